From an optimization exercise on the open Yosys and OpenROAD flow, aimed at small area; shortcuts taken in it are not production practice.
Where RTL was checked, it was by simulation tests only, not by an equivalence proof against the original.
Runs are listed by start time; runs that overlapped did not see each other's results, and the first one shown may already differ from the original design.
Not every run is shown, and edits may drop behaviour that the tests do not exercise.
Function not checked in runs 1 to 7: the RTL went through the layout flow alone.
No activity file was given, so power comes from the tool's default toggle rates.

<file path="config.mk">
export PLATFORM = sky130hd
export DESIGN_NAME = pll
export DESIGN_NICKNAME = pll
export VERILOG_FILES = /design/flow/design.v
export SDC_FILE = /design/flow/constraint.sdc
export NUM_CORES = 4
export LEC_CHECK = 0
export CAP_MARGIN = 20
export CORE_MARGIN = 2
export CORE_UTILIZATION = 45
export SLEW_MARGIN = 20
</file>
<file path="constraint.sdc">
create_clock -name core_clock -period 10.0 [get_ports {clk}]
set_input_delay 2.0000 -clock core_clock [delete_from_list [all_inputs] [get_ports {clk}]]
set_output_delay 2.0000 -clock core_clock [all_outputs]
set_load 0.01 [all_outputs]
</file>
<file path="design.v">
module pll(
	input clk, 
	input reset,
	input sig_in,
	input [6:0] phase_adj,      
	input [11:0] delay_adj,     
	input [15:0] default_freq,  
	output reg osc_out,
	output reg sig_bad,
	output reg [14-1:0] per_avg);
	reg [15:0] freq, freq_nxt, diff, diff_nxt;
	reg        fb, fb_nxt, fb_buf_dly, sig, sig_dly, sig_buf_dly, osc, osc_dly;
	reg        sig_bad_nxt;
	reg [768 - 1:0] sig_buffer, fb_buffer;
	wire fb_buf = fb_buffer[768 - 1];
	wire sig_buf = sig_buffer[768 - 1];
	reg [23:0] ctr, ctr_nxt, osc_nxt;
	reg [16:0] freq_nxt_x;
	always @(*) begin
		ctr_nxt = ctr + {8'b0, freq};
		osc_nxt = ctr_nxt + {phase_adj, 17'b0};
		freq_nxt_x = {1'b0, freq} + {diff[15], diff};
		if(!reset)
			freq_nxt = default_freq;
		else if(freq_nxt_x[16])
			freq_nxt = diff[0] ? 16'b0 : 16'hFFFF;
		else
			freq_nxt = freq_nxt_x[15:0];
	end
	always @(posedge clk or negedge reset) begin
		if(!reset) begin
			ctr     <= 24'b0;
			osc     <= 1'b0;
			osc_dly <= 1'b0;
		end else begin
			ctr     <= ctr_nxt;
			osc     <= osc_nxt[23];
			osc_dly <= osc;
		end
	end
	always @(posedge clk) begin
		osc_out <= ctr_nxt[23];
		freq <= freq_nxt;
	end
	reg [1:0] err, err_nxt, err_dif;
	reg       pd_up, pd_up_nxt, pd_dn, pd_dn_nxt;
	wire sig_edge = sig_buf && !sig_buf_dly;
	wire fb_edge  = fb_buf && !fb_buf_dly;
	always @(*) begin
		pd_up_nxt = ((pd_up && pd_dn) || sig_bad) ? 1'b0 : pd_up | sig_edge;
		pd_dn_nxt = ((pd_up && pd_dn) || sig_bad) ? 1'b0 : pd_dn | fb_edge;
		err     = {1'b0, pd_up} - {1'b0, pd_dn};
		err_nxt = {1'b0, pd_up_nxt} - {1'b0, pd_dn_nxt};
		err_dif = err_nxt - err;
		diff_nxt = {{9{err_nxt[1]}}, err_nxt, 5'b0} + {err_dif, 14'b0};
	end
	always @(posedge clk or negedge reset) begin
		if(!reset) begin
			diff  <= 16'b0;
			pd_up <= 1'b0;
			pd_dn <= 1'b0;
		end else begin
			diff  <= diff_nxt;
			pd_up <= pd_up_nxt;
			pd_dn <= pd_dn_nxt;
		end
	end
	reg [11:0] dly_ctr, dly_ctr_nxt, dly_ctr_max;
	reg        dly_count, dly_count_nxt;
	always @(*) begin
		dly_count_nxt = dly_count;
		dly_ctr_nxt = dly_ctr;
		fb_nxt = fb;
		if(osc ^ osc_dly) begin
			dly_ctr_nxt = dly_ctr_max;
			dly_count_nxt = 1'b1;
		end else if(!dly_ctr) begin
			dly_count_nxt = 1'b0;
			fb_nxt = osc;
		end else if(dly_count) begin
			dly_ctr_nxt = dly_ctr - 1;
		end
	end
	always @(posedge clk or negedge reset) begin
		if(!reset) begin
			dly_ctr   <= 12'b0;
			dly_count <= 1'b0;
			fb        <= 1'b0;
			sig       <= 1'b0;
		end else begin
			dly_ctr   <= dly_ctr_nxt;
			dly_count <= dly_count_nxt;
			fb        <= fb_nxt;
			sig       <= sig_in;
		end
	end
	always @(posedge clk) begin
		dly_ctr_max <= delay_adj;
		sig_dly     <= sig;
		sig_buf_dly <= sig_buf;
		fb_buf_dly  <= fb_buf;
	end
	reg [14-1:0] per_buffer[4 - 1:0];
	reg [14-1:0] per_ctr, per_ctr_nxt, bad_ctr, bad_ctr_nxt, trn_ctr, trn_ctr_nxt;
	reg [14-1:0] post_bad_ctr, post_bad_ctr_nxt;
	reg     [3:0] flush_ctr, flush_ctr_nxt;
	reg           per_upd, per_upd_nxt, post_bad_cnt, post_bad_cnt_nxt;
	wire [14:0] per_buf_sum00 = {1'b0, per_buffer[0]} + {1'b0, per_buffer[1]};
	wire [14:0] per_buf_sum01 = {1'b0, per_buffer[2]} + {1'b0, per_buffer[3]};
	wire [14:0] per_buf_sum10 = {1'b0, per_buf_sum00[14:1]} + {1'b0, per_buf_sum01[14:1]};
	wire not_flushed = |(flush_ctr);
	wire trn_bad = (trn_ctr < {2'b0, per_avg[14-1:2]}) || (trn_ctr > per_avg);
	always @(*) begin
		if(per_upd)
			per_ctr_nxt = 14'b0;
		else
			per_ctr_nxt = per_ctr + 1;
		per_upd_nxt = fb && !fb_buffer[0];
		if(per_upd_nxt && not_flushed)
			flush_ctr_nxt = flush_ctr - 1;
		else
			flush_ctr_nxt = flush_ctr;
		if(sig ^ sig_dly)
			trn_ctr_nxt = 1'b0;
		else if(trn_ctr == 14'hFFFF)
			trn_ctr_nxt = trn_ctr;
		else
			trn_ctr_nxt = trn_ctr + 1;
		if((sig ^ sig_dly && (trn_ctr < {2'b0, per_avg[14-1:2]})) ||
		   (trn_ctr > per_avg) || not_flushed)
			bad_ctr_nxt = 768;
		else if(bad_ctr == 14'b0)
			bad_ctr_nxt = 14'b0;
		else
			bad_ctr_nxt = bad_ctr - 1;
		post_bad_ctr_nxt = post_bad_ctr;
		post_bad_cnt_nxt = post_bad_cnt;
		if(bad_ctr) begin
			post_bad_ctr_nxt = {2'b0, per_avg[14-1:2]};
		end else if(post_bad_ctr && (post_bad_cnt || fb_edge)) begin
			post_bad_ctr_nxt = post_bad_ctr - 1;
			post_bad_cnt_nxt = 1'b1;
		end else if(!post_bad_ctr) begin
			post_bad_ctr_nxt = 14'b0;
			post_bad_cnt_nxt = 1'b0;
		end
		sig_bad_nxt = (|(bad_ctr)) || (|(post_bad_ctr));
	end
	always @(posedge clk or negedge reset) begin
		if(!reset) begin
			per_ctr      <= 14'b0;
			trn_ctr      <= 14'b0;
			per_avg      <= 14'b0;
			per_upd      <= 1'b1;
			bad_ctr      <= 14'b0;
			sig_bad      <= 1'b0;
			post_bad_ctr <= 14'b0;
			post_bad_cnt <= 1'b0;
			flush_ctr    <= 8;
		end else begin
			per_ctr      <= per_ctr_nxt;
			trn_ctr      <= trn_ctr_nxt;
			per_avg      <= per_buf_sum10[14:1];
			per_upd      <= per_upd_nxt;
			bad_ctr      <= bad_ctr_nxt;
			sig_bad      <= sig_bad_nxt;
			post_bad_ctr <= post_bad_ctr_nxt;
			post_bad_cnt <= post_bad_cnt_nxt;
			flush_ctr    <= flush_ctr_nxt;
		end
	end
	integer i;
	always @(posedge clk) begin
		if(per_upd) begin
			for(i = 0; i < 4 - 1; i = i + 1)
				per_buffer[i + 1] <= per_buffer[i];
			per_buffer[0] <= per_ctr;
		end
		sig_buffer <= {sig_buffer[768-2:0], sig_dly};
		fb_buffer  <= {fb_buffer [768-2:0], fb     };
	end
endmodule
</file>
<file path="run.sh">
#!/bin/bash
# synth_recipe.tcl (not shown) runs the flow's synth.tcl, then flattens the netlist and writes it again
# the make line also repeats each setting of config.mk as NAME=value (left out here)
make -C /OpenROAD-flow-scripts/flow DESIGN_CONFIG=/design/flow/config.mk WORK_HOME=/design/flow/orfs CLKGATE_MAP_FILE= SYNTH_SCRIPT=/design/flow/synth_recipe.tcl finish
</file>
==> impl_metrics.env, run 1 <==
export IMPL_slew_headroom_pct=41.38
export IMPL_drtAntennaViolNets=0
export IMPL_syn_area_um2=42170
export IMPL_p_leak_nw=20.25
export IMPL_io_pins=54
export IMPL_critical_path_max_stage_delay_ns=0.43
export IMPL_floorplan_die_area_um2=96170
export IMPL_yosysUniqueCellTypes=71
export IMPL_cp_slowest_cell="fa_1"
export IMPL_cp_cell_sequence="ha_1 > fa_1 > a211oi_1 > o21ai_0 > a31oi_1 > a211oi_1 > o31a_1 > o211ai_1 > xnor2_1 > ha_1 > a21o_1 > a21oi_1 > o21ai_0 > o32ai_1 > a21oi_1 > mux2i_1 > xnor2_1"
export IMPL_cp_end_kind="flip-flop"
export IMPL_root_buffer="clkbuf_16"
export IMPL_gp_congestion=0.8168
export IMPL_cts_resized=0
export IMPL_grt_total_usage_pct=11.94
export IMPL_die_w_um=310.1
export IMPL_design_core_area_um2=93050
export IMPL_grt_max_degree=71
export IMPL_synth_compound_area_share_pct=3.489
export IMPL_overflow=0
export IMPL_grt_pass1_vias=19162
export IMPL_antenna_found_initial=0
export IMPL_syn_inst=2607
export IMPL_synth_common_cells="dfxtp_1, dfrtp_1, ha_1"
export IMPL_start_util_pct=45.32
export IMPL_outcome="timing/DRC/antenna clean"
export IMPL_vdd_drop_max_v=0.0001813
export IMPL_synth_seq_cells=1748
export IMPL_crit_fanout=4
export IMPL_hold_buffers=0
export IMPL_drv_slew=0
export IMPL_fmax_ghz=0.2445
export IMPL_ys_warn_count=3
export IMPL_fin_area_um2=49720
export IMPL_drc=0
export IMPL_post_route_min_period_ns=4.090
export IMPL_cp_required_ns=10.62
export IMPL_clock_sinks=1748
export IMPL_critical_path_class="reg2reg"
export IMPL_cts_setup_buffers=0
export IMPL_vias_per_cell=4.276
export IMPL_crit_buf_inv=0
export IMPL_cts_tree="built"
export IMPL_clk_latency_ns=0.74
export IMPL_clk_transition_reported_paths_ns=0.06
export IMPL_seq_area_frac_synth_pct=85.91
export IMPL_synth_top_cell_area_share_pct=74.20
export IMPL_rsz0062_at_grt="false"
export IMPL_cp_arrival_ns=4.71
export IMPL_fin_crit_sh_pct=40.90
export IMPL_syn_to_final_growth_pct=17.91
export IMPL_synth_avg_cell_area_um2=16.17
export IMPL_setup_violations=0
export IMPL_rows=112
export IMPL_hold_violations=0
export IMPL_synth_edf_count=61
export IMPL_io_buffers=53
export IMPL_vias=17952
export IMPL_synth_xor_area_share_pct=2.469
export IMPL_powerDensity_nw_per_um2=283.8
export IMPL_final_nets=2961
export IMPL_max_cap_violations=0
export IMPL_grt_pass1_wl_um=94100
export IMPL_synth_fp_nets=2758
export IMPL_synthMuxAreaShare_pct=0.2403
export IMPL_synth_top_family_by_area="simple AND/OR/NAND/NOR gates"
export IMPL_tightest_slew_ns=0.8749
export IMPL_ys_dominant_reg_cell="dfxtp_1"
export IMPL_min_path_type="reg2reg"
export IMPL_cp_start_kind="flip-flop"
export IMPL_yosysTopAreaCell="dfxtp_1"
export IMPL_dp_final_hpwl_um=30460
export IMPL_fp_dieH_um=310.1
export IMPL_yosys_area_share_simple_pct=3.807
export IMPL_ys_async_sr_fraction_pct=7.094
export IMPL_setup_tns_final_ns=0
export IMPL_dr_pass1_iters=5
export IMPL_numCtsBuffers=158
export IMPL_wl_um=55080
export IMPL_htreeDepth=4
export IMPL_layout_drive_gt1_share_pct=9.619
export IMPL_crit_family="compound AO/OA/AOI/OAI gates"
export IMPL_clock_path_buffers=3
export IMPL_post_dp_cell_area_um2=44240
export IMPL_finalClockSkew_ns=0.02900
export IMPL_synthAdderAreaFrac_pct=3.442
export IMPL_dr_first_iter_drc_count=724
export IMPL_post_drt_wl_per_cell_um=13.12
export IMPL_yosysMostFrequentCell="dfxtp_1"
export IMPL_synthTopCellsByArea="dfxtp_1, dfrtp_1, edfxtp_1, ha_1, xnor2_1"
## placed cells by master (no fill, tap or decap), types with 46 or more instances in the layout
master	count
o21ai_0	46
xor2_1	47
edfxtp_1	61
clkbuf_16	162
ha_1	108
dfrtp_1	122
clkdlybuf4s50_1	52
a21oi_1	53
nand2_1	60
dfxtp_1	1563
inv_1	52
nor2_1	98
xnor2_1	70
## registers in the layout, summed over array words and instances, names as in the netlist, 4 cells and up
| signal | cells |
|---|---|
| sig_buffer | 768 |
| ctr | 24 |
| flush_ctr | 4 |
| fb_buffer | 768 |
| per_ctr | 14 |
| dly_ctr_max | 12 |
| per_buffer | 56 |
| bad_ctr | 14 |
| trn_ctr | 14 |
| dly_ctr | 12 |
| per_avg | 14 |
| diff | 4 |
| freq | 16 |
| post_bad_ctr | 14 |
## per-layer routing
metal  share of wire [%]  vias to the layer above  track usage, %  routed length, um
met5                   0                        -               0                  0
met4                 2.7                        0           5.393               1471
met3                 4.6                      118           3.249               2514
met2                  42                      288           17.24              23090
met1                  51                     8517           16.77              28000
li1                    -                     9029               -                  -
## power by group
group          internal [W]  total, W  switching (W)
Clock               0.00360   0.00611        0.00252
Sequential          0.00715   0.00727       0.000119
Combinational      0.000328  0.000725       0.000396
## cell families (layout without fill, tap and decap cells)
group | after synthesis | count (layout)
multiplexers | 10 | 10
AND/OR/NAND/NOR | 325 | 325
other | 0 | 2
flip-flops | 1748 | 1748
adder cells (fa/ha/maj) | 113 | 113
buffers and inverters | 67 | 402
XOR/XNOR | 118 | 118
AO/OA/AOI/OAI | 226 | 226
## path summary, 6_finish.rpt
check / to / slack, ns / cells past startpoint / startpoint
setup / recovery: osc$_DFF_PN0_ / 5.91 / 17 / freq[0]$_DFFE_PP_
hold / removal: sig_buffer[330]$_DFF_P_ / 0.30 / 0 / sig_buffer[329]$_DFF_P_
setup reg to reg: osc$_DFF_PN0_ / 5.91 / 17 / freq[0]$_DFFE_PP_
hold reg to reg: sig_buffer[330]$_DFF_P_ / 0.30 / 0 / sig_buffer[329]$_DFF_P_
max in group asynchronous: ctr[10]$_DFF_PN0_ / 7.54 / 2 / reset
min in group asynchronous: per_ctr[12]$_DFF_PN0_ / 1.23 / 1 / reset
## stage by stage
stage / setup slack (ns) / instances / hold slack (ns) / util, % / power (W)
floorplan: 6.502 / 2607 / 0.3096 / - / 0.007941
global placement: 5.884 / 3904 / 0.3106 / 47.54 / 0.008097
finish: 5.910 / 4198 / 0.3048 / 53.43 / 0.01411
CTS: 5.902 / 4196 / 0.3007 / 53.43 / 0.01430
global route: 5.567 / 4196 / 0.3050 / 53.43 / 0.01468
detailed placement: 5.884 / 3904 / 0.3121 / 47.55 / 0.008145
## final cells by class
cell class	count	area (um^2)
fillers	7402	43330
flip-flops and latches	1748	36230
multi-input cells	792	5683
clock buffers	229	4586
well taps	1254	1569
clock inverters	63	885.9
repair buffers	58	569.3
inverters	52	195.2
diodes	2	5.005
==> run 2, diff against run 1 <==
==> design.v (replaced) <==
module pll(
	input clk,
	input reset,
	input sig_in,
	input [6:0] phase_adj,      
	input [11:0] delay_adj,     
	input [15:0] default_freq,  
	output osc_out,
	output reg sig_bad,
	output reg [14-1:0] per_avg);
	reg [15:0] freq, freq_nxt, diff;
	reg        fb, fb_nxt, fb_d1, sig, sig_dly, sig_buf_dly, osc, osc_dly;
	reg        sig_bad_nxt;
	reg [768 - 1:0] sig_buffer;
	wire sig_buf = sig_buffer[768 - 1];
	reg [23:0] ctr, ctr_nxt, osc_nxt;
	reg [16:0] freq_nxt_x;
	assign osc_out = ctr[23];
	always @(*) begin
		ctr_nxt = ctr + {8'b0, freq};
		osc_nxt = ctr_nxt + {phase_adj, 17'b0};
		freq_nxt_x = {1'b0, freq} + {diff[15], diff};
		if(!reset)
			freq_nxt = default_freq;
		else if(freq_nxt_x[16])
			freq_nxt = 16'hFFFF;  
		else
			freq_nxt = freq_nxt_x[15:0];
	end
	always @(posedge clk or negedge reset) begin
		if(!reset) begin
			ctr     <= 24'b0;
			osc     <= 1'b0;
			osc_dly <= 1'b0;
		end else begin
			ctr     <= ctr_nxt;
			osc     <= osc_nxt[23];
			osc_dly <= osc;
		end
	end
	always @(posedge clk)
		freq <= freq_nxt;
	reg [1:0] err, err_prev, err_dif;
	reg       pd_up, pd_up_nxt, pd_dn, pd_dn_nxt, pd_up_d, pd_dn_d;
	wire sig_edge = sig_buf && !sig_buf_dly;
	wire fb_edge;
	always @(*) begin
		pd_up_nxt = ((pd_up && pd_dn) || sig_bad) ? 1'b0 : pd_up | sig_edge;
		pd_dn_nxt = ((pd_up && pd_dn) || sig_bad) ? 1'b0 : pd_dn | fb_edge;
		err      = {1'b0, pd_up} - {1'b0, pd_dn};
		err_prev = {1'b0, pd_up_d} - {1'b0, pd_dn_d};
		err_dif  = err - err_prev;
		diff     = {{9{err[1]}}, err, 5'b0} + {err_dif, 14'b0};
	end
	always @(posedge clk or negedge reset) begin
		if(!reset) begin
			pd_up   <= 1'b0;
			pd_dn   <= 1'b0;
			pd_up_d <= 1'b0;
			pd_dn_d <= 1'b0;
		end else begin
			pd_up   <= pd_up_nxt;
			pd_dn   <= pd_dn_nxt;
			pd_up_d <= pd_up;
			pd_dn_d <= pd_dn;
		end
	end
	reg [11:0] dly_ctr, dly_ctr_nxt, dly_ctr_max;
	always @(*) begin
		dly_ctr_nxt = dly_ctr;
		fb_nxt = fb;
		if(osc ^ osc_dly)
			dly_ctr_nxt = dly_ctr_max;
		else if(!dly_ctr)
			fb_nxt = osc;
		else
			dly_ctr_nxt = dly_ctr - 1;
	end
	always @(posedge clk or negedge reset) begin
		if(!reset) begin
			dly_ctr   <= 12'b0;
			fb        <= 1'b0;
			sig       <= 1'b0;
		end else begin
			dly_ctr   <= dly_ctr_nxt;
			fb        <= fb_nxt;
			sig       <= sig_in;
		end
	end
	always @(posedge clk) begin
		dly_ctr_max <= delay_adj;
		sig_dly     <= sig;
		sig_buf_dly <= sig_buf;
		fb_d1       <= fb;
	end
	reg [14-1:0] per_buffer[4 - 1:0];
	reg [14-1:0] per_ctr, per_ctr_nxt, trn_ctr, trn_ctr_nxt;
	reg     [9:0] bad_ctr, bad_ctr_nxt;
	reg    [11:0] post_bad_ctr, post_bad_ctr_nxt;
	reg     [3:0] flush_ctr, flush_ctr_nxt;
	reg           per_upd, per_upd_nxt, post_bad_cnt, post_bad_cnt_nxt;
	wire [14:0] per_buf_sum00 = {1'b0, per_buffer[0]} + {1'b0, per_buffer[1]};
	wire [14:0] per_buf_sum01 = {1'b0, per_buffer[2]} + {1'b0, per_buffer[3]};
	wire [14:0] per_buf_sum10 = {1'b0, per_buf_sum00[14:1]} + {1'b0, per_buf_sum01[14:1]};
	wire not_flushed = |(flush_ctr);
	always @(*) begin
		if(per_upd)
			per_ctr_nxt = 14'b0;
		else
			per_ctr_nxt = per_ctr + 1;
		per_upd_nxt = fb && !fb_d1;
		if(per_upd_nxt && not_flushed)
			flush_ctr_nxt = flush_ctr - 1;
		else
			flush_ctr_nxt = flush_ctr;
		if(sig ^ sig_dly)
			trn_ctr_nxt = 1'b0;
		else if(trn_ctr == 14'h3FFF)
			trn_ctr_nxt = trn_ctr;
		else
			trn_ctr_nxt = trn_ctr + 1;
		if((sig ^ sig_dly && (trn_ctr < {2'b0, per_avg[14-1:2]})) ||
		   (trn_ctr > per_avg) || not_flushed)
			bad_ctr_nxt = 768;
		else if(bad_ctr == 10'b0)
			bad_ctr_nxt = 10'b0;
		else
			bad_ctr_nxt = bad_ctr - 1;
		post_bad_ctr_nxt = post_bad_ctr;
		post_bad_cnt_nxt = post_bad_cnt;
		if(bad_ctr) begin
			post_bad_ctr_nxt = per_avg[14-1:2];
		end else if(post_bad_ctr && (post_bad_cnt || fb_edge)) begin
			post_bad_ctr_nxt = post_bad_ctr - 1;
			post_bad_cnt_nxt = 1'b1;
		end else if(!post_bad_ctr) begin
			post_bad_ctr_nxt = 12'b0;
			post_bad_cnt_nxt = 1'b0;
		end
		sig_bad_nxt = (|(bad_ctr)) || (|(post_bad_ctr));
	end
	always @(posedge clk or negedge reset) begin
		if(!reset) begin
			per_ctr      <= 14'b0;
			trn_ctr      <= 14'b0;
			per_avg      <= 14'b0;
			per_upd      <= 1'b1;
			bad_ctr      <= 10'b0;
			sig_bad      <= 1'b0;
			post_bad_ctr <= 12'b0;
			post_bad_cnt <= 1'b0;
			flush_ctr    <= 8;
		end else begin
			per_ctr      <= per_ctr_nxt;
			trn_ctr      <= trn_ctr_nxt;
			per_avg      <= per_buf_sum10[14:1];
			per_upd      <= per_upd_nxt;
			bad_ctr      <= bad_ctr_nxt;
			sig_bad      <= sig_bad_nxt;
			post_bad_ctr <= post_bad_ctr_nxt;
			post_bad_cnt <= post_bad_cnt_nxt;
			flush_ctr    <= flush_ctr_nxt;
		end
	end
	integer i;
	always @(posedge clk) begin
		if(per_upd) begin
			for(i = 0; i < 4 - 1; i = i + 1)
				per_buffer[i + 1] <= per_buffer[i];
			per_buffer[0] <= per_ctr;
		end
		sig_buffer <= {sig_buffer[768-2:0], sig_dly};
	end
	reg [2:0] fe_n, fe_n_nxt;
	reg [9:0] fe_ctr, fe_ctr_nxt, fe_gap;
	reg [2:0] fe_sel;
	assign fb_edge = (fe_n != 3'd0) && (fe_ctr == 10'd0);
	always @(*) begin
		fe_sel = fe_n - {2'b0, per_upd};
		case(fe_sel)
			3'd1:    fe_gap = per_ctr[9:0];
			3'd2:    fe_gap = per_buffer[0][9:0];
			3'd3:    fe_gap = per_buffer[1][9:0];
			default: fe_gap = per_buffer[2][9:0];
		endcase
		fe_n_nxt = fe_n + {2'b0, per_upd_nxt} - {2'b0, fb_edge};
		if(fb_edge && fe_n != 3'd1)
			fe_ctr_nxt = fe_gap;
		else if(per_upd_nxt && (fe_n == 3'd0 || fb_edge))
			fe_ctr_nxt = 768 - 1;
		else
			fe_ctr_nxt = fe_ctr - 1;
	end
	always @(posedge clk or negedge reset) begin
		if(!reset)
			fe_n <= 3'd0;
		else
			fe_n <= fe_n_nxt;
	end
	always @(posedge clk)
		fe_ctr <= fe_ctr_nxt;
endmodule
==> run 2 against run 1 <==
Against the previous run:
- largest power group unchanged
- routed wire length fell by 27%
- final cell count fell by 31%
- clock skew fell by 0.012 ns
- clock power fell by 43%
- critical path type unchanged
==> impl_metrics.env, run 2 <==
export IMPL_htreeDepth=3
export IMPL_synth_common_cells="dfxtp_1, dfrtp_1, ha_1"
export IMPL_crit_fanout=4
export IMPL_synthMuxAreaShare_pct=0.5165
export IMPL_regMostFlops="sig_buffer"
export IMPL_clock_path_buffers=3
export IMPL_fp_dieH_um=250.6
export IMPL_ys_async_sr_fraction_pct=12.00
export IMPL_p_leak_nw=13.22
export IMPL_final_nets=2210
export IMPL_gp_congestion=0.8195
export IMPL_hold_buffers=0
export IMPL_whs_ns=0.3177
export IMPL_min_path_type="reg2reg"
export IMPL_r2r_setup_slack_ns=6.05
export IMPL_cp_cell_sequence="ha_1 > fa_1 > a21oi_1 > o21ai_1 > a21oi_1 > o22ai_1 > a221o_1 > o211ai_1 > xnor2_1 > ha_1 > and3_1 > a221o_1 > a221oi_2 > xor2_1"
export IMPL_cp_end_kind="flip-flop"
export IMPL_layout_drive_gt1_share_pct=8.929
export IMPL_outcome="timing/DRC/antenna clean"
export IMPL_final_common_cell="dfxtp_1"
export IMPL_root_buffer="clkbuf_16"
export IMPL_grt_max_degree=77
export IMPL_yosys_area_share_simple_pct=6.395
export IMPL_drv_slew=0
export IMPL_synth_top_family_by_area="simple AND/OR/NAND/NOR gates"
export IMPL_top_regs="sig_buffer: 768 flops, per_buffer: 56 flops, ctr: 24 flops"
export IMPL_io_buffers=53
export IMPL_post_drt_wl_per_cell_um=13.91
export IMPL_dp_final_hpwl_um=24560
export IMPL_critical_path_max_stage_delay_ns=0.42
export IMPL_synth_compound_area_share_pct=6.358
export IMPL_final_cell_mix="dfxtp_1, dfrtp_1, ha_1"
export IMPL_post_dp_cell_area_um2=28870
export IMPL_p_sw_share_pct=25.69
export IMPL_reg2regPathDepth=14
export IMPL_synth_avg_cell_area_um2=14.27
export IMPL_cp_arrival_ns=4.51
export IMPL_powerDensity_nw_per_um2=284.8
export IMPL_whs_endpoint="sig_buffer[652]$_DFF_P_"
export IMPL_post_route_min_period_ns=3.954
export IMPL_r2r_start="freq[0]$_DFFE_PP_"
export IMPL_antenna_found_initial=1
export IMPL_seq_area_frac_synth_pct=76.29
export IMPL_ys_warn_count=2
export IMPL_rows=90
export IMPL_synth_fp_nets=2075
export IMPL_vias=13558
export IMPL_wl_um=40490
export IMPL_clock_sinks=983
export IMPL_drtAntennaViolNets=0
export IMPL_holdPathStages=0
export IMPL_switchingPower_w=0.002342
export IMPL_finalClockSkew_ns=0.01678
export IMPL_grt_total_usage_pct=13.39
export IMPL_synth_top_cell_area_share_pct=58.80
export IMPL_start_util_pct=45.44
export IMPL_syn_area_um2=27370
export IMPL_ys_dominant_reg_cell="dfxtp_1"
export IMPL_dr_first_iter_drc_count=621
export IMPL_fin_crit_sh_pct=39.54
export IMPL_yosysUniqueCellTypes=78
export IMPL_cp_slowest_cell="fa_1"
export IMPL_hold_violations=0
export IMPL_cts_tree="built"
export IMPL_io_pins=54
export IMPL_dr_pass1_iters=4
export IMPL_place_ws_ns=5.860
export IMPL_max_cap_violations=0
export IMPL_die_w_um=250.6
export IMPL_vias_per_cell=4.659
export IMPL_yosysTopAreaCell="dfxtp_1"
export IMPL_crit_buf_inv=0
export IMPL_setup_tns_final_ns=0
export IMPL_yosysMostFrequentCell="dfxtp_1"
export IMPL_drc=0
export IMPL_synthAdderAreaFrac_pct=5.604
export IMPL_cp_required_ns=10.55
export IMPL_syn_inst=1918
export IMPL_cts_resized=0
export IMPL_synth_seq_cells=983
export IMPL_clock_power_share_pct=38.0
export IMPL_critical_path_class="reg2reg"
export IMPL_vdd_drop_max_v=0.0001601
export IMPL_synth_edf_count=61
export IMPL_largest_reg_flops=768
export IMPL_fin_area_um2=32010
export IMPL_clk_latency_ns=0.63
export IMPL_numCtsBuffers=91
export IMPL_share_comb_of_total_power_pct=14.1
export IMPL_syn_to_final_growth_pct=16.94
export IMPL_tightest_slew_ns=0.9065
export IMPL_clk_transition_reported_paths_ns=0.06
export IMPL_synthTopCellsByArea="dfxtp_1, dfrtp_1, edfxtp_1, ha_1, xnor2_1"
export IMPL_pwr_share_seq_pct=47.9
export IMPL_setup_violations=0
export IMPL_hold_start="sig_buffer[651]$_DFF_P_"
export IMPL_reg2reg_to="osc$_DFF_PN0_"
export IMPL_floorplan_die_area_um2=62820
export IMPL_grt_pass1_wl_um=69010
export IMPL_synth_xor_area_share_pct=3.831
export IMPL_slew_headroom_pct=39.57
export IMPL_intPower_w=0.006774
export IMPL_cp_start_kind="flip-flop"
export IMPL_setup_slack_ns=6.046
export IMPL_overflow=0
export IMPL_grt_pass1_vias=13933
export IMPL_antenna_cells=0
export IMPL_crit_family="compound AO/OA/AOI/OAI gates"
export IMPL_design_core_area_um2=60250
export IMPL_fmax_ghz=0.2529
export IMPL_rsz0062_at_grt="false"
export IMPL_cts_setup_buffers=0
run 2: cell types whose count changed after synthesis, moves of 5 or more:
| cell | before | now |
|---|---|---|
| nand2_1 | 60 | 75 |
| a22oi_1 | 0 | 11 |
| ha_1 | 108 | 113 |
| or3_1 | 9 | 16 |
| nand2b_1 | 13 | 8 |
| dfxtp_1 | 1563 | 804 |
| dfrtp_1 | 122 | 116 |
| o21ai_0 | 46 | 41 |
| a21oi_1 | 53 | 71 |
| nor2_1 | 98 | 111 |
run 2: power by group through the flow:
| stage | logic, W | clock network [W] | registers (W) |
|---|---|---|---|
| floorplan | 0.000948 | 0 | 0.00439 |
| global placement | 0.00125 | 0 | 0.00444 |
| detailed placement | 0.00128 | 0 | 0.00445 |
| CTS | 0.00129 | 0.00357 | 0.00437 |
| global route | 0.00145 | 0.00372 | 0.00439 |
| finish | 0.00128 | 0.00346 | 0.00437 |
run 2: cell type report:
cell class / instances / area [um^2]
repair buffers: 60 / 584.3
clock buffers: 129 / 2684
fillers: 4936 / 28240
inverters: 54 / 202.7
flip-flops and latches: 983 / 20880
well taps: 782 / 978.4
multi-input cells: 863 / 6235
clock inverters: 39 / 442.9
run 2: kinds of logic after synthesis:
group / after synthesis
XOR/XNOR: 118
flip-flops: 983
multiplexers: 14
buffers and inverters: 72
adder cells (fa/ha/maj): 119
AO/OA/AOI/OAI: 259
AND/OR/NAND/NOR: 353
run 2: worst register-to-register path, delay by kind of cell (launching register included):
kind | cells | cell delay, ns
xor gates and xnor gates | 2 | 0.34
AOI/OAI and AO/OA | 8 | 2.04
DFF | 1 | 0.38
and+or+nand+nor | 1 | 0.18
adders and majority gates | 3 | 0.95
run 2: worst max path at each step:
stage,slack [ns],end,startpoint,cells after the start
floorplan,6.44,osc$_DFF_PN0_,freq[0]$_DFFE_PP_,14
global placement,5.95,freq[0]$_DFFE_PP_,reset,3
detailed placement,5.86,freq[0]$_DFFE_PP_,reset,3
CTS,6.04,osc$_DFF_PN0_,freq[0]$_DFFE_PP_,14
global route,5.72,osc$_DFF_PN0_,freq[0]$_DFFE_PP_,14
finish,6.05,osc$_DFF_PN0_,freq[0]$_DFFE_PP_,14
run 2: stage by stage:
stage	cells	power, W	utilization, %
global route	2910	0.009568	53.13
global placement	2742	0.005691	47.92
CTS	2910	0.009233	53.11
detailed placement	2742	0.005732	47.92
finish	2910	0.009116	53.13
floorplan	1918	0.005342	-
run 2: routing by layer:
metal | vias up | track usage (%) | wire length [um]
met1 | 6430 | 18.95 | 20390
met5 | - | 0 | 0
met3 | 107 | 3.627 | 1969
li1 | 6828 | - | -
met4 | 0 | 5.218 | 1305
met2 | 193 | 19.56 | 16820
==> run 3, diff against run 2 <==
--- a/config.mk
+++ b/config.mk
@@ -9,3 +9,4 @@
 export CORE_MARGIN = 2
 export CORE_UTILIZATION = 45
+export CTS_BUF_LIST = sky130_fd_sc_hd__clkbuf_4
 export SLEW_MARGIN = 20
==> run 3 against run 2 <==
Against the previous run:
- still clean on timing, DRC and antenna
- power fell by 4.7%
- setup slack worse by 0.095 ns
- final cell count increased by 8.5%
- fmax shrank 2.4%
- critical path depth decreased by 13
- combinational power barely moved
- die area did not move
- non-clock buffer count unchanged
- worst hold slack lost 0.020 ns
==> impl_metrics.env, run 3 <==
export IMPL_final_common_cell="dfxtp_1"
export IMPL_pwr_share_seq_pct=50.2
export IMPL_rows=90
export IMPL_hold_buffers=0
export IMPL_top_regs="sig_buffer: 768 flops, per_buffer: 56 flops, ctr: 24 flops"
export IMPL_root_buffer="clkbuf_4"
export IMPL_dp_final_hpwl_um=24560
export IMPL_min_path_type="reg2reg"
export IMPL_synth_seq_cells=983
export IMPL_fin_crit_sh_pct=40.50
export IMPL_syn_to_final_growth_pct=16.16
export IMPL_share_comb_of_total_power_pct=14.8
export IMPL_dr_pass1_iters=5
export IMPL_synth_fp_nets=2075
export IMPL_synth_edf_count=61
export IMPL_hold_violations=0
export IMPL_yosysMostFrequentCell="dfxtp_1"
export IMPL_overflow=0
export IMPL_post_drt_wl_per_cell_um=13.13
export IMPL_ys_warn_count=2
export IMPL_rsz0062_at_grt="false"
export IMPL_switchingPower_w=0.002355
export IMPL_cts_tree="built"
export IMPL_holdPathStages=0
export IMPL_cts_setup_buffers=0
export IMPL_powerDensity_nw_per_um2=273.1
export IMPL_cp_arrival_ns=2.05
export IMPL_vias=14346
export IMPL_clk_latency_ns=0.97
export IMPL_largest_reg_flops=768
export IMPL_critical_path_max_stage_delay_ns=0.60
export IMPL_p_sw_share_pct=27.11
export IMPL_finalClockSkew_ns=0.05919
export IMPL_final_nets=2344
export IMPL_intPower_w=0.006330
export IMPL_r2r_start="freq[0]$_DFFE_PP_"
export IMPL_syn_inst=1918
export IMPL_slew_headroom_pct=41.02
export IMPL_tightest_slew_ns=0.8848
export IMPL_post_route_min_period_ns=4.050
export IMPL_clock_sinks=983
export IMPL_clk_transition_reported_paths_ns=0.06
export IMPL_synth_avg_cell_area_um2=14.27
export IMPL_clock_path_buffers=3
export IMPL_yosysTopAreaCell="dfxtp_1"
export IMPL_setup_violations=0
export IMPL_design_core_area_um2=60250
export IMPL_htreeDepth=4
export IMPL_crit_fanout=2
export IMPL_yosysUniqueCellTypes=78
export IMPL_cp_cell_sequence="clkdlybuf4s50_1"
export IMPL_whs_ns=0.2977
export IMPL_synthTopCellsByArea="dfxtp_1, dfrtp_1, edfxtp_1, ha_1, xnor2_1"
export IMPL_grt_total_usage_pct=13.98
export IMPL_setup_tns_final_ns=0
export IMPL_cp_required_ns=8.00
export IMPL_floorplan_die_area_um2=62820
export IMPL_fmax_ghz=0.2469
export IMPL_antenna_found_initial=3
export IMPL_gp_congestion=0.8195
export IMPL_drtAntennaViolNets=0
export IMPL_seq_area_frac_synth_pct=76.29
export IMPL_ys_async_sr_fraction_pct=12.00
export IMPL_die_w_um=250.6
export IMPL_hold_start="sig_buffer[684]$_DFF_P_"
export IMPL_numCtsBuffers=225
export IMPL_io_buffers=53
export IMPL_vias_per_cell=4.544
export IMPL_cts_resized=0
export IMPL_startpoint="per_avg[8]$_DFF_PN0_"
export IMPL_max_cap_violations=0
export IMPL_ys_dominant_reg_cell="dfxtp_1"
export IMPL_io_pins=54
export IMPL_crit_buf_inv=1
export IMPL_outcome="timing/DRC/antenna clean"
export IMPL_regMostFlops="sig_buffer"
export IMPL_grt_pass1_vias=15138
export IMPL_cp_slowest_cell="clkdlybuf4s50_1"
export IMPL_final_cell_mix="dfxtp_1, clkbuf_4, dfrtp_1"
export IMPL_layout_drive_gt1_share_pct=16.86
export IMPL_cp_end_kind="primary output"
export IMPL_critical_path_class="reg2out"
export IMPL_grt_pass1_wl_um=71600
export IMPL_drv_slew=0
export IMPL_clock_power_share_pct=35.0
export IMPL_dr_first_iter_drc_count=712
export IMPL_drc=0
export IMPL_fp_dieH_um=250.6
export IMPL_wl_um=41460
export IMPL_p_total_w=0.008685
export IMPL_cp_start_kind="flip-flop"
export IMPL_start_util_pct=45.44
export IMPL_reg2regPathDepth=14
export IMPL_vdd_drop_max_v=0.0001385
export IMPL_synth_common_cells="dfxtp_1, dfrtp_1, ha_1"
export IMPL_synth_top_cell_area_share_pct=58.80
export IMPL_p_leak_nw=13.42
export IMPL_grt_max_degree=77
export IMPL_cp_depth=1
export IMPL_crit_family="buffers and inverters"
export IMPL_syn_area_um2=27370
[run 3: cell counts after synthesis]
Identical to the previous run, type by type.
[run 3: power by group through the flow]
stage                     clock [W]  combinational [W]  sequential [W]
after CTS                   0.00319            0.00129         0.00436
after floorplan                   0           0.000948         0.00439
after global placement            0            0.00125         0.00444
after detailed placement          0            0.00128         0.00445
final                       0.00304            0.00128         0.00436
after global routing        0.00340            0.00145         0.00439
[run 3: worst paths after layout]
check	endpoint	slack, ns
max in group asynchronous	trn_ctr[7]$_DFFE_PN0P_	7.54
setup / recovery	per_avg[8]	5.95
hold reg to reg	sig_buffer[685]$_DFF_P_	0.30
min in group asynchronous	ctr[7]$_DFF_PN0_	1.07
setup reg to reg	osc$_DFF_PN0_	6.03
hold / removal	sig_buffer[685]$_DFF_P_	0.30
[run 3: per-layer routing]
| layer | global-route usage [%] | wire, um | vias up |
|---|---|---|---|
| met3 | 4.978 | 2153 | 72 |
| met5 | 0 | 0 | - |
| li1 | - | - | 7259 |
| met1 | 18.82 | 20790 | 6744 |
| met4 | 7.305 | 909 | 0 |
| met2 | 19.78 | 17610 | 271 |
[run 3: cell type report]
type	count	area, um^2
Fill cell	5065	28450
Multi-Input combinational cell	863	6235
Antenna cell	2	5.005
Clock inverter	76	377.9
Inverter	54	202.7
Sequential cell	983	20880
Tap cell	782	978.4
Timing Repair Buffer	60	584.3
Clock buffer	337	2530
[run 3: cells by family after synthesis]
logic type / Yosys count / synth area share [%]
compound gates: 259 / 6.358
xor+xnor: 118 / 3.830
fa+ha+maj: 119 / 5.604
buf+inv: 72 / 1.006
flops: 983 / 76.29
mux: 14 / 0.5165
simple gates: 353 / 6.395
[run 3: stage by stage]
step                      worst slack (ns)  cell area, um^2  instances  utilization, %
after CTS                            5.772            31780       3155           52.74
final                                5.950            31800       3157           52.78
after floorplan                      6.438            27370       1918               -
after global routing                 5.716            31800       3157           52.78
after detailed placement             5.860            28870       2742           47.92
after global placement               5.949            28870       2742           47.92
==> run 4, diff against run 3 <==
==> flow/run.sh (new file) <==
#!/bin/bash
# Standard ORFS layout, with two changes: CTS uses small clock buffers and no
# dummy loads, and the port buffers are the smallest buffer cell.
set -euo pipefail
export CTS_ARGS="-sink_clustering_enable -repair_clock_nets -dont_use_dummy_load -buf_list sky130_fd_sc_hd__clkbuf_4"
export BUFFER_PORTS_ARGS="-buffer_cell sky130_fd_sc_hd__buf_1"
bash standard.sh synth > synth.log 2>&1
bash standard.sh finish > finish.log 2>&1
==> standard.sh (new file) <==
#!/bin/bash
# synth_recipe.tcl (not shown) runs the flow's synth.tcl, then flattens the netlist and writes it again
# the make line also repeats each setting of config.mk as NAME=value (left out here)
make -C /OpenROAD-flow-scripts/flow DESIGN_CONFIG=/design/flow/config.mk WORK_HOME=/design/flow/orfs CLKGATE_MAP_FILE= SYNTH_SCRIPT=/design/flow/synth_recipe.tcl "${@:-finish}"
--- a/config.mk
+++ b/config.mk
@@ -9,4 +9,3 @@
 export CORE_MARGIN = 2
 export CORE_UTILIZATION = 45
-export CTS_BUF_LIST = sky130_fd_sc_hd__clkbuf_4
 export SLEW_MARGIN = 20
removed: run.sh
==> run 4 against run 3 <==
Against the previous run:
- sequential power barely moved
- routed wire length shrank 0.91%
- final area down 4.7%
- fmax rose by 0.86%
- synthesized area stayed put
- register-to-register slack got worse by 0.05 ns
- sequential cell count unchanged
- final cell count is 5.7% lower
- critical path type is now reg2reg
==> impl_metrics.env, run 4 <==
export IMPL_syn_area_um2=27370
export IMPL_final_common_cell="dfxtp_1"
export IMPL_slew_headroom_pct=34.77
export IMPL_clock_path_buffers=3
export IMPL_vdd_drop_max_v=0.00009411
export IMPL_yosysTopAreaCell="dfxtp_1"
export IMPL_wl_met1_um=20340
export IMPL_ys_async_sr_fraction_pct=12.00
export IMPL_seq_area_frac_synth_pct=76.29
export IMPL_antenna_found_initial=2
export IMPL_largest_reg_flops=768
export IMPL_cp_start_kind="flip-flop"
export IMPL_drc=0
export IMPL_cts_resized=0
export IMPL_synth_seq_cells=983
export IMPL_cts_setup_buffers=0
export IMPL_post_route_min_period_ns=4.015
export IMPL_grt_max_degree=75
export IMPL_wl_met3_um=2287
export IMPL_clk_latency_ns=1.02
export IMPL_setup_tns_final_ns=0
export IMPL_gp_congestion=0.8041
export IMPL_cp_cell_sequence="ha_1 > fa_1 > a21oi_1 > o21ai_1 > a21oi_1 > o22ai_1 > a221o_1 > o211ai_1 > xnor2_1 > ha_1 > and3_1 > a221o_1 > a221oi_2 > xor2_1"
export IMPL_regMostFlops="sig_buffer"
export IMPL_fin_crit_sh_pct=40.15
export IMPL_grt_total_usage_pct=13.76
export IMPL_cp_slowest_cell="fa_1"
export IMPL_syn_inst=1918
export IMPL_final_nets=2349
export IMPL_hold_buffers=0
export IMPL_drtAntennaViolNets=0
export IMPL_rsz0062_at_grt="false"
export IMPL_overflow=0
export IMPL_p_leak_nw=12.59
export IMPL_htreeDepth=4
export IMPL_root_buffer="clkbuf_4"
export IMPL_ys_dominant_reg_cell="dfxtp_1"
export IMPL_synth_edf_count=61
export IMPL_finalClockSkew_ns=0.1085
export IMPL_crit_buf_inv=0
export IMPL_synth_avg_cell_area_um2=14.27
export IMPL_p_total_w=0.007880
export IMPL_top_regs="sig_buffer: 768 flops, per_buffer: 56 flops, ctr: 24 flops"
export IMPL_yosysUniqueCellTypes=78
export IMPL_yosysMostFrequentCell="dfxtp_1"
export IMPL_syn_to_final_growth_pct=10.66
export IMPL_cts_tree="built"
export IMPL_clock_sinks=983
export IMPL_outcome="timing/DRC/antenna clean"
export IMPL_synth_top_cell_area_share_pct=58.80
export IMPL_synth_fp_nets=2075
export IMPL_crit_family="compound AO/OA/AOI/OAI gates"
export IMPL_start_util_pct=45.44
export IMPL_layout_drive_gt1_share_pct=12.19
export IMPL_fmax_ghz=0.2491
export IMPL_dr_first_iter_drc_count=687
export IMPL_grt_pass1_vias=14776
export IMPL_setup_violations=0
export IMPL_design_core_area_um2=60250
export IMPL_min_path_type="reg2reg"
export IMPL_rows=90
export IMPL_grt_pass1_wl_um=70110
export IMPL_wl_um=41090
export IMPL_io_buffers=53
export IMPL_io_pins=54
export IMPL_ys_warn_count=2
export IMPL_critical_path_max_stage_delay_ns=0.41
export IMPL_final_cell_mix="dfxtp_1, clkbuf_4, dfrtp_1"
export IMPL_powerDensity_nw_per_um2=260.1
export IMPL_hold_violations=0
export IMPL_fp_dieH_um=250.6
export IMPL_vias=14086
export IMPL_max_cap_violations=0
export IMPL_die_w_um=250.6
export IMPL_wl_met2_um=17350
export IMPL_clk_transition_reported_paths_ns=0.06
export IMPL_synthTopCellsByArea="dfxtp_1, dfrtp_1, edfxtp_1, ha_1, xnor2_1"
export IMPL_post_drt_wl_per_cell_um=13.81
export IMPL_floorplan_die_area_um2=62820
export IMPL_vias_per_cell=4.733
export IMPL_dr_pass1_iters=5
export IMPL_drv_slew=0
export IMPL_crit_fanout=4
export IMPL_cp_required_ns=10.85
export IMPL_synth_common_cells="dfxtp_1, dfrtp_1, ha_1"
export IMPL_numCtsBuffers=229
export IMPL_critical_path_class="reg2reg"
export IMPL_cp_arrival_ns=4.86
export IMPL_fillers=5150
export IMPL_tightest_slew_ns=0.9784
export IMPL_highest_layer="met5"
export IMPL_cp_end_kind="flip-flop"
export IMPL_dp_final_hpwl_um=24910
==> run 4: power breakdown <==
group | total, W | internal (W) | leakage [nW] | switching [W]
sequential | 0.00436 | 0.00418 | 8.53 | 0.000182
clock | 0.00227 | 0.00103 | 1.05 | 0.00124
combinational | 0.00125 | 0.000533 | 3.01 | 0.000717
total | 0.00788 | 0.00574 | 12.6 | 0.00214
==> run 4: worst reg2reg max path, delay by kind of cell (launching register included) <==
family	cells	cell delay, ns
xor+xnor	2	0.35
flops	1	0.36
simple gates	1	0.19
compound gates	8	2.06
fa+ha+maj	3	0.94
==> run 4: final timing paths <==
kind                                         start                       to  slack (ns)  cells after the start
max                              freq[0]$_DFFE_PP_            osc$_DFF_PN0_        5.98                     14
min                        sig_buffer[161]$_DFF_P_  sig_buffer[162]$_DFF_P_        0.23                      0
max reg2reg                      freq[0]$_DFFE_PP_            osc$_DFF_PN0_        5.98                     14
min reg2reg                sig_buffer[161]$_DFF_P_  sig_buffer[162]$_DFF_P_        0.23                      0
max in group asynchronous                    reset   trn_ctr[2]$_DFFE_PN0P_        7.19                      3
min in group asynchronous                    reset         ctr[1]$_DFF_PN0_        1.28                      2
==> run 4: cell type report <==
cell class              instances  area (um^2)  area share, %
flip-flops and latches        983        20880          68.94
inverters                      54        202.7         0.6692
multi-input cells             863         6235          20.58
repair buffers                 61        262.8         0.8674
well taps                     782        978.4          3.230
diodes                          4        10.01        0.03305
clock buffers                 229         1719          5.676
==> run 4: cells by family after synthesis <==
kind of cell | synth area share, %
flip-flops | 76.29
XOR/XNOR | 3.830
buffers and inverters | 1.006
AO/OA/AOI/OAI | 6.358
adder cells (fa/ha/maj) | 5.604
multiplexers | 0.5165
AND/OR/NAND/NOR | 6.395
==> run 4: per-stage QoR <==
stage | setup slack, ns | instance area [um^2] | cells | util (%) | hold slack (ns)
4_1_cts | 5.974 | 30270 | 2972 | 50.25 | 0.2092
5_1_grt | 5.627 | 30280 | 2973 | 50.27 | 0.1939
3_5_place_dp | 5.713 | 28550 | 2743 | 47.40 | 0.3121
3_3_place_gp | 5.721 | 28550 | 2743 | 47.38 | 0.3120
2_1_floorplan | 6.438 | 27370 | 1918 | - | 0.3096
6_report | 5.985 | 30290 | 2976 | 50.28 | 0.2260
==> run 4: routing by layer <==
metal	up-vias	track usage (%)
met4	2	7.819
met5	-	0
li1	7102	-
met1	6657	18.31
met3	81	5.206
met2	244	19.17
==> run 5, diff against run 4 <==
==> flow/run.sh (replaced) <==
#!/bin/bash
# Standard ORFS layout, with two changes: CTS uses small clock buffers in
# larger clusters and no dummy loads, and the port buffers are the smallest
# buffer cell.
set -euo pipefail
export CTS_ARGS="-sink_clustering_enable -repair_clock_nets -dont_use_dummy_load -buf_list {sky130_fd_sc_hd__clkbuf_4 sky130_fd_sc_hd__clkbuf_8} -sink_clustering_size 20 -sink_clustering_max_diameter 50"
export BUFFER_PORTS_ARGS="-buffer_cell sky130_fd_sc_hd__buf_1"
bash standard.sh synth > synth.log 2>&1
bash standard.sh finish > finish.log 2>&1
==> run 5 against run 4 <==
Against the previous run:
- clock-buffer cell count down 151
- first-iteration DRC count is 3.2% higher
- die area unchanged
- clock power decreased by 21%
- setup slack better by 0.044 ns
- clock skew fell by 0.028 ns
- synthesized cell count stayed put
- worst hold slack improved by 0.037 ns
- final cell count is 5.1% lower
- still clean
==> impl_metrics.env, run 5 <==
export IMPL_outcome="timing/DRC/antenna clean"
export IMPL_yosysMostFrequentCell="dfxtp_1"
export IMPL_final_nets=2198
export IMPL_cts_resized=0
export IMPL_vias_per_cell=4.705
export IMPL_cp_end_kind="flip-flop"
export IMPL_max_cap_violations=0
export IMPL_pwr_share_seq_pct=58.8
export IMPL_floorplan_die_area_um2=62820
export IMPL_rows=90
export IMPL_cts_tree="built"
export IMPL_setup_slack_ns=6.029
export IMPL_dr_pass1_iters=7
export IMPL_clock_sinks=983
export IMPL_syn_inst=1918
export IMPL_htreeDepth=3
export IMPL_slew_headroom_pct=34.79
export IMPL_clock_path_buffers=3
export IMPL_wl_um=39480
export IMPL_io_buffers=53
export IMPL_dp_final_hpwl_um=24910
export IMPL_synth_avg_cell_area_um2=14.27
export IMPL_seq_area_frac_synth_pct=76.29
export IMPL_r2r_start="freq[0]$_DFFE_PP_"
export IMPL_synth_top_cell_area_share_pct=58.80
export IMPL_cts_setup_buffers=0
export IMPL_ys_dominant_reg_cell="dfxtp_1"
export IMPL_die_w_um=250.6
export IMPL_fmax_ghz=0.2518
export IMPL_clk_latency_ns=0.67
export IMPL_root_buffer="clkbuf_8"
export IMPL_setup_violations=0
export IMPL_cp_depth=14
export IMPL_antenna_found_initial=2
export IMPL_synth_common_cells="dfxtp_1, dfrtp_1, ha_1"
export IMPL_fin_cells=2823
export IMPL_fin_crit_sh_pct=39.71
export IMPL_crit_fanout=4
export IMPL_hold_violations=0
export IMPL_fp_dieH_um=250.6
export IMPL_final_common_cell="dfxtp_1"
export IMPL_syn_to_final_growth_pct=8.283
export IMPL_design_core_area_um2=60250
export IMPL_drtAntennaViolNets=0
export IMPL_largest_reg_flops=768
export IMPL_yosysTopAreaCell="dfxtp_1"
export IMPL_post_drt_wl_per_cell_um=13.99
export IMPL_cp_required_ns=10.55
export IMPL_tightest_slew_ns=0.9782
export IMPL_holdPathStages=0
export IMPL_share_comb_of_total_power_pct=16.9
export IMPL_overflow=0
export IMPL_clock_power_share_pct=24.3
export IMPL_finalClockSkew_ns=0.08045
export IMPL_critical_path_max_stage_delay_ns=0.41
export IMPL_switchingPower_w=0.002002
export IMPL_grt_pass1_wl_um=66960
export IMPL_r2r_setup_slack_ns=6.03
export IMPL_ys_async_sr_fraction_pct=12.00
export IMPL_hold_buffers=0
export IMPL_grt_pass1_vias=13365
export IMPL_min_path_type="reg2reg"
export IMPL_synth_fp_nets=2075
export IMPL_grt_max_degree=75
export IMPL_p_sw_share_pct=27.03
export IMPL_intPower_w=0.005404
export IMPL_whs_endpoint="sig_buffer[676]$_DFF_P_"
export IMPL_numCtsBuffers=78
export IMPL_place_inst=2743
export IMPL_fillers=5125
export IMPL_synth_edf_count=61
export IMPL_reg2regPathDepth=14
export IMPL_drv_slew=0
export IMPL_io_pins=54
export IMPL_powerDensity_nw_per_um2=249.8
export IMPL_synthTopCellsByArea="dfxtp_1, dfrtp_1, edfxtp_1, ha_1, xnor2_1"
export IMPL_cp_slowest_cell="fa_1"
export IMPL_top_regs="sig_buffer: 768 flops, per_buffer: 56 flops, ctr: 24 flops"
export IMPL_layout_drive_gt1_share_pct=5.689
export IMPL_ys_warn_count=2
export IMPL_crit_buf_inv=0
export IMPL_crit_family="compound AO/OA/AOI/OAI gates"
export IMPL_clk_transition_reported_paths_ns=0.10
export IMPL_cp_arrival_ns=4.52
export IMPL_vdd_drop_max_v=0.0001044
export IMPL_final_cell_mix="dfxtp_1, dfrtp_1, ha_1"
export IMPL_place_ws_ns=5.713
export IMPL_critical_path_class="reg2reg"
export IMPL_hold_start="sig_buffer[675]$_DFF_P_"
export IMPL_drc=0
export IMPL_yosysUniqueCellTypes=78
export IMPL_post_route_min_period_ns=3.971
export IMPL_syn_area_um2=27370
export IMPL_gp_congestion=0.8041
export IMPL_regMostFlops="sig_buffer"
export IMPL_vias=13283
export IMPL_reg2reg_to="osc$_DFF_PN0_"
export IMPL_setup_tns_final_ns=0
export IMPL_p_leak_nw=12.10
export IMPL_cp_start_kind="flip-flop"
export IMPL_synth_seq_cells=983
export IMPL_dr_first_iter_drc_count=709
export IMPL_rsz0062_at_grt="false"
export IMPL_cp_cell_sequence="ha_1 > fa_1 > a21oi_1 > o21ai_1 > a21oi_1 > o22ai_1 > a221o_1 > o211ai_1 > xnor2_1 > ha_1 > and3_1 > a221o_1 > a221oi_2 > xor2_1"
export IMPL_grt_total_usage_pct=12.99
export IMPL_start_util_pct=45.44
run 5: logic make-up (layout without fill, tap and decap cells):
logic type               after synthesis  in the layout  share of synthesized area, %
other                                  0              2                             0
buffers and inverters                 72            193                         1.006
multiplexers                          14             14                        0.5165
flip-flops                           983            983                         76.29
AND/OR/NAND/NOR                      353            353                         6.395
AO/OA/AOI/OAI                        259            259                         6.358
XOR/XNOR                             118            118                         3.830
adder cells (fa/ha/maj)              119            119                         5.604
run 5: worst reg2reg max path: cells and delay by family (launching register included):
family / cells / cell delay [ns]
compound gates: 8 / 2.06
fa+ha+maj: 3 / 0.94
flops: 1 / 0.37
xor+xnor: 2 / 0.35
simple gates: 1 / 0.19
run 5: area by class of cell:
type | instances | area, um^2 | area share (%)
Inverter | 54 | 202.7 | 0.6839
Sequential cell | 983 | 20880 | 70.45
Timing Repair Buffer | 61 | 262.8 | 0.8865
Antenna cell | 2 | 5.005 | 0.01689
Multi-Input combinational cell | 863 | 6235 | 21.04
Clock buffer | 78 | 1074 | 3.622
Tap cell | 782 | 978.4 | 3.301
run 5: metrics by stage:
stage / total power, W / cell area (um^2) / hold slack (ns) / util (%)
detailed placement: 0.005697 / 28550 / 0.3121 / 47.40
CTS: 0.007524 / 29630 / 0.2564 / 49.18
finish: 0.007405 / 29640 / 0.2631 / 49.20
floorplan: 0.005342 / 27370 / 0.3096 / -
global placement: 0.005650 / 28550 / 0.3120 / 47.38
global route: 0.007850 / 29640 / 0.2559 / 49.19
run 5: layer usage:
layer | wire, um | up-vias | GRT usage [%] | share of wire, %
met5 | 0 | - | 0 | 0
met3 | 2105 | 79 | 3.783 | 5.3
li1 | - | 6738 | - | -
met2 | 16250 | 201 | 18.75 | 41
met4 | 1136 | 0 | 4.842 | 2.9
met1 | 19990 | 6265 | 18.49 | 51
run 5: power groups by stage:
stage,clock (W),sequential [W],combinational [W]
finish,0.00180,0.00435,0.00125
global route,0.00204,0.00438,0.00143
CTS,0.00191,0.00435,0.00126
detailed placement,0,0.00444,0.00126
global placement,0,0.00443,0.00122
floorplan,0,0.00439,0.000948
run 5: how the worst max path moves through the flow:
stage / from / slack, ns / to
floorplan: freq[0]$_DFFE_PP_ / 6.44 / osc$_DFF_PN0_
global placement: reset / 5.72 / freq[15]$_DFF_P_
detailed placement: reset / 5.71 / freq[15]$_DFF_P_
CTS: freq[0]$_DFFE_PP_ / 6.03 / osc$_DFF_PN0_
global route: freq[0]$_DFFE_PP_ / 5.65 / osc$_DFF_PN0_
finish: freq[0]$_DFFE_PP_ / 6.03 / osc$_DFF_PN0_
==> run 6, diff against run 5 <==
--- a/design.v
+++ b/design.v
@@ -8,6 +8,7 @@
 	output osc_out,
 	output reg sig_bad,
-	output reg [14-1:0] per_avg);
+	output [14-1:0] per_avg);
 	reg [15:0] freq, freq_nxt, diff;
+	reg        pd_up_d, pd_dn_d;
 	reg        fb, fb_nxt, fb_d1, sig, sig_dly, sig_buf_dly, osc, osc_dly;
 	reg        sig_bad_nxt;
@@ -32,15 +33,17 @@
 			ctr     <= 24'b0;
 			osc     <= 1'b0;
-			osc_dly <= 1'b0;
 		end else begin
 			ctr     <= ctr_nxt;
 			osc     <= osc_nxt[23];
-			osc_dly <= osc;
-		end
-	end
-	always @(posedge clk)
-		freq <= freq_nxt;
+		end
+	end
+	always @(posedge clk) begin
+		freq    <= freq_nxt;
+		osc_dly <= osc;
+		pd_up_d <= pd_up;
+		pd_dn_d <= pd_dn;
+	end
 	reg [1:0] err, err_prev, err_dif;
-	reg       pd_up, pd_up_nxt, pd_dn, pd_dn_nxt, pd_up_d, pd_dn_d;
+	reg       pd_up, pd_up_nxt, pd_dn, pd_dn_nxt;
 	wire sig_edge = sig_buf && !sig_buf_dly;
 	wire fb_edge;
@@ -57,11 +60,7 @@
 			pd_up   <= 1'b0;
 			pd_dn   <= 1'b0;
-			pd_up_d <= 1'b0;
-			pd_dn_d <= 1'b0;
 		end else begin
 			pd_up   <= pd_up_nxt;
 			pd_dn   <= pd_dn_nxt;
-			pd_up_d <= pd_up;
-			pd_dn_d <= pd_dn;
 		end
 	end
@@ -80,13 +79,12 @@
 		if(!reset) begin
 			dly_ctr   <= 12'b0;
-			fb        <= 1'b0;
 			sig       <= 1'b0;
 		end else begin
 			dly_ctr   <= dly_ctr_nxt;
-			fb        <= fb_nxt;
 			sig       <= sig_in;
 		end
 	end
 	always @(posedge clk) begin
+		fb          <= fb_nxt;
 		dly_ctr_max <= delay_adj;
 		sig_dly     <= sig;
@@ -99,11 +97,13 @@
 	reg    [11:0] post_bad_ctr, post_bad_ctr_nxt;
 	reg     [3:0] flush_ctr, flush_ctr_nxt;
-	reg           per_upd, per_upd_nxt, post_bad_cnt, post_bad_cnt_nxt;
+	reg           per_upd, per_upd_nxt, per_upd_d, post_bad_cnt, post_bad_cnt_nxt;
 	wire [14:0] per_buf_sum00 = {1'b0, per_buffer[0]} + {1'b0, per_buffer[1]};
 	wire [14:0] per_buf_sum01 = {1'b0, per_buffer[2]} + {1'b0, per_buffer[3]};
 	wire [14:0] per_buf_sum10 = {1'b0, per_buf_sum00[14:1]} + {1'b0, per_buf_sum01[14:1]};
+	wire [14-1:0] per_avg_r = per_buf_sum10[14:1];
+	assign per_avg = reset ? per_avg_r : 14'b0;
 	wire not_flushed = |(flush_ctr);
 	always @(*) begin
-		if(per_upd)
+		if(per_upd_d)
 			per_ctr_nxt = 14'b0;
 		else
@@ -120,6 +120,6 @@
 		else
 			trn_ctr_nxt = trn_ctr + 1;
-		if((sig ^ sig_dly && (trn_ctr < {2'b0, per_avg[14-1:2]})) ||
-		   (trn_ctr > per_avg) || not_flushed)
+		if((sig ^ sig_dly && (trn_ctr < {2'b0, per_avg_r[14-1:2]})) ||
+		   (trn_ctr > per_avg_r) || not_flushed)
 			bad_ctr_nxt = 768;
 		else if(bad_ctr == 10'b0)
@@ -130,5 +130,5 @@
 		post_bad_cnt_nxt = post_bad_cnt;
 		if(bad_ctr) begin
-			post_bad_ctr_nxt = per_avg[14-1:2];
+			post_bad_ctr_nxt = per_avg_r[14-1:2];
 		end else if(post_bad_ctr && (post_bad_cnt || fb_edge)) begin
 			post_bad_ctr_nxt = post_bad_ctr - 1;
@@ -142,7 +142,5 @@
 	always @(posedge clk or negedge reset) begin
 		if(!reset) begin
-			per_ctr      <= 14'b0;
 			trn_ctr      <= 14'b0;
-			per_avg      <= 14'b0;
 			per_upd      <= 1'b1;
 			bad_ctr      <= 10'b0;
@@ -152,7 +150,5 @@
 			flush_ctr    <= 8;
 		end else begin
-			per_ctr      <= per_ctr_nxt;
 			trn_ctr      <= trn_ctr_nxt;
-			per_avg      <= per_buf_sum10[14:1];
 			per_upd      <= per_upd_nxt;
 			bad_ctr      <= bad_ctr_nxt;
@@ -165,5 +161,7 @@
 	integer i;
 	always @(posedge clk) begin
-		if(per_upd) begin
+		per_upd_d <= per_upd;
+		per_ctr   <= per_ctr_nxt;
+		if(per_upd_d) begin
 			for(i = 0; i < 4 - 1; i = i + 1)
 				per_buffer[i + 1] <= per_buffer[i];
@@ -177,7 +175,7 @@
 	assign fb_edge = (fe_n != 3'd0) && (fe_ctr == 10'd0);
 	always @(*) begin
-		fe_sel = fe_n - {2'b0, per_upd};
+		fe_sel = fe_n - {2'b0, per_upd | per_upd_d};
 		case(fe_sel)
-			3'd1:    fe_gap = per_ctr[9:0];
+			3'd1:    fe_gap = {8'b10111111, per_upd, !per_upd};
 			3'd2:    fe_gap = per_buffer[0][9:0];
 			3'd3:    fe_gap = per_buffer[1][9:0];
==> flow/run.sh (replaced) <==
#!/bin/bash
# Standard ORFS layout, with two changes: CTS uses small clock buffers in
# larger clusters and no dummy loads, and the port buffers are the smallest
# buffer cell.
set -euo pipefail
export CTS_ARGS="-sink_clustering_enable -repair_clock_nets -dont_use_dummy_load -buf_list sky130_fd_sc_hd__clkbuf_8 -sink_clustering_size 20 -sink_clustering_max_diameter 50"
export BUFFER_PORTS_ARGS="-buffer_cell sky130_fd_sc_hd__buf_1"
bash standard.sh synth > synth.log 2>&1
bash standard.sh finish > finish.log 2>&1
==> run 6 against run 5 <==
Against the previous run:
- sequential cell count is 13 lower
- register-to-register slack got worse by 2.3 ns
- largest cell class unchanged
- sequential share of layout area is 0.88 points lower
- synthesized cell count increased by 2.9%
- critical path depth rose by 7
- via count is 2.4% higher
- highest routed layer unchanged
- power shrank 11%
- synthesized area decreased by 0.51%
- final cell count grew 1.5%
- sequential power is 5.3% lower
- clock skew increased by 0.015 ns
- routed wire length grew 2.3%
==> impl_metrics.env, run 6 <==
export IMPL_outcome="timing/DRC/antenna clean"
export IMPL_max_cap_violations=0
export IMPL_drc=0
export IMPL_yosysMostFrequentCell="dfxtp_1"
export IMPL_vdd_drop_max_v=0.00009054
export IMPL_powerDensity_nw_per_um2=224.7
export IMPL_synth_common_cells="dfxtp_1, nor2_1, ha_1"
export IMPL_grt_max_degree=72
export IMPL_crit_buf_inv=1
export IMPL_hold_buffers=0
export IMPL_fp_dieH_um=250
export IMPL_layout_drive_gt1_share_pct=6.292
export IMPL_reg2regPathDepth=25
export IMPL_cp_cell_sequence="and2_1 > fa_1 > a21o_1 > a21oi_1 > o21bai_1 > a21oi_1 > nor2b_1 > o21a_1 > o31a_1 > nor2_1 > xnor2_1 > ha_1 > a21oi_1 > o21ai_1 > a211oi_1 > nor2b_1 > o21ai_0 > nand2b_1 > a21oi_1 > nor2_1 > buf_1"
export IMPL_setup_violations=0
export IMPL_cts_tree="built"
export IMPL_cp_slowest_cell="a21oi_1"
export IMPL_grt_pass1_vias=13701
export IMPL_r2r_setup_slack_ns=3.72
export IMPL_regMostFlops="sig_buffer"
export IMPL_yosysUniqueCellTypes=88
export IMPL_hold_start="sig_buffer[760]$_DFF_P_"
export IMPL_holdPathStages=0
export IMPL_final_nets=2231
export IMPL_synth_fp_nets=2121
export IMPL_post_route_min_period_ns=7.612
export IMPL_fin_crit_sh_pct=76.12
export IMPL_crit_top_cell="a21oi_1"
export IMPL_floorplan_die_area_um2=62500
export IMPL_hold_violations=0
export IMPL_die_w_um=250
export IMPL_synthTopCellsByArea="dfxtp_1, dfrtp_1, edfxtp_1, ha_1, xnor2_1"
export IMPL_clk_transition_reported_paths_ns=0.09
export IMPL_dr_pass1_iters=5
export IMPL_design_core_area_um2=60130
export IMPL_clock_sinks=970
export IMPL_syn_inst=1974
export IMPL_cts_setup_buffers=0
export IMPL_io_pins=54
export IMPL_grt_total_usage_pct=13.17
export IMPL_gp_congestion=0.8205
export IMPL_ys_async_sr_fraction_pct=8.866
export IMPL_tightest_slew_ns=0.9682
export IMPL_syn_area_um2=27230
export IMPL_synth_edf_count=62
export IMPL_grt_pass1_wl_um=68350
export IMPL_rows=90
export IMPL_dr_first_iter_drc_count=710
export IMPL_wl_um=40370
export IMPL_finalClockSkew_ns=0.09546
export IMPL_critical_path_max_stage_delay_ns=0.54
export IMPL_dp_final_hpwl_um=25210
export IMPL_reg2reg_to="bad_ctr[8]$_DFF_PN0_"
export IMPL_yosysTopAreaCell="dfxtp_1"
export IMPL_overflow=0
export IMPL_fillers=5179
export IMPL_ys_warn_count=2
export IMPL_whs_endpoint="sig_buffer[761]$_DFF_P_"
export IMPL_fmax_ghz=0.1314
export IMPL_ys_dominant_reg_cell="dfxtp_1"
export IMPL_numCtsBuffers=75
export IMPL_drv_slew=0
export IMPL_synth_seq_cells=970
export IMPL_syn_to_final_growth_pct=8.050
export IMPL_min_path_type="reg2reg"
export IMPL_cp_start_kind="flip-flop"
export IMPL_p_leak_nw=11.82
export IMPL_p_total_w=0.006611
export IMPL_clk_latency_ns=0.68
export IMPL_rsz0062_at_grt="false"
export IMPL_crit_fanout=10
export IMPL_setup_tns_final_ns=0
export IMPL_cp_end_kind="primary output"
export IMPL_slew_headroom_pct=34.99
export IMPL_final_cell_mix="dfxtp_1, nor2_1, ha_1"
export IMPL_start_util_pct=45.29
export IMPL_final_common_cell="dfxtp_1"
export IMPL_vias=13600
export IMPL_drtAntennaViolNets=0
export IMPL_cp_required_ns=8.00
export IMPL_largest_reg_flops=768
export IMPL_clock_path_buffers=3
export IMPL_io_buffers=53
export IMPL_antenna_found_initial=1
export IMPL_cp_arrival_ns=5.61
export IMPL_root_buffer="clkbuf_8"
export IMPL_r2r_start="per_buffer[0][0]$_DFFE_PP_"
export IMPL_crit_family="compound AO/OA/AOI/OAI gates"
export IMPL_cts_resized=0
export IMPL_synth_avg_cell_area_um2=13.80
export IMPL_vias_per_cell=4.747
export IMPL_post_drt_wl_per_cell_um=14.09
export IMPL_synth_top_cell_area_share_pct=60.43
export IMPL_top_regs="sig_buffer: 768 flops, per_buffer: 56 flops, ctr: 24 flops"
export IMPL_seq_area_frac_synth_pct=75.18
export IMPL_htreeDepth=3
export IMPL_critical_path_class="reg2out"
## run 6: area by class of cell
cell class | count | area (um^2) | area share, %
sequential | 970 | 20470 | 69.58
inverter | 73 | 274.0 | 0.9312
timing repair buffer | 62 | 270.3 | 0.9185
multi-input combinational | 902 | 6394 | 21.73
antenna | 1 | 2.502 | 0.008504
tap | 782 | 978.4 | 3.325
clock buffer | 75 | 1032 | 3.508
## run 6: worst max-delay path by stage
| stage | start | to | slack [ns] | depth (start not counted) |
|---|---|---|---|---|
| global placement | per_buffer[0][0]$_DFFE_PP_ | per_avg[13] | 3.09 | 21 |
| global route | per_buffer[0][1]$_DFFE_PP_ | per_avg[13] | 1.90 | 20 |
| detailed placement | per_buffer[0][0]$_DFFE_PP_ | per_avg[13] | 2.93 | 21 |
| CTS | per_buffer[0][0]$_DFFE_PP_ | per_avg[13] | 2.25 | 21 |
| finish | per_buffer[0][0]$_DFFE_PP_ | per_avg[13] | 2.39 | 21 |
| floorplan | per_buffer[0][0]$_DFFE_PP_ | per_avg[12] | 3.89 | 19 |
## run 6: worst register-to-register path: stages (launching register included)
cell and delay [ns]:
edfxtp_1 0.43, and2_1 0.19, fa_1 0.41, a21o_1 0.18, a21oi_1 0.24, o21bai_1 0.10, a21oi_1 0.25, nor2b_1 0.08
o21a_1 0.19, o31a_1 0.27, nor2_1 0.12, xnor2_1 0.09, ha_1 0.44, a21oi_1 0.30, o21ai_1 0.18, a211oi_1 0.42
nor2b_1 0.09, o21ai_0 0.17, nand2b_1 0.07, a21oi_1 0.54, ha_1 0.28, o31ai_1 0.10, nor4_2 0.27, a32o_1 0.29
nand4_4 0.19, a211o_1 0.29
## run 6: cell families after synthesis
| kind of cell | Yosys count | share of synthesized area [%] |
|---|---|---|
| AO/OA/AOI/OAI | 290 | 7.135 |
| multiplexers | 3 | 0.1149 |
| buffers and inverters | 102 | 1.420 |
| adder cells (fa/ha/maj) | 109 | 5.201 |
| AND/OR/NAND/NOR | 388 | 7.250 |
| XOR/XNOR | 112 | 3.703 |
| flip-flops | 970 | 75.18 |
## run 6: power breakdown
group	switching (W)	internal (W)
combinational	0.000408	0.000314
sequential	0.0000957	0.00403
clock	0.00109	0.000673
## run 6: layer usage
metal	global-route usage (%)	wire length (um)	vias to the layer above
met5	0	0	-
met4	5.731	1194	0
met3	2.712	1695	85
met2	19.57	17030	212
met1	18.65	20450	6428
li1	-	-	6875
## run 6: through the flow
| stage | std cells | util, % | setup WS (ns) | area [um^2] | hold WS [ns] |
|---|---|---|---|---|---|
| after floorplan | 1974 | - | 3.892 | 27230 | 0.3096 |
| after detailed placement | 2789 | 47.20 | 2.931 | 28380 | 0.3121 |
| after global routing | 2865 | 48.93 | 1.900 | 29420 | 0.2869 |
| final | 2865 | 48.93 | 2.388 | 29420 | 0.2880 |
| after global placement | 2789 | 47.20 | 3.088 | 28380 | 0.3107 |
| after CTS | 2864 | 48.92 | 2.247 | 29410 | 0.2824 |
==> run 7, diff against run 6 <==
==> flow/run.sh (replaced) <==
#!/bin/bash
# Standard ORFS layout, with two changes: CTS uses small clock buffers in
# larger clusters and no dummy loads, and the port buffers are the smallest
# buffer cell.
set -euo pipefail
export CTS_ARGS="-sink_clustering_enable -repair_clock_nets -dont_use_dummy_load -buf_list sky130_fd_sc_hd__clkbuf_8 -sink_clustering_size 24 -sink_clustering_max_diameter 35"
export BUFFER_PORTS_ARGS="-buffer_cell sky130_fd_sc_hd__buf_1"
bash standard.sh synth > synth.log 2>&1
bash standard.sh finish > finish.log 2>&1
--- a/config.mk
+++ b/config.mk
@@ -8,4 +8,4 @@
 export CAP_MARGIN = 20
 export CORE_MARGIN = 2
-export CORE_UTILIZATION = 45
+export CORE_UTILIZATION = 60
 export SLEW_MARGIN = 20
==> run 7 against run 6 <==
Against the previous run:
- still clean
- setup slack got worse by 0.035 ns
- clock power grew 17%
- worst hold slack lost 0.019 ns
- non-clock buffer count is 3 lower
- clock skew shrank 0.021 ns
- sequential power is essentially flat
- sequential share of layout area down 0.44 points
- clock-buffer cell count up 32
- critical path depth did not move
- largest power group unchanged
==> impl_metrics.env, run 7 <==
export IMPL_fmax_ghz=0.1308
export IMPL_cp_slowest_cell="a21oi_1"
export IMPL_htreeDepth=3
export IMPL_grt_total_usage_pct=17.15
export IMPL_critical_path_class="reg2out"
export IMPL_synth_top_cell_area_share_pct=60.43
export IMPL_cts_tree="built"
export IMPL_clock_power_share_pct=29.8
export IMPL_yosysMostFrequentCell="dfxtp_1"
export IMPL_drtAntennaViolNets=0
export IMPL_clk_latency_ns=0.68
export IMPL_cts_setup_buffers=0
export IMPL_largest_reg_flops=768
export IMPL_rows=78
export IMPL_final_common_cell="dfxtp_1"
export IMPL_fin_crit_sh_pct=76.47
export IMPL_synth_seq_cells=970
export IMPL_io_buffers=53
export IMPL_antenna_cells=0
export IMPL_hold_buffers=0
export IMPL_start_util_pct=60.40
export IMPL_cp_end_kind="primary output"
export IMPL_crit_top_cell="a21oi_1"
export IMPL_cp_required_ns=8.00
export IMPL_grt_max_degree=82
export IMPL_dr_first_iter_drc_count=716
export IMPL_rsz0062_at_grt="false"
export IMPL_ys_dominant_reg_cell="dfxtp_1"
export IMPL_clock_sinks=970
export IMPL_hold_violations=0
export IMPL_seq_area_frac_synth_pct=75.18
export IMPL_outcome="timing/DRC/antenna clean"
export IMPL_finalClockSkew_ns=0.07419
export IMPL_drc=0
export IMPL_slew_headroom_pct=34.16
export IMPL_critical_path_max_stage_delay_ns=0.50
export IMPL_place_ws_ns=3.075
export IMPL_setup_slack_ns=2.353
export IMPL_setup_tns_final_ns=0
export IMPL_dr_pass1_iters=5
export IMPL_vdd_drop_max_v=0.0001681
export IMPL_min_path_type="reg2reg"
export IMPL_clock_path_buffers=3
export IMPL_syn_inst=1974
export IMPL_max_cap_violations=0
export IMPL_cp_cell_sequence="and2_1 > fa_1 > a21o_1 > a21oi_1 > o21bai_1 > a21oi_1 > nor2b_1 > o21a_1 > o31a_1 > nor2_1 > xnor2_1 > ha_1 > a21oi_1 > o21ai_1 > a211oi_1 > nor2b_1 > o21ai_0 > nand2b_1 > a21oi_1 > nor2_1 > buf_1"
export IMPL_fp_dieH_um=217.0
export IMPL_layout_drive_gt1_share_pct=7.579
export IMPL_cts_resized=0
export IMPL_syn_area_um2=27230
export IMPL_post_drt_wl_per_cell_um=14.34
export IMPL_intPower_w=0.005288
export IMPL_vias_per_cell=5.070
export IMPL_wl_um=38860
export IMPL_antenna_found_initial=0
export IMPL_overflow=0
export IMPL_dp_final_hpwl_um=23920
export IMPL_post_route_min_period_ns=7.647
export IMPL_share_comb_of_total_power_pct=10.5
export IMPL_final_nets=2260
export IMPL_powerDensity_nw_per_um2=233.7
export IMPL_numCtsBuffers=107
export IMPL_synth_edf_count=62
export IMPL_top_regs="sig_buffer: 768 flops, per_buffer: 56 flops, ctr: 24 flops"
export IMPL_yosysUniqueCellTypes=88
export IMPL_synth_common_cells="dfxtp_1, nor2_1, ha_1"
export IMPL_crit_fanout=10
export IMPL_syn_to_final_growth_pct=8.739
export IMPL_drv_slew=0
export IMPL_switchingPower_w=0.001633
export IMPL_die_w_um=217.0
export IMPL_final_cell_mix="dfxtp_1, nor2_1, clkbuf_8"
export IMPL_p_leak_nw=12.04
export IMPL_ys_warn_count=2
export IMPL_floorplan_die_area_um2=47110
export IMPL_regMostFlops="sig_buffer"
export IMPL_gp_congestion=0.8399
export IMPL_root_buffer="clkbuf_8"
export IMPL_grt_pass1_vias=13744
export IMPL_cp_arrival_ns=5.65
export IMPL_design_core_area_um2=45090
export IMPL_synth_avg_cell_area_um2=13.80
export IMPL_clk_transition_reported_paths_ns=0.08
export IMPL_yosysTopAreaCell="dfxtp_1"
export IMPL_synthTopCellsByArea="dfxtp_1, dfrtp_1, edfxtp_1, ha_1, xnor2_1"
export IMPL_pwr_share_seq_pct=59.6
export IMPL_ys_async_sr_fraction_pct=8.866
export IMPL_p_sw_share_pct=23.59
export IMPL_io_pins=54
export IMPL_synth_fp_nets=2121
export IMPL_cp_start_kind="flip-flop"
export IMPL_grt_pass1_wl_um=66210
export IMPL_vias=13745
export IMPL_setup_violations=0
export IMPL_tightest_slew_ns=0.9806
[run 7: path summary, 6_finish.rpt]
path / from / to / slack (ns) / cells past startpoint
max: per_buffer[0][0]$_DFFE_PP_ / per_avg[13] / 2.35 / 21
min: sig_buffer[15]$_DFF_P_ / sig_buffer[16]$_DFF_P_ / 0.27 / 0
max reg2reg: per_buffer[0][0]$_DFFE_PP_ / bad_ctr[8]$_DFF_PN0_ / 3.69 / 26
min reg2reg: sig_buffer[15]$_DFF_P_ / sig_buffer[16]$_DFF_P_ / 0.27 / 0
max in group asynchronous: reset / dly_ctr[2]$_DFFE_PN0N_ / 7.26 / 2
min in group asynchronous: reset / bad_ctr[5]$_DFF_PN0_ / 1.34 / 1
[run 7: final cells by class]
cell class,instances,area [um^2]
inverters,73,274.0
flip-flops and latches,970,20470
clock buffers,107,1473
well taps,600,750.7
fillers,3390,15480
repair buffers,59,247.7
multi-input cells,902,6394
[run 7: power by group through the flow]
stage / Sequential [W] / Combinational (W) / Clock [W]
global placement: 0.00421 / 0.000704 / 0
finish: 0.00413 / 0.000729 / 0.00206
CTS: 0.00413 / 0.000733 / 0.00216
detailed placement: 0.00421 / 0.000728 / 0
floorplan: 0.00418 / 0.000580 / 0
global route: 0.00414 / 0.000821 / 0.00231
[run 7: worst max-delay path: cells and delay by family, from the launching register on]
family / cells / cell delay, ns
xor+xnor: 1 / 0.10
flops: 1 / 0.44
fa+ha+maj: 2 / 0.86
compound gates: 11 / 2.80
buf+inv: 1 / 0.15
simple gates: 6 / 0.63
[run 7: logic make-up (layout without fill, tap and decap cells)]
kind of cell | Yosys count | after routing | share of synthesized area, %
AO/OA/AOI/OAI | 290 | 290 | 7.135
buffers and inverters | 102 | 239 | 1.420
flip-flops | 970 | 970 | 75.18
adder cells (fa/ha/maj) | 109 | 109 | 5.201
AND/OR/NAND/NOR | 388 | 388 | 7.250
XOR/XNOR | 112 | 112 | 3.703
multiplexers | 3 | 3 | 0.1149
[run 7: routing by layer]
metal,GRT usage (%),wire [um]
met2,25.30,16760
met1,24.58,19640
met3,4.193,1515
met5,0,0
met4,6.621,942
[run 7: per-stage QoR]
step,instance area (um^2),total power [W],hold WS [ns],utilization [%],std cells
after floorplan,27230,0.004755,0.3096,-,1974
after global placement,28130,0.004910,0.3111,62.39,2604
after detailed placement,28130,0.004938,0.3121,62.39,2604
after CTS,29600,0.007017,0.2682,65.66,2711
after global routing,29610,0.007270,0.2577,65.68,2711
final,29610,0.006921,0.2688,65.68,2711
==> run 8, diff against run 7 <==
--- a/design.v
+++ b/design.v
@@ -65,14 +65,18 @@
 		end
 	end
-	reg [11:0] dly_ctr, dly_ctr_nxt, dly_ctr_max;
+	reg [11:0] dly_ctr, dly_ctr_nxt;
 	always @(*) begin
 		dly_ctr_nxt = dly_ctr;
 		fb_nxt = fb;
 		if(osc ^ osc_dly)
-			dly_ctr_nxt = dly_ctr_max;
-		else if(!dly_ctr)
-			fb_nxt = osc;
-		else
-			dly_ctr_nxt = dly_ctr - 1;
+			dly_ctr_nxt = dly_ctr;
+		else begin
+			if(!dly_ctr)
+				fb_nxt = osc;
+			else
+				dly_ctr_nxt = dly_ctr - 1;
+			if(osc_nxt[23] ^ osc)
+				dly_ctr_nxt = delay_adj;
+		end
 	end
 	always @(posedge clk or negedge reset) begin
@@ -87,5 +91,4 @@
 	always @(posedge clk) begin
 		fb          <= fb_nxt;
-		dly_ctr_max <= delay_adj;
 		sig_dly     <= sig;
 		sig_buf_dly <= sig_buf;
==> flow/run.sh (replaced) <==
#!/bin/bash
# Standard ORFS layout, with two changes: CTS uses small clock buffers in
# larger clusters and no dummy loads, and the port buffers are the smallest
# buffer cell.
set -euo pipefail
export CTS_ARGS="-sink_clustering_enable -repair_clock_nets -dont_use_dummy_load -buf_list sky130_fd_sc_hd__clkbuf_8 -sink_clustering_size 20 -sink_clustering_max_diameter 50"
export BUFFER_PORTS_ARGS="-buffer_cell sky130_fd_sc_hd__buf_1"
bash standard.sh synth > synth.log 2>&1
bash standard.sh finish > finish.log 2>&1
--- a/config.mk
+++ b/config.mk
@@ -6,6 +6,7 @@
 export NUM_CORES = 4
 export LEC_CHECK = 0
+export ABC_AREA = 1
 export CAP_MARGIN = 20
 export CORE_MARGIN = 2
-export CORE_UTILIZATION = 60
+export CORE_UTILIZATION = 45
 export SLEW_MARGIN = 20
==> run 8 against run 7 <==
Against the previous run:
- global-route usage down 3.7 points
- routed wire length up 4.9%
- die area up 33%
- critical path depth up 2
- sequential power about the same
- clock power down 14%
- synthesized cell count up 13%
- utilization down 17 points
- worst hold slack worse by 0.013 ns
- synthesized area unchanged
- largest power group unchanged
- still clean
- combinational power up 39%
==> impl_metrics.env, run 8 <==
export IMPL_p_total_w=0.006889
export IMPL_overflow=0
export IMPL_largest_reg_flops=768
export IMPL_synth_top_cell_area_share_pct=59.55
export IMPL_syn_area_um2=27230
export IMPL_clk_latency_ns=0.66
export IMPL_antenna_cells=0
export IMPL_cp_arrival_ns=4.52
export IMPL_outcome="timing/DRC/antenna clean"
export IMPL_root_buffer="clkbuf_8"
export IMPL_final_nets=2495
export IMPL_setup_violations=0
export IMPL_cp_required_ns=8.00
export IMPL_wl_um=40790
export IMPL_drv_slew=0
export IMPL_design_core_area_um2=60130
export IMPL_fin_crit_sh_pct=65.21
export IMPL_drtAntennaViolNets=0
export IMPL_synthMuxAreaShare_pct=0
export IMPL_yosysMostFrequentCell="dfxtp_1"
export IMPL_vias=14336
export IMPL_grt_pass1_wl_um=69610
export IMPL_clock_path_buffers=3
export IMPL_critical_path_max_stage_delay_ns=0.45
export IMPL_yosysUniqueCellTypes=49
export IMPL_post_drt_wl_per_cell_um=13.04
export IMPL_yosys_area_share_simple_pct=9.662
export IMPL_layout_drive_gt1_share_pct=4.604
export IMPL_grt_max_degree=63
export IMPL_critical_path_class="reg2out"
export IMPL_synth_edf_count=62
export IMPL_cts_resized=0
export IMPL_crit_fanout=5
export IMPL_cp_cell_sequence="ha_1 > nand2_1 > o21ai_0 > a21oi_1 > o21bai_1 > a21oi_1 > nor2_1 > nor2_1 > o21bai_1 > nand4_1 > nand2_1 > nand2_1 > nand2_1 > inv_1 > ha_1 > inv_1 > nor3_1 > and2_1 > nand2_1 > nand3_1 > nand2_1 > nor2_1 > buf_1"
export IMPL_final_cell_mix="dfxtp_1, nand2_1, inv_1"
export IMPL_dr_pass1_iters=5
export IMPL_grt_total_usage_pct=13.41
export IMPL_tightest_slew_ns=0.8493
export IMPL_setup_tns_final_ns=0
export IMPL_vias_per_cell=4.583
export IMPL_ys_warn_count=2
export IMPL_synth_avg_cell_area_um2=12.24
export IMPL_post_route_min_period_ns=6.521
export IMPL_cts_setup_buffers=0
export IMPL_ys_dominant_reg_cell="dfxtp_1"
export IMPL_top_regs="sig_buffer: 768 flops, per_buffer: 56 flops, ctr: 24 flops"
export IMPL_final_common_cell="dfxtp_1"
export IMPL_max_cap_violations=0
export IMPL_fp_dieH_um=250
export IMPL_slew_headroom_pct=42.98
export IMPL_synth_xor_area_share_pct=2.959
export IMPL_place_inst=3051
export IMPL_ys_async_sr_fraction_pct=8.977
export IMPL_seq_area_frac_synth_pct=74.29
export IMPL_hold_violations=0
export IMPL_cts_tree="built"
export IMPL_numCtsBuffers=77
export IMPL_fmax_ghz=0.1534
export IMPL_whs_ns=0.2561
export IMPL_p_leak_nw=12.53
export IMPL_powerDensity_nw_per_um2=234.1
export IMPL_synth_top_family_by_area="simple AND/OR/NAND/NOR gates"
export IMPL_cp_slowest_cell="edfxtp_1"
export IMPL_drc=0
export IMPL_rows=90
export IMPL_htreeDepth=3
export IMPL_clock_sinks=958
export IMPL_clk_transition_reported_paths_ns=0.10
export IMPL_dp_final_hpwl_um=26370
export IMPL_io_pins=54
export IMPL_rsz0062_at_grt="false"
export IMPL_grt_pass1_vias=14256
export IMPL_crit_top_cell="nand2_1"
export IMPL_yosysTopAreaCell="dfxtp_1"
export IMPL_vdd_drop_max_v=0.00009824
export IMPL_fin_cells=3128
export IMPL_synth_fp_nets=2372
export IMPL_cp_end_kind="primary output"
export IMPL_io_buffers=53
export IMPL_cp_start_kind="flip-flop"
export IMPL_hold_buffers=0
export IMPL_synth_common_cells="dfxtp_1, nand2_1, inv_1"
export IMPL_synthAdderAreaFrac_pct=5.201
export IMPL_synthTopCellsByArea="dfxtp_1, dfrtp_1, edfxtp_1, ha_1, nand2_1"
export IMPL_syn_inst=2225
export IMPL_fillers=5347
export IMPL_start_util_pct=45.29
export IMPL_antenna_found_initial=0
export IMPL_finalClockSkew_ns=0.08008
export IMPL_die_w_um=250
export IMPL_synth_compound_area_share_pct=4.820
export IMPL_min_path_type="reg2reg"
export IMPL_floorplan_die_area_um2=62500
export IMPL_synth_seq_cells=958
export IMPL_syn_to_final_growth_pct=8.077
export IMPL_regMostFlops="sig_buffer"
export IMPL_dr_first_iter_drc_count=781
export IMPL_gp_congestion=0.8329
==> run 8: cells by family (layout without fill, tap and decap cells) <==
kind of cell	Yosys count	count (layout)
xor+xnor	92	92
fa+ha+maj	109	109
buf+inv	216	337
compound gates	228	228
flops	958	958
simple gates	622	622
==> run 8: layout make-up <==
cell class	count	area (um^2)	area share, %
tap	782	978.4	3.324
multi-input combinational	1051	6166	20.95
sequential	958	20230	68.75
clock buffer	77	1060	3.601
timing repair buffer	57	232.7	0.7907
inverter	203	762.0	2.589
==> run 8: path summary, 6_finish.rpt <==
check / startpoint / to / slack [ns] / cells after the start
setup / recovery: per_buffer[2][2]$_DFFE_PP_ / per_avg[12] / 3.48 / 23
hold / removal: sig_buffer[764]$_DFF_P_ / sig_buffer[765]$_DFF_P_ / 0.26 / 0
setup reg to reg: per_buffer[0][0]$_DFFE_PP_ / bad_ctr[6]$_DFF_PN0_ / 5.05 / 32
hold reg to reg: sig_buffer[764]$_DFF_P_ / sig_buffer[765]$_DFF_P_ / 0.26 / 0
max in group asynchronous: reset / trn_ctr[10]$_DFFE_PN0P_ / 7.32 / 2
min in group asynchronous: reset / post_bad_ctr[7]$_DFFE_PN0P_ / 1.44 / 1
==> run 8: through the flow <==
step                setup WS, ns  area [um^2]  utilization [%]
finish                     3.479        29430            48.95
CTS                        3.336        29430            48.95
detailed placement         4.125        28370            47.18
floorplan                  4.799        27230                -
global placement           4.215        28370            47.18
global route               2.892        29430            48.95
==> run 8: routing by layer <==
metal,routed length (um),part of all wire (%),up-vias,track usage [%]
met2,16880,41,232,19.96
li1,-,-,7364,-
met4,1202,2.9,0,4.876
met1,21040,52,6657,19.10
met5,0,0,-,0
met3,1670,4.1,83,3.118
==> run 8: where the power goes <==
part	internal, W	switching, W
logic	0.000380	0.000631
registers	0.00401	0.0000970
clock network	0.000690	0.00109
==> run 8: critical path, delay by kind of cell (launching register included) <==
family | cells | cell delay, ns
AND/OR/NAND/NOR | 13 | 1.38
AO/OA/AOI/OAI | 5 | 1.00
flip-flops | 1 | 0.45
buffers and inverters | 3 | 0.28
adder cells (fa/ha/maj) | 2 | 0.73
==> run 9, diff against run 8 <==
--- a/config.mk
+++ b/config.mk
@@ -6,5 +6,4 @@
 export NUM_CORES = 4
 export LEC_CHECK = 0
-export ABC_AREA = 1
 export CAP_MARGIN = 20
 export CORE_MARGIN = 2
==> run 9 against run 8 <==
Against the previous run:
- power is 3.6% lower
- utilization fell by 0.18 points
- sequential cell count is the same
- sequential power about the same
- synthesized area fell by 0.34%
- clock skew down 0.015 ns
- still clean
- final cell count fell by 8.0%
==> impl_metrics.env, run 9 <==
export IMPL_rows=90
export IMPL_critical_path_class="reg2out"
export IMPL_die_w_um=249.6
export IMPL_fin_cells=2878
export IMPL_start_util_pct=45.22
export IMPL_cp_end_kind="primary output"
export IMPL_grt_pass1_vias=13801
export IMPL_fp_dieH_um=249.6
export IMPL_antenna_found_initial=0
export IMPL_syn_area_um2=27140
export IMPL_crit_fanout=7
export IMPL_cp_start_kind="flip-flop"
export IMPL_io_buffers=53
export IMPL_synth_seq_cells=958
export IMPL_setup_violations=0
export IMPL_clk_transition_reported_paths_ns=0.11
export IMPL_drv_slew=0
export IMPL_design_core_area_um2=60020
export IMPL_multi_input_comb_area_um2=6523
export IMPL_max_cap_violations=0
export IMPL_p_leak_nw=11.75
export IMPL_slew_headroom_pct=30.03
export IMPL_vdd_drop_max_v=0.0001027
export IMPL_vias=13604
export IMPL_fin_crit_sh_pct=73.13
export IMPL_drc=0
export IMPL_wl_um=39760
export IMPL_clk_latency_ns=0.63
export IMPL_io_pins=54
export IMPL_yosysUniqueCellTypes=84
export IMPL_syn_to_final_growth_pct=7.856
export IMPL_synth_edf_count=62
export IMPL_antenna_cells=0
export IMPL_yosysTopAreaCell="dfxtp_1"
export IMPL_post_drt_wl_per_cell_um=13.82
export IMPL_seq_area_frac_synth_pct=74.55
export IMPL_place_inst=2802
export IMPL_layout_drive_gt1_share_pct=5.582
export IMPL_fin_area_um2=29270
export IMPL_tightest_slew_ns=1.046
export IMPL_regMostFlops="sig_buffer"
export IMPL_synth_top_cell_area_share_pct=59.75
export IMPL_fmax_ghz=0.1368
export IMPL_synth_fp_nets=2142
export IMPL_overflow=0
export IMPL_final_nets=2245
export IMPL_gp_congestion=0.8791
export IMPL_cts_resized=0
export IMPL_setup_tns_final_ns=0
export IMPL_syn_inst=1995
export IMPL_vias_per_cell=4.727
export IMPL_dr_pass1_iters=5
export IMPL_dr_first_iter_drc_count=665
export IMPL_synth_avg_cell_area_um2=13.60
export IMPL_post_route_min_period_ns=7.313
export IMPL_cts_setup_buffers=0
export IMPL_ys_warn_count=2
export IMPL_outcome="timing/DRC/antenna clean"
export IMPL_finalClockSkew_ns=0.06487
export IMPL_synth_common_cells="dfxtp_1, nor2_1, ha_1"
export IMPL_top_regs="sig_buffer: 768 flops, per_buffer: 56 flops, ctr: 24 flops"
export IMPL_min_path_type="reg2reg"
export IMPL_htreeDepth=3
export IMPL_ys_async_sr_fraction_pct=8.977
export IMPL_grt_pass1_wl_um=68120
export IMPL_grt_total_usage_pct=13.11
export IMPL_powerDensity_nw_per_um2=226.9
export IMPL_final_common_cell="dfxtp_1"
export IMPL_cp_arrival_ns=5.31
export IMPL_drtAntennaViolNets=0
export IMPL_dp_final_hpwl_um=24890
export IMPL_hold_buffers=0
export IMPL_fillers=5223
export IMPL_cts_tree="built"
export IMPL_clock_sinks=958
export IMPL_post_dp_cell_area_um2=28230
export IMPL_hold_violations=0
export IMPL_yosysMostFrequentCell="dfxtp_1"
export IMPL_grt_max_degree=83
export IMPL_ys_dominant_reg_cell="dfxtp_1"
export IMPL_cp_required_ns=8.00
export IMPL_final_cell_mix="dfxtp_1, nor2_1, ha_1"
export IMPL_clock_path_buffers=3
export IMPL_largest_reg_flops=768
export IMPL_ff_latch_area_um2=20230
export IMPL_rsz0062_at_grt="false"
export IMPL_root_buffer="clkbuf_8"
export IMPL_numCtsBuffers=76
export IMPL_synthTopCellsByArea="dfxtp_1, dfrtp_1, edfxtp_1, ha_1, xnor2_1"
export IMPL_floorplan_die_area_um2=62290
run 9: worst max-delay path: stages (launching register included):
cell and delay (ns):
edfxtp_1 0.44, and2_1 0.18, fa_1 0.39, a21o_1 0.17
a21oi_1 0.22, o21bai_1 0.09, a21oi_1 0.24, nor2b_1 0.08
o21a_1 0.19, nor3_1 0.15, nor2_1 0.09, o41ai_1 0.41
xnor2_1 0.15, ha_1 0.41, and3_1 0.21, a221oi_1 0.30
o31ai_2 0.17, a21o_1 0.20, a21oi_1 0.34, nor2_1 0.10
buf_1 0.16
run 9: path summary, 6_finish.rpt:
kind                                                 start                       to  slack (ns)  depth (start not counted)
worst max-delay path            per_buffer[1][0]$_DFFE_PP_              per_avg[13]        2.69                         20
worst min-delay path               sig_buffer[754]$_DFF_P_  sig_buffer[755]$_DFF_P_        0.28                          0
worst max register to register           freq[0]$_DFFE_PP_  dly_ctr[10]$_DFFE_PN0P_        3.60                         24
worst min register to register     sig_buffer[754]$_DFF_P_  sig_buffer[755]$_DFF_P_        0.28                          0
max in group asynchronous                            reset   dly_ctr[5]$_DFFE_PN0P_        7.25                          2
min in group asynchronous                            reset  trn_ctr[10]$_DFFE_PN0P_        1.35                          1
run 9: area by class of cell:
type,instances,share of cell area (%)
clock buffer,76,3.573
inverter,65,0.8335
multi-input combinational,938,22.28
sequential,958,69.12
tap,782,3.343
timing repair buffer,59,0.8463
run 9: kinds of logic (layout without fill, tap and decap cells):
kind of cell / after synthesis / count (layout) / synth area share [%]
muxes: 4 / 4 / 0.1475
and+or+nand+nor: 388 / 388 / 7.095
AOI/OAI and AO/OA: 308 / 308 / 7.312
adders and majority gates: 112 / 112 / 5.334
buffers and inverters: 99 / 200 / 1.438
DFF: 958 / 958 / 74.55
xor gates and xnor gates: 126 / 126 / 4.126
run 9: report_power, final:
part / switching [W] / internal, W / total (W)
registers: 0.000102 / 0.00398 / 0.00408
logic: 0.000459 / 0.000340 / 0.000799
clock network: 0.00108 / 0.000681 / 0.00176
total: 0.00164 / 0.00500 / 0.00664
run 9: per-layer routing:
layer	wire length (um)	global-route usage [%]	up-vias
li1	-	-	6903
met4	1127	5.422	0
met1	20240	18.40	6404
met2	16710	19.84	210
met3	1679	2.680	87
met5	0	0	-
run 9: metrics by stage:
stage	total power, W	utilization (%)	setup slack [ns]	hold slack (ns)
floorplan	0.004779	-	4.015	0.3096
global placement	0.004940	47.03	3.409	0.3116
detailed placement	0.004968	47.03	3.355	0.3121
CTS	0.006750	48.77	2.625	0.2793
global route	0.007007	48.77	2.123	0.2796
finish	0.006642	48.77	2.687	0.2782
==> run 10, diff against run 9 <==
==> flow/run.sh (replaced) <==
#!/bin/bash
# The standard ORFS layout, with these changes:
# - synthesis: ABC uses an area script, adders are left to ABC (no full-adder
#   cell extraction) and carry chains are mapped as ripple carry;
# - CTS: clkbuf_8 leaf buffers in clusters of up to 20 sinks, no dummy loads;
# - port buffers are buf_1 cells.
# Each step's full output goes to its own log file here.
set -euo pipefail
W=$PWD
sed "s#SYNTH_SCRIPT=[^ ]*#SYNTH_SCRIPT=$W/flow/synth.tcl#" standard.sh > my_standard.sh
export FLOW_ABC_SCRIPT=$W/flow/abc_area.script
export ADDER_MAP_FILE=
export SYNTH_OPERATIONS_ARGS="-extra-map $W/flow/lcu_ripple.v"
export CTS_ARGS="-sink_clustering_enable -repair_clock_nets -dont_use_dummy_load -buf_list sky130_fd_sc_hd__clkbuf_8 -sink_clustering_size 20 -sink_clustering_max_diameter 50"
export BUFFER_PORTS_ARGS="-buffer_cell sky130_fd_sc_hd__buf_1"
bash my_standard.sh synth > synth.log 2>&1
bash my_standard.sh finish > finish.log 2>&1
==> flow/abc_area.script (new file) <==
strash
&get -n
&fraig -x
&put
scorr
dc2
strash
&get -n
&dch -f
&nf
&put
==> flow/lcu_ripple.v (new file) <==
(* techmap_celltype = "$lcu" *)
module _lcu_ripple (P, G, CI, CO);
	parameter WIDTH = 2;
	(* force_downto *)
	input [WIDTH-1:0] P, G;
	input CI;
	(* force_downto *)
	output [WIDTH-1:0] CO;
	genvar i;
	generate
		for (i = 0; i < WIDTH; i = i + 1) begin : stage
			if (i == 0)
				assign CO[0] = G[0] | (P[0] & CI);
			else
				assign CO[i] = G[i] | (P[i] & CO[i-1]);
		end
	endgenerate
endmodule
==> flow/synth.tcl (new file) <==
# The standard flow's synthesis script (synth_recipe.tcl), with one change: ABC maps the
# logic with an area-oriented script (flow/abc_area.script) in place of
# ORFS's delay-oriented one. Registers are mapped before ABC runs, so they
# are the standard synthesis's.
proc synth {args} { yosys synth -nofsm -noshare {*}$args }
proc abc {args} {
  set i [lsearch $args -script]
  if {$i >= 0} {
    set args [lreplace $args $i [expr {$i + 1}] -script $::env(FLOW_ABC_SCRIPT)]
  }
  yosys abc {*}$args
}
source $::env(SCRIPTS_DIR)/synth.tcl
# left out here: clear keep_hierarchy, flatten, clean up, hide names made inside functions, write 1_2_yosys.v
==> run 10 against run 9 <==
Against the previous run:
- final cell count is 14% lower
- highest routed layer unchanged
- critical path depth is 1 lower
- utilization is 0.37 points higher
- synthesized area is 8.4% lower
- register-to-register slack worse by 1.2 ns
- first-iteration DRC count is 25% lower
- die area is 8.2% lower
- final area is 7.9% lower
- clock-buffer cell count is 8 lower
- clock power is 6% lower
- sequential cell count stayed put
==> impl_metrics.env, run 10 <==
export IMPL_outcome="timing/DRC/antenna clean"
export IMPL_final_cell_mix="dfxtp_1, xnor2_1, nor2_1"
export IMPL_synth_xor_area_share_pct=6.187
export IMPL_synth_common_cells="dfxtp_1, xnor2_1, nor2_1"
export IMPL_design_core_area_um2=54880
export IMPL_numCtsBuffers=68
export IMPL_max_cap_violations=0
export IMPL_gp_congestion=0.7754
export IMPL_dp_final_hpwl_um=18420
export IMPL_tightest_slew_ns=0.8656
export IMPL_rows=86
export IMPL_cp_arrival_ns=7.54
export IMPL_rsz0062_at_grt="true"
export IMPL_syn_to_final_growth_pct=8.431
export IMPL_critical_path_max_stage_delay_ns=0.46
export IMPL_synthAdderAreaFrac_pct=2.455
export IMPL_cts_tree="built"
export IMPL_synthMuxAreaShare_pct=1.117
export IMPL_hold_buffers=0
export IMPL_yosysUniqueCellTypes=44
export IMPL_antenna_cells=0
export IMPL_layout_drive_gt1_share_pct=4.622
export IMPL_fin_cells=2478
export IMPL_cp_slowest_cell="edfxtp_1"
export IMPL_fp_dieH_um=239.1
export IMPL_critical_path_class="reg2out"
export IMPL_holdPathStages=0
export IMPL_vias=11030
export IMPL_clock_sinks=958
export IMPL_final_nets=1814
export IMPL_finalClockSkew_ns=0.07196
export IMPL_grt_max_degree=72
export IMPL_ys_async_sr_fraction_pct=8.977
export IMPL_grt_total_usage_pct=11.43
export IMPL_io_pins=54
export IMPL_synth_top_family_by_area="XOR/XNOR gates"
export IMPL_setup_tns_final_ns=0
export IMPL_min_path_type="reg2reg"
export IMPL_hold_violations=0
export IMPL_final_common_cell="dfxtp_1"
export IMPL_clk_transition_reported_paths_ns=0.10
export IMPL_post_drt_wl_per_cell_um=12.67
export IMPL_seq_area_frac_synth_pct=81.34
export IMPL_vias_per_cell=4.451
export IMPL_dr_first_iter_drc_count=502
export IMPL_reg2regPathDepth=21
export IMPL_floorplan_die_area_um2=57170
export IMPL_cp_cell_sequence="xnor2_1 > o21ai_0 > maj3_1 > maj3_1 > maj3_1 > maj3_1 > xnor2_1 > clkinv_1 > maj3_1 > maj3_1 > maj3_1 > maj3_1 > maj3_1 > maj3_1 > maj3_1 > maj3_1 > a21oi_1 > and2_0 > buf_1"
export IMPL_p_leak_nw=10.27
export IMPL_synth_top_cell_area_share_pct=65.19
export IMPL_setup_violations=0
export IMPL_largest_reg_flops=768
export IMPL_powerDensity_nw_per_um2=236.8
export IMPL_place_inst=2410
export IMPL_grt_pass1_vias=11046
export IMPL_antenna_found_initial=0
export IMPL_post_route_min_period_ns=9.539
export IMPL_synthTopCellsByArea="dfxtp_1, dfrtp_1, edfxtp_1, xnor2_1, maj3_1"
export IMPL_start_util_pct=45.32
export IMPL_ys_warn_count=2
export IMPL_drc=0
export IMPL_synth_edf_count=62
export IMPL_fillers=4738
export IMPL_cp_start_kind="flip-flop"
export IMPL_clock_path_buffers=3
export IMPL_synth_compound_area_share_pct=3.899
export IMPL_clk_latency_ns=0.64
export IMPL_overflow=0
export IMPL_fin_crit_sh_pct=95.39
export IMPL_yosysTopAreaCell="dfxtp_1"
export IMPL_crit_fanout=6
export IMPL_dr_pass1_iters=5
export IMPL_crit_top_cell="maj3_1"
export IMPL_synth_fp_nets=1682
export IMPL_htreeDepth=3
export IMPL_die_w_um=239.1
export IMPL_yosysMostFrequentCell="dfxtp_1"
export IMPL_synth_seq_cells=958
export IMPL_grt_pass1_wl_um=53390
export IMPL_wl_um=31410
export IMPL_slew_headroom_pct=42.29
export IMPL_yosys_area_share_simple_pct=4.487
export IMPL_fmax_ghz=0.1048
export IMPL_syn_area_um2=24870
export IMPL_top_regs="sig_buffer: 768 flops, per_buffer: 56 flops, ctr: 24 flops"
export IMPL_fin_area_um2=26970
export IMPL_vdd_drop_max_v=0.0001256
export IMPL_cp_end_kind="primary output"
export IMPL_io_buffers=53
export IMPL_synth_avg_cell_area_um2=15.13
export IMPL_syn_inst=1644
export IMPL_ys_dominant_reg_cell="dfxtp_1"
export IMPL_drv_slew=0
export IMPL_root_buffer="clkbuf_8"
export IMPL_post_dp_cell_area_um2=26030
export IMPL_drtAntennaViolNets=0
export IMPL_cp_required_ns=8.00
export IMPL_regMostFlops="sig_buffer"
==> run 10: report_power, final <==
part / switching, W / internal (W)
Sequential: 0.000110 / 0.00399
Clock: 0.00104 / 0.000614
Combinational: 0.000308 / 0.000315
==> run 10: critical path: cells and delay by family (launching register included) <==
kind / cells / cell delay, ns
adder cells (fa/ha/maj): 12 / 4.80
AND/OR/NAND/NOR: 1 / 0.20
AO/OA/AOI/OAI: 2 / 0.64
XOR/XNOR: 2 / 0.52
flip-flops: 1 / 0.46
buffers and inverters: 2 / 0.27
==> run 10: worst paths after layout <==
kind | startpoint | endpoint | slack [ns]
min reg2reg | sig_buffer[294]$_DFF_P_ | sig_buffer[295]$_DFF_P_ | 0.27
max in group asynchronous | reset | dly_ctr[4]$_DFFE_PN0P_ | 7.27
min | sig_buffer[294]$_DFF_P_ | sig_buffer[295]$_DFF_P_ | 0.27
min in group asynchronous | reset | ctr[0]$_DFF_PN0_ | 1.43
max reg2reg | per_buffer[0][1]$_DFFE_PP_ | bad_ctr[3]$_DFF_PN0_ | 2.39
max | per_buffer[0][1]$_DFFE_PP_ | per_avg[13] | 0.46
==> run 10: logic make-up after synthesis <==
logic type      Yosys count
flops                   958
simple gates            237
xor+xnor                174
compound gates          155
fa+ha+maj                61
buf+inv                  34
mux                      25
==> run 10: repair_timing <==
action / CTS / global route
setup endpoints to repair: 0 / 2
gates resized for setup: 0 / 0
hold endpoints to repair: 0 / 0
buffers inserted: 0 / 0
==> run 10: final cells by class <==
cell class / count / area [um^2] / area share, %
repair buffers: 62 / 270.3 / 1.002
multi-input cells: 652 / 4522 / 16.77
flip-flops and latches: 958 / 20230 / 75.02
well taps: 704 / 880.8 / 3.266
inverters: 34 / 127.6 / 0.4732
clock buffers: 68 / 935.9 / 3.470
==> run 10: layer usage <==
layer  GRT usage, %  wire length, um  share of wire, %  up-vias
li1               -                -                 -     5637
met1          16.35            16440                52     5189
met2          16.35            12640                40      129
met3          3.487             1490               4.7       75
met4          4.148              830               2.6        0
met5              0                0                 0        -
==> run 10: stage by stage <==
| step | utilization (%) | hold slack, ns | setup slack (ns) | total power, W |
|---|---|---|---|---|
| floorplan | - | 0.3096 | 1.670 | 0.004670 |
| global placement | 47.42 | 0.3113 | 1.211 | 0.004786 |
| detailed placement | 47.44 | 0.3121 | 1.071 | 0.004818 |
| CTS | 49.14 | 0.2675 | 0.3325 | 0.006490 |
| global route | 49.15 | 0.2676 | -0.08201 | 0.006717 |
| finish | 49.15 | 0.2720 | 0.4608 | 0.006385 |
==> run 11, diff against run 10 <==
--- a/design.v
+++ b/design.v
@@ -97,5 +97,6 @@
 	reg [14-1:0] per_buffer[4 - 1:0];
 	reg [14-1:0] per_ctr, per_ctr_nxt, trn_ctr, trn_ctr_nxt;
-	reg     [9:0] bad_ctr, bad_ctr_nxt;
+	reg     [9:0] bad_lfsr, bad_lfsr_nxt;
+	reg           bad_act, bad_act_nxt, bad_evt;
 	reg    [11:0] post_bad_ctr, post_bad_ctr_nxt;
 	reg     [3:0] flush_ctr, flush_ctr_nxt;
@@ -123,14 +124,11 @@
 		else
 			trn_ctr_nxt = trn_ctr + 1;
-		if((sig ^ sig_dly && (trn_ctr < {2'b0, per_avg_r[14-1:2]})) ||
-		   (trn_ctr > per_avg_r) || not_flushed)
-			bad_ctr_nxt = 768;
-		else if(bad_ctr == 10'b0)
-			bad_ctr_nxt = 10'b0;
-		else
-			bad_ctr_nxt = bad_ctr - 1;
+		bad_evt = (sig ^ sig_dly && (trn_ctr < {2'b0, per_avg_r[14-1:2]})) ||
+		          (trn_ctr > per_avg_r) || not_flushed;
+		bad_lfsr_nxt = bad_evt ? 10'h3FF : {bad_lfsr[8:0], bad_lfsr[9] ^ bad_lfsr[6]};
+		bad_act_nxt  = bad_evt || (bad_act && bad_lfsr != 10'h1E0);
 		post_bad_ctr_nxt = post_bad_ctr;
 		post_bad_cnt_nxt = post_bad_cnt;
-		if(bad_ctr) begin
+		if(bad_act) begin
 			post_bad_ctr_nxt = per_avg_r[14-1:2];
 		end else if(post_bad_ctr && (post_bad_cnt || fb_edge)) begin
@@ -141,5 +139,5 @@
 			post_bad_cnt_nxt = 1'b0;
 		end
-		sig_bad_nxt = (|(bad_ctr)) || (|(post_bad_ctr));
+		sig_bad_nxt = bad_act || (|(post_bad_ctr));
 	end
 	always @(posedge clk or negedge reset) begin
@@ -147,5 +145,5 @@
 			trn_ctr      <= 14'b0;
 			per_upd      <= 1'b1;
-			bad_ctr      <= 10'b0;
+			bad_act      <= 1'b0;
 			sig_bad      <= 1'b0;
 			post_bad_ctr <= 12'b0;
@@ -155,5 +153,5 @@
 			trn_ctr      <= trn_ctr_nxt;
 			per_upd      <= per_upd_nxt;
-			bad_ctr      <= bad_ctr_nxt;
+			bad_act      <= bad_act_nxt;
 			sig_bad      <= sig_bad_nxt;
 			post_bad_ctr <= post_bad_ctr_nxt;
@@ -165,4 +163,5 @@
 	always @(posedge clk) begin
 		per_upd_d <= per_upd;
+		bad_lfsr  <= bad_lfsr_nxt;
 		per_ctr   <= per_ctr_nxt;
 		if(per_upd_d) begin
==> run 11 against run 10 <==
Against the previous run:
- clock power increased by 2%
- first-iteration DRC count increased by 9.4%
- via count decreased by 0.20%
- clock skew increased by 0.0087 ns
- global-route usage decreased by 0.067 points
- critical path depth unchanged
- die area decreased by 0.54%
- clock-buffer cell count increased by 4
- critical endpoint is now per_avg[12]
- final cell count decreased by 0.44%
- still clean on timing, DRC and antenna
- final area decreased by 0.36%
==> impl_metrics.env, run 11 <==
export IMPL_p_leak_nw=10.21
export IMPL_slew_headroom_pct=36.96
export IMPL_reg2regPathDepth=20
export IMPL_cts_setup_buffers=0
export IMPL_vias_per_cell=4.462
export IMPL_final_cell_mix="dfxtp_1, xnor2_1, nor2_1"
export IMPL_clock_path_buffers=3
export IMPL_ff_latch_area_um2=20210
export IMPL_ys_dominant_reg_cell="dfxtp_1"
export IMPL_multi_input_comb_area_um2=4431
export IMPL_regMostFlops="sig_buffer"
export IMPL_holdPathStages=0
export IMPL_synth_xor_area_share_pct=5.898
export IMPL_critical_path_class="reg2out"
export IMPL_r2r_start="per_buffer[0][1]$_DFFE_PP_"
export IMPL_max_cap_violations=0
export IMPL_switchingPower_w=0.001437
export IMPL_gp_congestion=0.7286
export IMPL_synth_fp_nets=1676
export IMPL_numCtsBuffers=72
export IMPL_htreeDepth=3
export IMPL_grt_pass1_vias=10953
export IMPL_io_pins=54
export IMPL_yosysTopAreaCell="dfxtp_1"
export IMPL_synthAdderAreaFrac_pct=2.549
export IMPL_dr_pass1_iters=5
export IMPL_startpoint="per_buffer[0][1]$_DFFE_PP_"
export IMPL_syn_to_final_growth_pct=8.634
export IMPL_cp_cell_sequence="xnor2_1 > o21ai_0 > maj3_1 > maj3_1 > maj3_1 > maj3_1 > maj3_1 > maj3_1 > maj3_1 > maj3_1 > xnor2_1 > clkinv_1 > maj3_1 > maj3_1 > maj3_1 > maj3_1 > xnor2_1 > and2_0 > buf_1"
export IMPL_final_common_cell="dfxtp_1"
export IMPL_p_sw_share_pct=22.73
export IMPL_vdd_drop_max_v=0.0001596
export IMPL_fmax_ghz=0.1057
export IMPL_setup_violations=0
export IMPL_clk_latency_ns=0.66
export IMPL_wl_met3_um=1342
export IMPL_rsz0062_at_grt="false"
export IMPL_crit_buf_inv=2
export IMPL_whs_endpoint="sig_buffer[469]$_DFF_P_"
export IMPL_yosysUniqueCellTypes=49
export IMPL_design_core_area_um2=54130
export IMPL_io_buffers=53
export IMPL_dp_final_hpwl_um=18280
export IMPL_die_w_um=238.5
export IMPL_drc=0
export IMPL_fin_area_um2=26870
export IMPL_fp_dieH_um=238.5
export IMPL_clock_power_share_pct=27.0
export IMPL_layout_drive_gt1_share_pct=4.856
export IMPL_yosysMostFrequentCell="dfxtp_1"
export IMPL_clock_sinks=959
export IMPL_min_path_type="reg2reg"
export IMPL_cp_end_kind="primary output"
export IMPL_ys_warn_count=2
export IMPL_floorplan_die_area_um2=56860
export IMPL_synth_top_cell_area_share_pct=66.36
export IMPL_overflow=0
export IMPL_antenna_cells=0
export IMPL_seq_area_frac_synth_pct=81.69
export IMPL_grt_max_degree=75
export IMPL_grt_pass1_wl_um=52780
export IMPL_hold_violations=0
export IMPL_yosys_area_share_simple_pct=4.891
export IMPL_crit_fanout=4
export IMPL_reg2reg_to="bad_act$_DFF_PN0_"
export IMPL_crit_top_cell="maj3_1"
export IMPL_hold_start="sig_buffer[468]$_DFF_P_"
export IMPL_wl_um=31290
export IMPL_synth_avg_cell_area_um2=15.10
export IMPL_root_buffer="clkbuf_8"
export IMPL_tightest_slew_ns=0.9455
export IMPL_synthTopCellsByArea="dfxtp_1, dfrtp_1, edfxtp_1, xnor2_1, maj3_1"
export IMPL_powerDensity_nw_per_um2=235.3
export IMPL_vias=11008
export IMPL_intPower_w=0.004887
export IMPL_synth_edf_count=62
export IMPL_post_drt_wl_per_cell_um=12.68
export IMPL_cp_slowest_cell="edfxtp_1"
export IMPL_ys_async_sr_fraction_pct=8.029
export IMPL_synth_common_cells="dfxtp_1, xnor2_1, nor2_1"
export IMPL_syn_area_um2=24740
export IMPL_outcome="timing/DRC/antenna clean"
export IMPL_cp_arrival_ns=7.46
export IMPL_grt_total_usage_pct=11.36
export IMPL_synthMuxAreaShare_pct=0.5260
export IMPL_cts_resized=0
export IMPL_drv_slew=0
export IMPL_fin_crit_sh_pct=94.57
export IMPL_highest_layer="met4"
export IMPL_cp_required_ns=8.00
export IMPL_critical_path_max_stage_delay_ns=0.47
export IMPL_share_comb_of_total_power_pct=8.7
export IMPL_largest_reg_flops=768
export IMPL_setup_tns_final_ns=0
export IMPL_top_regs="sig_buffer: 768 flops, per_buffer: 56 flops, ctr: 24 flops"
export IMPL_pwr_share_seq_pct=64.4
export IMPL_cp_start_kind="flip-flop"
export IMPL_rows=85
export IMPL_antenna_found_initial=0
export IMPL_crit_family="adder cells"
export IMPL_hold_buffers=0
export IMPL_final_nets=1811
export IMPL_clk_transition_reported_paths_ns=0.11
export IMPL_cts_tree="built"
export IMPL_synth_top_family_by_area="XOR/XNOR gates"
export IMPL_synth_seq_cells=959
export IMPL_wl_met2_um=12470
export IMPL_post_route_min_period_ns=9.457
export IMPL_dr_first_iter_drc_count=549
export IMPL_drtAntennaViolNets=0
export IMPL_syn_inst=1638
export IMPL_fillers=4652
export IMPL_synth_compound_area_share_pct=4.006
export IMPL_wl_met1_um=16360
export IMPL_start_util_pct=45.70
export IMPL_post_dp_cell_area_um2=25870
export IMPL_r2r_setup_slack_ns=2.37
export IMPL_finalClockSkew_ns=0.08064
## run 11: cell count changes in the layout (fill, tap and decap cells not counted), sizes merged, moves of 5 or more
cell	change
mux2	-22
nand3b	+9
clkinv	-5
a22oi	-5
mux2i	+10
a21oi	+6
nor2	+7
dfrtp	-9
xnor2	-12
dfxtp	+10
## run 11: through the flow
step                instances  hold slack, ns  power [W]  utilization (%)  setup WS, ns
global placement         2395          0.3106   0.004676            47.79         1.225
global route             2467          0.2684   0.006656            49.64       0.02004
finish                   2467          0.2635   0.006324            49.64        0.5426
detailed placement       2395          0.3121   0.004709            47.79         1.134
CTS                      2467          0.2701   0.006429            49.62        0.3856
floorplan                1638          0.3096   0.004582                -         1.726
## run 11: worst register-to-register path: cells and delay by family, from the launching register on
kind | cells | cell delay [ns]
simple gates | 1 | 0.14
flops | 1 | 0.47
fa+ha+maj | 13 | 5.20
compound gates | 2 | 0.75
xor+xnor | 4 | 0.89
## run 11: cells by family after synthesis
group / after synthesis
adders and majority gates: 63
and+or+nand+nor: 251
xor gates and xnor gates: 165
buffers and inverters: 29
muxes: 13
DFF: 959
AOI/OAI and AO/OA: 158
## run 11: power by group through the flow
stage / Combinational, W / Sequential [W] / Clock [W]
6_report: 0.000549 / 0.00407 / 0.00170
5_1_grt: 0.000621 / 0.00409 / 0.00195
4_1_cts: 0.000557 / 0.00407 / 0.00180
3_5_place_dp: 0.000553 / 0.00416 / 0
3_3_place_gp: 0.000528 / 0.00415 / 0
2_1_floorplan: 0.000447 / 0.00414 / 0
## run 11: final cells by class
type                    instances  share of cell area (%)
clock buffers                  72                   3.688
inverters                      29                  0.4051
multi-input cells             650                   16.49
flip-flops and latches        959                   75.20
well taps                     696                   3.241
repair buffers                 61                  0.9778
## run 11: routing by layer
metal / GRT usage [%] / vias up
met5: 0 / -
met4: 5.019 / 0
met3: 3.216 / 86
met2: 16.08 / 141
met1: 16.23 / 5138
li1: - / 5643
## run 11: how the worst max path moves through the flow
stage	to	cells after the start
3_3_place_gp	per_avg[12]	19
6_report	per_avg[12]	19
2_1_floorplan	per_avg[12]	18
3_5_place_dp	per_avg[12]	19
4_1_cts	per_avg[12]	19
5_1_grt	per_avg[12]	19
==> run 12, diff against run 11 <==
--- a/flow/run.sh
+++ b/flow/run.sh
@@ -12,5 +12,5 @@
 export ADDER_MAP_FILE=
 export SYNTH_OPERATIONS_ARGS="-extra-map $W/flow/lcu_ripple.v"
-export CTS_ARGS="-sink_clustering_enable -repair_clock_nets -dont_use_dummy_load -buf_list sky130_fd_sc_hd__clkbuf_8 -sink_clustering_size 20 -sink_clustering_max_diameter 50"
+export CTS_ARGS="-sink_clustering_enable -repair_clock_nets -dont_use_dummy_load -buf_list sky130_fd_sc_hd__clkbuf_16 -sink_clustering_size 40 -sink_clustering_max_diameter 60"
 export BUFFER_PORTS_ARGS="-buffer_cell sky130_fd_sc_hd__buf_1"
 bash my_standard.sh synth > synth.log 2>&1
==> run 12 against run 11 <==
Against the previous run:
- largest cell class unchanged
- combinational power is essentially flat
- non-clock buffer count unchanged
- clock-buffer cell count shrank 27
- fmax increased by 0.34%
- power grew 2.4%
- setup slack gained 0.032 ns
- clock skew grew 0.010 ns
- die area did not move
- first-iteration DRC count decreased by 5.3%
- critical path depth stayed put
- global-route usage shrank 0.30 points
==> impl_metrics.env, run 12 <==
export IMPL_outcome="timing/DRC/antenna clean"
export IMPL_cp_start_kind="flip-flop"
export IMPL_crit_top_cell="maj3_1"
export IMPL_r2r_setup_slack_ns=2.38
export IMPL_clk_transition_reported_paths_ns=0.12
export IMPL_design_core_area_um2=54130
export IMPL_final_common_cell="dfxtp_1"
export IMPL_yosysTopAreaCell="dfxtp_1"
export IMPL_grt_max_degree=75
export IMPL_cp_cell_sequence="xnor2_1 > o21ai_0 > maj3_1 > maj3_1 > maj3_1 > maj3_1 > maj3_1 > xnor2_1 > clkinv_1 > maj3_1 > maj3_1 > maj3_1 > maj3_1 > maj3_1 > maj3_1 > maj3_1 > xnor2_1 > and2_0 > buf_1"
export IMPL_fp_dieH_um=238.5
export IMPL_grt_total_usage_pct=11.06
export IMPL_drtAntennaViolNets=0
export IMPL_final_nets=1784
export IMPL_clock_sinks=959
export IMPL_r2r_start="per_buffer[0][1]$_DFFE_PP_"
export IMPL_cp_slowest_cell="edfxtp_1"
export IMPL_cts_setup_buffers=0
export IMPL_numCtsBuffers=45
export IMPL_clock_path_buffers=3
export IMPL_min_path_type="reg2reg"
export IMPL_setup_slack_ns=0.5746
export IMPL_top_regs="sig_buffer: 768 flops, per_buffer: 56 flops, ctr: 24 flops"
export IMPL_fin_area_um2=27010
export IMPL_synthTopCellsByArea="dfxtp_1, dfrtp_1, edfxtp_1, xnor2_1, maj3_1"
export IMPL_layout_drive_gt1_share_pct=3.383
export IMPL_critical_path_class="reg2out"
export IMPL_cp_required_ns=8.00
export IMPL_tightest_slew_ns=0.9559
export IMPL_root_buffer="clkbuf_16"
export IMPL_hold_buffers=0
export IMPL_setup_violations=0
export IMPL_cts_tree="built"
export IMPL_floorplan_die_area_um2=56860
export IMPL_rsz0062_at_grt="false"
export IMPL_yosysMostFrequentCell="dfxtp_1"
export IMPL_clk_latency_ns=0.62
export IMPL_yosysUniqueCellTypes=49
export IMPL_seq_area_frac_synth_pct=81.69
export IMPL_antenna_found_initial=0
export IMPL_post_drt_wl_per_cell_um=12.62
export IMPL_largest_reg_flops=768
export IMPL_powerDensity_nw_per_um2=239.7
export IMPL_grt_pass1_wl_um=51750
export IMPL_fillers=4611
export IMPL_p_leak_nw=10.24
export IMPL_post_dp_cell_area_um2=25870
export IMPL_syn_to_final_growth_pct=9.181
export IMPL_setup_tns_final_ns=0
export IMPL_synth_avg_cell_area_um2=15.10
export IMPL_vias=10846
export IMPL_finalClockSkew_ns=0.09108
export IMPL_start_util_pct=45.70
export IMPL_vias_per_cell=4.445
export IMPL_fmax_ghz=0.1061
export IMPL_cp_arrival_ns=7.43
export IMPL_dp_final_hpwl_um=18280
export IMPL_grt_busiest_layer="met1"
export IMPL_rows=85
export IMPL_vdd_drop_max_v=0.0001691
export IMPL_ys_dominant_reg_cell="dfxtp_1"
export IMPL_dr_pass1_iters=5
export IMPL_grt_pass1_vias=10632
export IMPL_fin_crit_sh_pct=94.25
export IMPL_synth_edf_count=62
export IMPL_synth_common_cells="dfxtp_1, xnor2_1, nor2_1"
export IMPL_critical_path_max_stage_delay_ns=0.47
export IMPL_cp_end_kind="primary output"
export IMPL_io_buffers=53
export IMPL_use_met3_pct=2.788
export IMPL_dr_first_iter_drc_count=520
export IMPL_use_met1_pct=16.22
export IMPL_die_w_um=238.5
export IMPL_whs_ns=0.2491
export IMPL_ys_async_sr_fraction_pct=8.029
export IMPL_gp_congestion=0.7286
export IMPL_final_cell_mix="dfxtp_1, xnor2_1, nor2_1"
export IMPL_hold_start="sig_buffer[357]$_DFF_P_"
export IMPL_syn_inst=1638
export IMPL_regMostFlops="sig_buffer"
export IMPL_slew_headroom_pct=36.27
export IMPL_synth_seq_cells=959
export IMPL_wl_um=30790
export IMPL_hold_violations=0
export IMPL_io_pins=54
export IMPL_holdPathStages=0
export IMPL_drc=0
export IMPL_overflow=0
export IMPL_synth_top_cell_area_share_pct=66.36
export IMPL_gr_usage_met2_pct=15.79
export IMPL_htreeDepth=2
export IMPL_reg2reg_to="bad_lfsr[2]$_SDFF_PP1_"
export IMPL_reg2regPathDepth=20
export IMPL_ys_warn_count=2
export IMPL_cts_resized=0
export IMPL_place_ws_ns=1.134
export IMPL_syn_area_um2=24740
export IMPL_max_cap_violations=0
export IMPL_synth_fp_nets=1676
export IMPL_crit_fanout=4
export IMPL_drv_slew=0
export IMPL_whs_endpoint="sig_buffer[358]$_DFF_P_"
export IMPL_antenna_cells=0
export IMPL_post_route_min_period_ns=9.425
## run 12: layer usage
| metal | vias to the layer above | share of wire, % |
|---|---|---|
| li1 | 5594 | - |
| met1 | 5071 | 53 |
| met2 | 123 | 40 |
| met3 | 58 | 4.1 |
| met4 | 0 | 3.0 |
| met5 | - | 0 |
## run 12: area by class of cell
| cell class | instances | area, um^2 | area share (%) |
|---|---|---|---|
| clock buffer | 45 | 1126 | 4.170 |
| inverter | 29 | 108.9 | 0.4031 |
| multi-input combinational | 650 | 4431 | 16.40 |
| tap | 696 | 870.8 | 3.224 |
| timing repair buffer | 61 | 262.8 | 0.9729 |
| sequential | 959 | 20210 | 74.82 |
## run 12: worst max path at each step
stage | from | end | slack, ns | cells after the start
floorplan | per_buffer[1][1]$_DFFE_PP_ | per_avg[12] | 1.73 | 18
global placement | per_buffer[1][1]$_DFFE_PP_ | per_avg[12] | 1.22 | 19
detailed placement | per_buffer[1][1]$_DFFE_PP_ | per_avg[12] | 1.13 | 19
CTS | per_buffer[0][1]$_DFFE_PP_ | per_avg[12] | 0.45 | 19
global route | per_buffer[0][1]$_DFFE_PP_ | per_avg[12] | 0.08 | 19
finish | per_buffer[0][1]$_DFFE_PP_ | per_avg[12] | 0.57 | 19
## run 12: critical path, delay by kind of cell (launching register included)
| kind | cells | cell delay (ns) |
|---|---|---|
| fa+ha+maj | 12 | 4.84 |
| flops | 1 | 0.47 |
| compound gates | 1 | 0.17 |
| xor+xnor | 3 | 0.89 |
| simple gates | 1 | 0.20 |
| buf+inv | 2 | 0.26 |
## run 12: cell families (layout without fill, tap and decap cells)
family	Yosys count	in the layout	share of synthesized area [%]
adders and majority gates	63	63	2.549
buffers and inverters	29	135	0.4400
DFF	959	959	81.69
and+or+nand+nor	251	251	4.891
muxes	13	13	0.5260
xor gates and xnor gates	165	165	5.898
AOI/OAI and AO/OA	158	158	4.006
## run 12: power breakdown
| group | internal (W) | switching (W) | total (W) |
|---|---|---|---|
| Sequential | 0.00398 | 0.0000889 | 0.00407 |
| Clock | 0.000805 | 0.00105 | 0.00185 |
| Combinational | 0.000259 | 0.000291 | 0.000550 |
## run 12: stage by stage
stage	util [%]	cells	total power, W
final	49.89	2440	0.006474
after global routing	49.89	2440	0.006790
after CTS	49.87	2440	0.006571
after detailed placement	47.79	2395	0.004709
after global placement	47.79	2395	0.004676
after floorplan	-	1638	0.004582
==> run 13, diff against run 12 <==
--- a/flow/run.sh
+++ b/flow/run.sh
@@ -12,5 +12,5 @@
 export ADDER_MAP_FILE=
 export SYNTH_OPERATIONS_ARGS="-extra-map $W/flow/lcu_ripple.v"
-export CTS_ARGS="-sink_clustering_enable -repair_clock_nets -dont_use_dummy_load -buf_list sky130_fd_sc_hd__clkbuf_16 -sink_clustering_size 40 -sink_clustering_max_diameter 60"
+export CTS_ARGS="-sink_clustering_enable -repair_clock_nets -dont_use_dummy_load -buf_list sky130_fd_sc_hd__clkbuf_8 -sink_clustering_size 24 -sink_clustering_max_diameter 30"
 export BUFFER_PORTS_ARGS="-buffer_cell sky130_fd_sc_hd__buf_1"
 bash my_standard.sh synth > synth.log 2>&1
==> run 13 against run 12 <==
Against the previous run:
- sequential share of layout area down 2.1 points
- routed wire length up 4.2%
- critical path type unchanged
- setup slack better by 0.0068 ns
- fmax about the same
- register-to-register slack better by 0.04 ns
- still clean
- global-route usage up 0.89 points
- sequential cell count unchanged
- clock power up 29%
- critical path depth unchanged
- non-clock buffer count unchanged
==> impl_metrics.env, run 13 <==
export IMPL_outcome="timing/DRC/antenna clean"
export IMPL_syn_inst=1638
export IMPL_rows=85
export IMPL_antenna_cells=0
export IMPL_cp_end_kind="primary output"
export IMPL_synthMuxAreaShare_pct=0.5260
export IMPL_cts_tree="built"
export IMPL_cp_arrival_ns=7.42
export IMPL_ys_dominant_reg_cell="dfxtp_1"
export IMPL_syn_area_um2=24740
export IMPL_vias=11316
export IMPL_cp_start_kind="flip-flop"
export IMPL_gp_congestion=0.7286
export IMPL_floorplan_die_area_um2=56860
export IMPL_synth_common_cells="dfxtp_1, xnor2_1, nor2_1"
export IMPL_synth_avg_cell_area_um2=15.10
export IMPL_ys_async_sr_fraction_pct=8.029
export IMPL_clock_sinks=959
export IMPL_hold_buffers=0
export IMPL_antenna_found_initial=0
export IMPL_finalClockSkew_ns=0.06734
export IMPL_fin_area_um2=27770
export IMPL_top_regs="sig_buffer: 768 flops, per_buffer: 56 flops, ctr: 24 flops"
export IMPL_root_buffer="clkbuf_8"
export IMPL_multi_input_comb_area_um2=4438
export IMPL_numCtsBuffers=137
export IMPL_clk_latency_ns=0.75
export IMPL_design_core_area_um2=54130
export IMPL_start_util_pct=45.70
export IMPL_synth_edf_count=62
export IMPL_powerDensity_nw_per_um2=252.6
export IMPL_drv_slew=0
export IMPL_regMostFlops="sig_buffer"
export IMPL_min_path_type="reg2reg"
export IMPL_synth_top_cell_area_share_pct=66.36
export IMPL_io_buffers=53
export IMPL_final_nets=1876
export IMPL_io_pins=54
export IMPL_yosysMostFrequentCell="dfxtp_1"
export IMPL_largest_reg_flops=768
export IMPL_setup_tns_final_ns=0
export IMPL_synth_xor_area_share_pct=5.898
export IMPL_tightest_slew_ns=0.9344
export IMPL_yosys_area_share_simple_pct=4.891
export IMPL_p_total_w=0.007015
export IMPL_overflow=0
export IMPL_dr_first_iter_drc_count=544
export IMPL_synth_seq_cells=959
export IMPL_setup_violations=0
export IMPL_cp_required_ns=8.00
export IMPL_ys_warn_count=2
export IMPL_ff_latch_area_um2=20210
export IMPL_clk_transition_reported_paths_ns=0.06
export IMPL_synthAdderAreaFrac_pct=2.549
export IMPL_grt_total_usage_pct=11.94
export IMPL_dr_pass1_iters=7
export IMPL_p_leak_nw=10.68
export IMPL_clock_path_buffers=3
export IMPL_grt_max_degree=75
export IMPL_rsz0062_at_grt="false"
export IMPL_grt_pass1_wl_um=54320
export IMPL_hold_violations=0
export IMPL_htreeDepth=4
export IMPL_dp_final_hpwl_um=18280
export IMPL_slew_headroom_pct=37.70
export IMPL_grt_pass1_vias=11521
export IMPL_synth_fp_nets=1676
export IMPL_die_w_um=238.5
export IMPL_fmax_ghz=0.1062
export IMPL_synth_top_family_by_area="XOR/XNOR gates"
export IMPL_yosysTopAreaCell="dfxtp_1"
export IMPL_layout_drive_gt1_share_pct=8.279
export IMPL_vias_per_cell=4.469
export IMPL_vdd_drop_max_v=0.0001429
export IMPL_post_route_min_period_ns=9.419
export IMPL_post_drt_wl_per_cell_um=12.67
export IMPL_wl_um=32090
export IMPL_synth_compound_area_share_pct=4.006
export IMPL_fp_dieH_um=238.5
export IMPL_drc=0
export IMPL_yosysUniqueCellTypes=49
export IMPL_synthTopCellsByArea="dfxtp_1, dfrtp_1, edfxtp_1, xnor2_1, maj3_1"
export IMPL_final_cell_mix="dfxtp_1, clkbuf_8, xnor2_1"
export IMPL_post_dp_cell_area_um2=25870
export IMPL_max_cap_violations=0
export IMPL_drtAntennaViolNets=0
export IMPL_fillers=4584
export IMPL_fin_crit_sh_pct=94.19
export IMPL_seq_area_frac_synth_pct=81.69
export IMPL_critical_path_class="reg2out"
export IMPL_crit_fanout=4
export IMPL_final_common_cell="dfxtp_1"
export IMPL_syn_to_final_growth_pct=12.28
-- run 13: cell counts after synthesis --
Identical to the previous run, type by type.
-- run 13: cells by family after synthesis --
group,after synthesis
flip-flops,959
AND/OR/NAND/NOR,251
AO/OA/AOI/OAI,158
XOR/XNOR,165
adder cells (fa/ha/maj),63
multiplexers,13
buffers and inverters,29
-- run 13: metal layers --
layer	global-route usage, %	vias up	wire length (um)
met5	0	-	0
met4	7.083	0	1125
met3	4.593	86	1772
met2	16.03	203	12810
met1	16.28	5261	16380
li1	-	5766	-
-- run 13: worst paths after layout --
path                                       startpoint                       end  slack (ns)  cells after the start
hold / removal                sig_buffer[357]$_DFF_P_   sig_buffer[358]$_DFF_P_        0.27                      0
hold reg to reg               sig_buffer[357]$_DFF_P_   sig_buffer[358]$_DFF_P_        0.27                      0
max in group asynchronous                       reset  flush_ctr[3]$_DFFE_PN1P_        7.50                      2
setup reg to reg           per_buffer[2][1]$_DFFE_PP_         bad_act$_DFF_PN0_        2.42                     20
setup / recovery           per_buffer[0][1]$_DFFE_PP_               per_avg[12]        0.58                     19
min in group asynchronous                       reset          ctr[1]$_DFF_PN0_        1.44                      1
-- run 13: worst max-delay path, stage by stage, from the launching register on --
cell      delay, ns
edfxtp_1       0.44
xnor2_1        0.25
o21ai_0        0.17
maj3_1         0.42
maj3_1         0.41
maj3_1         0.41
maj3_1         0.41
maj3_1         0.40
maj3_1         0.40
maj3_1         0.40
maj3_1         0.41
xnor2_1        0.25
clkinv_1       0.10
maj3_1         0.37
maj3_1         0.40
maj3_1         0.41
maj3_1         0.42
xnor2_2        0.28
and2_0         0.19
buf_1          0.16
-- run 13: what timing repair did --
item / in CTS / in global routing
buffers inserted: 0 / 0
endpoints found under the setup margin: 0 / 1
resized for setup: 0 / 1
-- run 13: layout make-up --
type	count	share of cell area [%]
Sequential cell	959	72.76
Multi-Input combinational cell	650	15.98
Clock buffer	137	6.789
Tap cell	696	3.135
Timing Repair Buffer	61	0.9460
Inverter	29	0.3919
-- run 13: power breakdown --
part           internal (W)  leakage [nW]  switching (W)
combinational      0.000259          1.54       0.000292
clock               0.00120         0.985        0.00119
sequential          0.00399          8.15      0.0000891
total               0.00545          10.7        0.00157
-- run 13: per-stage QoR --
stage	setup slack [ns]	util, %	cells	hold WS, ns
CTS	0.2944	51.27	2532	0.2552
finish	0.5814	51.31	2532	0.2676
floorplan	1.726	-	1638	0.3096
global route	0.09866	51.31	2532	0.2885
detailed placement	1.134	47.79	2395	0.3121
global placement	1.225	47.79	2395	0.3106
==> run 14, diff against run 13 <==
==> flow/run.sh (replaced) <==
#!/bin/bash
# The standard ORFS layout, with these changes:
# - synthesis: ABC uses an area script, adders are left to ABC (no full-adder
#   cell extraction), carry chains are mapped as ripple carry, and plain
#   additions of two variable operands are ripples of fa_1/ha_1 cells;
# - CTS: clkbuf_8 leaf buffers in clusters of up to 20 sinks, no dummy loads;
# - port buffers are buf_1 cells.
# Each step's full output goes to its own log file here.
set -euo pipefail
W=$PWD
sed "s#SYNTH_SCRIPT=[^ ]*#SYNTH_SCRIPT=$W/flow/synth.tcl#" standard.sh > my_standard.sh
export FLOW_ABC_SCRIPT=$W/flow/abc_area.script
export ADDER_MAP_FILE=
export SYNTH_OPERATIONS_ARGS="-extra-map $W/flow/lcu_ripple.v -extra-map $W/flow/alu_fa.v"
export CTS_ARGS="-sink_clustering_enable -repair_clock_nets -dont_use_dummy_load -buf_list sky130_fd_sc_hd__clkbuf_8 -sink_clustering_size 20 -sink_clustering_max_diameter 80"
export BUFFER_PORTS_ARGS="-buffer_cell sky130_fd_sc_hd__buf_1"
bash my_standard.sh synth > synth.log 2>&1
bash my_standard.sh finish > finish.log 2>&1
==> flow/alu_fa.v (new file) <==
// Plain additions of two variable operands (BI = 0, CI = 0) as a ripple of
// sky130 full/half adder cells; everything else falls back to yosys's maps.
(* techmap_celltype = "$alu" *)
module _80_alu_fa (A, B, CI, BI, X, Y, CO);
	parameter A_SIGNED = 0;
	parameter B_SIGNED = 0;
	parameter A_WIDTH = 1;
	parameter B_WIDTH = 1;
	parameter Y_WIDTH = 1;
	parameter _TECHMAP_CONSTMSK_CI_ = 0;
	parameter _TECHMAP_CONSTVAL_CI_ = 0;
	parameter _TECHMAP_CONSTMSK_BI_ = 0;
	parameter _TECHMAP_CONSTVAL_BI_ = 0;
	parameter _TECHMAP_CONSTMSK_A_ = 0;
	parameter _TECHMAP_CONSTVAL_A_ = 0;
	parameter _TECHMAP_CONSTMSK_B_ = 0;
	parameter _TECHMAP_CONSTVAL_B_ = 0;

	(* force_downto *) input [A_WIDTH-1:0] A;
	(* force_downto *) input [B_WIDTH-1:0] B;
	(* force_downto *) output [Y_WIDTH-1:0] X, Y;
	input CI, BI;
	(* force_downto *) output [Y_WIDTH-1:0] CO;

	(* force_downto *) wire [Y_WIDTH-1:0] AA, BB;
	\$pos #(.A_SIGNED(A_SIGNED), .A_WIDTH(A_WIDTH), .Y_WIDTH(Y_WIDTH)) A_conv (.A(A), .Y(AA));
	\$pos #(.A_SIGNED(B_SIGNED), .A_WIDTH(B_WIDTH), .Y_WIDTH(Y_WIDTH)) B_conv (.A(B), .Y(BB));

	function integer nvar;
		input integer msk, w;
		integer k;
		begin
			nvar = 0;
			for (k = 0; k < w; k = k + 1)
				if (!msk[k]) nvar = nvar + 1;
		end
	endfunction

	// constant bits only as zero extension of a narrower operand
	localparam OK = _TECHMAP_CONSTMSK_CI_ == 1 && _TECHMAP_CONSTVAL_CI_ == 0 &&
	                _TECHMAP_CONSTMSK_BI_ == 1 && _TECHMAP_CONSTVAL_BI_ == 0 &&
	                !A_SIGNED && !B_SIGNED &&
	                _TECHMAP_CONSTMSK_A_ == 0 && _TECHMAP_CONSTMSK_B_ == 0 &&
	                A_WIDTH >= 8 && B_WIDTH >= 8 && Y_WIDTH <= 32;
	wire _TECHMAP_FAIL_ = !OK;

	wire [Y_WIDTH:0] c;
	assign c[0] = 1'b0;
	assign X = AA ^ BB;
	genvar i;
	generate
		for (i = 0; i < Y_WIDTH; i = i + 1) begin : bit
			if (i >= A_WIDTH && i >= B_WIDTH) begin
				assign Y[i] = c[i];
				assign c[i+1] = 1'b0;
			end else if (i >= A_WIDTH || i >= B_WIDTH) begin
				if (i == 0) begin
					assign Y[i] = (i >= A_WIDTH) ? BB[i] : AA[i];
					assign c[i+1] = 1'b0;
				end else begin
					sky130_fd_sc_hd__ha_1 h (.A((i >= A_WIDTH) ? BB[i] : AA[i]), .B(c[i]), .COUT(c[i+1]), .SUM(Y[i]));
				end
			end else if (i == 0) begin
				sky130_fd_sc_hd__ha_1 h (.A(AA[i]), .B(BB[i]), .COUT(c[i+1]), .SUM(Y[i]));
			end else begin
				sky130_fd_sc_hd__fa_1 f (.A(AA[i]), .B(BB[i]), .CIN(c[i]), .COUT(c[i+1]), .SUM(Y[i]));
			end
			assign CO[i] = c[i+1];
		end
	endgenerate
endmodule
==> run 14 against run 13 <==
Against the previous run:
- still clean
- first-iteration DRC count rose by 3.5%
- sequential power hardly changed
- setup slack got worse by 0.30 ns
- worst hold slack better by 0.041 ns
- synthesized cell count shrank 10%
- critical path depth fell by 1
- fmax down 3.0%
- critical endpoint unchanged
- largest cell class unchanged
==> impl_metrics.env, run 14 <==
export IMPL_top_regs="sig_buffer: 768 flops, per_buffer: 56 flops, ctr: 24 flops"
export IMPL_ys_dominant_reg_cell="dfxtp_1"
export IMPL_post_drt_wl_per_cell_um=13.77
export IMPL_fin_crit_sh_pct=97.15
export IMPL_die_w_um=236.6
export IMPL_rows=85
export IMPL_max_cap_violations=0
export IMPL_antenna_cells=0
export IMPL_use_met3_pct=2.751
export IMPL_grt_total_usage_pct=11.58
export IMPL_yosysTopAreaCell="dfxtp_1"
export IMPL_critical_path_max_stage_delay_ns=0.59
export IMPL_fmax_ghz=0.1029
export IMPL_vias=10366
export IMPL_grt_busiest_layer="met1"
export IMPL_p_total_w=0.006073
export IMPL_regMostFlops="sig_buffer"
export IMPL_clock_sinks=959
export IMPL_yosysMostFrequentCell="dfxtp_1"
export IMPL_p_leak_nw=10.22
export IMPL_vdd_drop_max_v=0.0001094
export IMPL_crit_top_cell="fa_1"
export IMPL_antenna_found_initial=0
export IMPL_vias_per_cell=4.513
export IMPL_drc=0
export IMPL_cp_end_kind="primary output"
export IMPL_min_path_type="reg2reg"
export IMPL_post_dp_cell_area_um2=25520
export IMPL_finalClockSkew_ns=0.05646
export IMPL_syn_to_final_growth_pct=8.435
export IMPL_dr_pass1_iters=5
export IMPL_hold_violations=0
export IMPL_setup_violations=0
export IMPL_dr_first_iter_drc_count=563
export IMPL_yosysUniqueCellTypes=57
export IMPL_ys_warn_count=2
export IMPL_root_buffer="clkbuf_8"
export IMPL_cp_arrival_ns=7.71
export IMPL_cp_cell_sequence="ha_1 > fa_1 > fa_1 > fa_1 > fa_1 > fa_1 > fa_2 > fa_1 > fa_1 > fa_2 > fa_1 > fa_1 > fa_1 > fa_1 > fa_1 > fa_2 > and2_0 > clkbuf_2"
export IMPL_synth_top_cell_area_share_pct=67.43
export IMPL_overflow=0
export IMPL_syn_inst=1474
export IMPL_final_cell_mix="dfxtp_1, dfrtp_1, edfxtp_1"
export IMPL_synth_avg_cell_area_um2=16.52
export IMPL_cp_required_ns=8.00
export IMPL_multi_input_comb_area_um2=4109
export IMPL_clk_transition_reported_paths_ns=0.11
export IMPL_crit_buf_inv=1
export IMPL_largest_reg_flops=768
export IMPL_ff_latch_area_um2=20210
export IMPL_whs_ns=0.3088
export IMPL_synth_edf_count=62
export IMPL_hold_buffers=0
export IMPL_io_buffers=53
export IMPL_final_common_cell="dfxtp_1"
export IMPL_cp_slowest_cell="fa_2"
export IMPL_post_route_min_period_ns=9.715
export IMPL_setup_slack_ns=0.2854
export IMPL_synth_fp_nets=1590
export IMPL_crit_fanout=3
export IMPL_syn_area_um2=24340
export IMPL_grt_pass1_wl_um=53360
export IMPL_ys_async_sr_fraction_pct=8.029
export IMPL_drtAntennaViolNets=0
export IMPL_slew_headroom_pct=35.56
export IMPL_outcome="timing/DRC/antenna clean"
export IMPL_io_pins=54
export IMPL_cp_start_kind="flip-flop"
export IMPL_tightest_slew_ns=0.9540
export IMPL_place_ws_ns=0.1480
export IMPL_wl_um=31640
export IMPL_clock_path_buffers=3
export IMPL_clk_latency_ns=0.67
export IMPL_fp_dieH_um=236.6
export IMPL_start_util_pct=45.42
export IMPL_final_nets=1719
export IMPL_seq_area_frac_synth_pct=83.01
export IMPL_setup_tns_final_ns=0
export IMPL_crit_family="adder cells"
export IMPL_floorplan_die_area_um2=55970
export IMPL_synth_common_cells="dfxtp_1, dfrtp_1, fa_1"
export IMPL_use_met1_pct=17.31
export IMPL_fillers=4505
export IMPL_powerDensity_nw_per_um2=230.1
export IMPL_numCtsBuffers=55
export IMPL_design_core_area_um2=53600
export IMPL_layout_drive_gt1_share_pct=5.871
export IMPL_cts_tree="built"
export IMPL_htreeDepth=2
export IMPL_critical_path_class="reg2out"
export IMPL_grt_pass1_vias=10421
export IMPL_rsz0062_at_grt="false"
export IMPL_dp_final_hpwl_um=18460
export IMPL_grt_max_degree=71
export IMPL_fin_area_um2=26400
export IMPL_gp_congestion=0.7819
export IMPL_drv_slew=0
export IMPL_gr_usage_met2_pct=16.43
export IMPL_synth_seq_cells=959
export IMPL_synthTopCellsByArea="dfxtp_1, dfrtp_1, edfxtp_1, fa_1, a21oi_1"
==> run 14: cell types whose count changed in the layout (fill, tap and decap cells not counted), sizes merged, moves of 11 or more <==
cell / previous run / this run
clkbuf: 138 / 57
fa: 0 / 64
ha: 0 / 14
maj3: 63 / 2
mux2i: 13 / 0
nand2: 47 / 36
nor2: 94 / 49
o22a: 0 / 12
xnor2: 117 / 27
xor2: 47 / 18
==> run 14: path summary, 6_finish.rpt <==
path	start	endpoint	slack, ns	cells after the start
min	sig_buffer[105]$_DFF_P_	sig_buffer[106]$_DFF_P_	0.31	0
max	per_buffer[1][0]$_DFFE_PP_	per_avg[12]	0.29	18
max in group asynchronous	reset	per_upd$_DFF_PN1_	7.33	3
max reg2reg	freq[0]$_DFFE_PP_	dly_ctr[8]$_DFFE_PN0P_	0.44	32
min reg2reg	sig_buffer[105]$_DFF_P_	sig_buffer[106]$_DFF_P_	0.31	0
min in group asynchronous	reset	pd_dn$_DFF_PN0_	1.30	1
==> run 14: per-stage QoR <==
step / util [%] / std cells
final: 49.25 / 2297
after global routing: 49.25 / 2297
after CTS: 49.05 / 2291
after detailed placement: 47.61 / 2234
after global placement: 47.61 / 2234
after floorplan: - / 1474
==> run 14: where the power goes <==
group	switching (W)	total [W]	internal, W	leakage (nW)
Sequential	0.0000834	0.00406	0.00398	8.16
Combinational	0.000248	0.000481	0.000233	1.67
Clock	0.00104	0.00153	0.000496	0.395
==> run 14: routing by layer <==
layer | share of wire [%] | vias to the layer above
li1 | - | 5128
met1 | 52 | 5002
met2 | 40 | 159
met3 | 4.6 | 77
met4 | 3.1 | 0
met5 | 0 | -
==> run 14: final cells by class <==
class	count	area share, %
multi-input combinational	490	15.57
clock buffer	55	2.868
timing repair buffer	72	1.356
inverter	25	0.3555
sequential	959	76.56
tap	696	3.299
==> run 14: timing repair <==
action                     in CTS  in global routing
setup endpoints to repair       1                 13
setup buffers                   2                  4
pin swaps                       1                  2
cloned                          0                  2
gates resized for setup         1                 20
==> run 14: worst register-to-register path: cells and delay by family (launching register included) <==
family	cells	cell delay, ns
compound gates	5	1.11
flops	1	0.38
fa+ha+maj	23	7.36
buf+inv	2	0.35
xor+xnor	2	0.29
==> run 14: kinds of logic after synthesis <==
group,after synthesis,share of synthesized area (%)
compound gates,171,4.826
xor+xnor,45,1.619
fa+ha+maj,80,6.065
buf+inv,25,0.3855
flops,959,83.01
simple gates,194,4.097
==> run 15, diff against run 14 <==
--- a/flow/run.sh
+++ b/flow/run.sh
@@ -13,5 +13,5 @@
 export ADDER_MAP_FILE=
 export SYNTH_OPERATIONS_ARGS="-extra-map $W/flow/lcu_ripple.v -extra-map $W/flow/alu_fa.v"
-export CTS_ARGS="-sink_clustering_enable -repair_clock_nets -dont_use_dummy_load -buf_list sky130_fd_sc_hd__clkbuf_8 -sink_clustering_size 20 -sink_clustering_max_diameter 80"
+export CTS_ARGS="-sink_clustering_enable -repair_clock_nets -dont_use_dummy_load -buf_list sky130_fd_sc_hd__clkbuf_8 -sink_clustering_size 22 -sink_clustering_max_diameter 70"
 export BUFFER_PORTS_ARGS="-buffer_cell sky130_fd_sc_hd__buf_1"
 bash my_standard.sh synth > synth.log 2>&1
==> run 15 against run 14 <==
Against the previous run:
- still clean on timing, DRC and antenna
- clock power is 3% lower
- sequential power about the same
- die area did not move
- power is 0.66% lower
- final cell count barely moved
- combinational power is 1% higher
- synthesized cell count unchanged
- routed wire length fell by 0.24%
- non-clock buffer count rose by 1
- via count hardly changed
- worst hold slack got worse by 0.0086 ns
==> impl_metrics.env, run 15 <==
export IMPL_fin_crit_sh_pct=97.23
export IMPL_final_common_cell="dfxtp_1"
export IMPL_antenna_found_initial=1
export IMPL_drc=0
export IMPL_cp_end_kind="primary output"
export IMPL_r2r_setup_slack_ns=0.43
export IMPL_dr_pass1_iters=5
export IMPL_start_util_pct=45.42
export IMPL_setup_violations=0
export IMPL_cp_start_kind="flip-flop"
export IMPL_r2r_start="freq[0]$_DFFE_PP_"
export IMPL_max_cap_violations=0
export IMPL_clock_sinks=959
export IMPL_vias_per_cell=4.513
export IMPL_cts_tree="built"
export IMPL_numCtsBuffers=51
export IMPL_root_buffer="clkbuf_8"
export IMPL_htreeDepth=2
export IMPL_io_pins=54
export IMPL_layout_drive_gt1_share_pct=5.569
export IMPL_finalClockSkew_ns=0.06642
export IMPL_grt_total_usage_pct=11.52
export IMPL_io_buffers=53
export IMPL_syn_to_final_growth_pct=8.255
export IMPL_rsz0062_at_grt="false"
export IMPL_min_path_type="reg2reg"
export IMPL_syn_area_um2=24340
export IMPL_critical_path_max_stage_delay_ns=0.59
export IMPL_grt_pass1_wl_um=52960
export IMPL_crit_fanout=2
export IMPL_clock_path_buffers=3
export IMPL_final_nets=1716
export IMPL_final_cell_mix="dfxtp_1, dfrtp_1, edfxtp_1"
export IMPL_synth_edf_count=62
export IMPL_yosysMostFrequentCell="dfxtp_1"
export IMPL_place_ws_ns=0.1480
export IMPL_overflow=0
export IMPL_grt_max_degree=71
export IMPL_top_regs="sig_buffer: 768 flops, per_buffer: 56 flops, ctr: 24 flops"
export IMPL_yosysUniqueCellTypes=57
export IMPL_fillers=4517
export IMPL_dp_final_hpwl_um=18460
export IMPL_cp_slowest_cell="fa_2"
export IMPL_syn_inst=1474
export IMPL_synth_common_cells="dfxtp_1, dfrtp_1, fa_1"
export IMPL_slew_headroom_pct=34.96
export IMPL_synth_top_cell_area_share_pct=67.43
export IMPL_design_core_area_um2=53600
export IMPL_post_route_min_period_ns=9.723
export IMPL_critical_path_class="reg2out"
export IMPL_synth_avg_cell_area_um2=16.52
export IMPL_synthTopCellsByArea="dfxtp_1, dfrtp_1, edfxtp_1, fa_1, a21oi_1"
export IMPL_cp_cell_sequence="ha_1 > fa_1 > fa_1 > fa_1 > fa_1 > fa_1 > fa_1 > fa_1 > fa_1 > fa_2 > fa_1 > fa_1 > fa_1 > fa_1 > fa_2 > fa_2 > and2_0 > clkbuf_2"
export IMPL_fin_cells=2296
export IMPL_cp_required_ns=8.00
export IMPL_seq_area_frac_synth_pct=83.01
export IMPL_largest_reg_flops=768
export IMPL_dr_first_iter_drc_count=541
export IMPL_tightest_slew_ns=0.9629
export IMPL_fmax_ghz=0.1028
export IMPL_clk_latency_ns=0.66
export IMPL_reg2regPathDepth=32
export IMPL_ys_dominant_reg_cell="dfxtp_1"
export IMPL_drv_slew=0
export IMPL_drtAntennaViolNets=0
export IMPL_startpoint="per_buffer[0][0]$_DFFE_PP_"
export IMPL_synth_fp_nets=1590
export IMPL_p_leak_nw=10.20
export IMPL_vdd_drop_max_v=0.0001415
export IMPL_regMostFlops="sig_buffer"
export IMPL_crit_top_cell="fa_1"
export IMPL_grt_pass1_vias=10339
export IMPL_yosysTopAreaCell="dfxtp_1"
export IMPL_fp_dieH_um=236.6
export IMPL_post_drt_wl_per_cell_um=13.75
export IMPL_fin_util_pct=49.16
export IMPL_rows=85
export IMPL_outcome="timing/DRC/antenna clean"
export IMPL_hold_violations=0
export IMPL_setup_slack_ns=0.2769
export IMPL_holdPathStages=0
export IMPL_gp_congestion=0.7819
export IMPL_synth_seq_cells=959
export IMPL_vias=10362
export IMPL_powerDensity_nw_per_um2=228.9
export IMPL_place_inst=2234
export IMPL_cp_arrival_ns=7.72
export IMPL_ys_async_sr_fraction_pct=8.029
export IMPL_reg2reg_to="dly_ctr[8]$_DFFE_PN0P_"
export IMPL_setup_tns_final_ns=0
export IMPL_wl_um=31560
export IMPL_crit_path_end="per_avg[12]"
export IMPL_ys_warn_count=2
export IMPL_floorplan_die_area_um2=55970
export IMPL_die_w_um=236.6
export IMPL_clk_transition_reported_paths_ns=0.12
## run 15: cell counts after synthesis
Identical to the previous run, type by type.
## run 15: worst min-delay path by stage
stage,start,to
2_1_floorplan,sig_buffer[99]$_DFF_P_,sig_buffer[100]$_DFF_P_
3_3_place_gp,sig_buffer[746]$_DFF_P_,sig_buffer[747]$_DFF_P_
3_5_place_dp,sig_buffer[175]$_DFF_P_,sig_buffer[176]$_DFF_P_
4_1_cts,sig_buffer[98]$_DFF_P_,sig_buffer[99]$_DFF_P_
5_1_grt,sig_buffer[98]$_DFF_P_,sig_buffer[99]$_DFF_P_
6_report,sig_buffer[98]$_DFF_P_,sig_buffer[99]$_DFF_P_
## run 15: area by class of cell
class	count	area, um^2	area share [%]
Inverter	25	93.84	0.3561
Tap cell	696	870.8	3.305
Sequential cell	959	20210	76.68
Clock buffer	51	701.9	2.664
Antenna cell	2	5.005	0.01899
Multi-Input combinational cell	490	4103	15.57
Timing Repair Buffer	73	370.4	1.405
## run 15: timing repair
item | in CTS | in global routing
pin swaps | 1 | 2
setup endpoints to repair | 1 | 12
resized for setup | 2 | 18
hold buffers | 0 | 0
gates cloned | 0 | 2
setup buffers | 4 | 3
## run 15: layer usage
layer | up-vias | GRT usage, % | share of wire [%]
li1 | 5131 | - | -
met1 | 5017 | 17.17 | 52
met2 | 155 | 16.39 | 41
met3 | 59 | 2.425 | 4.4
met4 | 0 | 4.661 | 3.0
met5 | - | 0 | 0
## run 15: logic make-up (layout without fill, tap and decap cells)
group                      after synthesis  in the layout  synth area share [%]
AOI/OAI and AO/OA                      171            171                 4.826
xor gates and xnor gates                45             45                 1.619
adders and majority gates               80             80                 6.065
buffers and inverters                   25            149                0.3855
DFF                                    959            959                 83.01
other                                    0              2                     0
and+or+nand+nor                        194            194                 4.097
## run 15: worst max-delay path: cells and delay by family (launching register included)
kind / cells / cell delay [ns]
adder cells (fa/ha/maj): 16 / 6.42
buffers and inverters: 1 / 0.13
flip-flops: 1 / 0.41
AND/OR/NAND/NOR: 1 / 0.13
## run 15: power by group
group / internal, W / switching, W
Clock: 0.000462 / 0.00102
Sequential: 0.00398 / 0.0000835
Combinational: 0.000238 / 0.000248
## run 15: per-stage QoR
| stage | cell area [um^2] | hold slack, ns | power, W |
|---|---|---|---|
| finish | 26350 | 0.3002 | 0.006032 |
| global route | 26350 | 0.2880 | 0.006348 |
| CTS | 26260 | 0.2882 | 0.006072 |
| detailed placement | 25520 | 0.3121 | 0.004581 |
| global placement | 25520 | 0.3127 | 0.004549 |
| floorplan | 24360 | 0.3096 | 0.004445 |
==> run 16, diff against run 15 <==
--- a/flow/run.sh
+++ b/flow/run.sh
@@ -4,5 +4,5 @@
 #   cell extraction), carry chains are mapped as ripple carry, and plain
 #   additions of two variable operands are ripples of fa_1/ha_1 cells;
-# - CTS: clkbuf_8 leaf buffers in clusters of up to 20 sinks, no dummy loads;
+# - CTS: clkbuf_8 leaf buffers in clusters of up to 18 sinks, no dummy loads;
 # - port buffers are buf_1 cells.
 # Each step's full output goes to its own log file here.
@@ -13,5 +13,5 @@
 export ADDER_MAP_FILE=
 export SYNTH_OPERATIONS_ARGS="-extra-map $W/flow/lcu_ripple.v -extra-map $W/flow/alu_fa.v"
-export CTS_ARGS="-sink_clustering_enable -repair_clock_nets -dont_use_dummy_load -buf_list sky130_fd_sc_hd__clkbuf_8 -sink_clustering_size 22 -sink_clustering_max_diameter 70"
+export CTS_ARGS="-sink_clustering_enable -repair_clock_nets -dont_use_dummy_load -buf_list sky130_fd_sc_hd__clkbuf_8 -sink_clustering_size 18 -sink_clustering_max_diameter 80"
 export BUFFER_PORTS_ARGS="-buffer_cell sky130_fd_sc_hd__buf_1"
 bash my_standard.sh synth > synth.log 2>&1
==> flow/abc_area.script (replaced) <==
strash
&get -n
&fraig -x
&put
scorr
dc2
strash
&get -n
&dch -f
&nf -R 1000
&put
==> run 16 against run 15 <==
Against the previous run:
- critical endpoint unchanged
- largest cell class unchanged
- combinational power decreased by 5.1%
- still clean on timing, DRC and antenna
- critical path type unchanged
- fmax about the same
- final area about the same
==> impl_metrics.env, run 16 <==
export IMPL_outcome="timing/DRC/antenna clean"
export IMPL_dr_first_iter_drc_count=521
export IMPL_top_regs="sig_buffer: 768 flops, per_buffer: 56 flops, ctr: 24 flops"
export IMPL_floorplan_die_area_um2=55840
export IMPL_syn_area_um2=24280
export IMPL_min_path_type="reg2reg"
export IMPL_vdd_drop_max_v=0.0001253
export IMPL_p_leak_nw=10.18
export IMPL_crit_fanout=2
export IMPL_final_nets=1711
export IMPL_synth_edf_count=62
export IMPL_syn_inst=1464
export IMPL_overflow=0
export IMPL_clock_path_buffers=3
export IMPL_p_total_w=0.006089
export IMPL_design_core_area_um2=53600
export IMPL_synth_avg_cell_area_um2=16.59
export IMPL_whs_ns=0.3092
export IMPL_critical_path_class="reg2out"
export IMPL_synth_common_cells="dfxtp_1, dfrtp_1, fa_1"
export IMPL_vias=10255
export IMPL_synth_top_cell_area_share_pct=67.60
export IMPL_setup_violations=0
export IMPL_ff_latch_area_um2=20210
export IMPL_synth_fp_nets=1580
export IMPL_ys_warn_count=2
export IMPL_final_common_cell="dfxtp_1"
export IMPL_grt_pass1_wl_um=53210
export IMPL_clk_latency_ns=0.67
export IMPL_tightest_slew_ns=1.073
export IMPL_die_w_um=236.3
export IMPL_antenna_found_initial=0
export IMPL_syn_to_final_growth_pct=8.600
export IMPL_wl_um=31110
export IMPL_regMostFlops="sig_buffer"
export IMPL_setup_slack_ns=0.2732
export IMPL_htreeDepth=2
export IMPL_largest_reg_flops=768
export IMPL_hold_buffers=0
export IMPL_start_util_pct=45.30
export IMPL_synthTopCellsByArea="dfxtp_1, dfrtp_1, edfxtp_1, fa_1, a21oi_1"
export IMPL_hold_violations=0
export IMPL_post_route_min_period_ns=9.727
export IMPL_dr_pass1_iters=7
export IMPL_drtAntennaViolNets=0
export IMPL_cts_tree="built"
export IMPL_multi_input_comb_area_um2=4055
export IMPL_layout_drive_gt1_share_pct=5.901
export IMPL_numCtsBuffers=59
export IMPL_share_comb_of_total_power_pct=7.6
export IMPL_dp_final_hpwl_um=18010
export IMPL_place_ws_ns=0.1585
export IMPL_clock_sinks=959
export IMPL_drc=0
export IMPL_gp_congestion=0.7744
export IMPL_root_buffer="clkbuf_8"
export IMPL_grt_pass1_vias=10755
export IMPL_drv_slew=0
export IMPL_grt_max_degree=73
export IMPL_cp_arrival_ns=7.73
export IMPL_switchingPower_w=0.001367
export IMPL_max_cap_violations=0
export IMPL_io_buffers=53
export IMPL_ys_async_sr_fraction_pct=8.029
export IMPL_slew_headroom_pct=27.90
export IMPL_rows=85
export IMPL_grt_total_usage_pct=11.52
export IMPL_yosysUniqueCellTypes=55
export IMPL_pwr_share_seq_pct=66.7
export IMPL_fin_util_pct=49.20
export IMPL_cp_required_ns=8.00
export IMPL_clock_power_share_pct=25.8
export IMPL_cp_start_kind="flip-flop"
export IMPL_io_pins=54
export IMPL_ys_dominant_reg_cell="dfxtp_1"
export IMPL_synth_seq_cells=959
export IMPL_final_cell_mix="dfxtp_1, dfrtp_1, edfxtp_1"
export IMPL_cp_end_kind="primary output"
export IMPL_vias_per_cell=4.478
export IMPL_post_drt_wl_per_cell_um=13.59
export IMPL_fin_crit_sh_pct=97.27
export IMPL_powerDensity_nw_per_um2=230.9
export IMPL_seq_area_frac_synth_pct=83.22
export IMPL_intPower_w=0.004722
export IMPL_yosysTopAreaCell="dfxtp_1"
export IMPL_fp_dieH_um=236.3
export IMPL_yosysMostFrequentCell="dfxtp_1"
export IMPL_clk_transition_reported_paths_ns=0.10
export IMPL_finalClockSkew_ns=0.04087
export IMPL_fmax_ghz=0.1028
export IMPL_reg2regPathDepth=32
export IMPL_p_sw_share_pct=22.44
export IMPL_holdPathStages=0
export IMPL_fillers=4502
## run 16: worst paths after layout
path / slack [ns] / startpoint / end
min in group asynchronous: 1.37 / reset / sig$_DFF_PN0_
max in group asynchronous: 7.51 / reset / dly_ctr[3]$_DFFE_PN0P_
worst min-delay path: 0.31 / sig_buffer[56]$_DFF_P_ / sig_buffer[57]$_DFF_P_
worst max register to register: 0.43 / freq[0]$_DFFE_PP_ / dly_ctr[10]$_DFFE_PN0P_
worst max-delay path: 0.27 / per_buffer[0][0]$_DFFE_PP_ / per_avg[12]
worst min register to register: 0.31 / sig_buffer[56]$_DFF_P_ / sig_buffer[57]$_DFF_P_
## run 16: kinds of logic (layout without fill, tap and decap cells)
family                   Yosys count  count (layout)  share of synthesized area, %
AND/OR/NAND/NOR                  179             179                         3.736
XOR/XNOR                          46              46                         1.659
other                              0               1                             0
adder cells (fa/ha/maj)           81              81                         6.122
flip-flops                       959             959                         83.22
AO/OA/AOI/OAI                    177             177                         4.926
buffers and inverters             22             151                        0.3401
## run 16: worst max-delay path: stages, from the launching register on
cell and delay (ns):
edfxtp_1 0.41, ha_1 0.23, fa_1 0.39, fa_1 0.40, fa_2 0.36, fa_1 0.39
fa_1 0.40, fa_1 0.39, fa_1 0.42, fa_1 0.48, fa_1 0.46, fa_1 0.39
fa_1 0.39, fa_2 0.36, fa_1 0.39, fa_2 0.36, fa_2 0.58, and2_0 0.14
clkbuf_2 0.13
## run 16: cell type report
cell class	instances	area share, %
Sequential cell	959	76.63
Antenna cell	1	0.009489
Inverter	22	0.3132
Multi-Input combinational cell	483	15.38
Clock buffer	59	3.079
Tap cell	696	3.302
Timing Repair Buffer	70	1.286
## run 16: metrics by stage
stage               cell area (um^2)  instances  TNS (ns)
floorplan                      24290       1464         0
global placement               25430       2222         0
detailed placement             25430       2222         0
CTS                            26270       2284         0
global route                   26370       2289  -0.01495
finish                         26370       2290         0
## run 16: timing repair
action / 4_1_cts / 5_1_grt
endpoints found under the setup margin: 1 / 14
resized for setup: 2 / 13
pin swaps: 1 / 6
gates cloned: 0 / 0
buffers inserted: 3 / 5
## run 16: routing by layer
layer,GRT usage [%],vias to the layer above,part of all wire (%)
met1,16.70,4950,52
met4,3.970,0,2.4
li1,-,5089,-
met3,2.867,51,4.7
met2,16.90,165,41
met5,0,-,0
## run 16: power groups by stage
stage,clock (W),combinational [W],sequential (W)
floorplan,0,0.000312,0.00413
global placement,0,0.000404,0.00414
detailed placement,0,0.000429,0.00414
CTS,0.00167,0.000435,0.00406
global route,0.00181,0.000527,0.00408
finish,0.00157,0.000461,0.00406
==> run 17, diff against run 16 <==
--- a/design.v
+++ b/design.v
@@ -107,4 +107,15 @@
 	wire [14-1:0] per_avg_r = per_buf_sum10[14:1];
 	assign per_avg = reset ? per_avg_r : 14'b0;
+	function lt14;
+		input [13:0] a, b;
+		integer k;
+		reg c;
+		begin
+			c = 1'b0;
+			for(k = 0; k < 14; k = k + 1)
+				c = (~a[k] & b[k]) | (~(a[k] ^ b[k]) & c);
+			lt14 = c;
+		end
+	endfunction
 	wire not_flushed = |(flush_ctr);
 	always @(*) begin
@@ -124,6 +135,6 @@
 		else
 			trn_ctr_nxt = trn_ctr + 1;
-		bad_evt = (sig ^ sig_dly && (trn_ctr < {2'b0, per_avg_r[14-1:2]})) ||
-		          (trn_ctr > per_avg_r) || not_flushed;
+		bad_evt = (sig ^ sig_dly && lt14(trn_ctr, {2'b0, per_avg_r[14-1:2]})) ||
+		          lt14(per_avg_r, trn_ctr) || not_flushed;
 		bad_lfsr_nxt = bad_evt ? 10'h3FF : {bad_lfsr[8:0], bad_lfsr[9] ^ bad_lfsr[6]};
 		bad_act_nxt  = bad_evt || (bad_act && bad_lfsr != 10'h1E0);
==> run 17 against run 16 <==
Against the previous run:
- still clean
- final area shrank 0.88%
- fmax shrank 0.24%
- clock-buffer cell count grew 1
- final cell count shrank 1.3%
- worst hold slack lost 0.015 ns
- utilization grew 0.35 points
- critical endpoint unchanged
- clock skew grew 0.044 ns
==> impl_metrics.env, run 17 <==
export IMPL_outcome="timing/DRC/antenna clean"
export IMPL_fp_dieH_um=235.6
export IMPL_grt_pass1_wl_um=51980
export IMPL_grt_total_usage_pct=11.30
export IMPL_htreeDepth=2
export IMPL_post_route_min_period_ns=9.751
export IMPL_r2r_start="freq[0]$_DFFE_PP_"
export IMPL_layout_drive_gt1_share_pct=5.658
export IMPL_ys_dominant_reg_cell="dfxtp_1"
export IMPL_place_inst=2199
export IMPL_ys_warn_count=2
export IMPL_powerDensity_nw_per_um2=233.9
export IMPL_gp_congestion=0.7782
export IMPL_max_cap_violations=0
export IMPL_critical_path_class="reg2out"
export IMPL_syn_to_final_growth_pct=8.339
export IMPL_synth_fp_nets=1568
export IMPL_p_leak_nw=10.11
export IMPL_dp_final_hpwl_um=17290
export IMPL_hold_violations=0
export IMPL_slew_headroom_pct=37.03
export IMPL_holdPathStages=0
export IMPL_dr_first_iter_drc_count=455
export IMPL_design_core_area_um2=52760
export IMPL_ff_latch_area_um2=20210
export IMPL_fmax_ghz=0.1026
export IMPL_drtAntennaViolNets=0
export IMPL_synth_common_cells="dfxtp_1, dfrtp_1, a21oi_1"
export IMPL_synthTopCellsByArea="dfxtp_1, dfrtp_1, edfxtp_1, fa_1, a21oi_1"
export IMPL_yosysTopAreaCell="dfxtp_1"
export IMPL_antenna_found_initial=0
export IMPL_die_w_um=235.6
export IMPL_cp_required_ns=8.00
export IMPL_synth_edf_count=62
export IMPL_whs_endpoint="sig_buffer[691]$_DFF_P_"
export IMPL_root_buffer="clkbuf_8"
export IMPL_clock_sinks=959
export IMPL_numCtsBuffers=60
export IMPL_fin_cells=2261
export IMPL_finalClockSkew_ns=0.08504
export IMPL_reg2regPathDepth=35
export IMPL_cp_start_kind="flip-flop"
export IMPL_r2r_setup_slack_ns=0.46
export IMPL_dr_pass1_iters=8
export IMPL_final_common_cell="dfxtp_1"
export IMPL_synth_top_cell_area_share_pct=68.04
export IMPL_setup_violations=0
export IMPL_regMostFlops="sig_buffer"
export IMPL_fillers=4465
export IMPL_ys_async_sr_fraction_pct=8.029
export IMPL_hold_buffers=0
export IMPL_syn_area_um2=24130
export IMPL_largest_reg_flops=768
export IMPL_startpoint="per_buffer[2][0]$_DFFE_PP_"
export IMPL_fin_crit_sh_pct=97.51
export IMPL_clk_transition_reported_paths_ns=0.11
export IMPL_floorplan_die_area_um2=55480
export IMPL_io_pins=54
export IMPL_final_nets=1691
export IMPL_min_path_type="reg2reg"
export IMPL_seq_area_frac_synth_pct=83.75
export IMPL_cts_tree="built"
export IMPL_final_cell_mix="dfxtp_1, dfrtp_1, a21oi_1"
export IMPL_syn_inst=1452
export IMPL_grt_max_degree=72
export IMPL_vdd_drop_max_v=0.0001237
export IMPL_synth_avg_cell_area_um2=16.62
export IMPL_start_util_pct=45.73
export IMPL_grt_pass1_vias=10279
export IMPL_io_buffers=53
export IMPL_overflow=0
export IMPL_drc=0
export IMPL_cp_arrival_ns=7.75
export IMPL_post_drt_wl_per_cell_um=13.44
export IMPL_post_dp_cell_area_um2=25240
export IMPL_reg2reg_to="dly_ctr[10]$_DFFE_PN0P_"
export IMPL_synth_seq_cells=959
export IMPL_drv_slew=0
export IMPL_multi_input_comb_area_um2=3867
export IMPL_vias=10133
export IMPL_clk_latency_ns=0.69
export IMPL_vias_per_cell=4.482
export IMPL_wl_um=30380
export IMPL_rows=84
export IMPL_top_regs="sig_buffer: 768 flops, per_buffer: 56 flops, ctr: 24 flops"
export IMPL_yosysMostFrequentCell="dfxtp_1"
export IMPL_tightest_slew_ns=0.9445
export IMPL_crit_fanout=3
export IMPL_fin_area_um2=26140
export IMPL_cp_end_kind="primary output"
export IMPL_clock_path_buffers=3
export IMPL_yosysUniqueCellTypes=45
export IMPL_hold_start="sig_buffer[690]$_DFF_P_"
export IMPL_antenna_cells=0
[run 17: timing repair]
item                       4_1_cts  5_1_grt
pin swaps                        1        3
setup endpoints to repair        2        6
gates resized for setup          6       10
buffers inserted                 1        1
[run 17: critical path, stage by stage (launching register included)]
cell and delay (ns):
edfxtp_1 0.42, ha_1 0.23, fa_1 0.38, fa_1 0.39, fa_1 0.41, fa_2 0.36
fa_1 0.38, fa_1 0.39, fa_1 0.40, fa_2 0.37, fa_1 0.42, fa_1 0.41
fa_1 0.40, fa_1 0.40, fa_1 0.47, fa_2 0.38, fa_2 0.59, and2_0 0.17
buf_2 0.14
[run 17: cell type report]
class	instances	share of cell area, %
Sequential cell	959	77.31
Multi-Input combinational cell	465	14.80
Tap cell	688	3.293
Clock buffer	60	3.159
Timing Repair Buffer	61	1.039
Inverter	28	0.4021
[run 17: power breakdown]
part / leakage, nW / switching [W] / internal, W / total [W]
sequential: 8.16 / 0.0000823 / 0.00398 / 0.00406
clock: 0.431 / 0.00104 / 0.000537 / 0.00158
combinational: 1.52 / 0.000257 / 0.000215 / 0.000472
total: 10.1 / 0.00138 / 0.00473 / 0.00611
[run 17: worst max-delay path by stage]
stage | to | slack, ns | cells past startpoint
after detailed placement | dly_ctr[11]$_DFFE_PN0P_ | 0.25 | 34
after global placement | dly_ctr[11]$_DFFE_PN0P_ | 0.49 | 34
after CTS | per_avg[12] | 0.02 | 18
final | per_avg[12] | 0.25 | 18
after floorplan | dly_ctr[9]$_DFFE_PN0P_ | 0.30 | 31
after global routing | dly_ctr[11]$_DFFE_PN0P_ | -0.03 | 35
[run 17: per-stage QoR]
| step | total power [W] | hold slack, ns | setup WS, ns | utilization, % | TNS, ns |
|---|---|---|---|---|---|
| after detailed placement | 0.004602 | 0.3121 | 0.2499 | 47.85 | 0 |
| final | 0.006114 | 0.2947 | 0.2494 | 49.54 | 0 |
| after CTS | 0.006190 | 0.2845 | 0.02097 | 49.45 | 0 |
| after global placement | 0.004570 | 0.3109 | 0.4947 | 47.85 | 0 |
| after global routing | 0.006422 | 0.2954 | -0.02708 | 49.54 | -0.06533 |
| after floorplan | 0.004461 | 0.3096 | 0.3015 | - | 0 |
[run 17: kinds of logic after synthesis]
logic type / Yosys count / share of synthesized area (%)
DFF: 959 / 83.75
buffers and inverters: 28 / 0.4356
adders and majority gates: 80 / 6.119
xor gates and xnor gates: 38 / 1.379
and+or+nand+nor: 168 / 3.454
AOI/OAI and AO/OA: 179 / 4.859
[run 17: routing by layer]
metal | routed length [um] | vias up | global-route usage, %
met5 | 0 | - | 0
met4 | 928 | 0 | 5.115
met3 | 1404 | 74 | 2.533
met2 | 12360 | 156 | 15.79
met1 | 15690 | 4881 | 16.75
li1 | - | 5022 | -
==> run 18, diff against run 17 <==
--- a/design.v
+++ b/design.v
@@ -66,17 +66,16 @@
 	end
 	reg [11:0] dly_ctr, dly_ctr_nxt;
-	always @(*) begin
-		dly_ctr_nxt = dly_ctr;
-		fb_nxt = fb;
-		if(osc ^ osc_dly)
-			dly_ctr_nxt = dly_ctr;
-		else begin
-			if(!dly_ctr)
-				fb_nxt = osc;
-			else
-				dly_ctr_nxt = dly_ctr - 1;
-			if(osc_nxt[23] ^ osc)
-				dly_ctr_nxt = delay_adj;
-		end
+	reg dly_run, dly_b;
+	integer j;
+	always @(*) begin
+		fb_nxt = (!(osc ^ osc_dly) && !dly_ctr) ? osc : fb;
+		dly_run = (|dly_ctr) && !(osc ^ osc_dly);
+		dly_b = dly_run;
+		for(j = 0; j < 12; j = j + 1) begin
+			dly_ctr_nxt[j] = dly_ctr[j] ^ dly_b;
+			dly_b = dly_b & ~dly_ctr[j];
+		end
+		if(osc_nxt[23] ^ osc)
+			dly_ctr_nxt = delay_adj;
 	end
 	always @(posedge clk or negedge reset) begin
@@ -100,4 +99,6 @@
 	reg           bad_act, bad_act_nxt, bad_evt;
 	reg    [11:0] post_bad_ctr, post_bad_ctr_nxt;
+	reg           pb_nz, pb_b;
+	integer       m;
 	reg     [3:0] flush_ctr, flush_ctr_nxt;
 	reg           per_upd, per_upd_nxt, per_upd_d, post_bad_cnt, post_bad_cnt_nxt;
@@ -139,14 +140,14 @@
 		bad_lfsr_nxt = bad_evt ? 10'h3FF : {bad_lfsr[8:0], bad_lfsr[9] ^ bad_lfsr[6]};
 		bad_act_nxt  = bad_evt || (bad_act && bad_lfsr != 10'h1E0);
-		post_bad_ctr_nxt = post_bad_ctr;
-		post_bad_cnt_nxt = post_bad_cnt;
+		pb_nz = |post_bad_ctr;
+		pb_b = pb_nz && (post_bad_cnt || fb_edge);
+		for(m = 0; m < 12; m = m + 1) begin
+			post_bad_ctr_nxt[m] = post_bad_ctr[m] ^ pb_b;
+			pb_b = pb_b & ~post_bad_ctr[m];
+		end
+		post_bad_cnt_nxt = pb_nz && (post_bad_cnt || fb_edge);
 		if(bad_act) begin
 			post_bad_ctr_nxt = per_avg_r[14-1:2];
-		end else if(post_bad_ctr && (post_bad_cnt || fb_edge)) begin
-			post_bad_ctr_nxt = post_bad_ctr - 1;
-			post_bad_cnt_nxt = 1'b1;
-		end else if(!post_bad_ctr) begin
-			post_bad_ctr_nxt = 12'b0;
-			post_bad_cnt_nxt = 1'b0;
+			post_bad_cnt_nxt = post_bad_cnt;
 		end
 		sig_bad_nxt = bad_act || (|(post_bad_ctr));
==> flow/abc_area.script (replaced) <==
strash
&get -n
&fraig -x
&put
scorr
dc2
strash
&get -n
&dch -f
&nf -R 1000
&put
strash
&get -n
&dch -f
&nf -R 1000
&put
==> run 18 against run 17 <==
Against the previous run:
- still clean
- register-to-register slack better by 0.03 ns
- first-iteration DRC count increased by 1.8%
- global-route usage hardly changed
- non-clock buffer count is 6 higher
- clock power barely moved
- setup slack gained 0.053 ns
- sequential cell count is the same
- die area shrank 0.41%
- clock-buffer cell count unchanged
- final area down 0.30%
- largest cell class unchanged
- largest power group unchanged
==> impl_metrics.env, run 18 <==
export IMPL_outcome="timing/DRC/antenna clean"
export IMPL_finalClockSkew_ns=0.04711
export IMPL_p_leak_nw=10.04
export IMPL_cp_required_ns=8.00
export IMPL_crit_top_cell="fa_1"
export IMPL_share_comb_of_total_power_pct=6.8
export IMPL_io_buffers=53
export IMPL_crit_family="adder cells"
export IMPL_ys_dominant_reg_cell="dfxtp_1"
export IMPL_final_nets=1671
export IMPL_pwr_share_seq_pct=67.1
export IMPL_cp_arrival_ns=7.70
export IMPL_final_cell_mix="dfxtp_1, dfrtp_1, edfxtp_1"
export IMPL_grt_pass1_wl_um=52250
export IMPL_clock_power_share_pct=26.0
export IMPL_dr_first_iter_drc_count=463
export IMPL_cp_end_kind="primary output"
export IMPL_syn_to_final_growth_pct=8.462
export IMPL_regMostFlops="sig_buffer"
export IMPL_critical_path_max_stage_delay_ns=0.59
export IMPL_setup_slack_ns=0.3024
export IMPL_synth_avg_cell_area_um2=16.85
export IMPL_clock_path_buffers=3
export IMPL_synth_common_cells="dfxtp_1, dfrtp_1, fa_1"
export IMPL_rows=84
export IMPL_seq_area_frac_synth_pct=84.10
export IMPL_ys_warn_count=2
export IMPL_p_sw_share_pct=21.97
export IMPL_synth_edf_count=62
export IMPL_htreeDepth=2
export IMPL_clock_sinks=959
export IMPL_antenna_found_initial=0
export IMPL_cp_start_kind="flip-flop"
export IMPL_syn_inst=1426
export IMPL_synth_fp_nets=1542
export IMPL_vdd_drop_max_v=0.0001112
export IMPL_start_util_pct=45.63
export IMPL_io_pins=54
export IMPL_top_regs="sig_buffer: 768 flops, per_buffer: 56 flops, ctr: 24 flops"
export IMPL_cts_tree="built"
export IMPL_ys_async_sr_fraction_pct=8.029
export IMPL_post_route_min_period_ns=9.698
export IMPL_crit_buf_inv=1
export IMPL_max_cap_violations=0
export IMPL_hold_violations=0
export IMPL_drv_slew=0
export IMPL_grt_max_degree=73
export IMPL_synth_seq_cells=959
export IMPL_dp_final_hpwl_um=17390
export IMPL_clk_latency_ns=0.65
export IMPL_wl_um=30170
export IMPL_drc=0
export IMPL_cp_slowest_cell="fa_2"
export IMPL_drtAntennaViolNets=0
export IMPL_cp_cell_sequence="ha_1 > fa_1 > fa_1 > fa_1 > fa_1 > fa_1 > fa_1 > fa_1 > fa_2 > fa_1 > fa_1 > fa_2 > fa_1 > fa_1 > fa_2 > fa_2 > and2_0 > clkbuf_2"
export IMPL_synthTopCellsByArea="dfxtp_1, dfrtp_1, edfxtp_1, fa_1, xnor2_1"
export IMPL_vias_per_cell=4.450
export IMPL_slew_headroom_pct=40.71
export IMPL_gp_congestion=0.8090
export IMPL_hold_buffers=0
export IMPL_syn_area_um2=24030
export IMPL_critical_path_class="reg2out"
export IMPL_dr_pass1_iters=4
export IMPL_clk_transition_reported_paths_ns=0.11
export IMPL_rsz0062_at_grt="false"
export IMPL_setup_violations=0
export IMPL_fp_dieH_um=235.1
export IMPL_yosysMostFrequentCell="dfxtp_1"
export IMPL_min_path_type="reg2reg"
export IMPL_switchingPower_w=0.001328
export IMPL_setup_tns_final_ns=0
export IMPL_floorplan_die_area_um2=55260
export IMPL_design_core_area_um2=52660
export IMPL_root_buffer="clkbuf_8"
export IMPL_crit_fanout=4
export IMPL_synth_top_cell_area_share_pct=68.32
export IMPL_yosysUniqueCellTypes=48
export IMPL_final_common_cell="dfxtp_1"
export IMPL_die_w_um=235.1
export IMPL_layout_drive_gt1_share_pct=5.666
export IMPL_fin_crit_sh_pct=96.98
export IMPL_yosysTopAreaCell="dfxtp_1"
export IMPL_post_drt_wl_per_cell_um=13.45
export IMPL_overflow=0
export IMPL_grt_pass1_vias=10348
export IMPL_intPower_w=0.004714
export IMPL_tightest_slew_ns=0.8894
export IMPL_grt_total_usage_pct=11.32
export IMPL_powerDensity_nw_per_um2=231.8
export IMPL_place_ws_ns=0.2793
export IMPL_vias=9976
export IMPL_largest_reg_flops=768
export IMPL_numCtsBuffers=60
export IMPL_fmax_ghz=0.1031
## run 18: cell types whose count changed after synthesis, moves of 4 or more
| cell | delta |
|---|---|
| nor2_1 | -13 |
| maj3_1 | +11 |
| or2_0 | +9 |
| clkinv_1 | -7 |
| nand2b_1 | -14 |
| a21oi_1 | -18 |
| nand3_1 | +4 |
| a22o_1 | -10 |
| nor4_1 | +4 |
| o22ai_1 | -6 |
| nand2_1 | +7 |
## run 18: area by class of cell
cell class	instances	area, um^2
fillers	4385	26600
flip-flops and latches	959	20210
multi-input cells	446	3774
well taps	688	860.8
clock buffers	60	825.8
repair buffers	67	310.3
inverters	21	78.83
diodes	1	2.502
## run 18: power groups by stage
stage	combinational [W]	clock (W)	sequential, W
2_1_floorplan	0.000265	0	0.00412
3_3_place_gp	0.000347	0	0.00414
3_5_place_dp	0.000371	0	0.00414
4_1_cts	0.000375	0.00167	0.00406
5_1_grt	0.000478	0.00181	0.00407
6_report	0.000412	0.00157	0.00406
## run 18: cell families after synthesis
| family | Yosys count | share of synthesized area, % |
|---|---|---|
| compound gates | 146 | 3.973 |
| xor+xnor | 39 | 1.422 |
| fa+ha+maj | 91 | 6.603 |
| buf+inv | 21 | 0.3281 |
| flops | 959 | 84.10 |
| mux | 1 | 0.04166 |
| simple gates | 169 | 3.531 |
## run 18: final timing paths
check,depth (start not counted),slack (ns),from,endpoint
max in group asynchronous,2,7.47,reset,dly_ctr[9]$_DFF_PN0_
hold reg to reg,0,0.28,sig_buffer[575]$_DFF_P_,sig_buffer[576]$_DFF_P_
hold / removal,0,0.28,sig_buffer[575]$_DFF_P_,sig_buffer[576]$_DFF_P_
min in group asynchronous,1,1.34,reset,post_bad_ctr[7]$_DFF_PN0_
setup / recovery,18,0.30,per_buffer[0][0]$_DFFE_PP_,per_avg[12]
setup reg to reg,35,0.49,freq[0]$_DFFE_PP_,dly_ctr[4]$_DFF_PN0_
## run 18: through the flow
step	utilization (%)	hold slack (ns)	std cells	power, W	area (um^2)
after floorplan	-	0.3096	1426	0.004390	24030
after global placement	47.74	0.3125	2173	0.004486	25140
after detailed placement	47.74	0.3121	2173	0.004516	25140
after CTS	49.33	0.2770	2234	0.006103	25970
after global routing	49.49	0.2773	2241	0.006359	26060
final	49.49	0.2788	2242	0.006042	26060
## run 18: timing repair
| action | in CTS | in global routing |
|---|---|---|
| setup endpoints to repair | 1 | 13 |
| buffers inserted | 1 | 6 |
| gates resized for setup | 1 | 10 |
| pin swaps | 0 | 3 |
| hold endpoints to repair | 0 | 0 |
| cloned | 0 | 1 |
## run 18: metal layers
layer | track usage [%] | wire (um)
met1 | 16.45 | 15740
met2 | 16.17 | 12250
met3 | 3.043 | 1351
met4 | 4.296 | 823
met5 | 0 | 0
==> run 19, diff against run 18 <==
--- a/config.mk
+++ b/config.mk
@@ -6,6 +6,6 @@
 export NUM_CORES = 4
 export LEC_CHECK = 0
-export CAP_MARGIN = 20
+export CAP_MARGIN = 5
 export CORE_MARGIN = 2
 export CORE_UTILIZATION = 45
-export SLEW_MARGIN = 20
+export SLEW_MARGIN = 5
==> run 19 against run 18 <==
Against the previous run:
- largest power group unchanged
- final area stayed put
- setup slack did not move
- clock power is essentially flat
- synthesized area did not move
- critical path type unchanged
- sequential share of layout area stayed put
- die area did not move
- fmax stayed put
- critical endpoint unchanged
- via count unchanged
- utilization stayed put
- global-route usage unchanged
- largest cell class unchanged
- combinational power about the same
==> impl_metrics.env, run 19 <==
export IMPL_min_path_type="reg2reg"
export IMPL_setup_tns_final_ns=0
export IMPL_root_buffer="clkbuf_8"
export IMPL_layout_drive_gt1_share_pct=5.666
export IMPL_clock_sinks=959
export IMPL_final_nets=1671
export IMPL_fin_cells=2242
export IMPL_gp_congestion=0.8090
export IMPL_tightest_slew_ns=1.201
export IMPL_synth_fp_nets=1542
export IMPL_post_drt_wl_per_cell_um=13.45
export IMPL_synth_common_cells="dfxtp_1, dfrtp_1, fa_1"
export IMPL_seq_area_frac_synth_pct=84.10
export IMPL_fin_crit_sh_pct=96.98
export IMPL_grt_busiest_layer="met1"
export IMPL_finalClockSkew_ns=0.04711
export IMPL_hold_violations=0
export IMPL_synthTopCellsByArea="dfxtp_1, dfrtp_1, edfxtp_1, fa_1, xnor2_1"
export IMPL_clock_path_buffers=3
export IMPL_final_common_cell="dfxtp_1"
export IMPL_regMostFlops="sig_buffer"
export IMPL_setup_violations=0
export IMPL_design_core_area_um2=52660
export IMPL_syn_area_um2=24030
export IMPL_fp_dieH_um=235.1
export IMPL_use_met1_pct=16.45
export IMPL_top_regs="sig_buffer: 768 flops, per_buffer: 56 flops, ctr: 24 flops"
export IMPL_grt_max_degree=73
export IMPL_die_w_um=235.1
export IMPL_slew_headroom_pct=19.07
export IMPL_syn_to_final_growth_pct=8.462
export IMPL_grt_total_usage_pct=11.32
export IMPL_yosys_area_share_simple_pct=3.531
export IMPL_numCtsBuffers=60
export IMPL_dr_pass1_iters=4
export IMPL_cp_start_kind="flip-flop"
export IMPL_final_cell_mix="dfxtp_1, dfrtp_1, edfxtp_1"
export IMPL_synth_top_cell_area_share_pct=68.32
export IMPL_share_comb_of_total_power_pct=6.8
export IMPL_synthMuxAreaShare_pct=0.04166
export IMPL_pwr_share_seq_pct=67.1
export IMPL_outcome="timing/DRC/antenna clean"
export IMPL_yosysMostFrequentCell="dfxtp_1"
export IMPL_start_util_pct=45.63
export IMPL_cp_required_ns=8.00
export IMPL_synth_edf_count=62
export IMPL_use_met3_pct=3.043
export IMPL_synth_top_family_by_area="adder cells"
export IMPL_largest_reg_flops=768
export IMPL_vdd_drop_max_v=0.0001112
export IMPL_place_inst=2173
export IMPL_floorplan_die_area_um2=55260
export IMPL_wl_um=30170
export IMPL_cp_arrival_ns=7.70
export IMPL_dr_first_iter_drc_count=456
export IMPL_clk_transition_reported_paths_ns=0.11
export IMPL_vias_per_cell=4.450
export IMPL_powerDensity_nw_per_um2=231.8
export IMPL_grt_pass1_vias=10348
export IMPL_cp_end_kind="primary output"
export IMPL_htreeDepth=2
export IMPL_switchingPower_w=0.001327
export IMPL_drv_slew=0
export IMPL_synth_seq_cells=959
export IMPL_intPower_w=0.004714
export IMPL_fmax_ghz=0.1031
export IMPL_ys_async_sr_fraction_pct=8.029
export IMPL_dp_final_hpwl_um=17390
export IMPL_yosysTopAreaCell="dfxtp_1"
export IMPL_fin_util_pct=49.49
export IMPL_io_buffers=53
export IMPL_fin_area_um2=26060
export IMPL_rsz0062_at_grt="false"
export IMPL_yosysUniqueCellTypes=48
export IMPL_io_pins=54
export IMPL_antenna_found_initial=0
export IMPL_synth_compound_area_share_pct=3.973
export IMPL_whs_ns=0.2788
export IMPL_crit_fanout=4
export IMPL_grt_pass1_wl_um=52250
export IMPL_synth_avg_cell_area_um2=16.85
export IMPL_ys_dominant_reg_cell="dfxtp_1"
export IMPL_drtAntennaViolNets=0
export IMPL_post_dp_cell_area_um2=25140
export IMPL_clock_power_share_pct=26.0
export IMPL_max_cap_violations=0
export IMPL_syn_inst=1426
export IMPL_gr_usage_met2_pct=16.17
export IMPL_rows=84
export IMPL_critical_path_class="reg2out"
export IMPL_vias=9976
export IMPL_synthAdderAreaFrac_pct=6.603
export IMPL_clk_latency_ns=0.65
export IMPL_synth_xor_area_share_pct=1.422
export IMPL_cts_tree="built"
export IMPL_ys_warn_count=2
export IMPL_overflow=0
export IMPL_drc=0
export IMPL_post_route_min_period_ns=9.698
export IMPL_p_leak_nw=10.04
export IMPL_p_sw_share_pct=21.97
[run 19: path summary, 6_finish.rpt]
kind	start	slack (ns)	end	cells after the start
max	per_buffer[0][0]$_DFFE_PP_	0.30	per_avg[12]	18
min reg2reg	sig_buffer[575]$_DFF_P_	0.28	sig_buffer[576]$_DFF_P_	0
min in group asynchronous	reset	1.34	post_bad_ctr[7]$_DFF_PN0_	1
max reg2reg	freq[0]$_DFFE_PP_	0.49	dly_ctr[4]$_DFF_PN0_	35
max in group asynchronous	reset	7.47	dly_ctr[9]$_DFF_PN0_	2
min	sig_buffer[575]$_DFF_P_	0.28	sig_buffer[576]$_DFF_P_	0
[run 19: power groups by stage]
stage / logic (W) / clock network, W / registers (W)
2_1_floorplan: 0.000265 / 0 / 0.00412
3_3_place_gp: 0.000347 / 0 / 0.00414
3_5_place_dp: 0.000371 / 0 / 0.00414
4_1_cts: 0.000375 / 0.00167 / 0.00406
5_1_grt: 0.000478 / 0.00181 / 0.00407
6_report: 0.000412 / 0.00157 / 0.00406
[run 19: repair_timing]
item,4_1_cts,5_1_grt
setup buffers,1,6
cloned,0,1
endpoints found under the setup margin,1,13
hold buffers,0,0
endpoints found under the hold margin,0,0
pin swaps,0,3
resized for setup,1,10
[run 19: layout make-up]
type / instances / area, um^2
flip-flops and latches: 959 / 20210
repair buffers: 67 / 310.3
well taps: 688 / 860.8
diodes: 1 / 2.502
inverters: 21 / 78.83
clock buffers: 60 / 825.8
fillers: 4385 / 26600
multi-input cells: 446 / 3774
[run 19: kinds of logic (layout without fill, tap and decap cells)]
group | Yosys count | after routing
adder cells (fa/ha/maj) | 91 | 91
buffers and inverters | 21 | 148
flip-flops | 959 | 959
other | 0 | 1
AO/OA/AOI/OAI | 146 | 146
AND/OR/NAND/NOR | 169 | 169
XOR/XNOR | 39 | 39
multiplexers | 1 | 1
[run 19: stage by stage]
step | total power, W | setup WS (ns)
finish | 0.006042 | 0.3024
global route | 0.006359 | 0.02528
CTS | 0.006103 | 0.01878
detailed placement | 0.004516 | 0.2793
global placement | 0.004486 | 0.4446
floorplan | 0.004390 | 0.4215
[run 19: critical path, cell delays in order, from the launching register on]
cell,delay (ns)
edfxtp_1,0.43
ha_1,0.23
fa_1,0.39
fa_1,0.40
fa_1,0.39
fa_1,0.39
fa_1,0.39
fa_1,0.39
fa_1,0.39
fa_2,0.36
fa_1,0.38
fa_1,0.39
fa_2,0.37
fa_1,0.39
fa_1,0.48
fa_2,0.42
fa_2,0.59
and2_0,0.14
clkbuf_2,0.13
[run 19: metal layers]
layer / vias to the layer above / routed length, um
met5: - / 0
met3: 70 / 1351
met2: 137 / 12250
met4: 0 / 823
met1: 4832 / 15740
li1: 4937 / -
==> run 20, diff against run 19 <==
--- a/flow/run.sh
+++ b/flow/run.sh
@@ -4,5 +4,6 @@
 #   cell extraction), carry chains are mapped as ripple carry, and plain
 #   additions of two variable operands are ripples of fa_1/ha_1 cells;
-# - CTS: clkbuf_8 leaf buffers in clusters of up to 18 sinks, no dummy loads;
+# - CTS: clkbuf_8 leaf buffers in clusters of up to 18 sinks, clkbuf_4
+#   above them, no dummy loads;
 # - port buffers are buf_1 cells.
 # Each step's full output goes to its own log file here.
@@ -13,5 +14,5 @@
 export ADDER_MAP_FILE=
 export SYNTH_OPERATIONS_ARGS="-extra-map $W/flow/lcu_ripple.v -extra-map $W/flow/alu_fa.v"
-export CTS_ARGS="-sink_clustering_enable -repair_clock_nets -dont_use_dummy_load -buf_list sky130_fd_sc_hd__clkbuf_8 -sink_clustering_size 18 -sink_clustering_max_diameter 80"
+export CTS_ARGS="-sink_clustering_enable -repair_clock_nets -dont_use_dummy_load -buf_list sky130_fd_sc_hd__clkbuf_8 -root_buf sky130_fd_sc_hd__clkbuf_4 -tree_buf sky130_fd_sc_hd__clkbuf_4 -sink_clustering_size 18 -sink_clustering_max_diameter 80"
 export BUFFER_PORTS_ARGS="-buffer_cell sky130_fd_sc_hd__buf_1"
 bash my_standard.sh synth > synth.log 2>&1
--- a/config.mk
+++ b/config.mk
@@ -6,6 +6,6 @@
 export NUM_CORES = 4
 export LEC_CHECK = 0
-export CAP_MARGIN = 5
+export CAP_MARGIN = 20
 export CORE_MARGIN = 2
 export CORE_UTILIZATION = 45
-export SLEW_MARGIN = 5
+export SLEW_MARGIN = 20
==> run 20 against run 19 <==
Against the previous run:
- fmax is essentially flat
- final cell count about the same
- clock skew up 0.016 ns
- via count grew 0.28%
- critical endpoint unchanged
==> impl_metrics.env, run 20 <==
export IMPL_outcome="timing/DRC/antenna clean"
export IMPL_design_core_area_um2=52660
export IMPL_synthTopCellsByArea="dfxtp_1, dfrtp_1, edfxtp_1, fa_1, xnor2_1"
export IMPL_htreeDepth=2
export IMPL_root_buffer="clkbuf_4"
export IMPL_place_ws_ns=0.2793
export IMPL_yosysMostFrequentCell="dfxtp_1"
export IMPL_hold_start="sig_buffer[575]$_DFF_P_"
export IMPL_r2r_setup_slack_ns=0.49
export IMPL_ys_dominant_reg_cell="dfxtp_1"
export IMPL_vias_per_cell=4.458
export IMPL_synth_avg_cell_area_um2=16.85
export IMPL_ys_async_sr_fraction_pct=8.029
export IMPL_cp_start_kind="flip-flop"
export IMPL_synth_edf_count=62
export IMPL_dr_first_iter_drc_count=458
export IMPL_final_nets=1671
export IMPL_crit_fanout=2
export IMPL_slew_headroom_pct=41.03
export IMPL_regMostFlops="sig_buffer"
export IMPL_layout_drive_gt1_share_pct=6.310
export IMPL_fin_crit_sh_pct=97.05
export IMPL_fin_area_um2=26060
export IMPL_io_buffers=53
export IMPL_io_pins=54
export IMPL_grt_pass1_vias=10349
export IMPL_antenna_found_initial=1
export IMPL_floorplan_die_area_um2=55260
export IMPL_p_leak_nw=10.02
export IMPL_cts_tree="built"
export IMPL_clock_path_buffers=3
export IMPL_cp_arrival_ns=7.70
export IMPL_highest_layer="met4"
export IMPL_dr_pass1_iters=4
export IMPL_final_cell_mix="dfxtp_1, dfrtp_1, edfxtp_1"
export IMPL_post_route_min_period_ns=9.705
export IMPL_die_w_um=235.1
export IMPL_setup_violations=0
export IMPL_cp_required_ns=8.00
export IMPL_vias=10004
export IMPL_min_path_type="reg2reg"
export IMPL_clock_sinks=959
export IMPL_r2r_start="freq[0]$_DFFE_PP_"
export IMPL_rows=84
export IMPL_powerDensity_nw_per_um2=230.8
export IMPL_fmax_ghz=0.1030
export IMPL_critical_path_class="reg2out"
export IMPL_dp_final_hpwl_um=17390
export IMPL_wl_met2_um=12250
export IMPL_reg2regPathDepth=35
export IMPL_clk_transition_reported_paths_ns=0.11
export IMPL_syn_inst=1426
export IMPL_setup_tns_final_ns=0
export IMPL_fp_dieH_um=235.1
export IMPL_fin_cells=2244
export IMPL_grt_total_usage_pct=11.32
export IMPL_syn_to_final_growth_pct=8.457
export IMPL_ys_warn_count=2
export IMPL_wl_um=30260
export IMPL_gp_congestion=0.8090
export IMPL_final_common_cell="dfxtp_1"
export IMPL_top_regs="sig_buffer: 768 flops, per_buffer: 56 flops, ctr: 24 flops"
export IMPL_drc=0
export IMPL_drv_slew=0
export IMPL_setup_slack_ns=0.2955
export IMPL_finalClockSkew_ns=0.06360
export IMPL_wl_met1_um=15680
export IMPL_max_cap_violations=0
export IMPL_grt_max_degree=73
export IMPL_seq_area_frac_synth_pct=84.10
export IMPL_grt_pass1_wl_um=52310
export IMPL_startpoint="per_buffer[0][0]$_DFFE_PP_"
export IMPL_post_drt_wl_per_cell_um=13.48
export IMPL_largest_reg_flops=768
export IMPL_yosysTopAreaCell="dfxtp_1"
export IMPL_synth_seq_cells=959
export IMPL_hold_violations=0
export IMPL_synth_fp_nets=1542
export IMPL_place_inst=2173
export IMPL_vdd_drop_max_v=0.0001064
export IMPL_syn_area_um2=24030
export IMPL_reg2reg_to="dly_ctr[4]$_DFF_PN0_"
export IMPL_crit_path_end="per_avg[12]"
export IMPL_tightest_slew_ns=0.8846
export IMPL_hold_buffers=0
export IMPL_yosysUniqueCellTypes=48
export IMPL_wl_met3_um=1478
export IMPL_cp_end_kind="primary output"
export IMPL_numCtsBuffers=60
export IMPL_start_util_pct=45.63
export IMPL_overflow=0
export IMPL_synth_common_cells="dfxtp_1, dfrtp_1, fa_1"
export IMPL_drtAntennaViolNets=0
export IMPL_clk_latency_ns=0.85
export IMPL_post_dp_cell_area_um2=25140
export IMPL_synth_top_cell_area_share_pct=68.32
==> run 20: repair_timing <==
| item | in CTS | in global routing |
|---|---|---|
| resized for setup | 8 | 13 |
| buffers inserted | 3 | 4 |
| cloned | 0 | 1 |
| pin swaps | 1 | 3 |
| endpoints found under the setup margin | 2 | 14 |
==> run 20: layout make-up <==
cell class	count	area, um^2
fill	4391	26600
sequential	959	20210
multi-input combinational	446	3799
tap	688	860.8
clock buffer	60	794.5
timing repair buffer	67	310.3
inverter	21	78.83
antenna	3	7.507
==> run 20: critical path: stages (launching register included) <==
cell and delay, ns:
edfxtp_1 0.43, ha_1 0.23, fa_2 0.35, fa_2 0.35, fa_1 0.39, fa_1 0.47
fa_1 0.44, fa_1 0.40, fa_2 0.35, fa_1 0.38, fa_1 0.39, fa_2 0.35
fa_2 0.35, fa_1 0.39, fa_2 0.36, fa_2 0.42, fa_2 0.57, and2_0 0.13
buf_2 0.13
==> run 20: stage by stage <==
step | utilization [%] | power (W) | hold WS, ns
detailed placement | 47.74 | 0.004516 | 0.3121
floorplan | - | 0.004390 | 0.3096
global route | 49.48 | 0.006330 | 0.2775
CTS | 49.33 | 0.006074 | 0.2648
global placement | 47.74 | 0.004486 | 0.3125
finish | 49.49 | 0.006014 | 0.2763
==> run 20: layer usage <==
| metal | up-vias | track usage [%] |
|---|---|---|
| met2 | 145 | 16.15 |
| met4 | 0 | 4.334 |
| met3 | 75 | 2.996 |
| li1 | 4937 | - |
| met1 | 4847 | 16.51 |
| met5 | - | 0 |
==> run 20: kinds of logic after synthesis <==
family / share of synthesized area [%]
and+or+nand+nor: 3.531
adders and majority gates: 6.603
buffers and inverters: 0.3281
xor gates and xnor gates: 1.422
muxes: 0.04166
DFF: 84.10
AOI/OAI and AO/OA: 3.973
==> run 20: worst min path at each step <==
stage | endpoint | slack, ns | cells after the start
after floorplan | sig_buffer[100]$_DFF_P_ | 0.31 | 0
after global placement | sig_buffer[5]$_DFF_P_ | 0.31 | 0
after detailed placement | sig_buffer[121]$_DFF_P_ | 0.31 | 0
after CTS | sig_buffer[377]$_DFF_P_ | 0.26 | 0
after global routing | sig_buffer[576]$_DFF_P_ | 0.28 | 0
final | sig_buffer[576]$_DFF_P_ | 0.28 | 0
==> run 20: power by group <==
group | switching [W] | internal [W]
registers | 0.0000792 | 0.00398
clock network | 0.00104 | 0.000509
logic | 0.000213 | 0.000199
total | 0.00133 | 0.00469
==> run 21, diff against run 20 <==
==> flow/run.sh (replaced) <==
#!/bin/bash
# The standard ORFS layout, with these changes:
# - synthesis: ABC uses an area script, adders are left to ABC (no full-adder
#   cell extraction), carry chains are mapped as ripple carry, and plain
#   additions of two variable operands are ripples of fa_1/ha_1 cells;
# - CTS: clkbuf_8 leaf buffers in clusters of up to 18 sinks, no dummy loads;
# - port buffers are buf_1 cells.
# Each step's full output goes to its own log file here.
set -euo pipefail
W=$PWD
sed "s#SYNTH_SCRIPT=[^ ]*#SYNTH_SCRIPT=$W/flow/synth.tcl#" standard.sh > my_standard.sh
export FLOW_ABC_SCRIPT=$W/flow/abc_area.script
export ADDER_MAP_FILE=
export SYNTH_OPERATIONS_ARGS="-extra-map $W/flow/lcu_ripple.v -extra-map $W/flow/alu_fa.v"
export CTS_ARGS="-sink_clustering_enable -repair_clock_nets -dont_use_dummy_load -buf_list sky130_fd_sc_hd__clkbuf_8 -sink_clustering_size 18 -sink_clustering_max_diameter 80"
export BUFFER_PORTS_ARGS="-buffer_cell sky130_fd_sc_hd__buf_1"
bash my_standard.sh synth > synth.log 2>&1
bash my_standard.sh finish > finish.log 2>&1
--- a/config.mk
+++ b/config.mk
@@ -9,3 +9,5 @@
 export CORE_MARGIN = 2
 export CORE_UTILIZATION = 45
+export GPL_ROUTABILITY_DRIVEN = 0
+export GPL_TIMING_DRIVEN = 0
 export SLEW_MARGIN = 20
==> run 21 against run 20 <==
Against the previous run:
- routed wire length shrank 1.5%
- largest cell class unchanged
- sequential share of layout area shrank 0.53 points
- first-iteration DRC count grew 5.5%
- clock power is essentially flat
- critical endpoint unchanged
- setup slack lost 0.024 ns
- sequential cell count is the same
- highest routed layer unchanged
- clock-buffer cell count is the same
- fmax shrank 0.24%
- sequential power is essentially flat
- utilization grew 0.34 points
==> impl_metrics.env, run 21 <==
export IMPL_final_nets=1673
export IMPL_ys_warn_count=2
export IMPL_design_core_area_um2=52660
export IMPL_synth_avg_cell_area_um2=16.85
export IMPL_fp_dieH_um=235.1
export IMPL_switchingPower_w=0.001356
export IMPL_crit_buf_inv=1
export IMPL_synth_xor_area_share_pct=1.422
export IMPL_share_comb_of_total_power_pct=7.6
export IMPL_syn_to_final_growth_pct=9.212
export IMPL_drc=0
export IMPL_htreeDepth=2
export IMPL_vdd_drop_max_v=0.0001186
export IMPL_grt_pass1_vias=10169
export IMPL_finalClockSkew_ns=0.04100
export IMPL_outcome="timing/DRC/antenna clean"
export IMPL_dr_first_iter_drc_count=483
export IMPL_hold_buffers=0
export IMPL_highest_layer="met4"
export IMPL_setup_slack_ns=0.2720
export IMPL_synthMuxAreaShare_pct=0.04166
export IMPL_cp_start_kind="flip-flop"
export IMPL_p_sw_share_pct=22.22
export IMPL_final_common_cell="dfxtp_1"
export IMPL_post_drt_wl_per_cell_um=13.29
export IMPL_cp_slowest_cell="fa_2"
export IMPL_yosysUniqueCellTypes=48
export IMPL_post_route_min_period_ns=9.728
export IMPL_synth_top_cell_area_share_pct=68.32
export IMPL_critical_path_class="reg2out"
export IMPL_yosysMostFrequentCell="dfxtp_1"
export IMPL_synthTopCellsByArea="dfxtp_1, dfrtp_1, edfxtp_1, fa_1, xnor2_1"
export IMPL_grt_max_degree=56
export IMPL_p_total_w=0.006102
export IMPL_wl_met1_um=15450
export IMPL_die_w_um=235.1
export IMPL_place_ws_ns=-0.3241
export IMPL_cp_cell_sequence="ha_1 > fa_1 > fa_2 > fa_2 > fa_1 > fa_1 > fa_1 > fa_2 > fa_1 > fa_1 > fa_1 > fa_1 > fa_1 > fa_1 > fa_1 > fa_2 > and2_0 > clkbuf_2"
export IMPL_synth_common_cells="dfxtp_1, dfrtp_1, fa_1"
export IMPL_crit_family="adder cells"
export IMPL_grt_total_usage_pct=11.10
export IMPL_critical_path_max_stage_delay_ns=0.58
export IMPL_antenna_cells=0
export IMPL_wl_met2_um=12120
export IMPL_cp_arrival_ns=7.73
export IMPL_numCtsBuffers=60
export IMPL_dr_pass1_iters=5
export IMPL_min_path_type="reg2reg"
export IMPL_hold_violations=0
export IMPL_syn_inst=1426
export IMPL_clock_path_buffers=3
export IMPL_cts_tree="built"
export IMPL_wl_met3_um=1266
export IMPL_io_pins=54
export IMPL_drv_slew=0
export IMPL_syn_area_um2=24030
export IMPL_crit_top_cell="fa_1"
export IMPL_regMostFlops="sig_buffer"
export IMPL_dp_final_hpwl_um=17260
export IMPL_clock_sinks=959
export IMPL_synth_edf_count=62
export IMPL_intPower_w=0.004746
export IMPL_wl_um=29810
export IMPL_io_buffers=53
export IMPL_root_buffer="clkbuf_8"
export IMPL_synth_seq_cells=959
export IMPL_synthAdderAreaFrac_pct=6.603
export IMPL_fmax_ghz=0.1028
export IMPL_layout_drive_gt1_share_pct=6.238
export IMPL_clk_latency_ns=0.66
export IMPL_ys_dominant_reg_cell="dfxtp_1"
export IMPL_slew_headroom_pct=40.87
export IMPL_synth_top_family_by_area="adder cells"
export IMPL_rows=84
export IMPL_tightest_slew_ns=0.8869
export IMPL_yosys_area_share_simple_pct=3.531
export IMPL_setup_violations=0
export IMPL_seq_area_frac_synth_pct=84.10
export IMPL_start_util_pct=45.63
export IMPL_top_regs="sig_buffer: 768 flops, per_buffer: 56 flops, ctr: 24 flops"
export IMPL_clock_power_share_pct=25.8
export IMPL_crit_fanout=2
export IMPL_overflow=0
export IMPL_antenna_found_initial=0
export IMPL_cp_end_kind="primary output"
export IMPL_p_leak_nw=10.09
export IMPL_fin_crit_sh_pct=97.28
export IMPL_max_cap_violations=0
export IMPL_drtAntennaViolNets=0
export IMPL_vias_per_cell=4.429
export IMPL_synth_fp_nets=1542
export IMPL_powerDensity_nw_per_um2=232.5
export IMPL_yosysTopAreaCell="dfxtp_1"
export IMPL_vias=9935
export IMPL_clk_transition_reported_paths_ns=0.10
export IMPL_floorplan_die_area_um2=55260
export IMPL_synth_compound_area_share_pct=3.973
export IMPL_final_cell_mix="dfxtp_1, dfrtp_1, edfxtp_1"
export IMPL_cp_required_ns=8.00
export IMPL_largest_reg_flops=768
export IMPL_pwr_share_seq_pct=66.6
export IMPL_ys_async_sr_fraction_pct=8.029
export IMPL_grt_pass1_wl_um=50940
==> run 21: metrics by stage <==
| step | TNS (ns) | cell area (um^2) | std cells | util [%] | hold WS [ns] |
|---|---|---|---|---|---|
| finish | 0 | 26240 | 2243 | 49.83 | 0.2930 |
| CTS | 0 | 26060 | 2233 | 49.49 | 0.2978 |
| detailed placement | -2.351 | 25190 | 2171 | 47.85 | 0.3121 |
| global route | -0.07383 | 26240 | 2243 | 49.83 | 0.3031 |
| floorplan | 0 | 24030 | 1426 | - | 0.3096 |
| global placement | -5.550 | 25090 | 2167 | 47.64 | 0.3128 |
==> run 21: cell families after synthesis <==
logic type      Yosys count
compound gates          146
xor+xnor                 39
fa+ha+maj                91
buf+inv                  21
flops                   959
mux                       1
simple gates            169
==> run 21: layout make-up <==
type | count | area (um^2)
Clock buffer | 60 | 825.8
Tap cell | 688 | 860.8
Multi-Input combinational cell | 449 | 3882
Sequential cell | 959 | 20210
Inverter | 21 | 78.83
Timing Repair Buffer | 66 | 381.6
Fill cell | 4336 | 26420
==> run 21: repair_timing <==
action                     CTS  global route
gates cloned                 0             3
pin swaps                    2             3
setup buffers                2             7
setup endpoints to repair   13            14
resized for setup            5            12
==> run 21: path summary, 6_finish.rpt <==
path | start | to | slack (ns) | cells past startpoint
min in group asynchronous | reset | ctr[2]$_DFF_PN0_ | 1.21 | 1
setup / recovery | per_buffer[0][0]$_DFFE_PP_ | per_avg[12] | 0.27 | 18
hold reg to reg | sig_buffer[568]$_DFF_P_ | sig_buffer[569]$_DFF_P_ | 0.29 | 0
setup reg to reg | freq[0]$_DFFE_PP_ | dly_ctr[1]$_DFF_PN0_ | 0.39 | 33
hold / removal | sig_buffer[568]$_DFF_P_ | sig_buffer[569]$_DFF_P_ | 0.29 | 0
max in group asynchronous | reset | per_upd$_DFF_PN1_ | 7.99 | 3
==> run 21: worst register-to-register path: cells and delay by family, from the launching register on <==
| kind | cells | cell delay, ns |
|---|---|---|
| compound gates | 6 | 0.81 |
| fa+ha+maj | 23 | 7.67 |
| xor+xnor | 2 | 0.36 |
| flops | 1 | 0.39 |
| buf+inv | 2 | 0.30 |
==> run 21: per-layer routing <==
layer  track usage, %  vias up
li1                 -     4936
met1            16.52     4773
met2            15.46      152
met3            2.385       74
met4            5.121        0
met5                0        -
==> run 21: power by group through the flow <==
stage               combinational (W)  sequential [W]  clock [W]
global route                 0.000528         0.00408    0.00180
finish                       0.000464         0.00406    0.00158
global placement             0.000343         0.00414          0
detailed placement           0.000362         0.00414          0
CTS                          0.000372         0.00406    0.00166
floorplan                    0.000265         0.00412          0

-- separate check: timing with driven ports --
The flow's constraints put no driver on any port. The routed layouts listed below were extracted and timed again, unchanged, in two steps.
Step 1 assumes that a clkbuf_16 drives the clock port and a buf_2 every other input.
Step 2 adds t to the input delays and takes it off the output delays; t is the mean of the earliest and latest rising clock arrival at the registers after step 1. Input paths then give back, and output paths get back, about the clock's delay inside the block.
Slacks: ideal / step 1 / step 2; pairs: ideal / step 1.
run | t, ns | setup WS [ns] | hold WS [ns] | pins driven straight from the clock port
run 1 | 0.788 | 5.910 / 5.910 / 5.910 | 0.305 / 0.305 / 0.305 | 1
run 2 | 0.677 | 6.046 / 6.046 / 5.951 | 0.318 / 0.318 / 0.318 | 1
run 3 | 0.992 | 5.950 / 5.901 / 5.948 | 0.298 / 0.298 / 0.298 | 1
run 4 | 1.007 | 5.985 / 5.985 / 5.831 | 0.226 / 0.226 / 0.226 | 1
run 5 | 0.685 | 6.029 / 6.029 / 5.777 | 0.263 / 0.263 / 0.263 | 1
run 6 | 0.680 | 2.388 / 2.337 / 3.018 | 0.288 / 0.288 / 0.288 | 1
run 7 | 0.703 | 2.353 / 2.300 / 3.003 | 0.269 / 0.269 / 0.269 | 1
run 8 | 0.685 | 3.479 / 3.423 / 4.109 | 0.256 / 0.256 / 0.256 | 1
run 9 | 0.664 | 2.687 / 2.638 / 3.302 | 0.278 / 0.278 / 0.278 | 1
run 10 | 0.657 | 0.461 / 0.410 / 1.067 | 0.272 / 0.272 / 0.272 | 1
run 11 | 0.678 | 0.543 / 0.492 / 1.170 | 0.264 / 0.264 / 0.264 | 1
run 12 | 0.631 | 0.575 / 0.518 / 1.150 | 0.249 / 0.249 / 0.249 | 1
run 13 | 0.769 | 0.581 / 0.529 / 1.298 | 0.268 / 0.268 / 0.268 | 1
run 14 | 0.687 | 0.285 / 0.235 / 0.444 | 0.309 / 0.309 / 0.309 | 1
run 15 | 0.679 | 0.277 / 0.226 / 0.435 | 0.300 / 0.300 / 0.300 | 1
run 16 | 0.698 | 0.273 / 0.226 / 0.427 | 0.309 / 0.309 / 0.309 | 1
run 17 | 0.698 | 0.249 / 0.198 / 0.465 | 0.295 / 0.295 / 0.295 | 1
run 18 | 0.691 | 0.302 / 0.254 / 0.488 | 0.279 / 0.279 / 0.279 | 1
run 19 | 0.691 | 0.302 / 0.254 / 0.488 | 0.279 / 0.279 / 0.279 | 1
run 20 | 0.886 | 0.295 / 0.247 / 0.485 | 0.276 / 0.276 / 0.276 | 1
run 21 | 0.691 | 0.272 / 0.223 / 0.395 | 0.293 / 0.293 / 0.293 | 1
After both steps setup and hold are still met in every run listed. For run 5, which loses most, drivers alone change the setup slack by 0.000 ns; drivers and shift together by -0.252 ns.
